What follows belongs to an exercise in optimizing a design on an open flow for small area and a short achievable clock period; a production flow would make more cautious choices.
RTL that was checked went through simulation tests only; none was proved equivalent to the original.
Order is by start time. A run may have started before the one above it ended, and the first run may already hold edits.
Some runs may be left out. An edit can pass the tests and still lose a function that they never use.
No functional check of the RTL was part of runs 3 to 5 and 9.
Power and IR drop assume default switching activity.

==> flow/design.v <==
module full_adder_1bit (A, B, Cin, S, Cout);
    input A, B, Cin;
    output S, Cout;
    wire D;
    assign D = A ^ B;
    assign S = Cin ^ D;
    assign Cout = (Cin & D) | (A & B);
endmodule
module addsub_4bit (Sum, Ovfl, A, B, sub);
	input [3:0] A, B;
	input sub;
	output [3:0] Sum;
	output Ovfl;
    wire c1, c2, c3, c4;
	full_adder_1bit FA1( .A(A[0]), .B(B[0] ^ sub), .Cin(sub), .S(Sum[0]), .Cout(c1));
	full_adder_1bit FA2( .A(A[1]), .B(B[1] ^ sub), .Cin(c1), .S(Sum[1]), .Cout(c2));
	full_adder_1bit FA3( .A(A[2]), .B(B[2] ^ sub), .Cin(c2), .S(Sum[2]), .Cout(c3));
	full_adder_1bit FA4( .A(A[3]), .B(B[3] ^ sub), .Cin(c3), .S(Sum[3]), .Cout(c4));
    assign Ovfl = c4 ^ c3;
endmodule
module CLA_4bit(
    input [3:0] A,   
    input [3:0] B,   
    input Cin,       
    output [3:0] Sum,   
    output Cout,       
    output Ovfl
);
    wire [3:0] G;  
    wire [3:0] P;  
    wire [4:0] C;  
    assign G = A & B;  
    assign P = A ^ B;  
    assign C[0] = Cin;  
    assign C[1] = G[0] | (P[0] & C[0]);
    assign C[2] = G[1] | (P[1] & C[1]);
    assign C[3] = G[2] | (P[2] & C[2]);
    assign C[4] = G[3] | (P[3] & C[3]);
    assign Sum = P ^ C[3:0];  
    assign Cout = C[4];  
    assign Ovfl = C[4] ^ C[3]; 
endmodule
module CLA_16bit(
    input [15:0] A,   
    input [15:0] B,   
    input Cin,        
    output [15:0] Sum,   
    output Cout,        
    output Ovfl
);
wire C1, C2, C3;
CLA_4bit CLA1(
    .A(A[3:0]),
    .B(B[3:0]),
    .Cin(Cin),
    .Sum(Sum[3:0]),
    .Cout(C1),
    .Ovfl()
);
CLA_4bit CLA2(
    .A(A[7:4]),
    .B(B[7:4]),
    .Cin(C1),
    .Sum(Sum[7:4]),
    .Cout(C2),
    .Ovfl() 
);
CLA_4bit CLA3(
    .A(A[11:8]),
    .B(B[11:8]),
    .Cin(C2),
    .Sum(Sum[11:8]),
    .Cout(C3),
    .Ovfl() 
);
CLA_4bit CLA4(
    .A(A[15:12]),
    .B(B[15:12]),
    .Cin(C3),
    .Sum(Sum[15:12]),
    .Cout(Cout),
    .Ovfl(Ovfl)
);
endmodule
module PSA_16bit(Sum, Error, A, B);
    input [15:0] A, B;
    output [15:0] Sum;
    output Error;
    wire O1, O2, O3, O4;
    wire [15:0] checkSum;
    addsub_4bit A1( .A(A[15:12]), .B(B[15:12]), .Sum(checkSum[15:12]), .Ovfl(O1), .sub(1'b0));
    addsub_4bit A2( .A(A[11:8]), .B(B[11:8]), .Sum(checkSum[11:8]), .Ovfl(O2), .sub(1'b0));
    addsub_4bit A3( .A(A[7:4]), .B(B[7:4]), .Sum(checkSum[7:4]), .Ovfl(O3), .sub(1'b0));
    addsub_4bit A4( .A(A[3:0]), .B(B[3:0]), .Sum(checkSum[3:0]), .Ovfl(O4), .sub(1'b0));
    assign Sum[3:0] = (O4 & ~(A[3] ^ B[3])) ? (A[3] ? 4'h1 : 4'h7 ) : checkSum[3:0]; 
    assign Sum[7:4] = (O3 & ~(A[7] ^ B[7])) ? (A[7] ? 4'h1 : 4'h7 ) : checkSum[7:4]; 
    assign Sum[11:8] = (O4 & ~(A[11] ^ B[11])) ? (A[11] ? 4'h1 : 4'h7 ) : checkSum[11:8]; 
    assign Sum[15:12] = (O4 & ~(A[15] ^ B[15])) ? (A[15] ? 4'h1 : 4'h7 ) : checkSum[15:12]; 
    assign Error = O1 | O2 | O3 | O4;
endmodule
module ALU (rd, rs, rt, Opcode, flag_out, flags_in);
    input [15:0] rs, rt;
    input [3:0] Opcode;
    input [2:0] flags_in; 
    output reg [15:0] rd;
    output reg [2:0] flag_out; 
    wire [15:0] Sum;
    wire Ovfl;
    wire [15:0] A_complemented;
    wire [15:0] B_complemented;
    wire [15:0] Sum_intermediate;
    wire [15:0] Cin_intermediate;
    wire Cout;
    assign A_complemented = rs;
    assign B_complemented = Opcode[0] ? ~rt : rt; 
    CLA_16bit CLAADDSUB(.Sum(Sum_intermediate), .A(rs), .B(B_complemented), .Cin(Opcode[0]), .Cout(Cout), .Ovfl(Ovfl));
    assign Sum = (Ovfl & ~(A_complemented[15] ^ B_complemented[15])) ? (A_complemented[15] ? 16'h100 : 16'h7FFF ) : Sum_intermediate; 
    wire [11:0] sum1, sum2;   
    wire [15:0] final_sum;   
    wire [3:0] lower_sum1, upper_sum1, lower_sum2, upper_sum2;
    wire [3:0] lower_final_sum, upper_final_sum, final_upper;
    wire carry1, carry2, carry_out1, carry_out2, final_carry, final_carry2, final_carry3;
    CLA_4bit add_upper_rs_rt(.A(rs[3:0]), .B(rt[3:0]), .Cin(1'b0), .Sum(lower_sum1), .Cout(carry_out1));
    CLA_4bit add_lower_rs_rt(.A(rs[7:4]), .B(rt[7:4]), .Cin(carry_out1), .Sum(lower_sum2), .Cout(carry1));
    CLA_4bit add_upper_rs_rt_2(.A(rs[11:8]), .B(rt[11:8]), .Cin(1'b0), .Sum(upper_sum1), .Cout(carry_out2));
    CLA_4bit add_lower_rs_rt_2(.A(rs[15:12]), .B(rt[15:12]), .Cin(carry_out2), .Sum(upper_sum2), .Cout(carry2));
    assign sum1 = {{3{carry1}}, carry1, lower_sum2, lower_sum1};
    assign sum2 = {{3{carry2}}, carry2, upper_sum2, upper_sum1};
    CLA_4bit add_final_lower(.A(sum1[3:0]), .B(sum2[3:0]), .Cin(1'b0), .Sum(lower_final_sum), .Cout(final_carry));
    CLA_4bit add_final_upper2(.A(sum1[7:4]), .B(sum2[7:4]), .Cin(final_carry), .Sum(upper_final_sum), .Cout(final_carry2));
    CLA_4bit add_final_upper3(.A(sum1[11:8]), .B(sum2[11:8]), .Cin(final_carry2), .Sum(final_upper), .Cout(final_carry3)); 
    assign final_sum = {{4{final_carry3}}, final_upper, upper_final_sum, lower_final_sum};
    wire [15:0] ror_data1, ror_data2, ror_data3, ror_data4;
    assign ror_data1 = rt[0] ? {rs[0], rs[15:1]} : rs;
    assign ror_data2 = rt[1] ? {ror_data1[1:0], ror_data1[15:2]} : ror_data1;
    assign ror_data3 = rt[2] ? {ror_data2[3:0], ror_data2[15:4]} : ror_data2;
    assign ror_data4 = rt[3] ? {ror_data3[7:0], ror_data3[15:8]} : ror_data3;
  wire [15:0] Sum_PADDSB; 
  PSA_16bit PSA(.A(rs), .B(rt), .Sum(Sum_PADDSB), .Error( ));
    wire [15:0] Shift_Out;
    wire [15:0] a, b, c, d;
    assign a = rt[0] ? ( Opcode[0] ? { rs[15], rs[15:1] } : { rs[14:0] , 1'b0 } ) : rs;
    assign b = rt[1] ? ( Opcode[0] ? { {2{a[15]}} , a[15:2] } : { a[13:0] , {2{1'b0}} } ) : a;
    assign c = rt[2] ? ( Opcode[0] ? { {4{b[15]}} , b[15:4] } : { b[11:0] , {4{1'b0}} } ) : b;
    assign d = rt[3] ? ( Opcode[0] ? { {8{c[15]}} , c[15:8] } : { c[7:0] , {8{1'b0}} } ) : c;
    assign Shift_Out = d;
    wire [15:0] temp_addr; 
    wire [15:0] Sum_intermediate_mem;
    wire [16:0] Cout_intermediate_mem;
    assign temp_addr = rs & 16'hFFFE; 
CLA_16bit CLAMEM(.Sum(Sum_intermediate_mem), .A(temp_addr), .B(rt), .Cin(1'b0), .Cout( )); 
    always@(*)begin
        case(Opcode)
            4'b0000: begin  
		    rd = Sum;
    		    flag_out[2] = Sum[15];
    		    flag_out[1] = Ovfl; 
    		    flag_out[0] = Sum == 0 ? 1'b1 : 1'b0; 
	    end 
            4'b0001: begin  
		    rd = Sum;
    		    flag_out[2] = Sum[15];
    		    flag_out[1] = Ovfl; 
    		    flag_out[0] = Sum == 0 ? 1'b1 : 1'b0; 
	    end 
            4'b0010: begin  
		    rd = rs ^ rt; 
		    flag_out = (rd == 0) ? {flags_in[2:1], 1'b1} : flags_in; 
	    end 
            4'b0011: begin  
		    rd = final_sum;
		    flag_out = flags_in;
	    end 
            4'b0100: begin  
		    rd = Shift_Out; 
		    flag_out = (rd == 0) ? {flags_in[2:1], 1'b1} : flags_in; 
	    end 
            4'b0101: begin  
		    rd = Shift_Out; 
		    flag_out = (rd == 0) ? {flags_in[2:1], 1'b1} : flags_in; 
	    end 
            4'b0110: begin  
		    rd = ror_data4; 
		    flag_out = (rd == 0) ? {flags_in[2:1], 1'b1} : flags_in; 
	    end 
            4'b0111: begin  
		    rd = Sum_PADDSB; 
			flag_out = flags_in;
	    end 
            4'b1000: begin  
		    rd = Sum_intermediate_mem;
			flag_out = flags_in;
	    end 
            4'b1001: begin  
		    rd = Sum_intermediate_mem;
			flag_out = flags_in;
	    end 
            default: begin  
 			rd = rs;
		   flag_out = flags_in;
	    end
        endcase
    end
endmodule
module dff (q, d, wen, clk, rst);
    output         q;  
    input          d;  
    input 	   wen;  
    input          clk;  
    input          rst;  
    reg            state;
    assign q = state;
    always @(posedge clk) begin
      state <= rst ? 1'b0 : (wen ? d : state);
    end
endmodule
module BitCell(clk, rst, D, WriteEnable, ReadEnable1, ReadEnable2, Bitline1, Bitline2);
    input clk, rst, D, WriteEnable, ReadEnable1, ReadEnable2;
    output Bitline1, Bitline2;
    wire Read;
    dff DFF(.q(Read), .d(D), .wen(WriteEnable), .clk(clk), .rst(rst));
    assign Bitline1 = ReadEnable1 & Read;
    assign Bitline2 = ReadEnable2 & Read;
endmodule
module Register( clk, rst, D, WriteReg, ReadEnable1, ReadEnable2, Bitline1, Bitline2);
    input clk, rst, ReadEnable1, ReadEnable2, WriteReg;
    input [15:0] D;
    output [15:0] Bitline1, Bitline2;
    BitCell B[15:0] (.clk(clk), .rst(rst), .D(D), .WriteEnable(WriteReg), .ReadEnable1(ReadEnable1), .ReadEnable2(ReadEnable2), .Bitline1(Bitline1), .Bitline2(Bitline2));
endmodule
module ReadDecoder_4_16( RegId, Wordline);
    input [3:0] RegId;
    output [15:0] Wordline;
    assign Wordline[0]  = ~RegId[3] & ~RegId[2] & ~RegId[1] & ~RegId[0];
    assign Wordline[1]  = ~RegId[3] & ~RegId[2] & ~RegId[1] &  RegId[0];
    assign Wordline[2]  = ~RegId[3] & ~RegId[2] &  RegId[1] & ~RegId[0];
    assign Wordline[3]  = ~RegId[3] & ~RegId[2] &  RegId[1] &  RegId[0];
    assign Wordline[4]  = ~RegId[3] &  RegId[2] & ~RegId[1] & ~RegId[0];
    assign Wordline[5]  = ~RegId[3] &  RegId[2] & ~RegId[1] &  RegId[0];
    assign Wordline[6]  = ~RegId[3] &  RegId[2] &  RegId[1] & ~RegId[0];
    assign Wordline[7]  = ~RegId[3] &  RegId[2] &  RegId[1] &  RegId[0];
    assign Wordline[8]  =  RegId[3] & ~RegId[2] & ~RegId[1] & ~RegId[0];
    assign Wordline[9]  =  RegId[3] & ~RegId[2] & ~RegId[1] &  RegId[0];
    assign Wordline[10] =  RegId[3] & ~RegId[2] &  RegId[1] & ~RegId[0];
    assign Wordline[11] =  RegId[3] & ~RegId[2] &  RegId[1] &  RegId[0];
    assign Wordline[12] =  RegId[3] &  RegId[2] & ~RegId[1] & ~RegId[0];
    assign Wordline[13] =  RegId[3] &  RegId[2] & ~RegId[1] &  RegId[0];
    assign Wordline[14] =  RegId[3] &  RegId[2] &  RegId[1] & ~RegId[0];
    assign Wordline[15] =  RegId[3] &  RegId[2] &  RegId[1] &  RegId[0];   
endmodule
module WriteDecoder_4_16(RegId, WriteReg, Wordline);
    input [3:0] RegId;
    output [15:0] Wordline;
    input WriteReg;
    assign Wordline[0]  = (WriteReg) ? (~RegId[3] & ~RegId[2] & ~RegId[1] & ~RegId[0]) : 1'b0;
    assign Wordline[1]  = (WriteReg) ? (~RegId[3] & ~RegId[2] & ~RegId[1] &  RegId[0]) : 1'b0;
    assign Wordline[2]  = (WriteReg) ? (~RegId[3] & ~RegId[2] &  RegId[1] & ~RegId[0]) : 1'b0;
    assign Wordline[3]  = (WriteReg) ? (~RegId[3] & ~RegId[2] &  RegId[1] &  RegId[0]) : 1'b0;
    assign Wordline[4]  = (WriteReg) ? (~RegId[3] &  RegId[2] & ~RegId[1] & ~RegId[0]) : 1'b0;
    assign Wordline[5]  = (WriteReg) ? (~RegId[3] &  RegId[2] & ~RegId[1] &  RegId[0]) : 1'b0;
    assign Wordline[6]  = (WriteReg) ? (~RegId[3] &  RegId[2] &  RegId[1] & ~RegId[0]) : 1'b0;
    assign Wordline[7]  = (WriteReg) ? (~RegId[3] &  RegId[2] &  RegId[1] &  RegId[0]) : 1'b0;
    assign Wordline[8]  = (WriteReg) ? ( RegId[3] & ~RegId[2] & ~RegId[1] & ~RegId[0]) : 1'b0;
    assign Wordline[9]  = (WriteReg) ? ( RegId[3] & ~RegId[2] & ~RegId[1] &  RegId[0]) : 1'b0;
    assign Wordline[10] = (WriteReg) ? ( RegId[3] & ~RegId[2] &  RegId[1] & ~RegId[0]) : 1'b0;
    assign Wordline[11] = (WriteReg) ? ( RegId[3] & ~RegId[2] &  RegId[1] &  RegId[0]) : 1'b0;
    assign Wordline[12] = (WriteReg) ? ( RegId[3] &  RegId[2] & ~RegId[1] & ~RegId[0]) : 1'b0;
    assign Wordline[13] = (WriteReg) ? ( RegId[3] &  RegId[2] & ~RegId[1] &  RegId[0]) : 1'b0;
    assign Wordline[14] = (WriteReg) ? ( RegId[3] &  RegId[2] &  RegId[1] & ~RegId[0]) : 1'b0;
    assign Wordline[15] = (WriteReg) ? ( RegId[3] &  RegId[2] &  RegId[1] &  RegId[0]) : 1'b0;
endmodule
module RegisterFile( clk, rst, SrcReg1, SrcReg2, DstReg, WriteReg, DstData, SrcData1, SrcData2);
    input clk, rst, WriteReg;
    input [3:0] SrcReg1, SrcReg2, DstReg;
    input [15:0] DstData;
    output [15:0] SrcData1, SrcData2;
    wire [15:0] ReadEnable1, ReadEnable2, WriteEnable;
    reg [15:0] bypass1, bypass2;
    wire [255:0] bitlines1, bitlines2;
    integer i;
    ReadDecoder_4_16 RD1( .RegId(SrcReg1), .Wordline(ReadEnable1));
    ReadDecoder_4_16 RD2( .RegId(SrcReg2), .Wordline(ReadEnable2));
    WriteDecoder_4_16 WD( .RegId(DstReg), .WriteReg(WriteReg), .Wordline(WriteEnable));
    Register R[15:0] (.clk(clk), .rst(rst), .D(DstData), .ReadEnable1(ReadEnable1), .ReadEnable2(ReadEnable2), .WriteReg(WriteEnable), .Bitline1(bitlines1), .Bitline2(bitlines2));
    always @(*) begin
        bypass1 = 16'h0000;
        bypass2 = 16'h0000;
        for (i = 0; i < 16; i = i + 1) begin
            bypass1 = bypass1 | bitlines1[16*i +: 16];
            bypass2 = bypass2 | bitlines2[16*i +: 16];
        end
    end
    assign SrcData1 = ( (ReadEnable1 == WriteEnable) & WriteReg ) ? DstData : bypass1;
    assign SrcData2 = ( (ReadEnable2 == WriteEnable) & WriteReg ) ? DstData : bypass2;
endmodule
module Control( opcode, rf_write, dm_write, memtoreg, lb, alu_src, branch );
	input [3:0] opcode;
	output reg rf_write, dm_write, memtoreg;
	output reg [1:0] lb, alu_src;
	output reg [2:0] branch;
	always @(*) begin
        case(opcode)
            4'b0000: begin rf_write = 1; dm_write = 0; memtoreg = 0; lb = 2'b00; alu_src = 2'b00; branch = 3'b000; end
            4'b0001: begin rf_write = 1; dm_write = 0; memtoreg = 0; lb = 2'b00; alu_src = 2'b00; branch = 3'b000; end
            4'b0010: begin rf_write = 1; dm_write = 0; memtoreg = 0; lb = 2'b00; alu_src = 2'b00; branch = 3'b000; end
            4'b0011: begin rf_write = 1; dm_write = 0; memtoreg = 0; lb = 2'b00; alu_src = 2'b00; branch = 3'b000; end
            4'b0100: begin rf_write = 1; dm_write = 0; memtoreg = 0; lb = 2'b00; alu_src = 2'b01; branch = 3'b000; end
            4'b0101: begin rf_write = 1; dm_write = 0; memtoreg = 0; lb = 2'b00; alu_src = 2'b01; branch = 3'b000; end
            4'b0110: begin rf_write = 1; dm_write = 0; memtoreg = 0; lb = 2'b00; alu_src = 2'b01; branch = 3'b000; end
            4'b0111: begin rf_write = 1; dm_write = 0; memtoreg = 0; lb = 2'b00; alu_src = 2'b00; branch = 3'b000; end
            4'b1000: begin rf_write = 1; dm_write = 0; memtoreg = 1; lb = 2'b00; alu_src = 2'b10; branch = 3'b000; end
            4'b1001: begin rf_write = 0; dm_write = 1; memtoreg = 0; lb = 2'b00; alu_src = 2'b10; branch = 3'b000; end
            4'b1010: begin rf_write = 1; dm_write = 0; memtoreg = 0; lb = 2'b01; alu_src = 2'b00; branch = 3'b000; end 
            4'b1011: begin rf_write = 1; dm_write = 0; memtoreg = 0; lb = 2'b11; alu_src = 2'b00; branch = 3'b000; end 
            4'b1100: begin rf_write = 0; dm_write = 0; memtoreg = 0; lb = 2'b00; alu_src = 2'b00; branch = 3'b001; end
            4'b1101: begin rf_write = 0; dm_write = 0; memtoreg = 0; lb = 2'b00; alu_src = 2'b00; branch = 3'b010; end 
            4'b1110: begin rf_write = 1; dm_write = 0; memtoreg = 0; lb = 2'b00; alu_src = 2'b00; branch = 3'b011; end 
            4'b1111: begin rf_write = 0; dm_write = 0; memtoreg = 0; lb = 2'b00; alu_src = 2'b00; branch = 3'b100; end        
            default: begin rf_write = 1; dm_write = 0; memtoreg = 0; lb = 2'b00; alu_src = 2'b00; branch = 3'b000; end
        endcase
    end
endmodule
module PC_control( C, F, I, PC_in, PC_out, Control_PC, PC_jump, took);
    input [2:0] C;  
    input [2:0] F;  
    input [8:0] I;  
    input [15:0] PC_in;  
    output [15:0] PC_out;  
    input [2:0] Control_PC;  
    input [15:0] PC_jump;  
    output took;
    wire Error1, Error2;
    reg flag;
    wire [15:0] PC_next, PC_branch, inc, branch_inc;
    reg [15:0] PC_new;
    assign inc = 2'b10;
    assign branch_inc = { {7{I[8]}}, I} << 1;
    assign PC_out = PC_new;
    wire [15:0] Cout;
    wire [15:0] Cout2;
    full_adder_1bit FA1[15:0]( .A(PC_in), .B(inc), .Cin({Cout[14:0],1'b0}), .S(PC_next), .Cout(Cout));
    full_adder_1bit FA2[15:0]( .A(PC_next), .B(branch_inc), .Cin({Cout2[14:0],1'b0}), .S(PC_branch), .Cout(Cout2));
    always @(*) begin
        case(C)
            3'b000: flag = (~F[0]) ? 1'b1 : 1'b0;
            3'b001: flag = (F[0]) ? 1'b1 : 1'b0;
            3'b010: flag = (~F[0] & ~F[2]) ? 1'b1 : 1'b0;
            3'b011: flag = (F[2]) ? 1'b1 : 1'b0;
            3'b100: flag = (F[0] | (~F[0] & ~F[2])) ? 1'b1 : 1'b0;
            3'b101: flag = (F[2] | F[0]) ? 1'b1 : 1'b0;
            3'b110: flag = (F[1]) ? 1'b1 : 1'b0;
            3'b111: flag = 1'b1;
            default: flag = 1'b0;
        endcase
    end
    always @(*) begin
        case(Control_PC)
	    3'b000: PC_new = PC_next;
            3'b001: PC_new = flag ? PC_branch : PC_next;
	    3'b010: PC_new = flag ? PC_jump : PC_next;
	    3'b011: PC_new = PC_next;
	    3'b100: PC_new = PC_in;
            default: PC_new = PC_next;
        endcase
    end
    assign took = (Control_PC == 3'b001 || Control_PC == 3'b010) & flag;
endmodule
module PC_Register(clk, rst, D, Q, wen);
    input clk, rst, wen;
    input [15:0] D;
    output [15:0] Q;
    wire [15:0] D2;
    dff DFF1[15:0](.q(Q), .d(D), .wen(wen), .clk(clk), .rst(rst));
endmodule
module Flag_Register(clk, rst, D, Q);
    input clk, rst;
    input [2:0] D;
    output [2:0] Q;
    dff N(.q(Q[2]), .d(D[2]), .wen(1'b1), .clk(clk), .rst(rst));
    dff V(.q(Q[1]), .d(D[1]), .wen(1'b1), .clk(clk), .rst(rst));
    dff Z(.q(Q[0]), .d(D[0]), .wen(1'b1), .clk(clk), .rst(rst));
endmodule
module IFID_Register(clk, rst, wen, inst_d, inst_q, pc_d, pc_q);
    input clk, rst, wen;
    input [15:0] inst_d, pc_d;
    output [15:0] inst_q, pc_q;
    dff DFF1[15:0](.q(inst_q), .d(inst_d), .wen(wen), .clk(clk), .rst(rst));
    dff DFF2[15:0](.q(pc_q), .d(pc_d), .wen(wen), .clk(clk), .rst(rst));
endmodule
module IDEX_Register(    
    input clk, rst, wen,
    input rf_write_d, dm_write_d, memtoreg_d,
    output rf_write_q, dm_write_q, memtoreg_q,
    input [1:0] lb_d, alu_src_d,
    output [1:0] lb_q, alu_src_q,
	input stall_d,
	output stall_q,
input flush_d,
	output flush_q,
    input [2:0] branch_d,
    output [2:0] branch_q,
    input [15:0] inst_d, pc_new_d,
    output [15:0] inst_q, pc_new_q,
    input [15:0] rf_data_out1_d, rf_data_out2_d, 
    input [3:0] rf_read_reg1_d, rf_read_reg2_d, rf_write_reg_d,
    output [15:0] rf_data_out1_q, rf_data_out2_q, 
    output [3:0] rf_read_reg1_q, rf_read_reg2_q, rf_write_reg_q
);
    dff DFF1(.q(rf_write_q), .d(rf_write_d), .wen(wen), .clk(clk), .rst(rst));
	dff DFF2(.q(dm_write_q), .d(dm_write_d), .wen(wen), .clk(clk), .rst(rst));
dff DFF15(.q(stall_q), .d(stall_d), .wen(wen), .clk(clk), .rst(rst));
dff DFF16(.q(flush_q), .d(flush_d), .wen(wen), .clk(clk), .rst(rst));
	dff DFF3(.q(memtoreg_q), .d(memtoreg_d), .wen(wen), .clk(clk), .rst(rst));
	dff DFF4[1:0](.q(lb_q), .d(lb_d), .wen(wen), .clk(clk), .rst(rst));
	dff DFF5[1:0](.q(alu_src_q), .d(alu_src_d), .wen(wen), .clk(clk), .rst(rst));   
	dff DFF6[2:0](.q(branch_q), .d(branch_d), .wen(wen), .clk(clk), .rst(rst)); 
	dff DFF7[15:0](.q(inst_q), .d(inst_d), .wen(wen), .clk(clk), .rst(rst));  
	dff DFF8[15:0](.q(pc_new_q), .d(pc_new_d), .wen(wen), .clk(clk), .rst(rst));   
	dff DFF10[15:0](.q(rf_data_out1_q), .d(rf_data_out1_d), .wen(wen), .clk(clk), .rst(rst)); 
	dff DFF11[15:0](.q(rf_data_out2_q), .d(rf_data_out2_d), .wen(wen), .clk(clk), .rst(rst)); 
	dff DFF12[3:0](.q(rf_read_reg1_q), .d(rf_read_reg1_d), .wen(wen), .clk(clk), .rst(rst)); 
	dff DFF13[3:0](.q(rf_read_reg2_q), .d(rf_read_reg2_d), .wen(wen), .clk(clk), .rst(rst)); 
	dff DFF14[3:0](.q(rf_write_reg_q), .d(rf_write_reg_d), .wen(wen), .clk(clk), .rst(rst)); 
endmodule
module EXMEM_Register(
    input clk, 
    input rst, 
    input wen,
    input rf_write_d, dm_write_d, memtoreg_d,
    output rf_write_q, dm_write_q, memtoreg_q,
    input [2:0] branch_d,
    output [2:0] branch_q,
    input [15:0] rf_data_out2_d, 
    input [3:0]rf_read_reg1_d, rf_read_reg2_d, rf_write_reg_d,
    output [15:0] rf_data_out2_q,
    output [3:0] rf_read_reg1_q, rf_read_reg2_q, rf_write_reg_q,
    input [15:0] result_d,
    output[15:0] result_q
);
    dff DFF1 (.q(rf_write_q), .d(rf_write_d), .wen(wen), .clk(clk), .rst(rst));
    dff DFF2 (.q(dm_write_q), .d(dm_write_d), .wen(wen), .clk(clk), .rst(rst));
    dff DFF3 (.q(memtoreg_q), .d(memtoreg_d), .wen(wen), .clk(clk), .rst(rst));
    dff DFF4 [15:0] (.q(rf_data_out2_q), .d(rf_data_out2_d), .wen(wen), .clk(clk), .rst(rst)); 
    dff DFF5 [3:0] (.q(rf_read_reg1_q), .d(rf_read_reg1_d), .wen(wen), .clk(clk), .rst(rst)); 
    dff DFF6 [3:0] (.q(rf_read_reg2_q), .d(rf_read_reg2_d), .wen(wen), .clk(clk), .rst(rst)); 
    dff DFF7 [3:0] (.q(rf_write_reg_q), .d(rf_write_reg_d), .wen(wen), .clk(clk), .rst(rst)); 
    dff DFF8 [15:0] (.q(result_q), .d(result_d), .wen(wen), .clk(clk), .rst(rst)); 
   dff DFF9 [2:0] (.q(branch_q), .d(branch_d), .wen(wen), .clk(clk), .rst(rst)); 
endmodule
module MEMWB_Register(
    input clk, 
    input rst, 
    input wen,
    input rf_write_d, memtoreg_d,
    output rf_write_q, memtoreg_q,
    input [2:0] branch_d,
    output [2:0] branch_q,
    input [15:0]  dm_data_d, result_d,
    input [3:0] rf_read_reg1_d, rf_read_reg2_d, rf_write_reg_d,
    output [15:0]   dm_data_q, result_q,
    output [3:0] rf_read_reg1_q, rf_read_reg2_q, rf_write_reg_q
);
    dff DFF1 (.q(rf_write_q), .d(rf_write_d), .wen(wen), .clk(clk), .rst(rst));
    dff DFF2 (.q(dm_write_q), .d(dm_write_d), .wen(wen), .clk(clk), .rst(rst));
    dff DFF3 (.q(memtoreg_q), .d(memtoreg_d), .wen(wen), .clk(clk), .rst(rst));
    dff DFF5 [3:0] (.q(rf_read_reg1_q), .d(rf_read_reg1_d), .wen(wen), .clk(clk), .rst(rst)); 
    dff DFF6 [3:0] (.q(rf_read_reg2_q), .d(rf_read_reg2_d), .wen(wen), .clk(clk), .rst(rst)); 
    dff DFF7 [3:0] (.q(rf_write_reg_q), .d(rf_write_reg_d), .wen(wen), .clk(clk), .rst(rst)); 
    dff DFF8 [15:0] (.q(dm_data_q), .d(dm_data_d), .wen(wen), .clk(clk), .rst(rst)); 
    dff DFF9 [15:0] (.q(result_q), .d(result_d), .wen(wen), .clk(clk), .rst(rst));
    dff DFF10 [2:0] (.q(branch_q), .d(branch_d), .wen(wen), .clk(clk), .rst(rst));  
endmodule
module IF(
    input clk,
    input rst,
    input if_wr,
    input [2:0] branch,
    input [15:0] pc_in,
    output [15:0] pc_out,
    output [15:0] inst_out,
    output [15:0] imem_addr,
    input [15:0] imem_data
);
    wire [15:0] pc_new, pc_next, pc, inst, holder, Cout, inc;
    assign inc = 2'b10;
    full_adder_1bit FA1[15:0]( .A(pc), .B(inc), .Cin({Cout[14:0],1'b0}), .S(pc_next), .Cout(Cout));
    assign pc_new = (branch == 3'b000) ? pc_next : pc_in;
    PC_Register PC(
        .clk(clk),
        .rst(rst),
        .D(pc_new),
        .Q(pc),
        .wen(if_wr)
    );
    assign imem_addr = pc;
    assign inst = imem_data;
    IFID_Register IFID(
        .clk(clk),
        .rst(rst),
        .wen(if_wr),
        .inst_d(inst),
        .inst_q(inst_out),
        .pc_d(pc),
        .pc_q(pc_out)
    );
endmodule
module ID(
    input clk,
    input rst,
    input [2:0] flags,
    input rf_write_in,
    input [15:0] pc_in, inst, rf_data_in_in, 
    input [3:0] rf_write_reg_in,
    output rf_write_out, dm_write_out, memtoreg_out,
    output [1:0] lb_out, alu_src_out,
    output [2:0] branch_out,
    output [15:0] inst_out, pc_new_out,
    output [15:0] rf_data_out1_out, rf_data_out2_out,
    output [3:0] rf_read_reg1_out, rf_read_reg2_out, rf_write_reg_out,
    output stall_out,
    output flush_out
);
    wire rf_write, dm_write, memtoreg;
    wire [1:0] lb, alu_src;
    wire [2:0] branch;
    wire [3:0] rf_read_reg1, rf_read_reg2, rf_write_reg;
    wire [15:0] rf_data_in, rf_data_out1, rf_data_out2;
    wire [15:0] pc_new;
    wire took;
    wire flag_setter, stall, flush;
    Control CM(
        .opcode(inst[15:12]),
        .rf_write(rf_write),
        .dm_write(dm_write),
        .memtoreg(memtoreg),
        .lb(lb),
        .alu_src(alu_src),
        .branch(branch)
    );
    assign flag_setter = rf_write_out && ((inst_out[15:12] == 4'b0000) || 
		(inst_out[15:12] == 4'b0001) ||
		(inst_out[15:12] == 4'b0010) ||
		(inst_out[15:12] == 4'b0100) ||
		(inst_out[15:12] == 4'b0101) ||
		(inst_out[15:12] == 4'b0110));
    assign stall = (memtoreg_out && ( (rf_write_reg_out == rf_read_reg1) || 
		(rf_write_reg_out == rf_read_reg2) )) ||
		( ^branch[1:0] && flag_setter );
    assign flush = ( ^branch[1:0] && ~stall && took);
    assign rf_read_reg1 = lb[0] ? inst[11:8] : inst[7:4];
    assign rf_read_reg2 = dm_write ? inst[11:8] : inst[3:0];
    assign rf_write_reg = inst[11:8];
    RegisterFile RF(
        .clk(clk),
        .rst(rst),
        .SrcReg1(rf_read_reg1),
        .SrcReg2(rf_read_reg2),
        .DstReg(rf_write_reg_in),
        .WriteReg(rf_write_in),
        .DstData(rf_data_in_in),
        .SrcData1(rf_data_out1),
        .SrcData2(rf_data_out2)
    );
    PC_control PCC(
        .C(inst[11:9]),
        .F(flags),
        .I(inst[8:0]),
        .PC_in(pc_in),
        .PC_out(pc_new),
        .Control_PC(branch),
        .PC_jump(rf_data_out1),
	.took(took)
    );
    IDEX_Register IDEX(
        .clk(clk),
        .rst(rst),
        .wen(1'b1),
	.stall_d(stall),
	.flush_d(flush),
        .inst_d(stall ? 16'h0000: inst),
        .inst_q(inst_out),
        .pc_new_d(stall ? 16'h0000: pc_new),
        .pc_new_q(pc_new_out),
        .rf_write_d(stall ? 1'h0: rf_write),
        .rf_write_q(rf_write_out),
        .dm_write_d(stall ? 1'h0: dm_write),
        .dm_write_q(dm_write_out),
        .memtoreg_d(stall ? 1'h0: memtoreg),
        .memtoreg_q(memtoreg_out),
        .lb_d(stall ? 2'h0: lb),
        .lb_q(lb_out),
        .alu_src_d(stall ? 2'h0: alu_src),
        .alu_src_q(alu_src_out),
        .branch_d(stall ? 2'h0: branch),
        .branch_q(branch_out),
        .rf_data_out1_d(stall ? 16'h0000: rf_data_out1),
        .rf_data_out1_q(rf_data_out1_out),
        .rf_data_out2_d(stall ? 16'h0000: rf_data_out2),
        .rf_data_out2_q(rf_data_out2_out),
        .rf_read_reg1_d(stall ? 4'h0: rf_read_reg1),
        .rf_read_reg1_q(rf_read_reg1_out),
        .rf_read_reg2_d(stall ? 4'h0: rf_read_reg2),
        .rf_read_reg2_q(rf_read_reg2_out),
        .rf_write_reg_d(stall ? 4'h0: rf_write_reg),
        .rf_write_reg_q(rf_write_reg_out),
	.stall_q(stall_out),
	.flush_q(flush_out)
    );
endmodule
module EX(
    input clk, 
    input rst,
    input rf_write, dm_write, memtoreg,
    input [1:0] lb, alu_src,
    input [2:0] branch,
    input [15:0] inst, pc_new, rf_data_out1, rf_data_out2, 
    input [3:0] rf_read_reg1, rf_read_reg2, rf_write_reg,
    input [15:0] exex_data1, exex_data2, memex_data1, memex_data2,
    input [1:0] mux1, mux2,
    output rf_write_out, dm_write_out, memtoreg_out,
    output [15:0] rf_data_out2_out, result_out,
    output [3:0] rf_read_reg1_out, rf_read_reg2_out, rf_write_reg_out,
    output [2:0] flags_out, branch_out
);
    wire [15:0] alu_input, alu_result, lb_input, result;
    wire [2:0] flags, flags_r;
     wire[15:0] alu_in1, alu_in2;
    assign alu_in1 = mux1[1] ? exex_data1 : (mux1[0] ? memex_data1 : rf_data_out1);
    assign alu_in2 = mux2[1] ? exex_data2 : (mux2[0] ? memex_data2 : rf_data_out2);
    assign alu_input = alu_src[0] ? {{12{1'b0}}, inst[3:0]} :
                       (alu_src[1]) ? {{12{inst[3]}}, inst[3:0]} << 1 :
                       alu_in2;
    ALU lu (.Opcode(inst[15:12]), .rs(alu_in1), .rt(alu_input), .flag_out(flags), .rd(alu_result), .flags_in(flags_r));
    Flag_Register FG(.clk(clk), .rst(rst), .D(flags), .Q(flags_r));
    assign flags_out = flags_r;
    assign lb_input = lb[1] ? ((alu_in1 & 16'h00FF) | inst[7:0] << 8) :
                      ((alu_in1 & 16'hFF00) | inst[7:0]);
    assign result = lb[0] ? lb_input :
                    (branch[1] & branch[0]) ? pc_new :
                    alu_result;
    EXMEM_Register EXMEM(
        .clk(clk),
        .rst(rst),
        .wen(1'b1),
	.branch_d(branch),
        .rf_write_d(rf_write),
        .dm_write_d(dm_write),
        .memtoreg_d(memtoreg),
        .rf_data_out2_d(rf_data_out2),
        .rf_read_reg1_d(rf_read_reg1),
        .rf_read_reg2_d(rf_read_reg2),
        .rf_write_reg_d(rf_write_reg),
        .result_d(result),
        .rf_write_q(rf_write_out),
        .dm_write_q(dm_write_out),
        .memtoreg_q(memtoreg_out),
        .rf_data_out2_q(rf_data_out2_out),
        .rf_read_reg1_q(rf_read_reg1_out),
        .rf_read_reg2_q(rf_read_reg2_out),
        .rf_write_reg_q(rf_write_reg_out),
        .result_q(result_out),
	.branch_q(branch_out)
    );
endmodule
module MEM(
    input clk, rst,
    input rf_write, dm_write, memtoreg,
    input mux,
    input [15:0] rf_data_out2,  result, memmem_data,
    input [3:0] rf_read_reg1, rf_read_reg2, rf_write_reg,
    input [2:0] branch,
    output [2:0] branch_out,
    output [15:0] dmem_addr, dmem_wdata,
    output dmem_we,
    input [15:0] dmem_rdata,
    output  rf_write_out, memtoreg_out,
    output [15:0] result_out, dm_data_out,
    output [3:0] rf_read_reg1_out, rf_read_reg2_out, rf_write_reg_out
);
    wire [15:0]rf_data_in, dm_data, data_in;
    assign data_in = mux ? memmem_data : rf_data_out2;
    assign dmem_addr = result;
    assign dmem_wdata = data_in;
    assign dmem_we = dm_write & ~rst;
    assign dm_data = dm_write ? 16'h0000 : dmem_rdata;
    MEMWB_Register EXMEM(
        .clk(clk),
        .rst(rst),
        .wen(1'b1),
        .rf_write_d(rf_write),
        .memtoreg_d(memtoreg),
	.branch_d(branch),
	.branch_q(branch_out),
        .rf_read_reg1_d(rf_read_reg1),
        .rf_read_reg2_d(rf_read_reg2),
        .rf_write_reg_d(rf_write_reg),
        .result_d(result),
        .dm_data_d(dm_data),
        .rf_write_q(rf_write_out),
        .memtoreg_q(memtoreg_out),
        .rf_read_reg1_q(rf_read_reg1_out),
        .rf_read_reg2_q(rf_read_reg2_out),
        .rf_write_reg_q(rf_write_reg_out),
        .result_q(result_out),
        .dm_data_q(dm_data_out)
    );
endmodule
module WB(
    input clk, rst,
    input rf_write, memtoreg,
    input [15:0] dm_data, result,
    input [3:0] rf_read_reg1, rf_read_reg2, rf_write_reg,
    output [15:0] rf_data_in_out,
    output rf_write_out,
    output [3:0] rf_write_reg_out
);
assign rf_write_out = rf_write;
assign rf_write_reg_out = rf_write_reg;
assign rf_data_in_out = memtoreg ? dm_data : result;
endmodule
module cpu2( 
    input clk, rst_n,
    output hlt,
    output [15:0] pc,
    output [15:0] imem_addr,
    input [15:0] imem_data,
    output [15:0] dmem_addr,
    output [15:0] dmem_wdata,
    output dmem_we,
    input [15:0] dmem_rdata
);
    wire rst;
    assign rst = !rst_n;
    wire if_wr;
    wire [15:0] inst_if, pc_if;
    wire rf_write_id, dm_write_id, memtoreg_id;
    wire [1:0] lb_id, alu_src_id;
    wire [2:0] branch_id;
    wire [15:0] inst_id, pc_new_id;
    wire [15:0] rf_data_out1_id, rf_data_out2_id;
    wire [3:0] rf_read_reg1_id, rf_read_reg2_id, rf_write_reg_id;
    wire rf_write_ex, dm_write_ex, memtoreg_ex;
    wire [15:0] rf_data_out2_ex, result_ex;
    wire [3:0] rf_read_reg1_ex, rf_read_reg2_ex, rf_write_reg_ex;
    wire [2:0] flags_ex, branch_ex;
    wire rf_write_mem, memtoreg_mem;
    wire [15:0] result_mem, dm_data_mem;
    wire [3:0] rf_read_reg1_mem, rf_read_reg2_mem, rf_write_reg_mem;
    wire [2:0] branch_mem;
    wire rf_write_wb;
    wire [15:0] rf_data_in_wb;
    wire [3:0]  rf_write_reg_wb;
    wire [15:0] test_rf_data;
    assign hlt = branch_mem[2];
    assign pc = pc_if;
   wire [1:0] mux1, mux2;
   wire mux3;
   wire [15:0] exex_data1, memex_data1, exex_data2, memex_data2, memmem_data;
	wire flush;
    IF IF_stage(
        .clk(clk),
        .rst(rst),
  	.branch(branch_id),
        .pc_in(pc_new_id),
        .inst_out(inst_if),
        .pc_out(pc_if),
        .if_wr(~if_wr),
        .imem_addr(imem_addr),
        .imem_data(imem_data)
    );
    ID ID_state(
        .clk(clk),
        .rst(rst),
        .flags(flush ? 3'b000 :flags_ex),
        .pc_in(flush ? 16'h0000 :pc_if),
        .inst(flush ? 16'h0000 :inst_if),
	.rf_write_in(flush ? 1'b0 : rf_write_wb),
	.rf_data_in_in( flush ? 16'h0000 :rf_data_in_wb),
	.rf_write_reg_in(flush ? 4'h0 : rf_write_reg_wb),
        .rf_write_out(rf_write_id),
        .dm_write_out(dm_write_id),
        .memtoreg_out(memtoreg_id),
        .lb_out(lb_id),
        .alu_src_out(alu_src_id),
        .branch_out(branch_id),
        .inst_out(inst_id),
        .pc_new_out(pc_new_id),
        .rf_data_out1_out(rf_data_out1_id),
        .rf_data_out2_out(rf_data_out2_id),
        .rf_read_reg1_out(rf_read_reg1_id),
        .rf_read_reg2_out(rf_read_reg2_id),
        .rf_write_reg_out(rf_write_reg_id),
	.stall_out(if_wr),
	.flush_out(flush)
    );
    EX EX_stage(
        .clk(clk),
        .rst(rst),
        .rf_write(rf_write_id),
        .dm_write(dm_write_id),
        .memtoreg(memtoreg_id),
        .lb(lb_id),
        .alu_src(alu_src_id),
        .branch(branch_id),
        .inst(inst_id),
        .pc_new(pc_new_id),
        .rf_data_out1(rf_data_out1_id),
        .rf_data_out2(rf_data_out2_id),
        .rf_read_reg1(rf_read_reg1_id),
        .rf_read_reg2(rf_read_reg2_id),
        .rf_write_reg(rf_write_reg_id),
	.exex_data1(exex_data1),
	.exex_data2(exex_data2),
	.memex_data1(memex_data1),
	.memex_data2(memex_data2),
 	.mux1(mux1),
	.mux2(mux2),
	.branch_out(branch_ex),
        .rf_write_out(rf_write_ex),
        .dm_write_out(dm_write_ex),
        .memtoreg_out(memtoreg_ex),
        .rf_data_out2_out(rf_data_out2_ex),
        .rf_read_reg1_out(rf_read_reg1_ex),
        .rf_read_reg2_out(rf_read_reg2_ex),
        .rf_write_reg_out(rf_write_reg_ex),
        .result_out(result_ex),
        .flags_out(flags_ex)
    );
    MEM MEM_stage(
        .clk(clk),
        .rst(rst),
	.mux(mux3),
	.memmem_data(memmem_data),
	.branch(branch_ex),
        .dmem_addr(dmem_addr),
        .dmem_wdata(dmem_wdata),
        .dmem_we(dmem_we),
        .dmem_rdata(dmem_rdata),
        .rf_write(rf_write_ex),      
        .memtoreg(memtoreg_ex),
        .dm_write(dm_write_ex),
        .rf_data_out2(rf_data_out2_ex),
        .rf_read_reg1(rf_read_reg1_ex),
        .rf_read_reg2(rf_read_reg2_ex),
        .rf_write_reg(rf_write_reg_ex),
	.result(result_ex),
        .rf_write_out(rf_write_mem),
        .memtoreg_out(memtoreg_mem),
        .rf_read_reg1_out(rf_read_reg1_mem),
        .rf_read_reg2_out(rf_read_reg2_mem),
        .rf_write_reg_out(rf_write_reg_mem),
        .result_out(result_mem),
	.dm_data_out(dm_data_mem),
	.branch_out(branch_mem)
    );
     WB WB_stage(
	.clk(clk),
        .rst(rst),
        .rf_write(rf_write_mem),      
        .memtoreg(memtoreg_mem),
        .rf_read_reg1(rf_read_reg1_mem),
        .rf_read_reg2(rf_read_reg2_mem),
        .rf_write_reg(rf_write_reg_mem),
	.result(result_mem),
	.dm_data(dm_data_mem),
	.rf_write_out(rf_write_wb),
        .rf_write_reg_out(rf_write_reg_wb),
        .rf_data_in_out(rf_data_in_wb)
);
    assign mux1 = (rf_write_id && (rf_read_reg1_id == rf_write_reg_ex)) ? 2'b10 : 
	(rf_write_id && (rf_read_reg1_id == rf_write_reg_mem))? 2'b01 : 2'b00;
    assign mux2 = (rf_write_id && (rf_read_reg2_id == rf_write_reg_ex)) ? 2'b10 : 
	(rf_write_id && (rf_read_reg2_id == rf_write_reg_mem))? 2'b01 : 2'b00;
    assign exex_data1 = result_ex;
    assign exex_data2 = result_ex;
    assign memex_data1 = rf_data_in_wb;
    assign memex_data2 = rf_data_in_wb;
    assign mux3 = (rf_write_mem && (rf_write_reg_mem == rf_read_reg2_ex));
    assign memmem_data = rf_data_in_wb;
    assign test_rf_data = memtoreg_mem ? dm_data_mem : result_mem;
endmodule
==> flow/run.sh <==
#!/bin/bash
# synth_recipe.tcl (not shown) runs the flow's synth.tcl, then flattens the netlist and writes it again
# the make line also repeats each setting of config.mk as NAME=value (left out here)
make -C /OpenROAD-flow-scripts/flow DESIGN_CONFIG=/design/flow/config.mk WORK_HOME=/design/flow/orfs CLKGATE_MAP_FILE= SYNTH_SCRIPT=/design/flow/synth_recipe.tcl finish
==> flow/config.mk <==
export PLATFORM = sky130hd
export DESIGN_NAME = cpu2
export DESIGN_NICKNAME = cpu2
export VERILOG_FILES = /design/flow/design.v
export SDC_FILE = /design/flow/constraint.sdc
export NUM_CORES = 4
export LEC_CHECK = 0
export CAP_MARGIN = 20
export CORE_MARGIN = 2
export CORE_UTILIZATION = 40
export PLACE_DENSITY = 0.6
export SLEW_MARGIN = 20
==> flow/constraint.sdc <==
create_clock -name core_clock -period 11.0 [get_ports {clk}]
set_input_delay 2.2000 -clock core_clock [delete_from_list [all_inputs] [get_ports {clk}]]
set_output_delay 2.2000 -clock core_clock [all_outputs]
set_load 0.01 [all_outputs]
==> results of run 1 <==
## layout by cell type, fill, tap and decap left out, drive strengths merged, types with 20 or more instances in the layout
cell,count
and2,189
mux2i,137
fa,69
and3,31
nand2,658
clkbuf,70
a22oi,72
a22o,23
a221oi,41
a222oi,49
inv,64
a211oi,42
o21ai,242
o211ai,30
nor2,225
ha,52
nor3,88
a21boi,164
nor2b,82
or2,28
clkdlybuf4s50,98
buf,135
a21oi,292
nand3,79
dfxtp,474
nor4,25
xnor2,40
o22ai,20
## stage by stage
step | cell area, sq um | power, mW | worst slack, ns | hold WS, ns
6_report | 33620 | 5.957 | 1.033 | 0.4330
5_1_grt | 33610 | 6.140 | 0.5090 | 0.4573
4_1_cts | 33610 | 5.870 | 1.208 | 0.4372
3_5_place_dp | 31720 | 3.942 | 1.253 | 0.4226
3_3_place_gp | 31710 | 3.955 | 1.273 | 0.4158
2_1_floorplan | 30020 | 3.131 | 1.766 | 0.4119
## power groups by stage
stage | sequential (mW) | clock, mW | combinational [mW]
floorplan | 1.85 | 0 | 1.28
global placement | 1.94 | 0 | 2.02
detailed placement | 1.94 | 0 | 2.01
CTS | 1.90 | 1.95 | 2.02
global route | 1.90 | 2.02 | 2.22
finish | 1.91 | 1.94 | 2.11
## worst max path at each step
stage                                        end  slack (ns)
global placement    EX_stage.EXMEM.DFF8[2].state        1.27
CTS                 EX_stage.EXMEM.DFF8[5].state        1.21
detailed placement  EX_stage.EXMEM.DFF8[5].state        1.25
global route        EX_stage.EXMEM.DFF8[5].state        0.51
floorplan           EX_stage.EXMEM.DFF8[5].state        1.77
finish              EX_stage.EXMEM.DFF8[5].state        1.03
## layout make-up
cell class | count | area [sq um]
multi-input combinational | 2920 | 18780
clock buffer | 70 | 1509
fill | 7495 | 40700
antenna | 5 | 12.51
timing repair buffer | 233 | 2006
tap | 969 | 1212
clock inverter | 24 | 380.4
inverter | 62 | 232.7
sequential | 474 | 9495
## worst max-delay path: cells and delay by family (launching register included)
family / cells / cell delay (ns)
fa+ha+maj: 15 / 5.47
simple gates: 6 / 1.56
compound gates: 7 / 1.44
flops: 1 / 0.63
buf+inv: 5 / 0.59
xor+xnor: 1 / 0.17
## cells by family after synthesis
group | after synthesis | share of synthesized area, %
adder cells (fa/ha/maj) | 121 | 6.769
multiplexers | 154 | 5.631
flip-flops | 474 | 31.61
AND/OR/NAND/NOR | 1452 | 22.95
buffers and inverters | 419 | 6.161
XOR/XNOR | 50 | 1.459
AO/OA/AOI/OAI | 1143 | 25.42
## layer usage
metal  vias up  global-route usage (%)  wire [microns]
met2      2270                   53.06           60120
met1     14462                   43.67           51880
met4         2                   24.17           11650
met5         -                       0              12
li1      13399                       -               -
met3       650                   9.100           16500
## sequential cells by signal (all words and copies together), names as in the netlist, 2 cells and up
register	cells
ID_state.RF.R.B.DFF.state	256
EX_stage.EXMEM.DFF4.state	16
EX_stage.EXMEM.DFF8.state	16
ID_state.IDEX.DFF10.state	16
ID_state.IDEX.DFF11.state	16
ID_state.IDEX.DFF8.state	16
IF_stage.IFID.DFF1.state	16
IF_stage.IFID.DFF2.state	16
IF_stage.PC.DFF1.state	16
MEM_stage.EXMEM.DFF8.state	16
MEM_stage.EXMEM.DFF9.state	16
ID_state.IDEX.DFF7.state	12
EX_stage.EXMEM.DFF6.state	4
EX_stage.EXMEM.DFF7.state	4
ID_state.IDEX.DFF12.state	4
ID_state.IDEX.DFF13.state	4
ID_state.IDEX.DFF14.state	4
MEM_stage.EXMEM.DFF7.state	4
ID_state.IDEX.DFF6.state	3
ID_state.IDEX.DFF4.state	2
ID_state.IDEX.DFF5.state	2
==> out/metrics.cfg, run 1 <==
[clocking]
cts_max_path_buffers=3
cts_tree=built
postCtsSetupBuffers=0
numCtsBuffers=51
htreeDepth=2
root_buffer=clkbuf_16
path_clk_slew_ns=0.07
holdBufCountCts=0
clock_sinks=474
cts_resized=0
insertion_delay_ns=0.65

[global_route]
grt_pass1_vias=28489
gr-total-overflow=0
grt_util_all_layers_pct=35.07
grt_max_degree=118
grt_pass1_wl_microns=201000
antenna_found_initial=3

[worst_setup_path]
cp_max_fo=28
reg2reg_depth=34
r2r_end=EX_stage.EXMEM.DFF8[5].state
critPathKind=flip-flop to flip-flop
timing.critical_path.from=ID_state.IDEX.DFF5[1].state
crit-reg2reg-launch=ID_state.IDEX.DFF5[1].state
regToRegSetupSlack_ns=1.03
crit_slowest_cell=dfxtp_1
cp.arrival_ns=10.51
slowest_delay_ns=0.63
required_ns=11.55
start_kind=flip-flop
worstSetupEndpointType=flip-flop
crit_top_cell=fa_1

[logic_synthesis]
ys_ff_latch=474
synthTopCellsByArea=dfxtp_1 32%, nand2_1 8.2%, a21oi_1 4.9%
async_reset_ff_share_pct=0
synth_most_common_cell=nand2_1
ys.flop_type=dfxtp_1
synth_fp_nets=3968
synth.avg_cell_area_sq_um=7.872
ys_warn_count=7
netlist-cell-type-count=94
yosysTopAreaCell=dfxtp_1
netlist_area_sq_mm=0.03002
ys_seq_area_share_pct=31.61
syn_inst=3813
synth_edf_count=0
yosysTopAreaCellShare_pct=31.61
netlist_top_cells_count=656 x nand2_1, 474 x dfxtp_1, 292 x a21oi_1

[power]
swShare_pct=39.03
p_leak_nw=12.06
power_frac_seq_pct=32.0
p_int_mw=3.632
combPwrFrac_pct=35.4
ir_drop_v=0.0001330
powerDensity_mw_per_mm2=177.2
power.share.clock_pct=32.6
p_switching_mw=2.325

[detailed_routing]
drc=0
routedWlPerCell_microns=29.46
drtAntennaViolNets=0
num_vias=30783
drt-total-wl_microns=140200
drt-initial-drc-count=4960
viasPerCell=6.471
first_pass_iters=10

[floorplan]
rows=100
start_util_pct=40.39
ios=100
dieArea_sq_mm=0.07725
fp.coreArea_sq_mm=0.07432
die_w_microns=277.9
die_h_microns=277.9

[flow_run]
max_cap_viol_count=0

[finish]
final_nets=3897
syn_to_final_growth_pct=12.01
drive_gt1_share_pct=8.803
fin_util_pct=45.24
fin_cells=4757

[sta]
max_freq_ghz=0.1003
grt_setup_unrepaired=false
worst_pin_slew_ns=1.272
tns_ns=0
fin_worst_skew_ns=0.04817
finalSetupViolCount=0
maxSlewViolCount=0
finalHoldViolations=0
timing.final.crit_share_pct=90.61
maxSlewHeadroom_pct=14.88
fin_crit_ns=9.967

[placed_design]
dp.cells=4658
hpwlAfterDp_microns=96060
numPortBuffers=99
gp_congestion=1.052

[worst_hold_path]
min_to=MEM_stage.EXMEM.DFF10[2].state
min_from=EX_stage.EXMEM.DFF9[2].state
holdPathStages=1
min_path_type=flip-flop to flip-flop

[status]
status=timing/DRC/antenna clean

==> run 2, diff against run 1 <==
==> flow/design.v (replaced) <==
module cpu2(
    input clk, rst_n,
    output hlt,
    output [15:0] pc,
    output [15:0] imem_addr,
    input [15:0] imem_data,
    output [15:0] dmem_addr,
    output [15:0] dmem_wdata,
    output dmem_we,
    input [15:0] dmem_rdata
);
    reg [15:0] pc_r;
    reg [15:0] if_inst, if_pc;
    reg [15:0] ex_inst, ex_pcnew, ex_rd1, ex_rd2;
    reg        ex_rfw, ex_stall, ex_flush;
    reg        ex_f1x, ex_f1m, ex_f2x, ex_f2m;    
    reg [2:0]  flags;
    reg        mem_rfw, mem_dmw, mem_mtr, mem_hlt, mem_m3;
    reg [3:0]  mem_wr;
    reg [15:0] mem_res, mem_sd;
    reg        wb_rfw, wb_hlt;
    reg [3:0]  wb_wr;
    reg [15:0] wb_data;
    wire [3:0] ex_op    = ex_inst[15:12];
    wire [3:0] ex_wr    = ex_inst[11:8];
    wire       ex_is_ld = (ex_op == 4'h8);
    wire       ex_is_st = (ex_op == 4'h9);
    wire       ex_br    = ex_op[3] & ex_op[2];           
    wire [3:0] ex_rr2   = ex_is_st ? ex_inst[11:8] : ex_inst[3:0];
    wire       ex_flagset = ex_rfw & ~ex_op[3] & ~(ex_op[1] & ex_op[0]);
    wire [15:0] id_inst = ex_flush ? 16'h0000 : if_inst;
    wire [15:0] id_pc   = ex_flush ? 16'h0000 : if_pc;
    wire [3:0]  op      = id_inst[15:12];
    wire id_is_st  = (op == 4'h9);
    wire id_lb0    = op[3] & ~op[2] & op[1];             
    wire id_is_b   = (op == 4'hC);
    wire id_is_br  = (op == 4'hD);
    wire id_is_hlt = (op == 4'hF);
    wire id_rfw    = ~(id_is_st | id_is_b | id_is_br | id_is_hlt);
    wire [3:0] rr1 = id_lb0 ? id_inst[11:8] : id_inst[7:4];
    wire [3:0] rr2 = id_is_st ? id_inst[11:8] : id_inst[3:0];
    wire stall = (ex_is_ld & ((ex_wr == rr1) | (ex_wr == rr2))) |
                 ((id_is_b | id_is_br) & ex_flagset);
    reg cond;
    always @(*) begin
        case (id_inst[11:9])
            3'b000: cond = ~flags[0];
            3'b001: cond = flags[0];
            3'b010: cond = ~flags[0] & ~flags[2];
            3'b011: cond = flags[2];
            3'b100: cond = flags[0] | ~flags[2];
            3'b101: cond = flags[2] | flags[0];
            3'b110: cond = flags[1];
            default: cond = 1'b1;
        endcase
    end
    wire flush = (id_is_b | id_is_br) & cond & ~stall;
    wire rf_we = wb_rfw & ~ex_flush;
    wire [15:0] rf_wd = wb_data & {16{rst_n}};
    wire [15:0] rfv [0:15];
    genvar gi;
    generate
        for (gi = 0; gi < 16; gi = gi + 1) begin : R
            reg [15:0] q;
            always @(posedge clk)
                if (~rst_n | (rf_we & (wb_wr == gi))) q <= rf_wd;
            assign rfv[gi] = q;
        end
    endgenerate
    wire [15:0] rd1 = (rf_we & (rr1 == wb_wr)) ? wb_data : rfv[rr1];
    wire [15:0] rd2 = (rf_we & (rr2 == wb_wr)) ? wb_data : rfv[rr2];
    wire [15:0] pc_next = id_pc + 16'd2;
    wire [15:0] pc_br   = pc_next + {{6{id_inst[8]}}, id_inst[8:0], 1'b0};
    wire [15:0] pc_new  = id_is_hlt ? id_pc :
                          (id_is_b & cond) ? pc_br :
                          (id_is_br & cond) ? rd1 : pc_next;
    wire [15:0] a1 = ex_f1x ? mem_res : ex_f1m ? wb_data : ex_rd1;
    wire [15:0] a2 = ex_f2x ? mem_res : ex_f2m ? wb_data : ex_rd2;
    wire ex_src0 = (ex_op == 4'h4) | (ex_op == 4'h5) | (ex_op == 4'h6);
    wire ex_src1 = ex_is_ld | ex_is_st;
    wire [3:0] imm4 = ex_inst[3:0];
    wire [15:0] rt = ex_src0 ? {12'h000, imm4} :
                     ex_src1 ? {{11{imm4[3]}}, imm4, 1'b0} : a2;
    wire        sub  = ~ex_op[3] & ex_op[0];
    wire [15:0] addA = {a1[15:1], a1[0] & ~ex_op[3]};
    wire [15:0] addB = sub ? ~rt : rt;
    wire [15:0] s    = addA + addB + {15'h0000, sub};
    wire        ovf  = (addA[15] == addB[15]) & (s[15] != addA[15]);
    wire [15:0] sat  = ovf ? (a1[15] ? 16'h0100 : 16'h7FFF) : s;
    wire [8:0]  red_lo = a1[7:0] + rt[7:0];
    wire [8:0]  red_hi = a1[15:8] + rt[15:8];
    wire [12:0] red_t  = {{4{red_lo[8]}}, red_lo[7:0]} + {{4{red_hi[8]}}, red_hi[7:0]};
    wire [15:0] red    = {{4{red_t[12]}}, red_t[11:0]};
    wire [4:0] n0 = a1[3:0] + rt[3:0];
    wire [4:0] n1 = a1[7:4] + rt[7:4];
    wire [4:0] n2 = a1[11:8] + rt[11:8];
    wire [4:0] n3 = a1[15:12] + rt[15:12];
    wire o0 = (a1[3] == rt[3]) & (n0[3] != a1[3]);
    wire o1 = (a1[7] == rt[7]) & (n1[3] != a1[7]);
    wire [15:0] psa;
    assign psa[3:0]   = o0 ? (a1[3] ? 4'h1 : 4'h7) : n0[3:0];
    assign psa[7:4]   = o1 ? (a1[7] ? 4'h1 : 4'h7) : n1[3:0];
    assign psa[11:8]  = (o0 & ~(a1[11] ^ rt[11])) ? (a1[11] ? 4'h1 : 4'h7) : n2[3:0];
    assign psa[15:12] = (o0 & ~(a1[15] ^ rt[15])) ? (a1[15] ? 4'h1 : 4'h7) : n3[3:0];
    wire [15:0] sll = a1 << imm4;
    wire [31:0] sr  = {{16{a1[15]}}, a1} >> imm4;
    wire [15:0] sra = sr[15:0];
    wire [31:0] rr  = {a1, a1} >> imm4;
    wire [15:0] ror = rr[15:0];
    reg [15:0] res;
    always @(*) begin
        case (ex_op)
            4'h0, 4'h1: res = sat;
            4'h2:       res = a1 ^ rt;
            4'h3:       res = red;
            4'h4:       res = sll;
            4'h5:       res = sra;
            4'h6:       res = ror;
            4'h7:       res = psa;
            4'h8, 4'h9: res = s;
            4'hA:       res = {a1[15:8], ex_inst[7:0]};
            4'hB:       res = {ex_inst[7:0], a1[7:0]};
            4'hE:       res = ex_pcnew;
            default:    res = a1;
        endcase
    end
    reg [2:0] flags_n;
    always @(*) begin
        case (ex_op)
            4'h0, 4'h1: flags_n = {~ovf & s[15], ovf, ~ovf & (s == 16'h0000)};
            4'h2, 4'h4, 4'h5, 4'h6: flags_n = {flags[2:1], flags[0] | (res == 16'h0000)};
            default:    flags_n = flags;
        endcase
    end
    assign dmem_addr  = mem_res;
    assign dmem_wdata = mem_m3 ? wb_data : mem_sd;
    assign dmem_we    = mem_dmw & rst_n;
    assign hlt       = wb_hlt;
    assign pc        = if_pc;
    assign imem_addr = pc_r;
    always @(posedge clk) begin
        if (~rst_n) begin
            pc_r <= 16'h0000; if_inst <= 16'h0000; if_pc <= 16'h0000;
            ex_inst <= 16'h0000; ex_pcnew <= 16'h0000;
            ex_rd1 <= 16'h0000; ex_rd2 <= 16'h0000;
            ex_rfw <= 1'b0; ex_stall <= 1'b0; ex_flush <= 1'b0;
            ex_f1x <= 1'b0; ex_f1m <= 1'b0; ex_f2x <= 1'b0; ex_f2m <= 1'b0;
            flags <= 3'b000;
            mem_rfw <= 1'b0; mem_dmw <= 1'b0; mem_mtr <= 1'b0; mem_hlt <= 1'b0;
            mem_m3 <= 1'b0; mem_wr <= 4'h0; mem_res <= 16'h0000; mem_sd <= 16'h0000;
            wb_rfw <= 1'b0; wb_hlt <= 1'b0; wb_wr <= 4'h0; wb_data <= 16'h0000;
        end else begin
            if (~ex_stall) begin
                pc_r    <= ex_br ? ex_pcnew : pc_r + 16'd2;
                if_inst <= imem_data;
                if_pc   <= pc_r;
            end
            ex_inst  <= stall ? 16'h0000 : id_inst;
            ex_pcnew <= stall ? 16'h0000 : pc_new;
            ex_rd1   <= stall ? 16'h0000 : rd1;
            ex_rd2   <= stall ? 16'h0000 : rd2;
            ex_rfw   <= ~stall & id_rfw;
            ex_stall <= stall;
            ex_flush <= flush;
            ex_f1x   <= ~stall & id_rfw & (rr1 == ex_wr);
            ex_f1m   <= ~stall & id_rfw & (rr1 == mem_wr);
            ex_f2x   <= ~stall & id_rfw & (rr2 == ex_wr);
            ex_f2m   <= ~stall & id_rfw & (rr2 == mem_wr);
            flags    <= flags_n;
            mem_rfw  <= ex_rfw;
            mem_dmw  <= ex_is_st;
            mem_mtr  <= ex_is_ld;
            mem_hlt  <= (ex_op == 4'hF);
            mem_wr   <= ex_wr;
            mem_res  <= res;
            mem_sd   <= ex_rd2;
            mem_m3   <= mem_rfw & (mem_wr == ex_rr2);
            wb_rfw   <= mem_rfw;
            wb_hlt   <= mem_hlt;
            wb_wr    <= mem_wr;
            wb_data  <= mem_mtr ? dmem_rdata : mem_res;
        end
    end
endmodule
==> run 2 against run 1 <==
Against the previous run: clock power fell by 11%; sequential share of layout area rose by 9.9 points; combinational power fell by 27%; non-clock buffer count fell by 59; total power fell by 10%; global-route usage fell by 1.4 points; die area fell by 13%; sequential power rose by 9%; hold slack improved by 0.024 ns; register-to-register slack improved by 3.0 ns; largest cell class unchanged; highest routed layer unchanged.
==> out/metrics.cfg, run 2 <==
[status]
status=timing/DRC/antenna clean  ; unchanged

[logic_synthesis]
netlist_top_cells_count=256 x edfxtp_1, 240 x nor2_1, 185 x dfxtp_1  ; was 656 x nand2_1, 474 x dfxtp_1, 292 x a21oi_1
yosysTopAreaCell=edfxtp_1  ; was dfxtp_1
synth.avg_cell_area_sq_um=9.684  ; was 7.872 sq um
yosysTopAreaCellShare_pct=29.39  ; was 31.61%
async_reset_ff_share_pct=0  ; unchanged
synth_fp_nets=2797  ; was 3968
ys_warn_count=1  ; was 7
netlist_area_sq_mm=0.02616  ; was 0.03002 sq mm
synth_edf_count=256  ; was 0
synthTopCellsByArea=edfxtp_1 29%, dfxtp_1 14%, a22oi_1 4.4%  ; was dfxtp_1 32%, nand2_1 8.2%, a21oi_1 4.9%
ys_ff_latch=441  ; was 474
ys.flop_type=edfxtp_1  ; was dfxtp_1
synth_most_common_cell=edfxtp_1  ; was nand2_1
ys_seq_area_share_pct=43.55  ; was 31.61%
netlist-cell-type-count=87  ; was 94
syn_inst=2701  ; was 3813

[sta]
worst_pin_slew_ns=1.153  ; was 1.272 ns
grt_setup_unrepaired=false  ; unchanged
finalSetupViolCount=0  ; unchanged
maxSlewHeadroom_pct=23.15  ; was 14.88%
maxSlewViolCount=0  ; unchanged
fin_worst_skew_ns=0.04634  ; was 0.04817 ns
max_freq_ghz=0.1441  ; was 0.1003 GHz
tns_ns=0  ; unchanged
finalHoldViolations=0  ; unchanged
timing.final.crit_share_pct=63.11  ; was 90.61%
fin_crit_ns=6.942  ; was 9.967 ns

[worst_setup_path]
crit_slowest_cell=a221oi_1  ; was dfxtp_1
critPathTopFamily=compound AO/OA/AOI/OAI gates  ; was adder cells
worstSetupEndpointType=flip-flop  ; unchanged
regToRegSetupSlack_ns=4.06  ; was 1.03 ns
reg2reg_depth=19  ; was 34
r2r_end=flags[0]  ; was EX_stage.EXMEM.DFF8[5].state
slowest_delay_ns=0.79  ; was 0.63 ns
critPathKind=flip-flop to flip-flop  ; unchanged
crit-reg2reg-launch=ex_inst[12]  ; was ID_state.IDEX.DFF5[1].state
required_ns=11.51  ; was 11.55 ns
crit_top_cell=nor2_1  ; was fa_1
start_kind=flip-flop  ; unchanged
cp_num_buf_inv=0  ; was 5
cp_cell_sequence=and2_1, nor2_1, o21ai_0, ha_1, a211oi_1, nor2_1, a21oi_1, nor2b_1, nor2_1, xnor2_1, ha_1, o21ai_0, o2bb2ai_1, a31oi_1, a221oi_1, o311ai_0, o41ai_1, nand4_1, o32ai_2
cp_max_fo=25  ; was 28
cp.arrival_ns=7.46  ; was 10.51 ns

[power]
p_int_mw=3.428  ; was 3.632 mW
p_leak_nw=10.87  ; was 12.06 nW
p_switching_mw=1.912  ; was 2.325 mW
combPwrFrac_pct=28.6  ; was 35.4%
swShare_pct=35.80  ; was 39.03%
ir_drop_v=0.0001520  ; was 0.0001330 V
power_frac_seq_pct=39.2  ; was 32.0%
power.share.clock_pct=32.2  ; was 32.6%
powerDensity_mw_per_mm2=178.6  ; was 177.2 mW/mm^2

[clocking]
cts_max_path_buffers=3  ; unchanged
path_clk_slew_ns=0.06  ; was 0.07 ns
root_buffer=clkbuf_16  ; unchanged
clock_sinks=441  ; was 474
holdBufCountCts=0  ; unchanged
numCtsBuffers=50  ; was 51
insertion_delay_ns=0.63  ; was 0.65 ns
postCtsSetupBuffers=0  ; unchanged
htreeDepth=2  ; unchanged
cts_tree=built  ; unchanged
cts_resized=0  ; unchanged

[placed_design]
gp_congestion=1.064  ; was 1.052
hpwlAfterDp_microns=81830  ; was 96060 microns
dp.cells=3538  ; was 4658
numPortBuffers=99  ; unchanged

[global_route]
grt_max_degree=66  ; was 118
antenna_found_initial=2  ; was 3
met3_usage_pct=6.413  ; was 9.100%
gr-total-overflow=0  ; unchanged
busiest_layer=met2  ; unchanged
grt.met2_usage_pct=53.48  ; was 53.06%
grt_pass1_vias=23131  ; was 28489
grt_pass1_wl_microns=164900  ; was 201000 microns
grt_util_all_layers_pct=33.64  ; was 35.07%
grtUsageMet1_pct=42.47  ; was 43.67%

[detailed_routing]
viasPerCell=6.628  ; was 6.471
routedWlPerCell_microns=31.96  ; was 29.46 microns
num_vias=24061  ; was 30783
drt-initial-drc-count=3446  ; was 4960
drc=0  ; unchanged
drt-total-wl_microns=116000  ; was 140200 microns
drtAntennaViolNets=0  ; unchanged
first_pass_iters=6  ; was 10

[finish]
antenna_cells=0  ; was 5
n_fill_cell=6065  ; was 7495
final_nets=2831  ; was 3897
layout_commonest_cell=edfxtp_1  ; was nand2_1
seq_area_sq_mm=0.01139  ; was 0.009495 sq mm
largest_register_ffs=256  ; unchanged
largest_register=R.q  ; was ID_state.RF.R.B.DFF.state
fin_cells=3630  ; was 4757
drive_gt1_share_pct=10.34  ; was 8.803%
final_cell_mix=256 x edfxtp_1, 230 x nor2_1, 183 x dfxtp_1  ; was 653 x nand2_1, 471 x dfxtp_1, 292 x a21oi_1
syn_to_final_growth_pct=14.31  ; was 12.01%
multi_input_area_sq_mm=0.01396  ; was 0.01878 sq mm

[floorplan]
die_h_microns=259.7  ; was 277.9 microns
fp.coreArea_sq_mm=0.06458  ; was 0.07432 sq mm
ios=100  ; unchanged
die_w_microns=259.7  ; was 277.9 microns
rows=93  ; was 100
dieArea_sq_mm=0.06745  ; was 0.07725 sq mm
start_util_pct=40.50  ; was 40.39%

[worst_hold_path]
min_to=mem_sd[15]  ; was MEM_stage.EXMEM.DFF10[2].state
holdPathStages=1  ; unchanged
min_from=ex_rd2[15]  ; was EX_stage.EXMEM.DFF9[2].state
min_path_type=flip-flop to flip-flop  ; unchanged

[flow_run]
max_cap_viol_count=0  ; unchanged

## run 2: kinds of logic (layout without fill, tap and decap cells)
group | Yosys count | count (layout) | share of synthesized area [%]
AND/OR/NAND/NOR | 915 | 915 | 17.81
AO/OA/AOI/OAI | 744 | 744 | 19.42
flip-flops | 441 | 441 | 43.55
buffers and inverters | 255 | 329 | 3.836
multiplexers | 186 | 186 | 8.940
XOR/XNOR | 97 | 97 | 3.248
adder cells (fa/ha/maj) | 63 | 63 | 3.205
## run 2: area by class of cell
type / count / area share (%)
Tap cell: 855 / 3.578
Clock buffer: 66 / 4.728
Sequential cell: 441 / 38.10
Multi-Input combinational cell: 2005 / 46.69
Inverter: 63 / 0.7909
Clock inverter: 26 / 0.9289
Timing Repair Buffer: 174 / 5.180
## run 2: how the worst max path moves through the flow
| stage | start | end | slack, ns | depth (start not counted) |
|---|---|---|---|---|
| 2_1_floorplan | rst_n | dmem_we | 5.76 | 4 |
| 3_3_place_gp | ex_inst[12] | flags[0] | 4.35 | 22 |
| 3_5_place_dp | ex_inst[12] | flags[0] | 4.18 | 19 |
| 4_1_cts | ex_inst[12] | flags[0] | 4.15 | 19 |
| 5_1_grt | ex_inst[12] | flags[0] | 3.31 | 21 |
| 6_report | ex_inst[12] | flags[0] | 4.06 | 19 |
## run 2: metal layers
layer	wire, microns	vias to the layer above
met5	17	-
met4	8055	2
met1	44680	11799
met3	10620	402
met2	52640	1516
li1	-	10342
## run 2: power groups by stage
stage / combinational, mW / sequential (mW) / clock (mW)
after global placement: 1.47 / 2.12 / 0
after CTS: 1.48 / 2.08 / 1.73
after detailed placement: 1.47 / 2.12 / 0
final: 1.53 / 2.09 / 1.72
after floorplan: 0.907 / 2.03 / 0
after global routing: 1.61 / 2.10 / 1.80
## run 2: metrics by stage
step	total power [mW]	util (%)	setup WS (ns)	instance area, sq um	hold WS, ns
2_1_floorplan	2.933	-	5.764	26160	0.4119
3_3_place_gp	3.588	43.68	4.350	28210	0.4441
3_5_place_dp	3.592	43.68	4.185	28210	0.4560
4_1_cts	5.298	46.30	4.150	29900	0.4717
5_1_grt	5.513	46.30	3.310	29900	0.4850
6_report	5.340	46.30	4.058	29900	0.4570
==> run 3, diff against run 2 <==
--- a/flow/design.v
+++ b/flow/design.v
@@ -15,3 +15,3 @@
     reg        ex_rfw, ex_stall, ex_flush;
-    reg        ex_f1x, ex_f1m, ex_f2x, ex_f2m;    
+    reg        ex_s1x, ex_s1m, ex_s1r, ex_s2x, ex_s2m, ex_s2r;
     reg [2:0]  flags;
@@ -43,2 +43,6 @@
                  ((id_is_b | id_is_br) & ex_flagset);
+    wire f1x = id_rfw & (rr1 == ex_wr);
+    wire f1m = id_rfw & (rr1 == mem_wr);
+    wire f2x = id_rfw & (rr2 == ex_wr);
+    wire f2m = id_rfw & (rr2 == mem_wr);
     reg cond;
@@ -71,4 +75,5 @@
     wire [15:0] rd2 = (rf_we & (rr2 == wb_wr)) ? wb_data : rfv[rr2];
-    wire [15:0] pc_next = id_pc + 16'd2;
-    wire [15:0] pc_br   = pc_next + {{6{id_inst[8]}}, id_inst[8:0], 1'b0};
+    wire [15:0] pc_next = {id_pc[15:1] + 15'd1, id_pc[0]};
+    wire [15:0] pc_brc  = {id_pc[15:1], 1'b1} + {{6{id_inst[8]}}, id_inst[8:0], 1'b1};
+    wire [15:0] pc_br   = {pc_brc[15:1], id_pc[0]};
     wire [15:0] pc_new  = id_is_hlt ? id_pc :
@@ -76,4 +81,4 @@
                           (id_is_br & cond) ? rd1 : pc_next;
-    wire [15:0] a1 = ex_f1x ? mem_res : ex_f1m ? wb_data : ex_rd1;
-    wire [15:0] a2 = ex_f2x ? mem_res : ex_f2m ? wb_data : ex_rd2;
+    wire [15:0] a1 = ({16{ex_s1x}} & mem_res) | ({16{ex_s1m}} & wb_data) | ({16{ex_s1r}} & ex_rd1);
+    wire [15:0] a2 = ({16{ex_s2x}} & mem_res) | ({16{ex_s2m}} & wb_data) | ({16{ex_s2r}} & ex_rd2);
     wire ex_src0 = (ex_op == 4'h4) | (ex_op == 4'h5) | (ex_op == 4'h6);
@@ -104,7 +109,23 @@
     assign psa[15:12] = (o0 & ~(a1[15] ^ rt[15])) ? (a1[15] ? 4'h1 : 4'h7) : n3[3:0];
-    wire [15:0] sll = a1 << imm4;
-    wire [31:0] sr  = {{16{a1[15]}}, a1} >> imm4;
-    wire [15:0] sra = sr[15:0];
-    wire [31:0] rr  = {a1, a1} >> imm4;
-    wire [15:0] ror = rr[15:0];
+    wire        is_sll = (ex_op == 4'h4);
+    wire        is_ror = (ex_op == 4'h6);
+    wire [15:0] a1rev;
+    genvar gj;
+    generate
+        for (gj = 0; gj < 16; gj = gj + 1) begin : REV
+            assign a1rev[gj] = a1[15 - gj];
+        end
+    endgenerate
+    wire [15:0] shy = is_sll ? a1rev : a1;
+    wire [31:0] shr = {shy, shy} >> imm4;
+    wire [15:0] shkeep = 16'hFFFF >> imm4;       
+    wire        shfill = ~is_sll & a1[15];
+    wire [15:0] sho = (shr[15:0] & (shkeep | {16{is_ror}})) |
+                      ({16{shfill}} & ~shkeep & {16{~is_ror}});
+    wire [15:0] shorev;
+    generate
+        for (gj = 0; gj < 16; gj = gj + 1) begin : REV2
+            assign shorev[gj] = sho[15 - gj];
+        end
+    endgenerate
     reg [15:0] res;
@@ -115,5 +136,4 @@
             4'h3:       res = red;
-            4'h4:       res = sll;
-            4'h5:       res = sra;
-            4'h6:       res = ror;
+            4'h4:       res = shorev;
+            4'h5, 4'h6: res = sho;
             4'h7:       res = psa;
@@ -130,3 +150,4 @@
             4'h0, 4'h1: flags_n = {~ovf & s[15], ovf, ~ovf & (s == 16'h0000)};
-            4'h2, 4'h4, 4'h5, 4'h6: flags_n = {flags[2:1], flags[0] | (res == 16'h0000)};
+            4'h2:       flags_n = {flags[2:1], flags[0] | (a1 == rt)};
+            4'h4, 4'h5, 4'h6: flags_n = {flags[2:1], flags[0] | (sho == 16'h0000)};
             default:    flags_n = flags;
@@ -146,3 +167,4 @@
             ex_rfw <= 1'b0; ex_stall <= 1'b0; ex_flush <= 1'b0;
-            ex_f1x <= 1'b0; ex_f1m <= 1'b0; ex_f2x <= 1'b0; ex_f2m <= 1'b0;
+            ex_s1x <= 1'b0; ex_s1m <= 1'b0; ex_s1r <= 1'b0;
+            ex_s2x <= 1'b0; ex_s2m <= 1'b0; ex_s2r <= 1'b0;
             flags <= 3'b000;
@@ -158,5 +180,5 @@
             ex_inst  <= stall ? 16'h0000 : id_inst;
-            ex_pcnew <= stall ? 16'h0000 : pc_new;
-            ex_rd1   <= stall ? 16'h0000 : rd1;
-            ex_rd2   <= stall ? 16'h0000 : rd2;
+            ex_pcnew <= pc_new;
+            ex_rd1   <= rd1;
+            ex_rd2   <= rd2;
             ex_rfw   <= ~stall & id_rfw;
@@ -164,6 +186,8 @@
             ex_flush <= flush;
-            ex_f1x   <= ~stall & id_rfw & (rr1 == ex_wr);
-            ex_f1m   <= ~stall & id_rfw & (rr1 == mem_wr);
-            ex_f2x   <= ~stall & id_rfw & (rr2 == ex_wr);
-            ex_f2m   <= ~stall & id_rfw & (rr2 == mem_wr);
+            ex_s1x   <= ~stall & f1x;
+            ex_s1m   <= ~stall & ~f1x & f1m;
+            ex_s1r   <= ~stall & ~f1x & ~f1m;
+            ex_s2x   <= ~stall & f2x;
+            ex_s2m   <= ~stall & ~f2x & f2m;
+            ex_s2r   <= ~stall & ~f2x & ~f2m;
             flags    <= flags_n;
--- a/flow/config.mk
+++ b/flow/config.mk
@@ -11,2 +11,3 @@
 export PLACE_DENSITY = 0.6
+export SETUP_SLACK_MARGIN = 5
 export SLEW_MARGIN = 20
==> run 3 against run 2 <==
Against the previous run: via count decreased by 5.0%; register-to-register slack improved by 1.4 ns; still clean; critical endpoint is now dmem_we; die area decreased by 4.1%; synthesized cell count decreased by 6.2%; clock-buffer cell count decreased by 7; clock skew increased by 0.0099 ns; cell count decreased by 4.8%.
==> out/metrics.cfg, run 3 <==
[worst_setup_path]
worstSetupEndpointType=output port  ; was flip-flop
cp_max_fo=36  ; was 25
required_ns=8.80  ; was 11.51 ns
critPathTopFamily=buffers and inverters  ; was compound AO/OA/AOI/OAI gates
cp.arrival_ns=3.51  ; was 7.46 ns
cp_cell_sequence=buf_4, and2_1, clkdlybuf4s50_1  ; was and2_1, nor2_1, o21ai_0, ha_1, a211oi_1, nor2_1, a21oi_1, nor2b_1, nor2_1, xnor2_1, ha_1, o21ai_0, o2bb2ai_1, a31oi_1, a221oi_1, o311ai_0, o41ai_1, nand4_1, o32ai_2
crit_slowest_cell=clkdlybuf4s50_1  ; was a221oi_1
critPathKind=input pin to output port  ; was flip-flop to flip-flop
start_kind=input pin  ; was flip-flop
slowest_delay_ns=0.56  ; was 0.79 ns
cp_num_buf_inv=2  ; was 0

[finish]
syn_to_final_growth_pct=14.86  ; was 14.31%
largest_register=R.q  ; unchanged
antenna_cells=0  ; unchanged
seq_area_sq_mm=0.01144  ; was 0.01139 sq mm
fin_util_pct=46.58  ; was 46.30%
largest_register_ffs=256  ; unchanged
drive_gt1_share_pct=10.50  ; was 10.34%
n_fill_cell=5812  ; was 6065
layout_commonest_cell=edfxtp_1  ; unchanged
multi_input_area_sq_mm=0.01287  ; was 0.01396 sq mm
final_cell_mix=256 x edfxtp_1, 220 x nor2_1, 183 x dfxtp_1  ; was 256 x edfxtp_1, 230 x nor2_1, 183 x dfxtp_1
final_nets=2678  ; was 2831

[clocking]
postCtsSetupBuffers=0  ; unchanged
numCtsBuffers=50  ; unchanged
holdBufCountCts=0  ; unchanged
htreeDepth=2  ; unchanged
clock_sinks=443  ; was 441
cts_max_path_buffers=3  ; unchanged
cts_tree=built  ; unchanged
root_buffer=clkbuf_16  ; unchanged
path_clk_slew_ns=0.06  ; about the same
insertion_delay_ns=0.63  ; about the same

[floorplan]
die_h_microns=254.4  ; was 259.7 microns
rows=91  ; was 93
ios=100  ; unchanged
dieArea_sq_mm=0.06470  ; was 0.06745 sq mm
die_w_microns=254.4  ; was 259.7 microns
fp.coreArea_sq_mm=0.06183  ; was 0.06458 sq mm
start_util_pct=40.55  ; was 40.50%

[sta]
fin_worst_skew_ns=0.05619  ; was 0.04634 ns
maxSlewHeadroom_pct=20.04  ; was 23.15%
timing.final.crit_share_pct=51.88  ; was 63.11%
max_freq_ghz=0.1752  ; was 0.1441 GHz
worst_slack_ns=5.293  ; was 4.058 ns
grt_setup_unrepaired=false  ; unchanged
finalHoldViolations=0  ; unchanged
tns_ns=0  ; unchanged
fin_crit_ns=5.707  ; was 6.942 ns
finalSetupViolCount=0  ; unchanged
maxSlewViolCount=0  ; unchanged
worst_pin_slew_ns=1.199  ; was 1.153 ns

[power]
p_leak_nw=10.76  ; was 10.87 nW
powerDensity_mw_per_mm2=166.2  ; was 178.6 mW/mm^2
ir_drop_v=0.0001366  ; was 0.0001520 V
finalPower_mw=4.787  ; was 5.340 mW

[logic_synthesis]
syn_inst=2533  ; was 2701
yosysTopAreaCell=edfxtp_1  ; unchanged
yosys.area_share.simple_pct=16.24  ; was 17.81%
synthTopCellsByArea=edfxtp_1 31%, dfxtp_1 15%, a22oi_1 4.1%  ; was edfxtp_1 29%, dfxtp_1 14%, a22oi_1 4.4%
synth_top_family_by_area=compound AO/OA/AOI/OAI gates  ; unchanged
synth.avg_cell_area_sq_um=9.898  ; was 9.684 sq um
synth_fp_nets=2630  ; was 2797
synth_edf_count=256  ; unchanged
synth_compound_area_share_pct=21.47  ; was 19.42%
synthAdderAreaFrac_pct=3.353  ; was 3.205%
netlist_top_cells_count=256 x edfxtp_1, 227 x nor2_1, 187 x dfxtp_1  ; was 256 x edfxtp_1, 240 x nor2_1, 185 x dfxtp_1
synth_xor_area_share_pct=3.458  ; was 3.248%
synthMuxAreaShare_pct=6.073  ; was 8.940%
ys_warn_count=1  ; unchanged
netlist_area_sq_mm=0.02507  ; was 0.02616 sq mm
synth_most_common_cell=edfxtp_1  ; unchanged
async_reset_ff_share_pct=0  ; unchanged
ys_seq_area_share_pct=45.59  ; was 43.55%
ys_ff_latch=443  ; was 441
netlist-cell-type-count=89  ; was 87
yosysTopAreaCellShare_pct=30.66  ; was 29.39%
ys.flop_type=edfxtp_1  ; unchanged

[detailed_routing]
first_pass_iters=7  ; was 6
drt-total-wl_microns=111700  ; was 116000 microns
viasPerCell=6.610  ; was 6.628
routedWlPerCell_microns=32.31  ; was 31.96 microns
num_vias=22850  ; was 24061
drc=0  ; unchanged
drt-initial-drc-count=3328  ; was 3446
drtAntennaViolNets=0  ; unchanged

[global_route]
grt_pass1_wl_microns=156500  ; was 164900 microns
grt_pass1_vias=21660  ; was 23131
gr-total-overflow=0  ; unchanged
antenna_found_initial=3  ; was 2
grt_max_degree=74  ; was 66
grt_util_all_layers_pct=33.78  ; was 33.64%

[placed_design]
numPortBuffers=99  ; unchanged
hpwlAfterDp_microns=76980  ; was 81830 microns
pre_cts_slack_ns=5.182  ; was 4.185 ns
gp_congestion=1.079  ; was 1.064

[flow_run]
max_cap_viol_count=0  ; unchanged

[status]
status=timing/DRC/antenna clean  ; unchanged

[worst_hold_path]
min_path_type=flip-flop to flip-flop  ; unchanged

[run 3: final cells by class]
type	instances	area share, %
well taps	837	3.637
inverters	48	0.6257
repair buffers	170	5.275
flip-flops and latches	443	39.71
clock buffers	59	4.566
clock inverters	32	1.482
multi-input cells	1868	44.70
[run 3: kinds of logic (layout without fill, tap and decap cells)]
logic type	Yosys count	count (layout)
xor gates and xnor gates	99	99
DFF	443	443
buffers and inverters	222	309
and+or+nand+nor	805	805
adders and majority gates	63	63
AOI/OAI and AO/OA	775	775
muxes	126	126
[run 3: power breakdown]
part	leakage [nW]	switching (mW)	internal (mW)	total, mW
sequential	4.17	0.130	1.88	2.01
combinational	5.75	0.662	0.335	0.997
clock	0.840	0.730	1.05	1.78
total	10.8	1.52	3.27	4.79
[run 3: final timing paths]
kind	cells past startpoint	to	from	slack [ns]
worst max-delay path	3	dmem_we	rst_n	5.29
worst min-delay path	2	pc_r[0]	ex_pcnew[0]	0.47
worst max register to register	19	mem_res[13]	ex_s1x	5.41
worst min register to register	2	pc_r[0]	ex_pcnew[0]	0.47
[run 3: per-layer routing]
layer	vias up	part of all wire, %	GRT usage (%)
met1	11147	39	44.62
li1	9797	-	-
met3	390	10	6.338
met5	-	0.0098	0
met2	1514	44	52.89
met4	2	6.1	17.36
[run 3: timing repair]
action / in CTS / in global routing
hold endpoints to repair: 0 / 0
gates resized for setup: 0 / 5
endpoints found under the setup margin: 0 / 7
[run 3: worst min-delay path: stages, from the launching register on]
cell and delay, ns:
dfxtp_1 0.31, nand2_1 0.06, a21oi_1 0.05
[run 3: through the flow]
step	instances	hold slack (ns)	instance area, sq um
after detailed placement	3365	0.4539	27040
after global placement	3365	0.4570	27040
after global routing	3457	0.4838	28800
final	3457	0.4677	28800
after CTS	3456	0.4722	28780
after floorplan	2533	0.4119	25070
==> run 4, diff against run 3 <==
--- a/flow/design.v
+++ b/flow/design.v
@@ -15,2 +15,3 @@
     reg        ex_rfw, ex_stall, ex_flush;
+    reg        ex_sub, ex_bimm;                    
     reg        ex_s1x, ex_s1m, ex_s1r, ex_s2x, ex_s2m, ex_s2r;
@@ -31,3 +32,3 @@
     wire [15:0] id_inst = ex_flush ? 16'h0000 : if_inst;
-    wire [15:0] id_pc   = ex_flush ? 16'h0000 : if_pc;
+    wire [15:0] id_pc   = if_pc;
     wire [3:0]  op      = id_inst[15:12];
@@ -83,13 +84,13 @@
     wire [15:0] a2 = ({16{ex_s2x}} & mem_res) | ({16{ex_s2m}} & wb_data) | ({16{ex_s2r}} & ex_rd2);
-    wire ex_src0 = (ex_op == 4'h4) | (ex_op == 4'h5) | (ex_op == 4'h6);
-    wire ex_src1 = ex_is_ld | ex_is_st;
     wire [3:0] imm4 = ex_inst[3:0];
-    wire [15:0] rt = ex_src0 ? {12'h000, imm4} :
-                     ex_src1 ? {{11{imm4[3]}}, imm4, 1'b0} : a2;
-    wire        sub  = ~ex_op[3] & ex_op[0];
+    wire [15:0] immv = ex_op[3] ? {{11{imm4[3]}}, imm4, 1'b0} : {12'h000, imm4};
+    wire [15:0] rt = ex_bimm ? immv : a2;
     wire [15:0] addA = {a1[15:1], a1[0] & ~ex_op[3]};
-    wire [15:0] addB = sub ? ~rt : rt;
-    wire [15:0] s    = addA + addB + {15'h0000, sub};
-    wire        ovf  = (addA[15] == addB[15]) & (s[15] != addA[15]);
+    wire [15:0] addB = rt ^ {16{ex_sub}};
+    wire [15:0] lo   = {1'b0, addA[14:0]} + {1'b0, addB[14:0]} + {15'h0000, ex_sub};
+    wire        c15  = lo[15];
+    wire [15:0] s    = {addA[15] ^ addB[15] ^ c15, lo[14:0]};
+    wire        ovf  = (addA[15] == addB[15]) & (c15 != addA[15]);
     wire [15:0] sat  = ovf ? (a1[15] ? 16'h0100 : 16'h7FFF) : s;
+    wire        szero = &((addA ^ addB) ~^ {addA[14:0] | addB[14:0], ex_sub});
     wire [8:0]  red_lo = a1[7:0] + rt[7:0];
@@ -149,3 +150,3 @@
         case (ex_op)
-            4'h0, 4'h1: flags_n = {~ovf & s[15], ovf, ~ovf & (s == 16'h0000)};
+            4'h0, 4'h1: flags_n = {~ovf & s[15], ovf, ~ovf & szero};
             4'h2:       flags_n = {flags[2:1], flags[0] | (a1 == rt)};
@@ -162,7 +163,14 @@
     always @(posedge clk) begin
+        ex_pcnew <= pc_new;
+        ex_rd1   <= rd1;
+        ex_rd2   <= rd2;
+        mem_sd   <= ex_rd2;
+        wb_data  <= mem_mtr ? dmem_rdata : mem_res;
+    end
+    always @(posedge clk) begin
         if (~rst_n) begin
             pc_r <= 16'h0000; if_inst <= 16'h0000; if_pc <= 16'h0000;
-            ex_inst <= 16'h0000; ex_pcnew <= 16'h0000;
-            ex_rd1 <= 16'h0000; ex_rd2 <= 16'h0000;
+            ex_inst <= 16'h0000;
             ex_rfw <= 1'b0; ex_stall <= 1'b0; ex_flush <= 1'b0;
+            ex_sub <= 1'b0; ex_bimm <= 1'b0;
             ex_s1x <= 1'b0; ex_s1m <= 1'b0; ex_s1r <= 1'b0;
@@ -171,4 +179,4 @@
             mem_rfw <= 1'b0; mem_dmw <= 1'b0; mem_mtr <= 1'b0; mem_hlt <= 1'b0;
-            mem_m3 <= 1'b0; mem_wr <= 4'h0; mem_res <= 16'h0000; mem_sd <= 16'h0000;
-            wb_rfw <= 1'b0; wb_hlt <= 1'b0; wb_wr <= 4'h0; wb_data <= 16'h0000;
+            mem_m3 <= 1'b0; mem_wr <= 4'h0; mem_res <= 16'h0000;
+            wb_rfw <= 1'b0; wb_hlt <= 1'b0; wb_wr <= 4'h0;
         end else begin
@@ -180,7 +188,7 @@
             ex_inst  <= stall ? 16'h0000 : id_inst;
-            ex_pcnew <= pc_new;
-            ex_rd1   <= rd1;
-            ex_rd2   <= rd2;
             ex_rfw   <= ~stall & id_rfw;
             ex_stall <= stall;
+            ex_sub   <= ~stall & (op == 4'h1);
+            ex_bimm  <= ~stall & ((op == 4'h4) | (op == 4'h5) | (op == 4'h6) |
+                                  (op == 4'h8) | (op == 4'h9));
             ex_flush <= flush;
@@ -199,3 +207,2 @@
             mem_res  <= res;
-            mem_sd   <= ex_rd2;
             mem_m3   <= mem_rfw & (mem_wr == ex_rr2);
@@ -204,3 +211,2 @@
             wb_wr    <= mem_wr;
-            wb_data  <= mem_mtr ? dmem_rdata : mem_res;
         end
--- a/flow/config.mk
+++ b/flow/config.mk
@@ -9,4 +9,4 @@
 export CORE_MARGIN = 2
-export CORE_UTILIZATION = 40
-export PLACE_DENSITY = 0.6
+export CORE_UTILIZATION = 55
+export PLACE_DENSITY = 0.65
 export SETUP_SLACK_MARGIN = 5
==> run 4 against run 3 <==
Against the previous run: synthesized area down 1.0%; clock skew down 0.026 ns; non-clock buffer count unchanged; sequential share of layout area up 1.4 points; total power up 11%; cell count down 9.5%; maximum frequency up 2.7%; setup slack better by 0.15 ns; first-iteration DRC count down 1.9%; die area down 28%; clock-buffer cell count up 1; critical endpoint unchanged; largest cell class unchanged.
==> out/metrics.cfg, run 4 <==
[status]
status=timing/DRC/antenna clean  ; unchanged

[worst_setup_path]
crit-reg2reg-launch=ex_inst[15]  ; was ex_s1x
critPathTopFamily=buffers and inverters  ; unchanged
critPathKind=input pin to output port  ; unchanged
crit_slowest_cell=clkdlybuf4s50_1  ; unchanged
slowest_delay_ns=0.55  ; was 0.56 ns
cp_cell_sequence=buf_4, and2_1, clkdlybuf4s50_1  ; unchanged
cp_max_fo=52  ; was 36
start_kind=input pin  ; unchanged
timing.critical_path.from=rst_n  ; unchanged
required_ns=8.80  ; about the same
cp.arrival_ns=3.36  ; was 3.51 ns
cp_num_buf_inv=2  ; unchanged
worstSetupEndpointType=output port  ; unchanged

[detailed_routing]
drtAntennaViolNets=0  ; unchanged
first_pass_iters=8  ; was 7
drc=0  ; unchanged
viasPerCell=7.039  ; was 6.610
routedWlPerCell_microns=30.47  ; was 32.31 microns
num_vias=22012  ; was 22850
drt-total-wl_microns=95280  ; was 111700 microns
drt-initial-drc-count=3265  ; was 3328

[sta]
worst_pin_slew_ns=1.195  ; was 1.199 ns
maxSlewViolCount=0  ; unchanged
grt_setup_unrepaired=false  ; unchanged
maxSlewHeadroom_pct=20.30  ; was 20.04%
fin_crit_ns=5.557  ; was 5.707 ns
worst_slack_ns=5.443  ; was 5.293 ns
finalHoldViolations=0  ; unchanged
hold_slack_ns=0.3601  ; was 0.4677 ns
max_freq_ghz=0.1800  ; was 0.1752 GHz
tns_ns=0  ; unchanged
fin_worst_skew_ns=0.03059  ; was 0.05619 ns
finalSetupViolCount=0  ; unchanged
timing.final.crit_share_pct=50.52  ; was 51.88%

[logic_synthesis]
syn_inst=2447  ; was 2533
ys_seq_area_share_pct=46.23  ; was 45.59%
ys.flop_type=edfxtp_1  ; unchanged
ys_ff_latch=445  ; was 443
yosysTopAreaCellShare_pct=30.98  ; was 30.66%
synthTopCellsByArea=edfxtp_1 31%, dfxtp_1 15%, a22oi_1 6.6%  ; was edfxtp_1 31%, dfxtp_1 15%, a22oi_1 4.1%
synth_most_common_cell=edfxtp_1  ; unchanged
async_reset_ff_share_pct=0  ; unchanged
synth.avg_cell_area_sq_um=10.14  ; was 9.898 sq um
synth_fp_nets=2558  ; was 2630
yosysTopAreaCell=edfxtp_1  ; unchanged
synth_edf_count=256  ; unchanged
netlist_area_sq_mm=0.02481  ; was 0.02507 sq mm
netlist-cell-type-count=91  ; was 89
ys_warn_count=1  ; unchanged
netlist_top_cells_count=256 x edfxtp_1, 218 x a22oi_1, 189 x dfxtp_1  ; was 256 x edfxtp_1, 227 x nor2_1, 187 x dfxtp_1

[placed_design]
gp_congestion=1.005  ; was 1.079
numPortBuffers=99  ; unchanged
hpwlAfterDp_microns=65790  ; was 76980 microns
placedInstanceArea_sq_mm=0.02641  ; was 0.02704 sq mm
pre_cts_slack_ns=5.461  ; was 5.182 ns

[clocking]
htreeDepth=2  ; unchanged
root_buffer=clkbuf_16  ; unchanged
insertion_delay_ns=0.61  ; was 0.63 ns
cts_resized=0  ; unchanged
postCtsSetupBuffers=0  ; unchanged
numCtsBuffers=46  ; was 50
path_clk_slew_ns=0.06  ; about the same
holdBufCountCts=0  ; unchanged
cts_max_path_buffers=3  ; unchanged
cts_tree=built  ; unchanged
clock_sinks=445  ; was 443

[power]
power.share.clock_pct=29.2  ; was 37.2%
p_int_mw=3.457  ; was 3.266 mW
ir_drop_v=0.0001745  ; was 0.0001366 V
power_frac_seq_pct=42.5  ; was 42.0%
p_leak_nw=10.32  ; was 10.76 nW
p_switching_mw=1.847  ; was 1.521 mW
powerDensity_mw_per_mm2=190.1  ; was 166.2 mW/mm^2
combPwrFrac_pct=28.3  ; was 20.8%
swShare_pct=34.82  ; was 31.78%

[finish]
fin_util_pct=62.82  ; was 46.58%
layout_commonest_cell=edfxtp_1  ; unchanged
final_cell_area_sq_mm=0.02790  ; was 0.02880 sq mm
largest_register=R.q  ; unchanged
largest_register_ffs=256  ; unchanged
final_cell_mix=256 x edfxtp_1, 218 x a22oi_1, 187 x dfxtp_1  ; was 256 x edfxtp_1, 220 x nor2_1, 183 x dfxtp_1
final_nets=2611  ; was 2678
syn_to_final_growth_pct=12.46  ; was 14.86%
drive_gt1_share_pct=10.22  ; was 10.50%

[global_route]
grt_util_all_layers_pct=39.86  ; was 33.78%
grt_max_degree=68  ; was 74
grt_pass1_wl_microns=138100  ; was 156500 microns
grt_pass1_vias=21101  ; was 21660
antenna_found_initial=2  ; was 3
gr-total-overflow=0  ; unchanged

[floorplan]
die_w_microns=216.4  ; was 254.4 microns
fp.coreArea_sq_mm=0.04441  ; was 0.06183 sq mm
die_h_microns=216.4  ; was 254.4 microns
rows=77  ; was 91
ios=100  ; unchanged
dieArea_sq_mm=0.04683  ; was 0.06470 sq mm
start_util_pct=55.86  ; was 40.55%

[worst_hold_path]
min_from=ex_rd2[1]  ; was ex_pcnew[0]
min_path_type=flip-flop to flip-flop  ; unchanged

[flow_run]
max_cap_viol_count=0  ; unchanged

run 4: cells by family after synthesis:
kind of cell	share of synthesized area [%]
adders and majority gates	4.095
buffers and inverters	4.155
and+or+nand+nor	13.85
AOI/OAI and AO/OA	21.78
xor gates and xnor gates	3.954
DFF	46.23
muxes	5.935
run 4: power groups by stage:
| stage | combinational [mW] | sequential, mW | clock (mW) |
|---|---|---|---|
| floorplan | 0.925 | 2.16 | 0 |
| global placement | 1.43 | 2.27 | 0 |
| detailed placement | 1.44 | 2.27 | 0 |
| CTS | 1.45 | 2.24 | 1.55 |
| global route | 1.58 | 2.27 | 1.62 |
| finish | 1.50 | 2.25 | 1.55 |
run 4: layer usage:
layer	global-route usage, %	routed length, microns
met4	25.21	7453
met5	0	11
met3	9.123	10440
met1	48.83	34390
met2	63.80	42980
run 4: final cells by class:
type                            instances  area (sq um)
Antenna cell                            1         2.502
Clock buffer                           60          1235
Clock inverter                         22         239.0
Fill cell                            3643         16510
Inverter                               64         240.2
Multi-Input combinational cell       1773         12450
Sequential cell                       445         11470
Tap cell                              592         740.7
Timing Repair Buffer                  170          1521
run 4: worst paths after layout:
path,slack (ns),end,cells after the start
worst max-delay path,5.44,dmem_we,3
worst min-delay path,0.36,mem_sd[1],0
worst max register to register,6.00,mem_res[14],17
worst min register to register,0.36,mem_sd[1],0
run 4: metrics by stage:
| step | power (mW) | cells |
|---|---|---|
| detailed placement | 3.711 | 3044 |
| CTS | 5.245 | 3126 |
| floorplan | 3.090 | 2447 |
| global route | 5.460 | 3126 |
| global placement | 3.698 | 3044 |
| finish | 5.304 | 3127 |
run 4: worst reg2reg max path, delay by kind of cell, from the launching register on:
| kind | cells | cell delay [ns] |
|---|---|---|
| compound gates | 9 | 2.44 |
| fa+ha+maj | 2 | 0.97 |
| buf+inv | 4 | 0.87 |
| flops | 1 | 0.31 |
| simple gates | 2 | 0.29 |
==> run 5, diff against run 4 <==
==> flow/flow/run.sh (new file) <==
#!/bin/bash
# The standard layout (standard synthesis, floorplan, placement, CTS,
# routing) with only the timing-repair target tightened: repair_timing aims
# for SETUP_SLACK_MARGIN ns of setup slack at the design's own clock period
# and constraints, which are not changed.
set -euo pipefail
bash standard.sh SETUP_SLACK_MARGIN=6.1 finish > standard_flow.log 2>&1
==> flow/standard.sh (new file) <==
#!/bin/bash
# synth_recipe.tcl (not shown) runs the flow's synth.tcl, then flattens the netlist and writes it again
# the make line also repeats each setting of config.mk as NAME=value (left out here)
make -C /OpenROAD-flow-scripts/flow DESIGN_CONFIG=/design/flow/config.mk WORK_HOME=/design/flow/orfs CLKGATE_MAP_FILE= SYNTH_SCRIPT=/design/flow/synth_recipe.tcl "${@:-finish}"
--- a/flow/config.mk
+++ b/flow/config.mk
@@ -11,3 +11,2 @@
 export PLACE_DENSITY = 0.65
-export SETUP_SLACK_MARGIN = 5
 export SLEW_MARGIN = 20
removed: flow/run.sh
==> run 5 against run 4 <==
Against the previous run: largest power group unchanged; first-iteration DRC count grew 8.8%; hold slack worse by 0.0035 ns; cell count is 0.32% higher; sequential power barely moved; wire length is 0.57% lower; synthesized cell count did not move.
==> out/metrics.cfg, run 5 <==
[status]
status=timing/DRC/antenna clean  ; unchanged

[logic_synthesis]
yosysTopAreaCell=edfxtp_1  ; unchanged
async_reset_ff_share_pct=0  ; unchanged
syn_inst=2447  ; unchanged
synthTopCellsByArea=edfxtp_1 31%, dfxtp_1 15%, a22oi_1 6.6%  ; unchanged
synth_edf_count=256  ; unchanged
yosysTopAreaCellShare_pct=30.98  ; unchanged
ys.flop_type=edfxtp_1  ; unchanged
synth.avg_cell_area_sq_um=10.14  ; unchanged
ys_warn_count=1  ; unchanged
netlist-cell-type-count=91  ; unchanged
netlist_top_cells_count=256 x edfxtp_1, 218 x a22oi_1, 189 x dfxtp_1  ; unchanged
synth_fp_nets=2558  ; unchanged
synth_most_common_cell=edfxtp_1  ; unchanged
ys_seq_area_share_pct=46.23  ; unchanged
ys_ff_latch=445  ; unchanged
netlist_area_sq_mm=0.02481  ; unchanged

[floorplan]
dieArea_sq_mm=0.04683  ; unchanged
rows=77  ; unchanged
die_h_microns=216.4  ; unchanged
fp.coreArea_sq_mm=0.04441  ; unchanged
ios=100  ; unchanged
start_util_pct=55.86  ; unchanged
die_w_microns=216.4  ; unchanged

[finish]
final_nets=2618  ; was 2611
layout_commonest_cell=edfxtp_1  ; unchanged
fin_util_pct=63.32  ; was 62.82%
antenna_cells=0  ; was 1
largest_register=R.q  ; unchanged
final_cell_mix=256 x edfxtp_1, 218 x a22oi_1, 184 x dfxtp_1  ; was 256 x edfxtp_1, 218 x a22oi_1, 187 x dfxtp_1
largest_register_ffs=256  ; unchanged
syn_to_final_growth_pct=13.35  ; was 12.46%
drive_gt1_share_pct=11.08  ; was 10.22%
fin_cells=3137  ; was 3127
n_fill_cell=3589  ; was 3643

[detailed_routing]
viasPerCell=6.948  ; was 7.039
maxUsedRoutingLayer=met5  ; unchanged
m1WireLength_microns=34180  ; was 34390 microns
dr_wl_met2_microns=43220  ; was 42980 microns
first_pass_iters=6  ; was 8
drc=0  ; unchanged
num_vias=21796  ; was 22012
routedWlPerCell_microns=30.20  ; was 30.47 microns
drt-initial-drc-count=3552  ; was 3265
wl_met3_microns=10830  ; was 10440 microns
drtAntennaViolNets=0  ; unchanged
drt-total-wl_microns=94740  ; was 95280 microns

[worst_setup_path]
required_ns=8.80  ; about the same
critPathKind=input pin to output port  ; unchanged
cp.arrival_ns=2.67  ; was 3.36 ns
start_kind=input pin  ; unchanged
regToRegSetupSlack_ns=6.31  ; was 6.00 ns
cp_max_fo=2  ; was 52
worstSetupEndpointType=output port  ; unchanged

[sta]
maxSlewHeadroom_pct=13.25  ; was 20.30%
fin_crit_ns=4.869  ; was 5.557 ns
grt_setup_unrepaired=false  ; unchanged
maxSlewViolCount=0  ; unchanged
timing.final.crit_share_pct=44.27  ; was 50.52%
finalSetupViolCount=0  ; unchanged
max_freq_ghz=0.2054  ; was 0.1800 GHz
tns_ns=0  ; unchanged
worst_pin_slew_ns=1.301  ; was 1.195 ns
fin_worst_skew_ns=0.02091  ; was 0.03059 ns
finalHoldViolations=0  ; unchanged

[clocking]
cts_tree=built  ; unchanged
cts_max_path_buffers=3  ; unchanged
root_buffer=clkbuf_16  ; unchanged
numCtsBuffers=46  ; unchanged
clock_sinks=445  ; unchanged
insertion_delay_ns=0.61  ; about the same
htreeDepth=2  ; unchanged
holdBufCountCts=0  ; unchanged
path_clk_slew_ns=0.06  ; about the same

[global_route]
antenna_found_initial=2  ; unchanged
grt_max_degree=65  ; was 68
grt_pass1_vias=20961  ; was 21101
grt_pass1_wl_microns=137600  ; was 138100 microns
grt_util_all_layers_pct=39.81  ; was 39.86%
gr-total-overflow=0  ; unchanged

[placed_design]
gp_congestion=1.035  ; was 1.005
dp.cells=3047  ; was 3044
hpwlAfterDp_microns=65140  ; was 65790 microns
numPortBuffers=99  ; unchanged

[flow_run]
max_cap_viol_count=0  ; unchanged

[worst_hold_path]
min_path_type=flip-flop to flip-flop  ; unchanged

[power]
ir_drop_v=0.0001569  ; was 0.0001745 V
powerDensity_mw_per_mm2=190.6  ; was 190.1 mW/mm^2
p_leak_nw=10.43  ; was 10.32 nW

==> run 5: cell counts after synthesis <==
Identical to the previous run, type by type.
==> run 5: layout make-up <==
class | instances | area, sq um | share of cell area (%)
inverters | 64 | 240.2 | 0.8542
clock buffers | 55 | 1205 | 4.284
well taps | 592 | 740.7 | 2.634
multi-input cells | 1773 | 12460 | 44.29
flip-flops and latches | 445 | 11480 | 40.81
clock inverters | 31 | 361.6 | 1.286
repair buffers | 177 | 1643 | 5.841
==> run 5: cells by family (layout without fill, tap and decap cells) <==
group	Yosys count	in the layout	share of synthesized area, %
AO/OA/AOI/OAI	794	794	21.78
AND/OR/NAND/NOR	670	670	13.85
flip-flops	445	445	46.23
buffers and inverters	229	327	4.155
XOR/XNOR	112	112	3.954
multiplexers	120	120	5.935
adder cells (fa/ha/maj)	77	77	4.095
==> run 5: routing by layer <==
layer | vias to the layer above | GRT usage, %
met1 | 10324 | 49.61
met4 | 2 | 22.53
met5 | - | 0
met2 | 1560 | 64.46
li1 | 9482 | -
met3 | 428 | 8.421
==> run 5: critical path, stage by stage <==
cell	delay (ns)
buf_16	0.11
and2_1	0.13
clkdlybuf4s15_2	0.22
==> run 5: repair_timing <==
action	CTS	global route
buffers inserted	1	1
gates cloned	1	0
endpoints found under the setup margin	2	9
pin swaps	0	1
resized for setup	8	8
==> run 5: final timing paths <==
kind	from	end	cells past startpoint
hold / removal	ex_rd2[13]	mem_sd[13]	0
setup / recovery	rst_n	dmem_we	3
setup reg to reg	ex_inst[15]	mem_res[15]	18
hold reg to reg	ex_rd2[13]	mem_sd[13]	0
==> run 5: metrics by stage <==
| stage | hold WS [ns] | instance area (sq um) | total power [mW] | setup WS, ns |
|---|---|---|---|---|
| floorplan | 0.3304 | 24810 | 3.090 | 6.108 |
| global placement | 0.3459 | 26430 | 3.681 | 5.446 |
| detailed placement | 0.3489 | 26450 | 3.694 | 5.428 |
| CTS | 0.3570 | 28080 | 5.305 | 6.125 |
| global route | 0.3641 | 28120 | 5.533 | 6.100 |
| finish | 0.3566 | 28120 | 5.361 | 6.131 |
==> run 5: where the power goes <==
| part | internal (mW) | total (mW) | switching [mW] |
|---|---|---|---|
| clock network | 0.933 | 1.62 | 0.690 |
| registers | 2.03 | 2.24 | 0.215 |
| logic | 0.566 | 1.50 | 0.931 |
==> run 6, diff against run 5 <==
--- a/flow/design.v
+++ b/flow/design.v
@@ -13,3 +13,3 @@
     reg [15:0] if_inst, if_pc;
-    reg [15:0] ex_inst, ex_pcnew, ex_rd1, ex_rd2;
+    reg [15:0] ex_inst, ex_pc, ex_rd1, ex_rd2;
     reg        ex_rfw, ex_stall, ex_flush;
@@ -17,2 +17,4 @@
     reg        ex_s1x, ex_s1m, ex_s1r, ex_s2x, ex_s2m, ex_s2r;
+    reg        ex_spc;
+    reg        ex_btk, ex_brtk;                    
     reg [2:0]  flags;
@@ -76,14 +78,12 @@
     wire [15:0] rd2 = (rf_we & (rr2 == wb_wr)) ? wb_data : rfv[rr2];
-    wire [15:0] pc_next = {id_pc[15:1] + 15'd1, id_pc[0]};
-    wire [15:0] pc_brc  = {id_pc[15:1], 1'b1} + {{6{id_inst[8]}}, id_inst[8:0], 1'b1};
-    wire [15:0] pc_br   = {pc_brc[15:1], id_pc[0]};
-    wire [15:0] pc_new  = id_is_hlt ? id_pc :
-                          (id_is_b & cond) ? pc_br :
-                          (id_is_br & cond) ? rd1 : pc_next;
-    wire [15:0] a1 = ({16{ex_s1x}} & mem_res) | ({16{ex_s1m}} & wb_data) | ({16{ex_s1r}} & ex_rd1);
+    wire id_brop = op[3] & op[2];                        
+    wire [15:0] a1 = ({16{ex_s1x}} & mem_res) | ({16{ex_s1m}} & wb_data) | ({16{ex_s1r}} & ex_rd1) |
+                     ({16{ex_spc}} & {ex_pc[15:1], 1'b1});
     wire [15:0] a2 = ({16{ex_s2x}} & mem_res) | ({16{ex_s2m}} & wb_data) | ({16{ex_s2r}} & ex_rd2);
     wire [3:0] imm4 = ex_inst[3:0];
-    wire [15:0] immv = ex_op[3] ? {{11{imm4[3]}}, imm4, 1'b0} : {12'h000, imm4};
+    wire [15:0] immv = ~ex_op[3] ? {12'h000, imm4} :
+                       ~ex_op[2] ? {{11{imm4[3]}}, imm4, 1'b0} :
+                       {{15{ex_btk}} & {{6{ex_inst[8]}}, ex_inst[8:0]}, 1'b1};
     wire [15:0] rt = ex_bimm ? immv : a2;
-    wire [15:0] addA = {a1[15:1], a1[0] & ~ex_op[3]};
+    wire [15:0] addA = {a1[15:1], a1[0] & ~(ex_op[3] & ~ex_op[2])};
     wire [15:0] addB = rt ^ {16{ex_sub}};
@@ -92,4 +92,4 @@
     wire [15:0] s    = {addA[15] ^ addB[15] ^ c15, lo[14:0]};
+    wire [15:0] pc_tgt = {s[15:1], ex_pc[0]};      
     wire        ovf  = (addA[15] == addB[15]) & (c15 != addA[15]);
-    wire [15:0] sat  = ovf ? (a1[15] ? 16'h0100 : 16'h7FFF) : s;
     wire        szero = &((addA ^ addB) ~^ {addA[14:0] | addB[14:0], ex_sub});
@@ -112,37 +112,30 @@
     wire        is_ror = (ex_op == 4'h6);
-    wire [15:0] a1rev;
-    genvar gj;
-    generate
-        for (gj = 0; gj < 16; gj = gj + 1) begin : REV
-            assign a1rev[gj] = a1[15 - gj];
-        end
-    endgenerate
-    wire [15:0] shy = is_sll ? a1rev : a1;
-    wire [31:0] shr = {shy, shy} >> imm4;
-    wire [15:0] shkeep = 16'hFFFF >> imm4;       
+    wire [3:0]  rot_n  = is_sll ? (4'h0 - imm4) : imm4;
+    wire [31:0] rotw   = {a1, a1} >> rot_n;
+    wire [15:0] rot    = rotw[15:0];
+    wire [15:0] keep   = is_ror ? 16'hFFFF : is_sll ? (16'hFFFF << imm4) : (16'hFFFF >> imm4);
     wire        shfill = ~is_sll & a1[15];
-    wire [15:0] sho = (shr[15:0] & (shkeep | {16{is_ror}})) |
-                      ({16{shfill}} & ~shkeep & {16{~is_ror}});
-    wire [15:0] shorev;
-    generate
-        for (gj = 0; gj < 16; gj = gj + 1) begin : REV2
-            assign shorev[gj] = sho[15 - gj];
-        end
-    endgenerate
-    reg [15:0] res;
-    always @(*) begin
-        case (ex_op)
-            4'h0, 4'h1: res = sat;
-            4'h2:       res = a1 ^ rt;
-            4'h3:       res = red;
-            4'h4:       res = shorev;
-            4'h5, 4'h6: res = sho;
-            4'h7:       res = psa;
-            4'h8, 4'h9: res = s;
-            4'hA:       res = {a1[15:8], ex_inst[7:0]};
-            4'hB:       res = {ex_inst[7:0], a1[7:0]};
-            4'hE:       res = ex_pcnew;
-            default:    res = a1;
-        endcase
-    end
+    wire [15:0] sho    = (rot & keep) | ({16{shfill}} & ~keep);
+    wire [7:0]  imm8   = ex_inst[7:0];
+    wire        op_add = ~ex_op[2] & ~ex_op[1];                
+    wire        op_xor = (ex_op == 4'h2);
+    wire        op_red = (ex_op == 4'h3);
+    wire        op_sh  = (ex_op == 4'h4) | (ex_op == 4'h5) | (ex_op == 4'h6);
+    wire        op_psa = (ex_op == 4'h7);
+    wire        op_llb = (ex_op == 4'hA);
+    wire        op_lhb = (ex_op == 4'hB);
+    wire        op_pcs = (ex_op == 4'hE);
+    wire        op_a1  = (ex_op == 4'hC) | (ex_op == 4'hD) | (ex_op == 4'hF);
+    wire        satv   = ovf & ~ex_op[3];
+    wire [15:0] addres = satv ? (a1[15] ? 16'h0100 : 16'h7FFF) : s;
+    wire [15:0] res =
+          ({16{op_add}} & addres)
+        | ({16{op_xor}} & (a1 ^ rt))
+        | ({16{op_red}} & red)
+        | ({16{op_sh}}  & sho)
+        | ({16{op_psa}} & psa)
+        | ({16{op_pcs}} & pc_tgt)
+        | ({16{op_a1}}  & ex_rd1)                  
+        | {{8{op_llb}} & a1[15:8], {8{op_lhb}} & a1[7:0]}
+        | {{8{op_lhb}} & imm8, {8{op_llb}} & imm8};
     reg [2:0] flags_n;
@@ -163,3 +156,5 @@
     always @(posedge clk) begin
-        ex_pcnew <= pc_new;
+        ex_pc    <= id_pc;
+        ex_btk   <= id_is_b & cond;
+        ex_brtk  <= id_is_br & cond;
         ex_rd1   <= rd1;
@@ -174,3 +169,3 @@
             ex_rfw <= 1'b0; ex_stall <= 1'b0; ex_flush <= 1'b0;
-            ex_sub <= 1'b0; ex_bimm <= 1'b0;
+            ex_sub <= 1'b0; ex_bimm <= 1'b0; ex_spc <= 1'b0;
             ex_s1x <= 1'b0; ex_s1m <= 1'b0; ex_s1r <= 1'b0;
@@ -183,3 +178,5 @@
             if (~ex_stall) begin
-                pc_r    <= ex_br ? ex_pcnew : pc_r + 16'd2;
+                pc_r    <= ~ex_br ? pc_r + 16'd2 :
+                           (ex_op == 4'hF) ? ex_pc :
+                           ex_brtk ? ex_rd1 : pc_tgt;
                 if_inst <= imem_data;
@@ -192,7 +189,8 @@
             ex_bimm  <= ~stall & ((op == 4'h4) | (op == 4'h5) | (op == 4'h6) |
-                                  (op == 4'h8) | (op == 4'h9));
+                                  (op == 4'h8) | (op == 4'h9) | id_brop);
+            ex_spc   <= ~stall & id_brop;
             ex_flush <= flush;
-            ex_s1x   <= ~stall & f1x;
-            ex_s1m   <= ~stall & ~f1x & f1m;
-            ex_s1r   <= ~stall & ~f1x & ~f1m;
+            ex_s1x   <= ~stall & f1x & ~id_brop;
+            ex_s1m   <= ~stall & ~f1x & f1m & ~id_brop;
+            ex_s1r   <= ~stall & ~f1x & ~f1m & ~id_brop;
             ex_s2x   <= ~stall & f2x;
==> flow/flow/run.sh (replaced) <==
#!/bin/bash
# The standard layout (standard synthesis, floorplan, placement, CTS,
# routing) with a tighter timing-repair target and a leaner clock tree and
# port buffers. The clock period and constraints are the design's own.
#  - repair_timing aims for SETUP_SLACK_MARGIN ns of setup slack
#  - CTS builds from clkbuf_4/clkbuf_8 without dummy loads
#  - every input and output port still gets its own buffer (buf_1)
set -euo pipefail
bash standard.sh \
  SETUP_SLACK_MARGIN=6.1 \
  "CTS_ARGS=-sink_clustering_enable -repair_clock_nets -dont_use_dummy_load -buf_list {sky130_fd_sc_hd__clkbuf_4 sky130_fd_sc_hd__clkbuf_8}" \
  "BUFFER_PORTS_ARGS=-buffer_cell sky130_fd_sc_hd__buf_1" \
  finish > standard_flow.log 2>&1
--- a/flow/config.mk
+++ b/flow/config.mk
@@ -9,4 +9,4 @@
 export CORE_MARGIN = 2
-export CORE_UTILIZATION = 55
-export PLACE_DENSITY = 0.65
+export CORE_UTILIZATION = 65
+export PLACE_DENSITY = 0.72
 export SLEW_MARGIN = 20
==> run 6 against run 5 <==
Against the previous run: global-route usage increased by 13 points; clock power decreased by 23%; first-iteration DRC count increased by 43%; synthesized cell count decreased by 3.8%; largest cell class unchanged; synthesized area decreased by 3.3%; critical path depth unchanged; maximum frequency about the same; setup slack improved by 0.0010 ns; core utilization increased by 8.5 points; non-clock buffer count decreased by 6; clock skew increased by 0.040 ns; wire length increased by 7.3%.
==> out/metrics.cfg, run 6 <==
[status]
status=timing/DRC/antenna clean  ; unchanged

[detailed_routing]
drt-total-wl_microns=101700  ; was 94740 microns
drc=0  ; unchanged
num_vias=23370  ; was 21796
drt-initial-drc-count=5081  ; was 3552
viasPerCell=8.012  ; was 6.948
first_pass_iters=15  ; was 6
drtAntennaViolNets=0  ; unchanged
routedWlPerCell_microns=34.85  ; was 30.20 microns

[logic_synthesis]
ys_ff_latch=448  ; was 445
synth_edf_count=256  ; unchanged
synth.avg_cell_area_sq_um=10.20  ; was 10.14 sq um
async_reset_ff_share_pct=0  ; unchanged
synthTopCellsByArea=edfxtp_1 32%, dfxtp_1 16%, a22oi_1 6.4%  ; was edfxtp_1 31%, dfxtp_1 15%, a22oi_1 6.6%
synth_fp_nets=2442  ; was 2558
netlist-cell-type-count=88  ; was 91
netlist_top_cells_count=256 x edfxtp_1, 203 x a22oi_1, 192 x dfxtp_1  ; was 256 x edfxtp_1, 218 x a22oi_1, 189 x dfxtp_1
netlist_area_sq_mm=0.02399  ; was 0.02481 sq mm
ys_warn_count=1  ; unchanged
yosysTopAreaCell=edfxtp_1  ; unchanged
syn_inst=2353  ; was 2447
ys.flop_type=edfxtp_1  ; unchanged
synth_most_common_cell=edfxtp_1  ; unchanged
yosysTopAreaCellShare_pct=32.04  ; was 30.98%
ys_seq_area_share_pct=48.06  ; was 46.23%

[finish]
layout_commonest_cell=edfxtp_1  ; unchanged
final_nets=2539  ; was 2618
multi_input_area_sq_mm=0.01192  ; was 0.01246 sq mm
largest_register=R.q  ; unchanged
n_fill_cell=2512  ; was 3589
largest_register_ffs=256  ; unchanged
seq_area_sq_mm=0.01154  ; was 0.01148 sq mm
syn_to_final_growth_pct=9.329  ; was 13.35%
drive_gt1_share_pct=11.40  ; was 11.08%
final_cell_area_sq_mm=0.02623  ; was 0.02812 sq mm
final_cell_mix=256 x edfxtp_1, 203 x a22oi_1, 183 x dfxtp_1  ; was 256 x edfxtp_1, 218 x a22oi_1, 184 x dfxtp_1

[global_route]
grtUsageMet1_pct=63.14  ; was 49.61%
grt_max_degree=40  ; was 65
met3_usage_pct=21.25  ; was 8.421%
grt_util_all_layers_pct=52.78  ; was 39.81%
grt_pass1_wl_microns=147900  ; was 137600 microns
grt_pass1_vias=22645  ; was 20961
busiest_layer=met2  ; unchanged
gr-total-overflow=0  ; unchanged
antenna_found_initial=3  ; was 2
grt.met2_usage_pct=77.74  ; was 64.46%

[placed_design]
pre_cts_slack_ns=5.532  ; was 5.428 ns
numPortBuffers=99  ; unchanged
hpwlAfterDp_microns=66480  ; was 65140 microns
gp_congestion=1.108  ; was 1.035
placedInstanceArea_sq_mm=0.02507  ; was 0.02645 sq mm

[clocking]
path_clk_slew_ns=0.05  ; was 0.06 ns
cts_max_path_buffers=3  ; unchanged
cts_tree=built  ; unchanged
insertion_delay_ns=0.67  ; was 0.61 ns
root_buffer=clkbuf_8  ; was clkbuf_16
numCtsBuffers=75  ; was 46
holdBufCountCts=0  ; unchanged
clock_sinks=448  ; was 445
htreeDepth=3  ; was 2

[floorplan]
rows=70  ; was 77
ios=100  ; unchanged
fp.coreArea_sq_mm=0.03652  ; was 0.04441 sq mm
die_w_microns=196.1  ; was 216.4 microns
die_h_microns=196.1  ; was 216.4 microns
dieArea_sq_mm=0.03847  ; was 0.04683 sq mm
start_util_pct=65.70  ; was 55.86%

[power]
p_leak_nw=9.477  ; was 10.43 nW
powerDensity_mw_per_mm2=186.3  ; was 190.6 mW/mm^2
ir_drop_v=0.0001922  ; was 0.0001569 V

[sta]
tns_ns=0  ; unchanged
fin_crit_ns=4.868  ; was 4.869 ns
worst_pin_slew_ns=1.123  ; was 1.301 ns
fin_worst_skew_ns=0.06065  ; was 0.02091 ns
maxSlewViolCount=0  ; unchanged
hold_slack_ns=0.3506  ; was 0.3566 ns
max_freq_ghz=0.2054  ; about the same
maxSlewHeadroom_pct=24.85  ; was 13.25%
finalHoldViolations=0  ; unchanged
worst_slack_ns=6.132  ; was 6.131 ns
grt_setup_unrepaired=false  ; unchanged
finalSetupViolCount=0  ; unchanged
timing.final.crit_share_pct=44.26  ; was 44.27%

[flow_run]
max_cap_viol_count=0  ; unchanged

[worst_hold_path]
min_path_type=flip-flop to flip-flop  ; unchanged

[worst_setup_path]
cp_num_buf_inv=2  ; unchanged
slowest_delay_ns=0.17  ; was 0.22 ns
crit_slowest_cell=clkbuf_16  ; was clkdlybuf4s15_2
worstSetupEndpointType=output port  ; unchanged
critPathTopFamily=buffers and inverters  ; unchanged
critPathKind=input pin to output port  ; unchanged
required_ns=8.80  ; about the same
cp_max_fo=20  ; was 2
cp_cell_sequence=clkbuf_16, and2_1, buf_1  ; was buf_16, and2_1, clkdlybuf4s15_2
regToRegSetupSlack_ns=6.25  ; was 6.31 ns
start_kind=input pin  ; unchanged
cp.arrival_ns=2.67  ; about the same

==> run 6: cell types whose count changed in the layout (fill, tap and decap cells not counted), sizes merged, moves of 22 or more <==
cell / before / now
buf: 78 / 169
a22o: 16 / 38
mux2i: 59 / 82
nor2b: 57 / 11
clkbuf: 55 / 77
clkdlybuf4s50: 97 / 0
and2: 75 / 52
a21oi: 173 / 137
==> run 6: logic make-up (layout without fill, tap and decap cells) <==
group | after synthesis | count (layout) | share of synthesized area [%]
other | 0 | 1 | 0
AOI/OAI and AO/OA | 755 | 755 | 21.48
buffers and inverters | 206 | 301 | 3.337
and+or+nand+nor | 652 | 652 | 13.50
adders and majority gates | 57 | 57 | 3.108
xor gates and xnor gates | 100 | 100 | 3.739
muxes | 135 | 135 | 6.774
DFF | 448 | 448 | 48.06
==> run 6: layout make-up <==
type,count,area share (%)
flip-flops and latches,448,44.00
repair buffers,171,3.596
inverters,55,0.7870
well taps,468,2.232
clock buffers,75,3.935
diodes,1,0.009539
multi-input cells,1699,45.44
==> run 6: final timing paths <==
path | startpoint | endpoint | cells after the start
worst max-delay path | rst_n | dmem_we | 3
worst max register to register | ex_inst[0] | mem_res[3] | 13
worst min register to register | if_pc[6] | ex_pc[6] | 0
worst min-delay path | if_pc[6] | ex_pc[6] | 0
==> run 6: metal layers <==
metal / share of wire (%) / vias up
met5: 0.022 / -
met4: 10 / 4
met3: 16 / 903
met2: 41 / 2514
met1: 32 / 10723
li1: - / 9226
==> run 6: what timing repair did <==
action / 4_1_cts / 5_1_grt
setup buffers: 0 / 1
setup endpoints to repair: 10 / 14
pin swaps: 0 / 1
resized for setup: 6 / 17
cloned: 0 / 1
==> run 6: power by group <==
part	total (mW)	switching, mW	internal (mW)
registers	2.29	0.271	2.02
clock network	1.25	0.650	0.601
logic	1.35	0.885	0.461
==> run 6: stage by stage <==
stage / instances / power [mW] / util [%]
after floorplan: 2353 / 2.998 / -
after global placement: 2839 / 3.515 / 68.63
after detailed placement: 2839 / 3.541 / 68.65
after CTS: 2914 / 4.751 / 71.56
after global routing: 2916 / 4.980 / 71.82
final: 2917 / 4.887 / 71.83
==> run 7, diff against run 6 <==
--- a/flow/design.v
+++ b/flow/design.v
@@ -83,5 +83,6 @@
     wire [3:0] imm4 = ex_inst[3:0];
+    wire        ex_is_hlt = (ex_op == 4'hF);
     wire [15:0] immv = ~ex_op[3] ? {12'h000, imm4} :
                        ~ex_op[2] ? {{11{imm4[3]}}, imm4, 1'b0} :
-                       {{15{ex_btk}} & {{6{ex_inst[8]}}, ex_inst[8:0]}, 1'b1};
+                       {({15{ex_btk}} & {{6{ex_inst[8]}}, ex_inst[8:0]}) | {15{ex_is_hlt}}, 1'b1};
     wire [15:0] rt = ex_bimm ? immv : a2;
@@ -128,6 +129,6 @@
     wire        op_a1  = (ex_op == 4'hC) | (ex_op == 4'hD) | (ex_op == 4'hF);
-    wire        satv   = ovf & ~ex_op[3];
+    wire        satv   = ovf & ~ex_op[3];      
     wire [15:0] addres = satv ? (a1[15] ? 16'h0100 : 16'h7FFF) : s;
     wire [15:0] res =
-          ({16{op_add}} & addres)
+          ({16{op_add | op_pcs}} & {addres[15:1], addres[0] | (op_pcs & ex_pc[0])})
         | ({16{op_xor}} & (a1 ^ rt))
@@ -136,3 +137,2 @@
         | ({16{op_psa}} & psa)
-        | ({16{op_pcs}} & pc_tgt)
         | ({16{op_a1}}  & ex_rd1)                  
@@ -179,3 +179,2 @@
                 pc_r    <= ~ex_br ? pc_r + 16'd2 :
-                           (ex_op == 4'hF) ? ex_pc :
                            ex_brtk ? ex_rd1 : pc_tgt;
@@ -202,3 +201,3 @@
             mem_mtr  <= ex_is_ld;
-            mem_hlt  <= (ex_op == 4'hF);
+            mem_hlt  <= ex_is_hlt;
             mem_wr   <= ex_wr;
==> flow/flow/run.sh (replaced) <==
#!/bin/bash
# The standard layout (standard synthesis, floorplan, placement, CTS,
# routing) with a tighter timing-repair target and a leaner clock tree and
# port buffers. The clock period and constraints are the design's own.
#  - repair_timing aims for SETUP_SLACK_MARGIN ns of setup slack
#  - CTS builds from clkbuf_4/clkbuf_8 in clusters of up to 12 sinks, without
#    dummy loads
#  - every input and output port still gets its own buffer (buf_1)
set -euo pipefail
bash standard.sh \
  SETUP_SLACK_MARGIN=6.15 \
  "CTS_ARGS=-sink_clustering_enable -repair_clock_nets -dont_use_dummy_load -sink_clustering_size 12 -sink_clustering_max_diameter 70 -buf_list {sky130_fd_sc_hd__clkbuf_4 sky130_fd_sc_hd__clkbuf_8}" \
  "BUFFER_PORTS_ARGS=-buffer_cell sky130_fd_sc_hd__buf_1" \
  finish > standard_flow.log 2>&1
--- a/flow/config.mk
+++ b/flow/config.mk
@@ -7,3 +7,3 @@
 export LEC_CHECK = 0
-export CAP_MARGIN = 20
+export CAP_MARGIN = 5
 export CORE_MARGIN = 2
@@ -11,2 +11,2 @@
 export PLACE_DENSITY = 0.72
-export SLEW_MARGIN = 20
+export SLEW_MARGIN = 5
==> run 7 against run 6 <==
Against the previous run: clock power fell by 26%; critical path depth did not move; synthesized cell count fell by 4.7%; total power fell by 6.0%; clock skew rose by 0.021 ns; largest cell class unchanged; highest routed layer unchanged.
==> out/metrics.cfg, run 7 <==
[power]
powerDensity_mw_per_mm2=179.4  ; was 186.3 mW/mm^2
p_leak_nw=9.466  ; was 9.477 nW
finalPower_mw=4.594  ; was 4.887 mW
ir_drop_v=0.0002168  ; was 0.0001922 V

[clocking]
numCtsBuffers=45  ; was 75
insertion_delay_ns=0.65  ; was 0.67 ns
cts_tree=built  ; unchanged
htreeDepth=2  ; was 3
clock_sinks=448  ; unchanged
root_buffer=clkbuf_8  ; unchanged
cts_max_path_buffers=3  ; unchanged
path_clk_slew_ns=0.08  ; was 0.05 ns

[finish]
final_cell_mix=256 x edfxtp_1, 186 x dfxtp_1, 176 x a22oi_1  ; was 256 x edfxtp_1, 203 x a22oi_1, 183 x dfxtp_1
final_cell_area_sq_mm=0.02560  ; was 0.02623 sq mm
largest_register=R.q  ; unchanged
syn_to_final_growth_pct=7.581  ; was 9.329%
final_nets=2411  ; was 2539
layout_commonest_cell=edfxtp_1  ; unchanged
largest_register_ffs=256  ; unchanged
fin_cells=2778  ; was 2917
antenna_cells=0  ; was 1
drive_gt1_share_pct=11.52  ; was 11.40%
fin_util_pct=70.44  ; was 71.83%

[placed_design]
gp_congestion=1.008  ; was 1.108
hpwlAfterDp_microns=60580  ; was 66480 microns
dp.cells=2730  ; was 2839
placedInstanceArea_sq_mm=0.02478  ; was 0.02507 sq mm
numPortBuffers=99  ; unchanged

[logic_synthesis]
synth_fp_nets=2341  ; was 2442
synth_edf_count=256  ; unchanged
syn_inst=2242  ; was 2353
netlist-cell-type-count=92  ; was 88
ys.flop_type=edfxtp_1  ; unchanged
ys_warn_count=1  ; unchanged
ys_seq_area_share_pct=48.45  ; was 48.06%
netlist_top_cells_count=256 x edfxtp_1, 192 x dfxtp_1, 176 x a22oi_1  ; was 256 x edfxtp_1, 203 x a22oi_1, 192 x dfxtp_1
synthTopCellsByArea=edfxtp_1 32%, dfxtp_1 16%, a22oi_1 5.6%  ; was edfxtp_1 32%, dfxtp_1 16%, a22oi_1 6.4%
netlist_area_sq_mm=0.02380  ; was 0.02399 sq mm
yosysTopAreaCell=edfxtp_1  ; unchanged
ys_ff_latch=448  ; unchanged
synth.avg_cell_area_sq_um=10.62  ; was 10.20 sq um
synth_most_common_cell=edfxtp_1  ; unchanged
yosysTopAreaCellShare_pct=32.30  ; was 32.04%
async_reset_ff_share_pct=0  ; unchanged

[detailed_routing]
routedWlPerCell_microns=32.04  ; was 34.85 microns
viasPerCell=7.557  ; was 8.012
drc=0  ; unchanged
maxUsedRoutingLayer=met5  ; unchanged
drtAntennaViolNets=0  ; unchanged
m1WireLength_microns=30000  ; was 32830 microns
drt-initial-drc-count=3034  ; was 5081
num_vias=20993  ; was 23370
wl_met3_microns=12050  ; was 16190 microns
dr_wl_met2_microns=38800  ; was 42180 microns
drt-total-wl_microns=89000  ; was 101700 microns
first_pass_iters=9  ; was 15

[worst_setup_path]
slowest_delay_ns=0.14  ; was 0.17 ns
cp_cell_sequence=clkbuf_8, and2_4, buf_2  ; was clkbuf_16, and2_1, buf_1
critPathTopFamily=buffers and inverters  ; unchanged
start_kind=input pin  ; unchanged
critPathKind=input pin to output port  ; unchanged
worstSetupEndpointType=output port  ; unchanged
crit_slowest_cell=clkbuf_8  ; was clkbuf_16
cp_max_fo=4  ; was 20
required_ns=8.80  ; about the same
cp_num_buf_inv=2  ; unchanged
cp.arrival_ns=2.61  ; was 2.67 ns

[sta]
grt_setup_unrepaired=false  ; unchanged
finalHoldViolations=0  ; unchanged
fin_crit_ns=4.809  ; was 4.868 ns
timing.final.crit_share_pct=43.72  ; was 44.26%
maxSlewViolCount=0  ; unchanged
tns_ns=0  ; unchanged
worst_pin_slew_ns=1.347  ; was 1.123 ns
max_freq_ghz=0.2079  ; was 0.2054 GHz
fin_worst_skew_ns=0.08214  ; was 0.06065 ns
maxSlewHeadroom_pct=9.907  ; was 24.85%
finalSetupViolCount=0  ; unchanged

[global_route]
gr-total-overflow=0  ; unchanged
grt_pass1_vias=20122  ; was 22645
grt_util_all_layers_pct=46.07  ; was 52.78%
grt_max_degree=63  ; was 40
grt_pass1_wl_microns=129300  ; was 147900 microns
antenna_found_initial=1  ; was 3

[flow_run]
max_cap_viol_count=0  ; unchanged

[status]
status=timing/DRC/antenna clean  ; unchanged

[floorplan]
fp.coreArea_sq_mm=0.03635  ; was 0.03652 sq mm
die_h_microns=195.3  ; was 196.1 microns
dieArea_sq_mm=0.03816  ; was 0.03847 sq mm
die_w_microns=195.3  ; was 196.1 microns
ios=100  ; unchanged
start_util_pct=65.48  ; was 65.70%
rows=70  ; unchanged

[worst_hold_path]
min_path_type=flip-flop to flip-flop  ; unchanged

-- run 7: cell types whose count changed after synthesis, sizes merged, moves of 10 or more --
cell,delta
clkbuf,-20
a221oi,+21
a22o,+19
buf,+15
nor3,-10
nand3,-25
o21ai,-13
inv,+23
nand2,-31
o211ai,-15
a22oi,-27
mux2i,+13
or2,-10
-- run 7: cell families (layout without fill, tap and decap cells) --
| family | Yosys count | in the layout | share of synthesized area (%) |
|---|---|---|---|
| compound gates | 709 | 710 | 20.92 |
| xor+xnor | 95 | 95 | 3.575 |
| fa+ha+maj | 65 | 65 | 3.607 |
| buf+inv | 223 | 290 | 4.364 |
| flops | 448 | 448 | 48.45 |
| mux | 148 | 148 | 7.355 |
| simple gates | 554 | 554 | 11.72 |
-- run 7: final timing paths --
kind | startpoint | to | slack [ns] | cells past startpoint
setup reg to reg | ex_s1r | mem_res[15] | 6.28 | 18
hold reg to reg | ex_rd2[6] | mem_sd[6] | 0.35 | 0
setup / recovery | rst_n | dmem_we | 6.19 | 3
hold / removal | ex_rd2[6] | mem_sd[6] | 0.35 | 0
-- run 7: cell type report --
type	instances	area [sq um]
Timing Repair Buffer	168	925.9
Fill cell	2648	10740
Sequential cell	448	11540
Tap cell	468	585.6
Multi-Input combinational cell	1572	11640
Inverter	77	289.0
Clock buffer	45	619.3
-- run 7: metrics by stage --
step | setup slack (ns) | hold WS [ns]
2_1_floorplan | 6.168 | 0.3306
3_3_place_gp | 5.733 | 0.3391
3_5_place_dp | 5.637 | 0.3383
4_1_cts | 6.192 | 0.3530
5_1_grt | 6.153 | 0.3624
6_report | 6.191 | 0.3494
-- run 7: report_power, final --
| group | leakage [nW] | switching, mW | internal, mW | total [mW] |
|---|---|---|---|---|
| Sequential | 4.22 | 0.262 | 2.03 | 2.29 |
| Combinational | 4.92 | 0.886 | 0.490 | 1.38 |
| Clock | 0.324 | 0.563 | 0.363 | 0.926 |
-- run 7: repair_timing --
item | CTS | global route
pin swaps | 0 | 2
endpoints found under the setup margin | 17 | 14
cloned | 0 | 1
gates resized for setup | 16 | 22
hold buffers | 0 | 0
buffers inserted | 0 | 2
-- run 7: worst register-to-register path, stage by stage, from the launching register on --
cell      delay (ns)
dfxtp_1         0.31
buf_4           0.21
a22o_2          0.33
a221oi_4        0.50
inv_1           0.20
ha_1            0.27
fa_1            0.48
xor2_1          0.27
ha_1            0.31
a21o_1          0.19
a21oi_1         0.23
o21bai_1        0.10
a21oi_1         0.23
o21ai_1         0.17
a21o_1          0.20
nand2_1         0.15
o311ai_0        0.17
a21oi_1         0.17
a21oi_1         0.07
-- run 7: metal layers --
metal	track usage (%)	up-vias
met5	0	-
met4	32.74	2
met3	11.61	630
met2	70.97	1894
met1	57.02	9769
li1	-	8698
==> run 8, diff against run 7 <==
--- a/flow/config.mk
+++ b/flow/config.mk
@@ -7,3 +7,3 @@
 export LEC_CHECK = 0
-export CAP_MARGIN = 5
+export CAP_MARGIN = 20
 export CORE_MARGIN = 2
@@ -11,2 +11,2 @@
 export PLACE_DENSITY = 0.72
-export SLEW_MARGIN = 5
+export SLEW_MARGIN = 20
==> run 8 against run 7 <==
Against the previous run: critical endpoint unchanged; clock-buffer cell count unchanged; die area did not move; clock skew decreased by 0.0044 ns; highest routed layer unchanged; setup slack got worse by 0.0027 ns; hold slack worse by 0.0019 ns; still clean; synthesized area unchanged.
==> out/metrics.cfg, run 8 <==
[power]
finalPower_mw=4.592  ; was 4.594 mW
p_switching_mw=1.708  ; was 1.710 mW
power.share.clock_pct=20.1  ; was 20.2%
swShare_pct=37.20  ; was 37.23%
powerDensity_mw_per_mm2=179.1  ; was 179.4 mW/mm^2
power_frac_seq_pct=49.9  ; about the same
combPwrFrac_pct=30.0  ; about the same
ir_drop_v=0.0002206  ; was 0.0002168 V
p_int_mw=2.884  ; was 2.883 mW
p_leak_nw=9.482  ; was 9.466 nW

[sta]
fin_crit_ns=4.812  ; was 4.809 ns
maxSlewViolCount=0  ; unchanged
worst_slack_ns=6.188  ; was 6.191 ns
fin_worst_skew_ns=0.07776  ; was 0.08214 ns
tns_ns=0  ; unchanged
max_freq_ghz=0.2078  ; was 0.2079 GHz
grt_setup_unrepaired=false  ; unchanged
hold_slack_ns=0.3475  ; was 0.3494 ns
maxSlewHeadroom_pct=14.69  ; was 9.907%
timing.final.crit_share_pct=43.75  ; was 43.72%
finalHoldViolations=0  ; unchanged
worst_pin_slew_ns=1.276  ; was 1.347 ns
finalSetupViolCount=0  ; unchanged

[worst_setup_path]
start_kind=input pin  ; unchanged
critPathTopFamily=buffers and inverters  ; unchanged
cp.arrival_ns=2.61  ; about the same
critPathKind=input pin to output port  ; unchanged
slowest_delay_ns=0.15  ; was 0.14 ns
required_ns=8.80  ; about the same
cp_cell_sequence=clkbuf_8, and2_4, buf_2  ; unchanged
worstSetupEndpointType=output port  ; unchanged
cp_num_buf_inv=2  ; unchanged
cp_max_fo=4  ; unchanged
crit_slowest_cell=clkbuf_8  ; unchanged

[logic_synthesis]
synthMuxAreaShare_pct=7.355  ; unchanged
yosys.area_share.simple_pct=11.72  ; unchanged
ys_ff_latch=448  ; unchanged
synth.avg_cell_area_sq_um=10.62  ; unchanged
synth_top_family_by_area=compound AO/OA/AOI/OAI gates  ; unchanged
synthAdderAreaFrac_pct=3.607  ; unchanged
ys_warn_count=1  ; unchanged
netlist-cell-type-count=92  ; unchanged
syn_inst=2242  ; unchanged
synth_compound_area_share_pct=20.92  ; unchanged
netlist_top_cells_count=256 x edfxtp_1, 192 x dfxtp_1, 176 x a22oi_1  ; unchanged
yosysTopAreaCell=edfxtp_1  ; unchanged
synth_edf_count=256  ; unchanged
synth_xor_area_share_pct=3.575  ; unchanged
netlist_area_sq_mm=0.02380  ; unchanged
synth_most_common_cell=edfxtp_1  ; unchanged
yosysTopAreaCellShare_pct=32.30  ; unchanged
synth_fp_nets=2341  ; unchanged
ys.flop_type=edfxtp_1  ; unchanged
async_reset_ff_share_pct=0  ; unchanged
synthTopCellsByArea=edfxtp_1 32%, dfxtp_1 16%, a22oi_1 5.6%  ; unchanged
ys_seq_area_share_pct=48.45  ; unchanged

[finish]
antenna_cells=0  ; unchanged
final_cell_mix=256 x edfxtp_1, 186 x dfxtp_1, 176 x a22oi_1  ; unchanged
fin_cells=2780  ; was 2778
largest_register_ffs=256  ; unchanged
n_fill_cell=2642  ; was 2648
syn_to_final_growth_pct=7.770  ; was 7.581%
largest_register=R.q  ; unchanged
layout_commonest_cell=edfxtp_1  ; unchanged
drive_gt1_share_pct=11.68  ; was 11.52%
final_nets=2413  ; was 2411
fin_util_pct=70.56  ; was 70.44%
final_cell_area_sq_mm=0.02565  ; was 0.02560 sq mm

[clocking]
cts_tree=built  ; unchanged
insertion_delay_ns=0.65  ; about the same
root_buffer=clkbuf_8  ; unchanged
holdBufCountCts=0  ; unchanged
cts_max_path_buffers=3  ; unchanged
htreeDepth=2  ; unchanged
clock_sinks=448  ; unchanged
path_clk_slew_ns=0.08  ; about the same
numCtsBuffers=45  ; unchanged

[detailed_routing]
drt-initial-drc-count=3094  ; was 3034
drtAntennaViolNets=0  ; unchanged
viasPerCell=7.546  ; was 7.557
first_pass_iters=9  ; unchanged
drt-total-wl_microns=88870  ; was 89000 microns
routedWlPerCell_microns=31.97  ; was 32.04 microns
drc=0  ; unchanged
num_vias=20978  ; was 20993

[placed_design]
numPortBuffers=99  ; unchanged
gp_congestion=1.008  ; unchanged
dp.cells=2730  ; unchanged
placedInstanceArea_sq_mm=0.02478  ; unchanged
hpwlAfterDp_microns=60580  ; unchanged
pre_cts_slack_ns=5.637  ; unchanged

[floorplan]
dieArea_sq_mm=0.03816  ; unchanged
die_w_microns=195.3  ; unchanged
rows=70  ; unchanged
start_util_pct=65.48  ; unchanged
die_h_microns=195.3  ; unchanged
ios=100  ; unchanged
fp.coreArea_sq_mm=0.03635  ; unchanged

[status]
status=timing/DRC/antenna clean  ; unchanged

[global_route]
grt_max_degree=63  ; unchanged
grt_pass1_wl_microns=129300  ; unchanged
grt_util_all_layers_pct=46.07  ; unchanged
antenna_found_initial=1  ; unchanged
grt_pass1_vias=20122  ; unchanged
gr-total-overflow=0  ; unchanged

[worst_hold_path]
min_path_type=flip-flop to flip-flop  ; unchanged

[flow_run]
max_cap_viol_count=0  ; unchanged

[run 8: cell count changes in the layout (fill, tap and decap cells not counted)]
cell and delta:
nor2_2 -1, nor2_4 +1, nor3b_1 -1, nand3_2 +1, buf_8 +2, nand3_1 -1
nor3b_2 +1
[run 8: power groups by stage]
stage / Sequential, mW / Clock [mW] / Combinational, mW
after global routing: 2.30 / 0.968 / 1.45
after floorplan: 2.18 / 0 / 0.877
after global placement: 2.30 / 0 / 1.29
after detailed placement: 2.30 / 0 / 1.29
after CTS: 2.27 / 0.911 / 1.30
final: 2.29 / 0.923 / 1.38
[run 8: cell families (layout without fill, tap and decap cells)]
family,Yosys count,after routing
AO/OA/AOI/OAI,709,710
XOR/XNOR,95,95
multiplexers,148,148
AND/OR/NAND/NOR,554,554
buffers and inverters,223,292
adder cells (fa/ha/maj),65,65
flip-flops,448,448
[run 8: final cells by class]
cell class                      instances  area, sq um  area share (%)
Multi-Input combinational cell       1572        11660           45.45
Inverter                               77        289.0           1.127
Clock buffer                           45        619.3           2.415
Sequential cell                       448        11540           45.00
Timing Repair Buffer                  170        955.9           3.727
Tap cell                              468        585.6           2.283
[run 8: final timing paths]
path              cells after the start     endpoint  slack, ns  startpoint
setup / recovery                      3      dmem_we       6.19       rst_n
hold / removal                        0    mem_sd[6]       0.35   ex_rd2[6]
setup reg to reg                     18  mem_res[15]       6.28      ex_s1r
hold reg to reg                       0    mem_sd[6]       0.35   ex_rd2[6]
[run 8: what timing repair did]
item	in CTS	in global routing
buffers inserted	0	2
pin swaps	0	2
gates cloned	0	1
resized for setup	16	22
setup endpoints to repair	17	14
[run 8: worst reg2reg max path, stage by stage, from the launching register on]
cell	delay, ns
dfxtp_1	0.31
buf_4	0.22
a22o_2	0.34
a221oi_4	0.50
inv_1	0.20
ha_1	0.26
fa_1	0.48
xor2_1	0.28
ha_1	0.32
a21o_1	0.19
a21oi_1	0.22
o21bai_1	0.10
a21oi_1	0.24
o21ai_1	0.18
a21o_1	0.21
nand2_1	0.14
o311ai_0	0.16
a21oi_1	0.16
a21oi_1	0.08
[run 8: layer usage]
| layer | track usage, % | up-vias | part of all wire (%) |
|---|---|---|---|
| li1 | - | 8704 | - |
| met1 | 57.02 | 9761 | 34 |
| met2 | 70.97 | 1937 | 44 |
| met3 | 11.61 | 574 | 13 |
| met4 | 32.74 | 2 | 8.8 |
| met5 | 0 | - | 0.015 |
==> run 9, diff against run 8 <==
--- a/flow/design.v
+++ b/flow/design.v
@@ -157,2 +157,4 @@
         ex_pc    <= id_pc;
+        if (~ex_stall) if_inst <= imem_data;
+        ex_inst[7:0] <= if_inst[7:0];
         ex_btk   <= id_is_b & cond;
@@ -166,5 +168,6 @@
         if (~rst_n) begin
-            pc_r <= 16'h0000; if_inst <= 16'h0000; if_pc <= 16'h0000;
-            ex_inst <= 16'h0000;
-            ex_rfw <= 1'b0; ex_stall <= 1'b0; ex_flush <= 1'b0;
+            pc_r <= 16'h0000; if_pc <= 16'h0000;
+            ex_inst[15:8] <= 8'h00;
+            ex_rfw <= 1'b0; ex_stall <= 1'b0;
+            ex_flush <= 1'b1;
             ex_sub <= 1'b0; ex_bimm <= 1'b0; ex_spc <= 1'b0;
@@ -180,6 +183,5 @@
                            ex_brtk ? ex_rd1 : pc_tgt;
-                if_inst <= imem_data;
                 if_pc   <= pc_r;
             end
-            ex_inst  <= stall ? 16'h0000 : id_inst;
+            ex_inst[15:8] <= stall ? 8'h00 : id_inst[15:8];
             ex_rfw   <= ~stall & id_rfw;
==> run 9 against run 8 <==
Against the previous run: combinational power decreased by 7%; setup slack got worse by 0.069 ns; sequential share of layout area up 0.41 points; via count rose by 4.1%; hold slack improved by 0.0065 ns; global-route usage rose by 1.9 points; total power fell by 3.4%; sequential power fell by 2%; clock skew grew 0.035 ns; design area grew 0.49%; non-clock buffer count increased by 11; wire length is 3.4% higher; critical path type unchanged; critical endpoint unchanged; largest cell class is now flip-flops and latches; largest power group unchanged; highest routed layer unchanged.
==> out/metrics.cfg, run 9 <==
[status]
status=timing/DRC/antenna clean  ; unchanged

[logic_synthesis]
synth_edf_count=272  ; was 256
syn_inst=2293  ; was 2242
synth_top_family_by_area=compound AO/OA/AOI/OAI gates  ; unchanged
synth_fp_nets=2392  ; was 2341
ys_warn_count=1  ; unchanged
synthAdderAreaFrac_pct=3.637  ; was 3.607%
async_reset_ff_share_pct=0  ; unchanged
ys_seq_area_share_pct=49.53  ; was 48.45%
yosysTopAreaCellShare_pct=34.61  ; was 32.30%
synth_most_common_cell=edfxtp_1  ; unchanged
synthMuxAreaShare_pct=4.978  ; was 7.355%
synth_compound_area_share_pct=22.35  ; was 20.92%
yosys.area_share.simple_pct=12.46  ; was 11.72%
synthTopCellsByArea=edfxtp_1 35%, dfxtp_1 15%, a22oi_1 7.2%  ; was edfxtp_1 32%, dfxtp_1 16%, a22oi_1 5.6%
netlist-cell-type-count=73  ; was 92
synth_xor_area_share_pct=3.414  ; was 3.575%
yosysTopAreaCell=edfxtp_1  ; unchanged
netlist_top_cells_count=272 x edfxtp_1, 227 x a22oi_1, 176 x dfxtp_1  ; was 256 x edfxtp_1, 192 x dfxtp_1, 176 x a22oi_1
netlist_area_sq_mm=0.02360  ; was 0.02380 sq mm
ys.flop_type=edfxtp_1  ; unchanged
synth.avg_cell_area_sq_um=10.29  ; was 10.62 sq um
ys_ff_latch=448  ; unchanged

[global_route]
grt_util_all_layers_pct=47.93  ; was 46.07%
grt_pass1_vias=21244  ; was 20122
antenna_found_initial=1  ; unchanged
grt_max_degree=44  ; was 63
gr-total-overflow=0  ; unchanged
grt_pass1_wl_microns=133500  ; was 129300 microns

[finish]
multi_input_area_sq_mm=0.01145  ; was 0.01166 sq mm
n_fill_cell=2627  ; was 2642
final_nets=2469  ; was 2413
syn_to_final_growth_pct=9.203  ; was 7.770%
largest_register=R.q  ; unchanged
final_cell_area_sq_mm=0.02577  ; was 0.02565 sq mm
layout_commonest_cell=edfxtp_1  ; unchanged
antenna_cells=0  ; unchanged
final_cell_mix=272 x edfxtp_1, 226 x a22oi_1, 166 x dfxtp_1  ; was 256 x edfxtp_1, 186 x dfxtp_1, 176 x a22oi_1
largest_register_ffs=256  ; unchanged
drive_gt1_share_pct=11.36  ; was 11.68%
seq_area_sq_mm=0.01170  ; was 0.01154 sq mm
fin_cells=2829  ; was 2780
fin_util_pct=72.29  ; was 70.56%

[clocking]
path_clk_slew_ns=0.08  ; about the same
insertion_delay_ns=0.67  ; was 0.65 ns
root_buffer=clkbuf_8  ; unchanged
htreeDepth=2  ; unchanged
clock_sinks=448  ; unchanged
holdBufCountCts=0  ; unchanged
numCtsBuffers=45  ; unchanged
cts_tree=built  ; unchanged
cts_max_path_buffers=3  ; unchanged

[placed_design]
gp_congestion=1.132  ; was 1.008
numPortBuffers=99  ; unchanged
dp.cells=2776  ; was 2730
placedInstanceArea_sq_mm=0.02483  ; was 0.02478 sq mm
hpwlAfterDp_microns=61320  ; was 60580 microns

[sta]
fin_crit_ns=4.881  ; was 4.812 ns
timing.final.crit_share_pct=44.37  ; was 43.75%
grt_setup_unrepaired=true  ; was false
tns_ns=0  ; unchanged
worst_pin_slew_ns=1.192  ; was 1.276 ns
maxSlewHeadroom_pct=20.25  ; was 14.69%
finalHoldViolations=0  ; unchanged
finalSetupViolCount=0  ; unchanged
fin_worst_skew_ns=0.1125  ; was 0.07776 ns
maxSlewViolCount=0  ; unchanged
max_freq_ghz=0.2049  ; was 0.2078 GHz
hold_slack_ns=0.3540  ; was 0.3475 ns

[power]
ir_drop_v=0.0001724  ; was 0.0002206 V
p_leak_nw=9.345  ; was 9.482 nW
powerDensity_mw_per_mm2=172.1  ; was 179.1 mW/mm^2

[floorplan]
fp.coreArea_sq_mm=0.03566  ; was 0.03635 sq mm
dieArea_sq_mm=0.03785  ; was 0.03816 sq mm
die_h_microns=194.6  ; was 195.3 microns
die_w_microns=194.6  ; was 195.3 microns
ios=100  ; unchanged
rows=69  ; was 70
start_util_pct=66.20  ; was 65.48%

[flow_run]
max_cap_viol_count=0  ; unchanged

[detailed_routing]
viasPerCell=7.721  ; was 7.546
first_pass_iters=8  ; was 9
drtAntennaViolNets=0  ; unchanged
drt-initial-drc-count=3630  ; was 3094
drt-total-wl_microns=91890  ; was 88870 microns
drc=0  ; unchanged
routedWlPerCell_microns=32.48  ; was 31.97 microns
num_vias=21842  ; was 20978

[worst_setup_path]
required_ns=8.80  ; about the same
worstSetupEndpointType=output port  ; unchanged
cp.arrival_ns=2.68  ; was 2.61 ns
cp_max_fo=2  ; was 4
regToRegSetupSlack_ns=6.29  ; was 6.28 ns
start_kind=input pin  ; unchanged
critPathKind=input pin to output port  ; unchanged

[worst_hold_path]
min_path_type=flip-flop to flip-flop  ; unchanged

## run 9: per-stage QoR
step           setup WS [ns]  power (mW)
4_1_cts                6.133       4.337
6_report               6.119       4.436
3_5_place_dp           5.408       3.452
3_3_place_gp           5.515       3.424
5_1_grt                6.113       4.551
2_1_floorplan          6.054       2.960
## run 9: cell type report
type	instances	area share [%]
Sequential cell	448	45.41
Multi-Input combinational cell	1618	44.44
Timing Repair Buffer	181	4.408
Tap cell	461	2.238
Inverter	76	1.107
Clock buffer	45	2.403
## run 9: power by group
group / total, mW / leakage (nW) / switching [mW] / internal, mW
Clock: 0.907 / 0.324 / 0.543 / 0.363
Sequential: 2.25 / 4.26 / 0.231 / 2.02
Combinational: 1.28 / 4.76 / 0.834 / 0.447
## run 9: cell families after synthesis
kind of cell             Yosys count
AO/OA/AOI/OAI                    778
XOR/XNOR                          92
adder cells (fa/ha/maj)           65
buffers and inverters            227
flip-flops                       448
multiplexers                     100
AND/OR/NAND/NOR                  583
## run 9: layer usage
metal	track usage [%]	part of all wire, %	up-vias
li1	-	-	8957
met2	73.20	43	2113
met1	57.75	33	10108
met4	37.44	9.8	2
met5	0	0.014	-
met3	13.19	15	662
## run 9: worst max-delay path: stages
cell and delay [ns]:
clkbuf_16 0.12, buf_12 0.12, and2_4 0.13, buf_6 0.11
## run 9: final timing paths
| check | cells past startpoint | start | end |
|---|---|---|---|
| worst min register to register | 0 | ex_rd2[11] | mem_sd[11] |
| worst min-delay path | 0 | ex_rd2[11] | mem_sd[11] |
| worst max-delay path | 4 | rst_n | dmem_we |
| worst max register to register | 14 | ex_inst[3] | mem_res[0] |
## run 9: repair_timing
action,4_1_cts,5_1_grt
setup endpoints to repair,20,18
gates cloned,2,0
pin swaps,0,3
resized for setup,28,25
setup buffers,2,2
hold endpoints to repair,0,0
==> run 10, diff against run 9 <==
--- a/flow/design.v
+++ b/flow/design.v
@@ -23,4 +23,3 @@
     reg [15:0] mem_res, mem_sd;
-    reg        wb_rfw, wb_hlt;
-    reg [3:0]  wb_wr;
+    reg        wb_hlt;
     reg [15:0] wb_data;
@@ -64,4 +63,5 @@
     wire flush = (id_is_b | id_is_br) & cond & ~stall;
-    wire rf_we = wb_rfw & ~ex_flush;
-    wire [15:0] rf_wd = wb_data & {16{rst_n}};
+    wire [15:0] wb_next = mem_mtr ? dmem_rdata : mem_res;
+    wire rf_we = mem_rfw & ~flush;
+    wire [15:0] rf_wd = wb_next & {16{rst_n}};
     wire [15:0] rfv [0:15];
@@ -72,3 +72,3 @@
             always @(posedge clk)
-                if (~rst_n | (rf_we & (wb_wr == gi))) q <= rf_wd;
+                if (~rst_n | (rf_we & (mem_wr == gi))) q <= rf_wd;
             assign rfv[gi] = q;
@@ -76,4 +76,4 @@
     endgenerate
-    wire [15:0] rd1 = (rf_we & (rr1 == wb_wr)) ? wb_data : rfv[rr1];
-    wire [15:0] rd2 = (rf_we & (rr2 == wb_wr)) ? wb_data : rfv[rr2];
+    wire [15:0] rd1 = rfv[rr1];
+    wire [15:0] rd2 = rfv[rr2];
     wire id_brop = op[3] & op[2];                        
@@ -164,3 +164,3 @@
         mem_sd   <= ex_rd2;
-        wb_data  <= mem_mtr ? dmem_rdata : mem_res;
+        wb_data  <= wb_next;
     end
@@ -178,3 +178,3 @@
             mem_m3 <= 1'b0; mem_wr <= 4'h0; mem_res <= 16'h0000;
-            wb_rfw <= 1'b0; wb_hlt <= 1'b0; wb_wr <= 4'h0;
+            wb_hlt <= 1'b0;
         end else begin
@@ -207,5 +207,3 @@
             mem_m3   <= mem_rfw & (mem_wr == ex_rr2);
-            wb_rfw   <= mem_rfw;
             wb_hlt   <= mem_hlt;
-            wb_wr    <= mem_wr;
         end
==> run 10 against run 9 <==
Against the previous run: critical path type unchanged; design area fell by 1.6%; synthesized cell count decreased by 4.3%; via count decreased by 1.5%; maximum frequency up 0.36%; setup slack better by 0.017 ns.
==> out/metrics.cfg, run 10 <==
[finish]
n_fill_cell=2500  ; was 2627
final_nets=2381  ; was 2469
syn_to_final_growth_pct=9.761  ; was 9.203%
largest_register_ffs=256  ; unchanged
layout_commonest_cell=edfxtp_1  ; unchanged
largest_register=R.q  ; unchanged
final_cell_area_sq_mm=0.02535  ; was 0.02577 sq mm
final_cell_mix=272 x edfxtp_1, 205 x a22oi_1, 158 x dfxtp_1  ; was 272 x edfxtp_1, 226 x a22oi_1, 166 x dfxtp_1
drive_gt1_share_pct=12.06  ; was 11.36%

[placed_design]
gp_congestion=1.073  ; was 1.132
placedInstanceArea_sq_mm=0.02425  ; was 0.02483 sq mm
hpwlAfterDp_microns=60480  ; was 61320 microns
pre_cts_slack_ns=5.399  ; was 5.408 ns
numPortBuffers=99  ; unchanged

[floorplan]
dieArea_sq_mm=0.03706  ; was 0.03785 sq mm
start_util_pct=65.42  ; was 66.20%
fp.coreArea_sq_mm=0.03531  ; was 0.03566 sq mm
ios=100  ; unchanged
die_h_microns=192.5  ; was 194.6 microns
rows=69  ; unchanged
die_w_microns=192.5  ; was 194.6 microns

[worst_setup_path]
critPathKind=input pin to output port  ; unchanged
cp_max_fo=3  ; was 2
timing.critical_path.from=rst_n  ; unchanged
start_kind=input pin  ; unchanged
r2r_end=mem_res[4]  ; was mem_res[0]
cp.arrival_ns=2.66  ; was 2.68 ns
required_ns=8.80  ; about the same
cp-endpoint=dmem_we  ; unchanged
crit-reg2reg-launch=ex_s2x  ; was ex_inst[3]
worstSetupEndpointType=output port  ; unchanged
reg2reg_depth=13  ; was 14
regToRegSetupSlack_ns=6.29  ; about the same

[detailed_routing]
first_pass_iters=12  ; was 8
drt-total-wl_microns=92330  ; was 91890 microns
drt-initial-drc-count=4340  ; was 3630
num_vias=21512  ; was 21842
drc=0  ; unchanged
routedWlPerCell_microns=33.59  ; was 32.48 microns
drtAntennaViolNets=0  ; unchanged
viasPerCell=7.825  ; was 7.721

[logic_synthesis]
netlist_top_cells_count=272 x edfxtp_1, 208 x a22oi_1, 171 x dfxtp_1  ; was 272 x edfxtp_1, 227 x a22oi_1, 176 x dfxtp_1
ys_seq_area_share_pct=50.18  ; was 49.53%
netlist_area_sq_mm=0.02310  ; was 0.02360 sq mm
synth.avg_cell_area_sq_um=10.52  ; was 10.29 sq um
ys_ff_latch=443  ; was 448
ys_warn_count=1  ; unchanged
netlist-cell-type-count=77  ; was 73
yosysTopAreaCell=edfxtp_1  ; unchanged
synth_most_common_cell=edfxtp_1  ; unchanged
synthTopCellsByArea=edfxtp_1 35%, dfxtp_1 15%, a22oi_1 6.8%  ; was edfxtp_1 35%, dfxtp_1 15%, a22oi_1 7.2%
synth_edf_count=272  ; unchanged
syn_inst=2195  ; was 2293
yosysTopAreaCellShare_pct=35.36  ; was 34.61%
ys.flop_type=edfxtp_1  ; unchanged
synth_fp_nets=2294  ; was 2392
async_reset_ff_share_pct=0  ; unchanged

[worst_hold_path]
min_path_type=flip-flop to flip-flop  ; unchanged
holdPathStages=0  ; unchanged

[sta]
grt_setup_unrepaired=true  ; unchanged
finalHoldViolations=0  ; unchanged
maxSlewViolCount=0  ; unchanged
maxSlewHeadroom_pct=9.684  ; was 20.25%
timing.final.crit_share_pct=44.21  ; was 44.37%
worst_slack_ns=6.137  ; was 6.119 ns
fin_worst_skew_ns=0.08278  ; was 0.1125 ns
hold_slack_ns=0.3512  ; was 0.3540 ns
max_freq_ghz=0.2056  ; was 0.2049 GHz
finalSetupViolCount=0  ; unchanged
tns_ns=0  ; unchanged
fin_crit_ns=4.863  ; was 4.881 ns
worst_pin_slew_ns=1.353  ; was 1.192 ns

[power]
ir_drop_v=0.0001857  ; was 0.0001724 V
powerDensity_mw_per_mm2=171.6  ; was 172.1 mW/mm^2
p_leak_nw=9.252  ; was 9.345 nW

[clocking]
path_clk_slew_ns=0.08  ; about the same
htreeDepth=2  ; unchanged
cts_max_path_buffers=3  ; unchanged
insertion_delay_ns=0.68  ; was 0.67 ns
cts_tree=built  ; unchanged
root_buffer=clkbuf_8  ; unchanged
numCtsBuffers=45  ; unchanged
clock_sinks=443  ; was 448

[global_route]
grt_util_all_layers_pct=49.74  ; was 47.93%
antenna_found_initial=9  ; was 1
grt_pass1_wl_microns=131600  ; was 133500 microns
grt_pass1_vias=20002  ; was 21244
grt_max_degree=36  ; was 44
gr-total-overflow=0  ; unchanged

[flow_run]
max_cap_viol_count=0  ; unchanged

[status]
status=timing/DRC/antenna clean  ; unchanged

-- run 10: how the worst min path moves through the flow --
stage / from / endpoint / slack (ns)
global route: ex_rd2[4] / mem_sd[4] / 0.36
detailed placement: ex_rd2[4] / mem_sd[4] / 0.35
CTS: ex_rd2[4] / mem_sd[4] / 0.36
finish: ex_rd2[4] / mem_sd[4] / 0.35
floorplan: ex_rd2[1] / mem_sd[1] / 0.33
global placement: ex_rd2[4] / mem_sd[4] / 0.34
-- run 10: stage by stage --
step | util, % | std cells | power [mW]
2_1_floorplan | - | 2195 | 2.889
3_3_place_gp | 68.64 | 2674 | 3.334
3_5_place_dp | 68.68 | 2675 | 3.353
4_1_cts | 70.95 | 2726 | 4.241
5_1_grt | 71.74 | 2741 | 4.457
6_report | 71.80 | 2749 | 4.352
-- run 10: where the power goes --
part | switching, mW | total [mW] | internal (mW)
combinational | 0.806 | 1.24 | 0.435
sequential | 0.208 | 2.20 | 1.99
clock | 0.545 | 0.909 | 0.364
total | 1.56 | 4.35 | 2.79
-- run 10: layer usage --
metal	global-route usage, %	part of all wire [%]	vias up
li1	-	-	8694
met1	59.90	32	9873
met2	72.00	42	2219
met3	18.71	16	716
met4	38.61	10	10
met5	0	0.090	-
-- run 10: cell type report --
| cell class | count | area [sq um] | area share [%] |
|---|---|---|---|
| diodes | 8 | 20.02 | 0.07896 |
| repair buffers | 177 | 1092 | 4.308 |
| well taps | 461 | 576.8 | 2.275 |
| flip-flops and latches | 443 | 11620 | 45.84 |
| multi-input cells | 1548 | 11160 | 44.03 |
| inverters | 67 | 259.0 | 1.022 |
| clock buffers | 45 | 619.3 | 2.443 |
-- run 10: cell families (layout without fill, tap and decap cells) --
kind of cell             after synthesis  after routing  synth area share (%)
AND/OR/NAND/NOR                      561            561                 12.29
adder cells (fa/ha/maj)               66             66                 3.759
XOR/XNOR                              85             85                 3.223
other                                  0              8                     0
multiplexers                          89             89                 4.420
buffers and inverters                204            289                 3.320
flip-flops                           443            443                 50.18
AO/OA/AOI/OAI                        747            747                 22.81
-- run 10: worst max-delay path, stage by stage --
cell and delay, ns:
buf_12 0.11, buf_16 0.12, and2_4 0.13, buf_6 0.11
-- run 10: repair_timing --
item	4_1_cts	5_1_grt
gates resized for setup	31	41
setup endpoints to repair	20	88
pin swaps	1	6
setup buffers	4	12
hold buffers	0	0
gates cloned	2	0
==> run 11, diff against run 10 <==
==> flow/flow/run.sh (replaced) <==
#!/bin/bash
# The standard layout (standard synthesis, floorplan, placement, CTS,
# routing) with these changes to how the layout is made; the clock period and
# constraints are the design's own:
#  - repair_timing aims for SETUP_SLACK_MARGIN ns of setup slack
#  - CTS builds from clkbuf_4/clkbuf_8 in clusters of up to 12 sinks, without
#    dummy loads
#  - every input and output port still gets its own buffer (buf_1)
#  - after placement, flow/fix_rst.tcl moves the dmem_we gate's rst_n input
#    from the first buffer of the reset tree onto the rst_n port buffer's net
set -euo pipefail
ARGS=(
  SETUP_SLACK_MARGIN=6.15
  "CTS_ARGS=-sink_clustering_enable -repair_clock_nets -dont_use_dummy_load -sink_clustering_size 12 -sink_clustering_max_diameter 70 -buf_list {sky130_fd_sc_hd__clkbuf_4 sky130_fd_sc_hd__clkbuf_8}"
  "BUFFER_PORTS_ARGS=-buffer_cell sky130_fd_sc_hd__buf_1"
)
bash standard.sh "${ARGS[@]}" place > standard_flow_place.log 2>&1
PLACE_ODB=orfs/results/${FLOW_PLATFORM}/cpu2/base/3_place.odb \
  openroad -no_init -exit flow/fix_rst.tcl > fix_rst.log 2>&1
bash standard.sh "${ARGS[@]}" finish > standard_flow_finish.log 2>&1
==> flow/flow/fix_rst.tcl (new file) <==
# Hang the dmem_we AND gate directly off rst_n's port buffer.
# After placement the rst_n port buffer feeds one buffer that roots the whole
# synchronous-reset tree, and the gate that forms dmem_we (a load on the
# port-to-port path rst_n -> dmem_we) sits under that extra buffer. Moving the
# gate's input onto the port buffer's own net keeps the logic and every port
# buffer as they are and only drops one buffer stage from that path.
set odb $::env(PLACE_ODB)
read_db $odb
set block [ord::get_db_block]
proc drv {net} {
  foreach it [$net getITerms] { if {[$it isOutputSignal]} { return $it } }
  return ""
}
proc is_buf {inst} {
  return [regexp {^sky130_fd_sc_hd__(buf|clkbuf)_[0-9]+$} [[$inst getMaster] getName]]
}
set in_buf [[lindex [[[$block findBTerm rst_n] getNet] getITerms] 0] getInst]
set n_in [[$in_buf findITerm X] getNet]
set out_buf [[lindex [[[$block findBTerm dmem_we] getNet] getITerms] 0] getInst]
set gate [[drv [[$out_buf findITerm A] getNet]] getInst]
puts "rst_n port buffer [$in_buf getName], net [$n_in getName]; dmem_we gate [$gate getName] [[$gate getMaster] getName]"
set moved 0
foreach it [$gate getITerms] {
  if {![$it isInputSignal]} { continue }
  set n [$it getNet]
  if {$n eq "NULL" || $n eq ""} { continue }
  # walk up through plain buffers towards the port buffer
  set cur $n
  set hops 0
  while {$cur ne $n_in && $hops < 8} {
    set d [drv $cur]
    if {$d eq ""} { break }
    set di [$d getInst]
    if {![is_buf $di]} { break }
    set cur [[$di findITerm A] getNet]
    incr hops
  }
  if {$cur eq $n_in && $hops > 0} {
    puts "moving [$gate getName]/[[$it getMTerm] getName] from [$n getName] to [$n_in getName] ($hops buffer(s) skipped)"
    $it disconnect
    $it connect $n_in
    incr moved
  }
}
puts "moved $moved pin(s)"
write_db $odb
==> run 11 against run 10 <==
Against the previous run: still clean; register-to-register slack got worse by 0.12 ns; first-iteration DRC count shrank 1.9%; sequential power about the same; clock power rose by 0.7%; critical endpoint is now mem_res[8].
==> out/metrics.cfg, run 11 <==
[status]
status=timing/DRC/antenna clean  ; unchanged

[global_route]
gr-total-overflow=0  ; unchanged
grt_pass1_wl_microns=130800  ; was 131600 microns
grt_pass1_vias=19888  ; was 20002
antenna_found_initial=8  ; was 9
grt_max_degree=71  ; was 36
grt_util_all_layers_pct=49.41  ; was 49.74%

[finish]
drive_gt1_share_pct=11.61  ; was 12.06%
largest_register_ffs=256  ; unchanged
final_cell_area_sq_mm=0.02518  ; was 0.02535 sq mm
syn_to_final_growth_pct=9.030  ; was 9.761%
largest_register=R.q  ; unchanged
final_cell_mix=272 x edfxtp_1, 207 x a22oi_1, 158 x dfxtp_1  ; was 272 x edfxtp_1, 205 x a22oi_1, 158 x dfxtp_1
final_nets=2375  ; was 2381
layout_commonest_cell=edfxtp_1  ; unchanged
n_fill_cell=2536  ; was 2500

[worst_setup_path]
start_kind=flip-flop  ; was input pin
cp.arrival_ns=5.30  ; was 2.66 ns
cp_max_fo=16  ; was 3
required_ns=11.48  ; was 8.80 ns
worstSetupEndpointType=flip-flop  ; was output port
critPathKind=flip-flop to flip-flop  ; was input pin to output port

[power]
p_leak_nw=9.166  ; was 9.252 nW
ir_drop_v=0.0001892  ; was 0.0001857 V
powerDensity_mw_per_mm2=172.7  ; was 171.6 mW/mm^2
finalPower_mw=4.350  ; was 4.352 mW

[logic_synthesis]
netlist_top_cells_count=272 x edfxtp_1, 208 x a22oi_1, 171 x dfxtp_1  ; unchanged
synth_fp_nets=2294  ; unchanged
synthTopCellsByArea=edfxtp_1 35%, dfxtp_1 15%, a22oi_1 6.8%  ; unchanged
ys_ff_latch=443  ; unchanged
async_reset_ff_share_pct=0  ; unchanged
yosysTopAreaCell=edfxtp_1  ; unchanged
synth_edf_count=272  ; unchanged
synth_most_common_cell=edfxtp_1  ; unchanged
yosysTopAreaCellShare_pct=35.36  ; unchanged
synth.avg_cell_area_sq_um=10.52  ; unchanged
syn_inst=2195  ; unchanged
ys_warn_count=1  ; unchanged
netlist_area_sq_mm=0.02310  ; unchanged
ys_seq_area_share_pct=50.18  ; unchanged
ys.flop_type=edfxtp_1  ; unchanged
netlist-cell-type-count=77  ; unchanged

[clocking]
insertion_delay_ns=0.69  ; was 0.68 ns
clock_sinks=443  ; unchanged
path_clk_slew_ns=0.09  ; was 0.08 ns
cts_max_path_buffers=3  ; unchanged
root_buffer=clkbuf_8  ; unchanged
numCtsBuffers=45  ; unchanged
holdBufCountCts=0  ; unchanged
htreeDepth=2  ; unchanged
cts_tree=built  ; unchanged

[detailed_routing]
num_vias=21395  ; was 21512
drt-initial-drc-count=4259  ; was 4340
routedWlPerCell_microns=33.56  ; was 33.59 microns
drt-total-wl_microns=91910  ; was 92330 microns
first_pass_iters=10  ; was 12
drc=0  ; unchanged
viasPerCell=7.811  ; was 7.825
drtAntennaViolNets=0  ; unchanged

[sta]
grt_setup_unrepaired=true  ; unchanged
fin_worst_skew_ns=0.09412  ; was 0.08278 ns
maxSlewHeadroom_pct=11.14  ; was 9.684%
tns_ns=0  ; unchanged
max_freq_ghz=0.2072  ; was 0.2056 GHz
finalHoldViolations=0  ; unchanged
fin_crit_ns=4.825  ; was 4.863 ns
worst_pin_slew_ns=1.332  ; was 1.353 ns
maxSlewViolCount=0  ; unchanged
timing.final.crit_share_pct=43.87  ; was 44.21%
finalSetupViolCount=0  ; unchanged
worst_slack_ns=6.175  ; was 6.137 ns

[floorplan]
start_util_pct=65.42  ; unchanged
ios=100  ; unchanged
die_w_microns=192.5  ; unchanged
fp.coreArea_sq_mm=0.03531  ; unchanged
die_h_microns=192.5  ; unchanged
rows=69  ; unchanged
dieArea_sq_mm=0.03706  ; unchanged

[worst_hold_path]
min_path_type=flip-flop to flip-flop  ; unchanged

[placed_design]
placedInstanceArea_sq_mm=0.02425  ; unchanged
numPortBuffers=99  ; unchanged
hpwlAfterDp_microns=60480  ; unchanged
gp_congestion=1.073  ; unchanged
pre_cts_slack_ns=5.399  ; unchanged

[flow_run]
max_cap_viol_count=0  ; unchanged

-- run 11: logic make-up (layout without fill, tap and decap cells) --
kind of cell / Yosys count / in the layout / share of synthesized area [%]
simple gates: 561 / 561 / 12.29
compound gates: 747 / 747 / 22.81
flops: 443 / 443 / 50.18
other cells: 0 / 4 / 0
xor+xnor: 85 / 85 / 3.223
buf+inv: 204 / 283 / 3.320
fa+ha+maj: 66 / 66 / 3.759
mux: 89 / 89 / 4.420
-- run 11: where the power goes --
part           internal (mW)  switching (mW)
combinational          0.429           0.806
sequential              1.99           0.207
clock                  0.364           0.551
-- run 11: worst max-delay path, cell delays in order (launching register included) --
cell and delay [ns]:
dfxtp_4 0.43, a22oi_1 0.37, and2_2 0.33, inv_1 0.18, ha_1 0.36, a21o_1 0.22, a21oi_4 0.19, inv_1 0.10
a21oi_1 0.18, nor2b_1 0.07, o21ai_0 0.14, nand2b_1 0.08, a21oi_2 0.17, xnor2_1 0.09, ha_2 0.37, nor2_1 0.05
or3_1 0.44, xnor2_1 0.15, a221o_1 0.33, a221oi_1 0.26, nor2_1 0.09
-- run 11: final timing paths --
check             startpoint    endpoint  slack (ns)  cells past startpoint
setup / recovery      ex_s1x  mem_res[8]        6.17                     20
hold / removal     ex_rd2[4]   mem_sd[4]        0.36                      0
setup reg to reg      ex_s1x  mem_res[8]        6.17                     20
hold reg to reg    ex_rd2[4]   mem_sd[4]        0.36                      0
-- run 11: metal layers --
| metal | GRT usage [%] | up-vias | routed length (microns) |
|---|---|---|---|
| met4 | 37.23 | 10 | 9135 |
| li1 | - | 8673 | - |
| met1 | 60.22 | 9869 | 30080 |
| met2 | 71.96 | 2170 | 38420 |
| met3 | 17.62 | 673 | 14210 |
| met5 | 0 | - | 65 |
-- run 11: final cells by class --
type	instances	area, sq um	area share, %
antenna	4	10.01	0.03975
clock buffer	45	619.3	2.459
inverter	67	259.0	1.028
multi-input combinational	1548	11150	44.26
sequential	443	11620	46.14
tap	461	576.8	2.290
timing repair buffer	171	952.2	3.781
-- run 11: per-stage QoR --
stage          cells  utilization, %  hold WS [ns]
2_1_floorplan   2195               -        0.3309
3_3_place_gp    2674           68.64        0.3384
3_5_place_dp    2675           68.68        0.3473
4_1_cts         2723           70.67        0.3560
5_1_grt         2735           71.29        0.3610
6_report        2739           71.32        0.3611
-- run 11: timing repair --
action / 4_1_cts / 5_1_grt
setup endpoints to repair: 19 / 75
resized for setup: 25 / 29
setup buffers: 3 / 10
pin swaps: 1 / 5
==> run 12, diff against run 11 <==
--- a/flow/flow/run.sh
+++ b/flow/flow/run.sh
@@ -12,3 +12,3 @@
 ARGS=(
-  SETUP_SLACK_MARGIN=6.15
+  SETUP_SLACK_MARGIN=6.45
   "CTS_ARGS=-sink_clustering_enable -repair_clock_nets -dont_use_dummy_load -sink_clustering_size 12 -sink_clustering_max_diameter 70 -buf_list {sky130_fd_sc_hd__clkbuf_4 sky130_fd_sc_hd__clkbuf_8}"
==> run 12 against run 11 <==
Against the previous run: maximum frequency is 1.8% higher; global-route usage is 0.40 points higher; sequential power hardly changed; hold slack better by 0.0044 ns; largest power group unchanged; clock skew is 0.025 ns lower; cell count is 0.73% higher; register-to-register slack better by 0.28 ns; still clean; sequential share of layout area is 0.91 points lower; wire length is 2.1% higher.
==> out/metrics.cfg, run 12 <==
[worst_setup_path]
start_kind=input pin  ; was flip-flop
regToRegSetupSlack_ns=6.45  ; was 6.17 ns
critPathTopFamily=buffers and inverters  ; was compound AO/OA/AOI/OAI gates
cp.arrival_ns=2.54  ; was 5.30 ns
worstSetupEndpointType=output port  ; was flip-flop
required_ns=8.80  ; was 11.48 ns
cp_num_buf_inv=2  ; unchanged
cp_max_fo=2  ; was 16
crit-reg2reg-launch=if_inst[14]  ; was ex_s1x
crit_slowest_cell=and2_4  ; was or3_1
r2r_end=R[4].q[8]  ; was mem_res[8]
reg2reg_depth=10  ; was 20
critPathKind=input pin to output port  ; was flip-flop to flip-flop
slowest_delay_ns=0.13  ; was 0.44 ns
cp_cell_sequence=buf_8, and2_4, buf_6  ; was a22oi_1, and2_2, inv_1, ha_1, a21o_1, a21oi_4, inv_1, a21oi_1, nor2b_1, o21ai_0, nand2b_1, a21oi_2, xnor2_1, ha_2, nor2_1, or3_1, xnor2_1, a221o_1, a221oi_1, nor2_1

[placed_design]
placedInstanceArea_sq_mm=0.02437  ; was 0.02425 sq mm
gp_congestion=1.073  ; about the same
pre_cts_slack_ns=5.266  ; was 5.399 ns
dp.cells=2674  ; was 2675
hpwlAfterDp_microns=62310  ; was 60480 microns
numPortBuffers=99  ; unchanged

[global_route]
grt_util_all_layers_pct=49.81  ; was 49.41%
grt_pass1_vias=20367  ; was 19888
grt_pass1_wl_microns=132300  ; was 130800 microns
grt_max_degree=71  ; unchanged
gr-total-overflow=0  ; unchanged
antenna_found_initial=4  ; was 8

[sta]
hold_slack_ns=0.3654  ; was 0.3611 ns
max_freq_ghz=0.2110  ; was 0.2072 GHz
tns_ns=0  ; unchanged
fin_worst_skew_ns=0.06906  ; was 0.09412 ns
maxSlewViolCount=0  ; unchanged
maxSlewHeadroom_pct=13.60  ; was 11.14%
timing.final.crit_share_pct=43.09  ; was 43.87%
finalSetupViolCount=0  ; unchanged
fin_crit_ns=4.740  ; was 4.825 ns
finalHoldViolations=0  ; unchanged
grt_setup_unrepaired=true  ; unchanged
worst_slack_ns=6.260  ; was 6.175 ns
worst_pin_slew_ns=1.295  ; was 1.332 ns

[logic_synthesis]
synthTopCellsByArea=edfxtp_1 35%, dfxtp_1 15%, a22oi_1 6.8%  ; unchanged
ys_seq_area_share_pct=50.18  ; unchanged
ys_ff_latch=443  ; unchanged
synth_fp_nets=2294  ; unchanged
yosysTopAreaCell=edfxtp_1  ; unchanged
synth_edf_count=272  ; unchanged
ys.flop_type=edfxtp_1  ; unchanged
netlist_area_sq_mm=0.02310  ; unchanged
synth_most_common_cell=edfxtp_1  ; unchanged
async_reset_ff_share_pct=0  ; unchanged
netlist-cell-type-count=77  ; unchanged
synth.avg_cell_area_sq_um=10.52  ; unchanged
syn_inst=2195  ; unchanged
netlist_top_cells_count=272 x edfxtp_1, 208 x a22oi_1, 171 x dfxtp_1  ; unchanged
yosysTopAreaCellShare_pct=35.36  ; unchanged
ys_warn_count=1  ; unchanged

[floorplan]
die_w_microns=192.5  ; unchanged
ios=100  ; unchanged
start_util_pct=65.42  ; unchanged
dieArea_sq_mm=0.03706  ; unchanged
die_h_microns=192.5  ; unchanged
fp.coreArea_sq_mm=0.03531  ; unchanged
rows=69  ; unchanged

[status]
status=timing/DRC/antenna clean  ; unchanged

[finish]
final_cell_mix=272 x edfxtp_1, 204 x a22oi_1, 154 x dfxtp_1  ; was 272 x edfxtp_1, 207 x a22oi_1, 158 x dfxtp_1
n_fill_cell=2405  ; was 2536
fin_cells=2759  ; was 2739
syn_to_final_growth_pct=11.44  ; was 9.030%
final_nets=2398  ; was 2375
fin_util_pct=72.90  ; was 71.32%
final_cell_area_sq_mm=0.02574  ; was 0.02518 sq mm
drive_gt1_share_pct=14.11  ; was 11.61%
largest_register=R.q  ; unchanged
layout_commonest_cell=edfxtp_1  ; unchanged
largest_register_ffs=256  ; unchanged

[clocking]
holdBufCountCts=0  ; unchanged
clock_sinks=443  ; unchanged
root_buffer=clkbuf_8  ; unchanged
cts_max_path_buffers=3  ; unchanged
path_clk_slew_ns=0.07  ; was 0.09 ns
cts_tree=built  ; unchanged
insertion_delay_ns=0.66  ; was 0.69 ns
numCtsBuffers=46  ; was 45
htreeDepth=2  ; unchanged

[power]
finalPower_mw=4.426  ; was 4.350 mW
ir_drop_v=0.0001891  ; was 0.0001892 V
powerDensity_mw_per_mm2=171.9  ; was 172.7 mW/mm^2
p_leak_nw=9.332  ; was 9.166 nW

[detailed_routing]
num_vias=21753  ; was 21395
viasPerCell=7.884  ; was 7.811
drt-initial-drc-count=4013  ; was 4259
drtAntennaViolNets=0  ; unchanged
drc=0  ; unchanged
routedWlPerCell_microns=34.00  ; was 33.56 microns
first_pass_iters=12  ; was 10
drt-total-wl_microns=93820  ; was 91910 microns

[worst_hold_path]
holdPathStages=0  ; unchanged
min_from=ex_rd2[12]  ; was ex_rd2[4]
min_path_type=flip-flop to flip-flop  ; unchanged
min_to=mem_sd[12]  ; was mem_sd[4]

[flow_run]
max_cap_viol_count=0  ; unchanged

[run 12: cell types whose count changed in the layout (fill, tap and decap cells not counted), sizes merged]
cell,before,now
buf,170,190
clkbuf,46,49
diode,4,1
clkinvlp,2,3
inv,63,62
[run 12: what timing repair did]
action | CTS | global route
buffers inserted | 8 | 27
gates resized for setup | 53 | 61
endpoints found under the setup margin | 264 | 276
gates cloned | 0 | 2
pin swaps | 4 | 11
[run 12: per-layer routing]
layer / track usage, % / part of all wire, %
met1: 60.12 / 32
met2: 73.62 / 42
met3: 16.95 / 15
met4: 37.90 / 11
met5: 0.4121 / 0.054
[run 12: worst max path at each step]
stage / slack, ns / cells after the start / startpoint / endpoint
after floorplan: 6.20 / 3 / rst_n / dmem_we
after global placement: 5.28 / 4 / rst_n / dmem_we
after detailed placement: 5.27 / 4 / rst_n / dmem_we
after CTS: 6.23 / 3 / rst_n / dmem_we
after global routing: 6.25 / 3 / rst_n / dmem_we
final: 6.26 / 3 / rst_n / dmem_we
[run 12: final cells by class]
| class | count | area [sq um] | area share [%] |
|---|---|---|---|
| multi-input cells | 1548 | 11440 | 44.46 |
| flip-flops and latches | 443 | 11640 | 45.23 |
| inverters | 67 | 262.8 | 1.021 |
| repair buffers | 193 | 1180 | 4.584 |
| well taps | 461 | 576.8 | 2.241 |
| clock buffers | 46 | 633.1 | 2.460 |
| diodes | 1 | 2.502 | 0.009721 |
[run 12: logic make-up after synthesis]
kind of cell	after synthesis	share of synthesized area, %
AO/OA/AOI/OAI	747	22.81
XOR/XNOR	85	3.223
adder cells (fa/ha/maj)	66	3.759
buffers and inverters	204	3.320
flip-flops	443	50.18
multiplexers	89	4.420
AND/OR/NAND/NOR	561	12.29
[run 12: worst register-to-register path, cell delays in order (launching register included)]
cell,delay (ns)
edfxtp_1,0.57
nand3b_1,0.37
mux2i_1,0.25
nor2_2,0.53
xnor2_1,0.21
nand4_1,0.24
a2111oi_1,0.65
a31o_2,0.26
o21ai_4,0.29
o41ai_4,0.42
buf_4,0.43
[run 12: power by group]
part | internal, mW | total (mW) | leakage, nW | switching (mW)
registers | 1.99 | 2.21 | 4.23 | 0.219
logic | 0.458 | 1.29 | 4.77 | 0.830
clock network | 0.371 | 0.925 | 0.331 | 0.553
==> run 13, diff against run 12 <==
--- a/flow/flow/run.sh
+++ b/flow/flow/run.sh
@@ -12,3 +12,3 @@
 ARGS=(
-  SETUP_SLACK_MARGIN=6.45
+  SETUP_SLACK_MARGIN=6.3
   "CTS_ARGS=-sink_clustering_enable -repair_clock_nets -dont_use_dummy_load -sink_clustering_size 12 -sink_clustering_max_diameter 70 -buf_list {sky130_fd_sc_hd__clkbuf_4 sky130_fd_sc_hd__clkbuf_8}"
==> run 13 against run 12 <==
Against the previous run: global-route usage is 0.65 points higher; clock power is 0.6% lower; maximum frequency hardly changed; core utilization is 1.1 points lower; critical endpoint unchanged; largest cell class unchanged; largest power group unchanged.
==> out/metrics.cfg, run 13 <==
[sta]
timing.final.crit_share_pct=43.10  ; was 43.09%
grt_setup_unrepaired=true  ; unchanged
worst_slack_ns=6.259  ; was 6.260 ns
tns_ns=0  ; unchanged
finalSetupViolCount=0  ; unchanged
fin_worst_skew_ns=0.04465  ; was 0.06906 ns
worst_pin_slew_ns=1.279  ; was 1.295 ns
finalHoldViolations=0  ; unchanged
maxSlewHeadroom_pct=14.66  ; was 13.60%
max_freq_ghz=0.2109  ; was 0.2110 GHz
maxSlewViolCount=0  ; unchanged
fin_crit_ns=4.742  ; was 4.740 ns

[finish]
final_nets=2383  ; was 2398
largest_register=R.q  ; unchanged
largest_register_ffs=256  ; unchanged
layout_commonest_cell=edfxtp_1  ; unchanged
fin_cells=2744  ; was 2759
drive_gt1_share_pct=12.31  ; was 14.11%
final_cell_mix=272 x edfxtp_1, 205 x a22oi_1, 156 x dfxtp_1  ; was 272 x edfxtp_1, 204 x a22oi_1, 154 x dfxtp_1
fin_util_pct=71.79  ; was 72.90%
syn_to_final_growth_pct=9.750  ; was 11.44%

[power]
powerDensity_mw_per_mm2=173.8  ; was 171.9 mW/mm^2
ir_drop_v=0.0002008  ; was 0.0001891 V
finalPower_mw=4.407  ; was 4.426 mW
p_leak_nw=9.252  ; was 9.332 nW

[logic_synthesis]
async_reset_ff_share_pct=0  ; unchanged
syn_inst=2195  ; unchanged
synth_xor_area_share_pct=3.223  ; unchanged
ys_warn_count=1  ; unchanged
synthAdderAreaFrac_pct=3.759  ; unchanged
ys_ff_latch=443  ; unchanged
synth_fp_nets=2294  ; unchanged
synthTopCellsByArea=edfxtp_1 35%, dfxtp_1 15%, a22oi_1 6.8%  ; unchanged
ys.flop_type=edfxtp_1  ; unchanged
synth_edf_count=272  ; unchanged
netlist-cell-type-count=77  ; unchanged
synthMuxAreaShare_pct=4.420  ; unchanged
netlist_top_cells_count=272 x edfxtp_1, 208 x a22oi_1, 171 x dfxtp_1  ; unchanged
synth_top_family_by_area=compound AO/OA/AOI/OAI gates  ; unchanged
synth_compound_area_share_pct=22.81  ; unchanged
yosysTopAreaCellShare_pct=35.36  ; unchanged
synth.avg_cell_area_sq_um=10.52  ; unchanged
netlist_area_sq_mm=0.02310  ; unchanged
ys_seq_area_share_pct=50.18  ; unchanged
yosysTopAreaCell=edfxtp_1  ; unchanged
synth_most_common_cell=edfxtp_1  ; unchanged
yosys.area_share.simple_pct=12.29  ; unchanged

[worst_hold_path]
min_path_type=flip-flop to flip-flop  ; unchanged

[worst_setup_path]
cp_num_buf_inv=2  ; unchanged
slowest_delay_ns=0.13  ; about the same
cp_cell_sequence=buf_16, and2_4, buf_6  ; was buf_8, and2_4, buf_6
crit_slowest_cell=and2_4  ; unchanged
worstSetupEndpointType=output port  ; unchanged
cp_max_fo=2  ; unchanged
start_kind=input pin  ; unchanged
critPathTopFamily=buffers and inverters  ; unchanged
cp.arrival_ns=2.54  ; about the same
required_ns=8.80  ; about the same
critPathKind=input pin to output port  ; unchanged

[detailed_routing]
drtAntennaViolNets=0  ; unchanged
first_pass_iters=13  ; was 12
viasPerCell=7.798  ; was 7.884
drt-total-wl_microns=93650  ; was 93820 microns
drc=0  ; unchanged
drt-initial-drc-count=4173  ; was 4013
num_vias=21397  ; was 21753
routedWlPerCell_microns=34.13  ; was 34.00 microns

[clocking]
root_buffer=clkbuf_8  ; unchanged
insertion_delay_ns=0.66  ; about the same
clock_sinks=443  ; unchanged
path_clk_slew_ns=0.07  ; about the same
cts_max_path_buffers=3  ; unchanged
htreeDepth=2  ; unchanged
cts_tree=built  ; unchanged
numCtsBuffers=45  ; was 46

[global_route]
gr-total-overflow=0  ; unchanged
grt_pass1_vias=20276  ; was 20367
grt_pass1_wl_microns=133300  ; was 132300 microns
grt_max_degree=42  ; was 71
grt_util_all_layers_pct=50.46  ; was 49.81%
antenna_found_initial=5  ; was 4

[placed_design]
numPortBuffers=99  ; unchanged
hpwlAfterDp_microns=61480  ; was 62310 microns
dp.cells=2678  ; was 2674
pre_cts_slack_ns=5.361  ; was 5.266 ns
gp_congestion=1.083  ; was 1.073

[status]
status=timing/DRC/antenna clean  ; unchanged

[flow_run]
max_cap_viol_count=0  ; unchanged

[floorplan]
start_util_pct=65.42  ; unchanged
die_w_microns=192.5  ; unchanged
ios=100  ; unchanged
rows=69  ; unchanged
fp.coreArea_sq_mm=0.03531  ; unchanged
die_h_microns=192.5  ; unchanged
dieArea_sq_mm=0.03706  ; unchanged

## run 13: cell count changes in the layout (fill, tap and decap cells not counted), sizes merged
cell      change
clkinv        +1
buf          -12
clkbuf        -4
bufbuf        +1
clkinvlp      -1
## run 13: final timing paths
check                           startpoint         end  slack (ns)  cells past startpoint
worst max register to register      ex_s2x  mem_res[9]        6.36                     18
worst max-delay path                 rst_n     dmem_we        6.26                      3
worst min-delay path            ex_rd2[14]  mem_sd[14]        0.37                      0
worst min register to register  ex_rd2[14]  mem_sd[14]        0.37                      0
## run 13: cell type report
type,count,area [sq um]
Timing Repair Buffer,179,1072
Sequential cell,443,11630
Inverter,67,259.0
Fill cell,2528,9960
Antenna cell,1,2.502
Clock buffer,45,619.3
Tap cell,461,576.8
Multi-Input combinational cell,1548,11190
## run 13: stage by stage
step,cell area [sq um],hold slack (ns)
after global placement,24250,0.3530
after detailed placement,24280,0.3503
after CTS,25090,0.3611
after global routing,25350,0.3712
after floorplan,23130,0.3309
final,25350,0.3666
## run 13: kinds of logic (layout without fill, tap and decap cells)
| logic type | Yosys count | after routing |
|---|---|---|
| simple gates | 561 | 561 |
| compound gates | 747 | 747 |
| fa+ha+maj | 66 | 66 |
| other cells | 0 | 1 |
| flops | 443 | 443 |
| mux | 89 | 89 |
| xor+xnor | 85 | 85 |
| buf+inv | 204 | 291 |
## run 13: repair_timing
action / in CTS / in global routing
hold buffers: 0 / 0
endpoints found under the setup margin: 29 / 25
buffers inserted: 7 / 9
cloned: 1 / 0
gates resized for setup: 42 / 42
pin swaps: 5 / 10
## run 13: where the power goes
| part | total, mW | switching, mW | internal (mW) |
|---|---|---|---|
| combinational | 1.26 | 0.823 | 0.441 |
| clock | 0.919 | 0.555 | 0.364 |
| sequential | 2.22 | 0.229 | 1.99 |
| total | 4.41 | 1.61 | 2.80 |
## run 13: layer usage
layer / up-vias / GRT usage [%] / wire length, microns
li1: 8676 / - / -
met1: 9843 / 59.49 / 29310
met2: 2103 / 73.98 / 39060
met3: 765 / 19.60 / 15040
met4: 10 / 39.31 / 10160
met5: - / 0 / 69
==> run 14, diff against run 13 <==
--- a/flow/design.v
+++ b/flow/design.v
@@ -62,3 +62,4 @@
     end
-    wire flush = (id_is_b | id_is_br) & cond & ~stall;
+    wire br_ld_hazard = ex_is_ld & ((ex_wr == id_inst[7:4]) | (ex_wr == id_inst[3:0]));
+    wire flush = (id_is_b | id_is_br) & cond & ~ex_flagset & ~br_ld_hazard;
     wire [15:0] wb_next = mem_mtr ? dmem_rdata : mem_res;
--- a/flow/flow/run.sh
+++ b/flow/flow/run.sh
@@ -12,3 +12,3 @@
 ARGS=(
-  SETUP_SLACK_MARGIN=6.3
+  SETUP_SLACK_MARGIN=6.4
   "CTS_ARGS=-sink_clustering_enable -repair_clock_nets -dont_use_dummy_load -sink_clustering_size 12 -sink_clustering_max_diameter 70 -buf_list {sky130_fd_sc_hd__clkbuf_4 sky130_fd_sc_hd__clkbuf_8}"
==> run 14 against run 13 <==
Against the previous run: clock power fell by 2.6%; via count fell by 1.3%; sequential power barely moved; largest power group unchanged; flip-flop and latch count did not move; register-to-register slack improved by 0.14 ns; combinational power barely moved; maximum frequency rose by 0.16%.
==> out/metrics.cfg, run 14 <==
[status]
status=timing/DRC/antenna clean  ; unchanged

[logic_synthesis]
ys_ff_latch=443  ; unchanged
ys_warn_count=1  ; unchanged
synth_compound_area_share_pct=22.60  ; was 22.81%
netlist-cell-type-count=78  ; was 77
yosysTopAreaCellShare_pct=35.08  ; was 35.36%
ys_seq_area_share_pct=49.79  ; was 50.18%
synth_edf_count=272  ; unchanged
netlist_area_sq_mm=0.02328  ; was 0.02310 sq mm
ys.flop_type=edfxtp_1  ; unchanged
synth_fp_nets=2326  ; was 2294
syn_inst=2227  ; was 2195
yosysTopAreaCell=edfxtp_1  ; unchanged
synth_xor_area_share_pct=3.310  ; was 3.223%
synth_most_common_cell=edfxtp_1  ; unchanged
synthMuxAreaShare_pct=4.831  ; was 4.420%
async_reset_ff_share_pct=0  ; unchanged
netlist_top_cells_count=272 x edfxtp_1, 204 x a22oi_1, 171 x dfxtp_1  ; was 272 x edfxtp_1, 208 x a22oi_1, 171 x dfxtp_1
yosys.area_share.simple_pct=12.11  ; was 12.29%
synth_top_family_by_area=compound AO/OA/AOI/OAI gates  ; unchanged
synthTopCellsByArea=edfxtp_1 35%, dfxtp_1 15%, a22oi_1 6.6%  ; was edfxtp_1 35%, dfxtp_1 15%, a22oi_1 6.8%
synth.avg_cell_area_sq_um=10.45  ; was 10.52 sq um
synthAdderAreaFrac_pct=3.687  ; was 3.759%

[worst_setup_path]
critPathKind=input pin to output port  ; unchanged
worstSetupEndpointType=output port  ; unchanged
cp.arrival_ns=2.53  ; was 2.54 ns
cp_max_fo=2  ; unchanged
start_kind=input pin  ; unchanged
required_ns=8.80  ; about the same

[power]
power.share.clock_pct=20.5  ; was 20.8%
combPwrFrac_pct=29.0  ; was 28.7%
swShare_pct=36.04  ; was 36.47%
p_leak_nw=9.180  ; was 9.252 nW
p_int_mw=2.798  ; was 2.800 mW
power_frac_seq_pct=50.5  ; about the same
powerDensity_mw_per_mm2=173.9  ; was 173.8 mW/mm^2
p_switching_mw=1.577  ; was 1.607 mW
ir_drop_v=0.0001671  ; was 0.0002008 V

[sta]
max_freq_ghz=0.2112  ; was 0.2109 GHz
finalHoldViolations=0  ; unchanged
grt_setup_unrepaired=true  ; unchanged
maxSlewViolCount=0  ; unchanged
worst_slack_ns=6.266  ; was 6.259 ns
worst_pin_slew_ns=1.264  ; was 1.279 ns
tns_ns=0  ; unchanged
maxSlewHeadroom_pct=15.66  ; was 14.66%
fin_worst_skew_ns=0.08603  ; was 0.04465 ns
fin_crit_ns=4.734  ; was 4.742 ns
finalSetupViolCount=0  ; unchanged
timing.final.crit_share_pct=43.04  ; was 43.10%

[finish]
fin_cells=2757  ; was 2744
n_fill_cell=2567  ; was 2528
drive_gt1_share_pct=10.55  ; was 12.31%
syn_to_final_growth_pct=8.050  ; was 9.750%
multi_input_area_sq_mm=0.01111  ; was 0.01119 sq mm
final_cell_area_sq_mm=0.02516  ; was 0.02535 sq mm
final_nets=2394  ; was 2383
largest_register_ffs=256  ; unchanged
largest_register=R.q  ; unchanged
layout_commonest_cell=edfxtp_1  ; unchanged
seq_area_sq_mm=0.01163  ; about the same
final_cell_mix=272 x edfxtp_1, 204 x a22oi_1, 158 x dfxtp_1  ; was 272 x edfxtp_1, 205 x a22oi_1, 156 x dfxtp_1

[clocking]
htreeDepth=2  ; unchanged
numCtsBuffers=44  ; was 45
cts_tree=built  ; unchanged
root_buffer=clkbuf_8  ; unchanged
insertion_delay_ns=0.68  ; was 0.66 ns
clock_sinks=443  ; unchanged
path_clk_slew_ns=0.08  ; was 0.07 ns
cts_max_path_buffers=3  ; unchanged

[global_route]
antenna_found_initial=3  ; was 5
grt_util_all_layers_pct=47.56  ; was 50.46%
grt_pass1_vias=20412  ; was 20276
grt_max_degree=62  ; was 42
grt_pass1_wl_microns=131700  ; was 133300 microns
gr-total-overflow=0  ; unchanged

[detailed_routing]
first_pass_iters=12  ; was 13
viasPerCell=7.658  ; was 7.798
drt-total-wl_microns=90300  ; was 93650 microns
drc=0  ; unchanged
num_vias=21114  ; was 21397
routedWlPerCell_microns=32.75  ; was 34.13 microns
drt-initial-drc-count=3911  ; was 4173
drtAntennaViolNets=0  ; unchanged

[floorplan]
fp.coreArea_sq_mm=0.03540  ; was 0.03531 sq mm
die_w_microns=193.3  ; was 192.5 microns
ios=100  ; unchanged
die_h_microns=193.3  ; was 192.5 microns
rows=69  ; unchanged
start_util_pct=65.78  ; was 65.42%
dieArea_sq_mm=0.03735  ; was 0.03706 sq mm

[placed_design]
pre_cts_slack_ns=5.063  ; was 5.361 ns
hpwlAfterDp_microns=61220  ; was 61480 microns
placedInstanceArea_sq_mm=0.02427  ; was 0.02428 sq mm
dp.cells=2701  ; was 2678
gp_congestion=1.078  ; was 1.083
numPortBuffers=99  ; unchanged

[worst_hold_path]
min_path_type=flip-flop to flip-flop  ; unchanged

[flow_run]
max_cap_viol_count=0  ; unchanged

run 14: changes by cell type in the layout (fill, tap and decap cells not counted), moves of 11 or more:
cell | previous run | this run
nand3_1 | 103 | 92
o21ai_2 | 3 | 19
a22o_1 | 32 | 44
a221oi_1 | 35 | 46
buf_4 | 73 | 62
o211ai_1 | 43 | 10
a21oi_1 | 127 | 138
run 14: area by class of cell:
class	count	area share [%]
diodes	3	0.02984
clock buffers	44	2.407
inverters	77	1.149
well taps	461	2.293
repair buffers	167	3.750
multi-input cells	1562	44.15
flip-flops and latches	443	46.22
run 14: routing by layer:
| layer | global-route usage [%] | share of wire (%) | up-vias |
|---|---|---|---|
| li1 | - | - | 8675 |
| met5 | 0 | 0 | - |
| met2 | 70.74 | 42 | 2058 |
| met3 | 14.26 | 15 | 623 |
| met4 | 33.05 | 9.4 | 0 |
| met1 | 59.78 | 33 | 9758 |
run 14: power groups by stage:
stage	registers (mW)	clock network [mW]	logic, mW
2_1_floorplan	2.13	0	0.804
3_5_place_dp	2.23	0	1.19
4_1_cts	2.19	0.887	1.20
6_report	2.21	0.895	1.27
5_1_grt	2.22	0.945	1.32
3_3_place_gp	2.22	0	1.17
run 14: what timing repair did:
action / CTS / global route
gates cloned: 1 / 1
buffers inserted: 1 / 4
endpoints found under the setup margin: 33 / 27
pin swaps: 1 / 3
hold buffers: 0 / 0
resized for setup: 32 / 31
run 14: worst max-delay path, cell delays in order:
cell,delay (ns)
buf_6,0.09
and2_4,0.13
buf_6,0.11
run 14: path summary, 6_finish.rpt:
path                    start          end  slack (ns)  cells past startpoint
setup / recovery        rst_n      dmem_we        6.27                      3
hold / removal     ex_rd2[14]   mem_sd[14]        0.36                      0
setup reg to reg  ex_inst[15]  mem_res[14]        6.50                     19
hold reg to reg    ex_rd2[14]   mem_sd[14]        0.36                      0
run 14: kinds of logic after synthesis:
group	after synthesis
multiplexers	96
AND/OR/NAND/NOR	555
XOR/XNOR	88
adder cells (fa/ha/maj)	65
AO/OA/AOI/OAI	757
flip-flops	443
buffers and inverters	223
run 14: per-stage QoR:
step / hold WS [ns] / utilization, % / power, mW
final: 0.3577 / 71.07 / 4.375
after global routing: 0.3676 / 71.06 / 4.489
after CTS: 0.3604 / 70.52 / 4.276
after detailed placement: 0.3536 / 68.56 / 3.412
after global placement: 0.3408 / 68.56 / 3.389
after floorplan: 0.3306 / - / 2.931
==> run 15, diff against run 14 <==
--- a/flow/flow/run.sh
+++ b/flow/flow/run.sh
@@ -12,3 +12,3 @@
 ARGS=(
-  SETUP_SLACK_MARGIN=6.4
+  SETUP_SLACK_MARGIN=6.5
   "CTS_ARGS=-sink_clustering_enable -repair_clock_nets -dont_use_dummy_load -sink_clustering_size 12 -sink_clustering_max_diameter 70 -buf_list {sky130_fd_sc_hd__clkbuf_4 sky130_fd_sc_hd__clkbuf_8}"
==> run 15 against run 14 <==
Against the previous run: now fails the layout checks on max-capacitance violations, max-slew violations; combinational power rose by 3%; setup slack got worse by 0.012 ns; maximum frequency fell by 0.26%; critical path depth did not move; register-to-register slack improved by 0.05 ns; wire length rose by 7.2%; global-route usage rose by 2.9 points; flip-flop and latch count did not move; synthesized area did not move; clock power rose by 3.9%; total power rose by 2.1%.
==> out/metrics.cfg, run 15 <==
[floorplan]
dieArea_sq_mm=0.03735  ; unchanged
rows=69  ; unchanged
die_h_microns=193.3  ; unchanged
start_util_pct=65.78  ; unchanged
ios=100  ; unchanged
fp.coreArea_sq_mm=0.03540  ; unchanged
die_w_microns=193.3  ; unchanged

[clocking]
clock_sinks=443  ; unchanged
cts_tree=built  ; unchanged
insertion_delay_ns=0.71  ; was 0.68 ns
htreeDepth=2  ; unchanged
root_buffer=clkbuf_8  ; unchanged
holdBufCountCts=0  ; unchanged
path_clk_slew_ns=0.08  ; about the same
numCtsBuffers=44  ; unchanged
cts_max_path_buffers=3  ; unchanged

[sta]
grt_setup_unrepaired=true  ; unchanged
worst_pin_slew_ns=1.516  ; was 1.264 ns
tns_ns=0  ; unchanged
finalHoldViolations=0  ; unchanged
hold_slack_ns=0.3683  ; was 0.3577 ns
fin_crit_ns=4.746  ; was 4.734 ns
maxSlewViolCount=10  ; was 0
max_freq_ghz=0.2107  ; was 0.2112 GHz
maxSlewHeadroom_pct=-1.447  ; was 15.66%
worst_slack_ns=6.254  ; was 6.266 ns
timing.final.crit_share_pct=43.15  ; was 43.04%
finalSetupViolCount=0  ; unchanged
fin_worst_skew_ns=0.1373  ; was 0.08603 ns

[finish]
largest_register=R.q  ; unchanged
drive_gt1_share_pct=11.08  ; was 10.55%
n_fill_cell=2496  ; was 2567
final_cell_mix=272 x edfxtp_1, 204 x a22oi_1, 157 x dfxtp_1  ; was 272 x edfxtp_1, 204 x a22oi_1, 158 x dfxtp_1
largest_register_ffs=256  ; unchanged
syn_to_final_growth_pct=8.459  ; was 8.050%
final_cell_area_sq_mm=0.02525  ; was 0.02516 sq mm
final_nets=2402  ; was 2394
fin_cells=2766  ; was 2757
layout_commonest_cell=edfxtp_1  ; unchanged
multi_input_area_sq_mm=0.01116  ; was 0.01111 sq mm
seq_area_sq_mm=0.01163  ; about the same

[worst_setup_path]
worstSetupEndpointType=output port  ; unchanged
cp_num_buf_inv=2  ; unchanged
required_ns=8.80  ; about the same
reg2reg_depth=14  ; was 19
start_kind=input pin  ; unchanged
cp.arrival_ns=2.55  ; was 2.53 ns
cp.depth=3  ; unchanged
cp_max_fo=2  ; unchanged
cp_cell_sequence=buf_8, and2_4, buf_6  ; was buf_6, and2_4, buf_6
slowest_delay_ns=0.13  ; about the same
critPathTopFamily=buffers and inverters  ; unchanged
crit_slowest_cell=and2_4  ; unchanged
critPathKind=input pin to output port  ; unchanged

[logic_synthesis]
synth_top_family_by_area=compound AO/OA/AOI/OAI gates  ; unchanged
synth.avg_cell_area_sq_um=10.45  ; unchanged
synth_xor_area_share_pct=3.310  ; unchanged
synth_edf_count=272  ; unchanged
synth_compound_area_share_pct=22.60  ; unchanged
synthAdderAreaFrac_pct=3.687  ; unchanged
yosysTopAreaCellShare_pct=35.08  ; unchanged
ys.flop_type=edfxtp_1  ; unchanged
synthMuxAreaShare_pct=4.831  ; unchanged
synth_most_common_cell=edfxtp_1  ; unchanged
yosysTopAreaCell=edfxtp_1  ; unchanged
synth_fp_nets=2326  ; unchanged
netlist_area_sq_mm=0.02328  ; unchanged
ys_warn_count=1  ; unchanged
ys_ff_latch=443  ; unchanged
async_reset_ff_share_pct=0  ; unchanged
yosys.area_share.simple_pct=12.11  ; unchanged
netlist_top_cells_count=272 x edfxtp_1, 204 x a22oi_1, 171 x dfxtp_1  ; unchanged
netlist-cell-type-count=78  ; unchanged
ys_seq_area_share_pct=49.79  ; unchanged
synthTopCellsByArea=edfxtp_1 35%, dfxtp_1 15%, a22oi_1 6.6%  ; unchanged
syn_inst=2227  ; unchanged

[detailed_routing]
drt-initial-drc-count=4157  ; was 3911
num_vias=22063  ; was 21114
drt-total-wl_microns=96780  ; was 90300 microns
first_pass_iters=17  ; was 12
drtAntennaViolNets=0  ; unchanged
routedWlPerCell_microns=34.99  ; was 32.75 microns
drc=0  ; unchanged
viasPerCell=7.977  ; was 7.658

[placed_design]
numPortBuffers=99  ; unchanged
gp_congestion=1.087  ; was 1.078
dp.cells=2706  ; was 2701
hpwlAfterDp_microns=64680  ; was 61220 microns
pre_cts_slack_ns=4.985  ; was 5.063 ns
placedInstanceArea_sq_mm=0.02428  ; was 0.02427 sq mm

[worst_hold_path]
holdPathStages=0  ; unchanged
min_path_type=flip-flop to flip-flop  ; unchanged

[power]
p_switching_mw=1.656  ; was 1.577 mW
combPwrFrac_pct=29.2  ; was 29.0%
p_leak_nw=9.233  ; was 9.180 nW
powerDensity_mw_per_mm2=176.9  ; was 173.9 mW/mm^2
power.share.clock_pct=20.8  ; was 20.5%
swShare_pct=37.08  ; was 36.04%
ir_drop_v=0.0002059  ; was 0.0001671 V
power_frac_seq_pct=49.9  ; was 50.5%
p_int_mw=2.810  ; was 2.798 mW

[status]
so_faults=max-capacitance violations, max-slew violations
status=finished with violations  ; was timing/DRC/antenna clean

[global_route]
grt_pass1_vias=21226  ; was 20412
antenna_found_initial=5  ; was 3
grt_pass1_wl_microns=139100  ; was 131700 microns
gr-total-overflow=0  ; unchanged
grt_util_all_layers_pct=50.41  ; was 47.56%
grt_max_degree=43  ; was 62

[flow_run]
max_cap_viol_count=1  ; was 0

run 15: worst register-to-register path, delay by kind of cell, from the launching register on:
family / cells / cell delay [ns]
AO/OA/AOI/OAI: 6 / 1.38
adder cells (fa/ha/maj): 1 / 0.51
buffers and inverters: 2 / 0.53
flip-flops: 1 / 0.30
multiplexers: 1 / 0.31
AND/OR/NAND/NOR: 4 / 1.20
run 15: path summary, 6_finish.rpt:
path                   from    endpoint  slack [ns]
setup / recovery      rst_n     dmem_we        6.25
hold / removal    ex_rd2[2]   mem_sd[2]        0.37
setup reg to reg     ex_s1m  mem_res[5]        6.55
hold reg to reg   ex_rd2[2]   mem_sd[2]        0.37
run 15: layer usage:
metal | share of wire [%] | vias up | global-route usage, %
li1 | - | 8698 | -
met1 | 32 | 10148 | 60.72
met2 | 42 | 2384 | 76.35
met3 | 15 | 833 | 17.47
met4 | 10 | 0 | 34.66
met5 | 0 | - | 0
run 15: area by class of cell:
class / instances / share of cell area [%]
antenna: 4 / 0.03964
clock buffer: 44 / 2.398
inverter: 77 / 1.174
multi-input combinational: 1563 / 44.18
sequential: 443 / 46.04
tap: 461 / 2.284
timing repair buffer: 174 / 3.885
run 15: logic make-up (layout without fill, tap and decap cells):
logic type	after synthesis	in the layout
DFF	443	443
buffers and inverters	223	295
AOI/OAI and AO/OA	757	758
and+or+nand+nor	555	556
muxes	96	96
other	0	4
adders and majority gates	65	65
xor gates and xnor gates	88	88
run 15: per-stage QoR:
step / power [mW] / util [%]
3_3_place_gp: 3.400 / 68.61
6_report: 4.466 / 71.34
2_1_floorplan: 2.931 / -
4_1_cts: 4.323 / 70.68
5_1_grt: 4.551 / 71.31
3_5_place_dp: 3.424 / 68.61
run 15: what timing repair did:
action / CTS / global route
endpoints found under the setup margin: 35 / 24
pin swaps: 1 / 7
cloned: 1 / 1
buffers inserted: 2 / 7
gates resized for setup: 39 / 41
run 15: power groups by stage:
stage / Clock [mW] / Sequential, mW / Combinational (mW)
detailed placement: 0 / 2.23 / 1.19
global route: 0.964 / 2.23 / 1.36
global placement: 0 / 2.22 / 1.18
finish: 0.930 / 2.23 / 1.31
CTS: 0.907 / 2.21 / 1.21
floorplan: 0 / 2.13 / 0.804
==> run 16, diff against run 15 <==
--- a/flow/flow/run.sh
+++ b/flow/flow/run.sh
@@ -12,3 +12,3 @@
 ARGS=(
-  SETUP_SLACK_MARGIN=6.5
+  SETUP_SLACK_MARGIN=6.35
   "CTS_ARGS=-sink_clustering_enable -repair_clock_nets -dont_use_dummy_load -sink_clustering_size 12 -sink_clustering_max_diameter 70 -buf_list {sky130_fd_sc_hd__clkbuf_4 sky130_fd_sc_hd__clkbuf_8}"
==> run 16 against run 15 <==
Against the previous run: now clean on timing, DRC and antenna; sequential power about the same; total power decreased by 2.1%; die area unchanged; clock skew decreased by 0.047 ns; critical path type unchanged; largest cell class unchanged; largest power group unchanged.
==> out/metrics.cfg, run 16 <==
[sta]
timing.final.crit_share_pct=43.04  ; was 43.15%
finalHoldViolations=0  ; unchanged
fin_worst_skew_ns=0.09055  ; was 0.1373 ns
finalSetupViolCount=0  ; unchanged
worst_pin_slew_ns=1.233  ; was 1.516 ns
tns_ns=0  ; unchanged
fin_crit_ns=4.735  ; was 4.746 ns
maxSlewHeadroom_pct=17.72  ; was -1.447%
max_freq_ghz=0.2112  ; was 0.2107 GHz
maxSlewViolCount=0  ; was 10
grt_setup_unrepaired=true  ; unchanged

[clocking]
root_buffer=clkbuf_8  ; unchanged
cts_max_path_buffers=3  ; unchanged
cts_tree=built  ; unchanged
htreeDepth=2  ; unchanged
numCtsBuffers=44  ; unchanged
holdBufCountCts=0  ; unchanged
clock_sinks=443  ; unchanged
path_clk_slew_ns=0.08  ; about the same
insertion_delay_ns=0.68  ; was 0.71 ns

[power]
swShare_pct=36.05  ; was 37.08%
powerDensity_mw_per_mm2=174.1  ; was 176.9 mW/mm^2
power_frac_seq_pct=50.6  ; was 49.9%
power.share.clock_pct=20.5  ; was 20.8%
p_leak_nw=9.162  ; was 9.233 nW
ir_drop_v=0.0001673  ; was 0.0002059 V
combPwrFrac_pct=29.0  ; was 29.2%
p_int_mw=2.796  ; was 2.810 mW
p_switching_mw=1.576  ; was 1.656 mW

[finish]
final_cell_mix=272 x edfxtp_1, 204 x a22oi_1, 158 x dfxtp_1  ; was 272 x edfxtp_1, 204 x a22oi_1, 157 x dfxtp_1
drive_gt1_share_pct=10.31  ; was 11.08%
final_nets=2391  ; was 2402
final_cell_area_sq_mm=0.02511  ; was 0.02525 sq mm
layout_commonest_cell=edfxtp_1  ; unchanged
largest_register=R.q  ; unchanged
n_fill_cell=2568  ; was 2496
syn_to_final_growth_pct=7.830  ; was 8.459%
largest_register_ffs=256  ; unchanged

[floorplan]
dieArea_sq_mm=0.03735  ; unchanged
fp.coreArea_sq_mm=0.03540  ; unchanged
ios=100  ; unchanged
start_util_pct=65.78  ; unchanged
rows=69  ; unchanged
die_w_microns=193.3  ; unchanged
die_h_microns=193.3  ; unchanged

[global_route]
grt_pass1_wl_microns=131800  ; was 139100 microns
busiest_layer=met2  ; unchanged
grt_max_degree=62  ; was 43
antenna_found_initial=3  ; was 5
grtUsageMet1_pct=59.53  ; was 60.72%
gr-total-overflow=0  ; unchanged
met3_usage_pct=14.49  ; was 17.47%
grt.met2_usage_pct=70.71  ; was 76.35%
grt_util_all_layers_pct=47.57  ; was 50.41%
grt_pass1_vias=20408  ; was 21226

[logic_synthesis]
netlist_area_sq_mm=0.02328  ; unchanged
ys_ff_latch=443  ; unchanged
yosys.area_share.simple_pct=12.11  ; unchanged
ys.flop_type=edfxtp_1  ; unchanged
synth_fp_nets=2326  ; unchanged
synth_xor_area_share_pct=3.310  ; unchanged
ys_seq_area_share_pct=49.79  ; unchanged
synthAdderAreaFrac_pct=3.687  ; unchanged
synth_top_family_by_area=compound AO/OA/AOI/OAI gates  ; unchanged
syn_inst=2227  ; unchanged
synth_most_common_cell=edfxtp_1  ; unchanged
synthTopCellsByArea=edfxtp_1 35%, dfxtp_1 15%, a22oi_1 6.6%  ; unchanged
ys_warn_count=1  ; unchanged
yosysTopAreaCellShare_pct=35.08  ; unchanged
synth_edf_count=272  ; unchanged
synth_compound_area_share_pct=22.60  ; unchanged
netlist_top_cells_count=272 x edfxtp_1, 204 x a22oi_1, 171 x dfxtp_1  ; unchanged
async_reset_ff_share_pct=0  ; unchanged
yosysTopAreaCell=edfxtp_1  ; unchanged
netlist-cell-type-count=78  ; unchanged
synth.avg_cell_area_sq_um=10.45  ; unchanged
synthMuxAreaShare_pct=4.831  ; unchanged

[worst_setup_path]
worstSetupEndpointType=output port  ; unchanged
start_kind=input pin  ; unchanged
crit_top_cell=buf_6
slowest_delay_ns=0.12  ; was 0.13 ns
critPathKind=input pin to output port  ; unchanged
cp_cell_sequence=buf_6, and2_4, buf_6  ; was buf_8, and2_4, buf_6
cp_max_fo=2  ; unchanged
regToRegSetupSlack_ns=6.44  ; was 6.55 ns
required_ns=8.80  ; about the same
cp_num_buf_inv=2  ; unchanged
cp.arrival_ns=2.53  ; was 2.55 ns
crit_slowest_cell=and2_4  ; unchanged
critPathTopFamily=buffers and inverters  ; unchanged

[placed_design]
gp_congestion=1.078  ; was 1.087
hpwlAfterDp_microns=61220  ; was 64680 microns
numPortBuffers=99  ; unchanged
placedInstanceArea_sq_mm=0.02427  ; was 0.02428 sq mm

[detailed_routing]
drt-initial-drc-count=3767  ; was 4157
num_vias=21227  ; was 22063
drtAntennaViolNets=0  ; unchanged
first_pass_iters=12  ; was 17
viasPerCell=7.710  ; was 7.977
drc=0  ; unchanged
routedWlPerCell_microns=32.80  ; was 34.99 microns
drt-total-wl_microns=90300  ; was 96780 microns

[worst_hold_path]
min_path_type=flip-flop to flip-flop  ; unchanged

[flow_run]
max_cap_viol_count=0  ; was 1

[status]
status=timing/DRC/antenna clean  ; was finished with violations

## run 16: changes by cell type in the layout (fill, tap and decap cells not counted), sizes merged
cell,before,now
diode,4,2
inv,73,74
a21o,30,29
buf,174,164
clkinv,2,3
clkinvlp,2,0
## run 16: stage by stage
step,util (%),power [mW],cells,hold WS [ns],setup WS [ns]
finish,70.93,4.372,2753,0.3610,6.265
global route,70.93,4.485,2753,0.3680,6.257
CTS,70.52,4.277,2747,0.3604,6.262
detailed placement,68.56,3.412,2701,0.3536,5.063
global placement,68.56,3.389,2701,0.3408,5.250
floorplan,-,2.931,2227,0.3306,6.050
## run 16: repair_timing
action / CTS / global route
gates cloned: 1 / 0
gates resized for setup: 29 / 28
setup buffers: 1 / 2
pin swaps: 1 / 1
endpoints found under the setup margin: 33 / 26
## run 16: power by group through the flow
stage	Combinational (mW)	Clock (mW)	Sequential (mW)
after global routing	1.32	0.945	2.22
after global placement	1.17	0	2.22
after floorplan	0.804	0	2.13
final	1.27	0.895	2.21
after CTS	1.20	0.887	2.19
after detailed placement	1.19	0	2.23
## run 16: final cells by class
type | count | area, sq um | share of cell area (%)
inverters | 77 | 289.0 | 1.151
repair buffers | 164 | 913.4 | 3.638
flip-flops and latches | 443 | 11620 | 46.30
well taps | 461 | 576.8 | 2.298
multi-input cells | 1562 | 11090 | 44.18
clock buffers | 44 | 605.6 | 2.412
diodes | 2 | 5.005 | 0.01994
## run 16: cell families after synthesis
group | count (synthesis)
AO/OA/AOI/OAI | 757
XOR/XNOR | 88
adder cells (fa/ha/maj) | 65
buffers and inverters | 223
flip-flops | 443
multiplexers | 96
AND/OR/NAND/NOR | 555
## run 16: worst paths after layout
kind                end        from  cells after the start
min reg2reg  mem_sd[14]  ex_rd2[14]                      0
min          mem_sd[14]  ex_rd2[14]                      0
max             dmem_we       rst_n                      3
max reg2reg  mem_res[8]      ex_s2m                     16
## run 16: routing by layer
metal | wire length [microns] | up-vias
li1 | - | 8672
met5 | 0 | -
met2 | 38400 | 2103
met1 | 30010 | 9836
met4 | 8291 | 0
met3 | 13600 | 616

## re-timing with driven ports
No port has a modelled driver above. Below, the same layouts with a new extraction and two added sets of constraints. Step 1 assumes that a clkbuf_16 drives the clock port and a buf_2 every other input. Step 2 moves the port delays by t, midway between the first and last clock arrival at a register: inputs arrive t later, outputs are due t later. That takes back most of the time a late clock gives input paths. Slacks: ideal ports / drivers / drivers and shift; pairs: ideal ports / drivers.
run	t, ns	setup WS [ns]	worst setup path after step 2	slew at the worst register clock pin (ns)	worst data-port slew with drivers (ns)
run 1	0.670	1.033 / 1.033 / 1.033	register to register	0.07 / 0.07	0.05
run 2	0.671	4.058 / 4.058 / 4.058	register to register	0.08 / 0.08	0.07
run 3	0.666	5.293 / 5.266 / 5.266	input to output	0.07 / 0.07	0.09
run 4	0.653	5.443 / 5.419 / 5.419	input to output	0.07 / 0.07	0.05
run 5	0.661	6.131 / 6.057 / 6.057	input to output	0.07 / 0.07	0.10
run 6	0.687	6.132 / 5.984 / 5.984	input to output	0.07 / 0.07	0.14
run 7	0.681	6.191 / 6.159 / 6.159	input to output	0.10 / 0.10	0.06
run 8	0.679	6.188 / 6.157 / 6.157	input to output	0.11 / 0.11	0.06
run 9	0.672	6.119 / 6.077 / 6.077	input to output	0.09 / 0.09	0.06
run 10	0.692	6.137 / 6.083 / 6.083	input to output	0.09 / 0.09	0.07
run 11	0.699	6.175 / 6.175 / 6.175	register to register	0.09 / 0.09	0.06
run 12	0.676	6.260 / 6.220 / 6.183	input to register	0.09 / 0.09	0.07
run 13	0.692	6.258 / 6.087 / 5.916	input to register	0.09 / 0.09	0.23
run 14	0.686	6.266 / 6.233 / 6.233	input to output	0.09 / 0.09	0.09
run 15	0.700	6.254 / 6.214 / 6.214	input to register	0.10 / 0.10	0.05
run 16	0.688	6.265 / 6.233 / 6.233	input to output	0.09 / 0.09	0.08
For run 13, which loses most, drivers alone change the setup slack by -0.171 ns; drivers and shift together by -0.342 ns.
